This is an optimization exercise on Yosys and OpenROAD, whose aim is small area, not a production implementation. Where RTL was checked, it was by simulation tests only, not by an equivalence proof against the original. The runs stand in the order in which they began. Some may have run side by side, so a run need not build on the results above it, and the first need not be the original design. Some runs may be left out. An edit can pass the tests and still lose a function that they never use. Function not checked in runs 10 and 11: the RTL went through the layout flow alone. In runs 11 to 21 the design's own scripts or RTL, not TritonCTS, make the clock network. No driver is modelled on the clock port, so clock power and skew are understated where the tree is cut down; a real chip needs a root buffer or a tree. Power and IR drop assume default switching activity.

==> design/flow/run.sh <==
#!/bin/bash
# synth_recipe.tcl (not shown) runs the flow's synth.tcl, then flattens the netlist and writes it again
# the make line also repeats each setting of config.mk as NAME=value (left out here)
make -C /OpenROAD-flow-scripts/flow DESIGN_CONFIG=/design/flow/config.mk WORK_HOME=/design/flow/orfs CLKGATE_MAP_FILE= SYNTH_SCRIPT=/design/flow/synth_recipe.tcl finish
==> design/flow/config.mk <==
export PLATFORM = sky130hd
export DESIGN_NAME = reactiontimer
export DESIGN_NICKNAME = reactiontimer
export VERILOG_FILES = /design/flow/design.v
export SDC_FILE = /design/flow/constraint.sdc
export NUM_CORES = 4
export LEC_CHECK = 0
export CAP_MARGIN = 20
export CORE_MARGIN = 2
export CORE_UTILIZATION = 40
export SLEW_MARGIN = 20
==> design/flow/constraint.sdc <==
create_clock -name core_clock -period 20.0 [get_ports {cin}]
set_input_delay 4.0000 -clock core_clock [delete_from_list [all_inputs] [get_ports {cin}]]
set_output_delay 4.0000 -clock core_clock [all_outputs]
set_load 0.01 [all_outputs]
==> design/flow/design.v <==
module ClockDivider(cin, rst, cout, tick);
	parameter HALF = 2;
	input cin;
	input rst;
	output reg cout;
	output tick;
	reg [14:0]count;
	assign tick = (count == HALF) & ~cout;
	always@(posedge cin) begin
		if (rst) begin
			count <= 15'd0;
			cout <= 1'b0;
		end
		else begin
			count <= count + 1'b1;
			if (count == HALF) begin
				cout <= cout ^ 1'b1;
				count <= 1'b0;
			end
		end
	end
endmodule
module count(cin, rst, reset_button, act, en, wrap, outnum);
	input cin, rst, reset_button, act, en;
	output wrap;
	output reg [3:0] outnum;
	assign wrap = en & act & (outnum == 4'b1001);
	always@(posedge cin)
	begin
		if(rst | reset_button)
			outnum <= 4'b0000;
		else if (en & act)
		begin
			if (outnum == 4'b1001)
				outnum <= 4'b0000;
			else
				outnum <= outnum + 1'b1;
		end
	end
endmodule
module delayCount (cin, rst, r, key, en, output_signal);
	input cin, rst;
	input [11:0]r;
	input key;
	input en;
	output reg output_signal;
	reg [11:0] counter;
	always@(posedge cin)
	begin
		if (rst)
		begin
			counter[11:0] <= 12'b000000000000;
			output_signal <= 1'b0;
		end
		else if (key)
		begin
			counter[11:0] <= r[11:0];
			output_signal <= 1'b0;
		end
		else if (en)
		begin
			if (counter == 12'b000000000000)
			begin
				output_signal <= 1'b1;
			end
			else
			begin
				counter <= counter - 1'b1;
				output_signal <= 1'b0;
			end
		end
	end
	endmodule
module highscore (cin, rst, b, timecount, switch, hs);
	input cin, rst;
	input b,switch;
	input [23:0] timecount;
	output reg [23:0] hs;
	reg b_q, switch_q, x;
	always@(posedge cin)
	begin
		if (rst)
		begin
			b_q <= 1'b0;
			switch_q <= 1'b0;
			x <= 1'b0;
			hs <= 24'd0;
		end
		else
		begin
			b_q <= b;
			switch_q <= switch;
			if (switch & ~switch_q)
				x <= x + 1'b1;
			if (b_q & ~b)
			begin
				if (hs == 0 && timecount != 0)
					hs <= timecount;
				else if(timecount < hs && timecount != 0)
					hs[23:0] <= timecount[23:0];
				else if(switch == 1 && x == 1)
					hs <= 0;
			end
		end
	end
endmodule
module linearshiftR(cin, rst, r);
	input cin, rst;
	output reg [11:0]r;
	always@(posedge cin)
	begin
		if (rst)
			r <= 12'b010010101101;
		else if (r == 12'b000000000000)
			r[11:0] <= 12'b000000001101;
		else
		begin
			r[11] <= r[10];
			r[10] <= r[9];
			r[9] <= r[8];
			r[8] <= r[7];
			r[7] <= r[6];
			r[6] <= r[5];
			r[5] <= r[4];
			r[4] <= r[3];
			r[3] <= r[2];
			r[2] <= r[1];
			r[1] <= r[0];
			r[0] <= r[5]^r[6];
		end
	end
endmodule
module shifter(cin, rst, en, c);
	input cin, rst, en;
	output reg [3:0]c;
	always@(posedge cin)
	begin
		if (rst)
			c <= 4'b0001;
		else if (en)
		begin
			c[3]<=c[2];
			c[2]<=c[1];
			c[1]<=c[0];
			c[0]<=c[3];
		end
	end
endmodule
module statemachine(key, cin, rst, y , s1);
	input key, cin, rst, y;
	output reg s1;
	always@(posedge cin)
	begin
		if (rst)
			s1 <= 1'b0;
		else
			s1 <= (key & ~s1) | (~y & s1);
	end
endmodule
module statereset(cin, rst, switch, en, r);
	input cin, rst, switch, en;
	output reg r;
	reg [1:0] s;
	always@(posedge cin)
	begin
		if (rst)
		begin
			s <= 2'b00;
			r <= 1'b0;
		end
		else if (en)
		begin
			s[1] <= s[0] & switch;
			s[0] <= switch;
			r    <= ~s[1] & s[0];
		end
	end
endmodule
module compareLED (cin, rst, switch, light2, flag);
	input [7:0]switch;
	input [7:0]light2;
	input cin, rst;
	output reg flag;
	always@(posedge cin)
	begin
		if (rst)
			flag <= 1'b0;
		else if (light2 == 8'b00000000)
			flag <= 1'b0;
		else if (switch[7:0] == light2[7:0])
			flag <= 1'b1;
		else
			flag <= 1'b0;
	end
endmodule
module decoder(a,seg);
	input [3:0]a;
	output reg [6:0]seg;
	always@(a)
		case(a)
			4'b0000 : seg[6:0] = 7'b1000000;
			4'b0001 : seg[6:0] = 7'b1111001;
			4'b0010 : seg[6:0] = 7'b0100100;
			4'b0011 : seg[6:0] = 7'b0110000;
			4'b0100 : seg[6:0] = 7'b0011001;
			4'b0101 : seg[6:0] = 7'b0010010;
			4'b0110 : seg[6:0] = 7'b0000010;
			4'b0111 : seg[6:0] = 7'b1111000;
			4'b1000 : seg[6:0] = 7'b0000000;
			4'b1001 : seg[6:0] = 7'b0010000;
			default : seg[6:0] = 7'b1000000;
		endcase
endmodule
module lightdecoder(c1,c2,signal2,cin,rst,light2);
	input [3:0]c1;
	input [3:0]c2;
	input signal2, cin, rst;
	output reg [9:0] light2;
	always@(posedge cin)
	begin
		if (rst)
			light2[9:0] <= 10'b0000000000;
		else if (signal2)
		begin
			if (light2[7:0] == 8'b00000000)
begin
				light2[3:0] <= c1[3:0];
				light2[7:4] <= c2[3:0];
				light2[9:8] <= 2'b00;
end
else
				light2[9:0] <= light2[9:0];
end
else
			light2[9:0] <=10'b0000000000;
end
endmodule
module multiplexer(a,b,switch,result);
	input [3:0]a;
	input [3:0]b;
	input switch;
	output reg [3:0]result;
	always@(a, b, switch)
	case(switch)
			0 : result[3:0] = a[3:0];
			1 : result[3:0] = b[3:0];
		endcase
endmodule
module highscoreMUX (a,b,switch,finalhs);
	input switch;
	input [23:0]a;
	input [23:0]b;
	output reg [23:0]finalhs;
	always@(a, b, switch)
		case(switch)
			0 : finalhs[23:0] = a[23:0];
			1 : finalhs[23:0] = b[23:0];
		endcase
endmodule
module sonic(
   input clock,
   input rst,
	output trig,
	input echo,
	output reg [32:0] distance
);
parameter ONE_US = 2;
parameter TEN_US = 20;
parameter FORTY_MS = 10000;
reg [32:0] us_counter;
reg _trig;
reg [9:0] one_us_cnt;
wire one_us = (one_us_cnt == 0);
reg [9:0] ten_us_cnt;
wire ten_us = (ten_us_cnt == 0);
reg [21:0] forty_ms_cnt;
wire forty_ms = (forty_ms_cnt == 0);
assign trig = _trig;
always @(posedge clock) begin
	if (rst) begin
		us_counter <= 0;
		_trig <= 1'b0;
		one_us_cnt <= 0;
		ten_us_cnt <= 0;
		forty_ms_cnt <= 0;
		distance <= 0;
	end
	else begin
	one_us_cnt <= (one_us ? ONE_US : one_us_cnt) - 1;
	ten_us_cnt <= (ten_us ? TEN_US : ten_us_cnt) - 1;
	forty_ms_cnt <= (forty_ms ? FORTY_MS : forty_ms_cnt) - 1;
	if (ten_us && _trig)
		_trig <= 1'b0;
	if (one_us) begin
		if (echo)
			us_counter <= us_counter + 1;
		else if (us_counter != 0) begin
			distance <= us_counter / 58;
			us_counter <= 0;
		end
	end
   if (forty_ms)
		_trig <= 1'b1;
	end
end
endmodule
module sensor(clock, rst, trig, echo, reset, stop);
input clock;
input rst;
input reset;
output trig;
output reg stop;
input echo;
wire [32:0] distance;
sonic s(clock, rst, trig, echo, distance);
wire cout, tick;
ClockDivider cd(clock, rst, cout, tick);
reg [32:0] b;
always @(posedge clock)  
begin
if (rst)
	begin
	b <= 33'd1;
	stop <= 0;
	end
else if (tick)
begin
b <= distance;
if (reset == 0)  
	begin
	stop <= 0;
	end
else if(b > 32'b000000000000000000000000000001111)
	begin
		stop <= 1;
	end
else if (reset != 0)
	begin
		stop <=0;
       end
end
end
endmodule
module Mode1(cin, rst, selection, selection2, trig, echo, key, counter, tick, highscore_mode1, activation, b,light1);
	input echo;
	output trig;
	input selection, selection2, key, cin, rst, tick;
	input [23:0] counter;
	output reg b;
	output reg activation;
	output reg [9:0] light1;
	output [23:0] highscore_mode1;
	wire [11:0]r;
	wire a;
	linearshiftR lsr1(cin, rst, r[11:0]);
	delayCount dc(cin, rst, r[11:0], ~key, tick, a);
	highscore hs1(cin, rst, b, counter[23:0], selection2, highscore_mode1[23:0]);
always@(posedge cin) begin
		if (rst) begin
			activation <= 1'b0;
			light1[9:0] <= 10'b0000000000;
		end
		else if (selection) begin
			activation <= b && a;
			light1[9:0] <= {10{b && a}};
		end
		else begin
			activation <= 1'b0;
			light1[9:0] <= 10'b0000000000;
		end
	end
wire stop;
sensor sn1(cin, rst, trig, echo, key, stop);
reg decide;
wire decide_next = selection2 ? stop : key;
always@(posedge cin)
begin
	if (rst)
		decide <= 1'b0;
	else
		decide <= decide_next;
end
always@(posedge cin)
begin
		if (rst)
			b <= 1'b0;
		else if (~selection)  
			b <= 1'b0;
		else if (decide_next & ~decide)
			b <= b^1'b1;
	end
endmodule
module Mode2(cin, rst, selection, selection2, key, counter, sw, tick, highscore_mode2, signal2,light2);
	input selection, key, cin, rst, tick;
	input selection2;
	input [23:0]counter;
	input [7:0] sw;
	output [23:0] highscore_mode2;
	output [9:0]light2;
	output reg signal2;
	wire match, s1, s2;
	wire [7:0] c;
	reg W, y;
		always@(posedge cin)
	begin
		if (rst)
		begin
			signal2 <= 1'b0;
			W <= 1'b0;
			y <= 1'b0;
		end
		else if(selection)
		begin
			W <= key;
			y <= match;
			if(s2)
			begin
				if(s1)
					signal2 <= 1'b1;
				else
					signal2 <= 1'b0;
			end
			else
				signal2 <= 1'b0;
		end
		else
		begin
			signal2 <= 1'b0;
			W <= 1'b0;
			y <= 1'b1;
		end
	end
shifter register1(cin, rst, tick, c[7:4]);
shifter register2(cin, rst, 1'b1, c[3:0]);
statemachine sm1(W, cin, rst, y, s1);
delayCount dc2(cin, rst, 12'b010111011100, W, tick, s2);
compareLED cl1(cin, rst, sw[7:0], light2[7:0], match);
lightdecoder ledseries(c[3:0],c[7:4], signal2, cin, rst, light2[9:0]);
highscore hs2(cin, rst, signal2, counter[23:0], selection2, highscore_mode2[23:0]);
endmodule
module reactiontimer(keybutton, selection, trig, echo, cin, rst, segments,d,led);
	input cin;
	input rst;
	input [1:0]keybutton;
	input [9:0]selection;
	output [41:0]segments;
	output d;
	output [9:0]led;
	input echo;
	output trig;
	wire cout, tick, activation1, activation2, activationALL, b;
	wire w0, w1, w2, w3, w4, w5;
	wire [23:0] highscoreone;
	wire [23:0] highscoretwo;
	wire [9:0]light1;
	wire [9:0]light2;
	wire [23:0]highscoreALL;
	wire [23:0]o;
	wire [23:0]C;
	wire R3, R4;
	reg R;
 	ClockDivider cd(cin, rst, cout, tick);
	Mode1 m1(cin, rst, ~selection[9], selection[0], trig, echo, keybutton[0], o[23:0], tick, highscoreone[23:0], activation1, b, light1[9:0]);
	Mode2 m2(cin, rst, selection[9], selection[0], ~keybutton[1], o[23:0], selection[7:0], tick, highscoretwo[23:0], activation2, light2[9:0]);
	statereset sr1(cin, rst, selection[9], tick, R3);
	statereset sr2(cin, rst, ~selection[9], tick, R4);
	assign activationALL = activation1 | activation2;
	assign led[9:0] = light1[9:0] | light2[9:0];
	count counter0(cin, rst, R, activationALL, tick, w0, o[3:0]);
	count counter1(cin, rst, R, activationALL, w0, w1, o[7:4]);
	count counter2(cin, rst, R, activationALL, w1, w2, o[11:8]);
	count counter3(cin, rst, R, activationALL, w2, w3, o[15:12]);
	count counter4(cin, rst, R, activationALL, w3, w4, o[19:16]);
	count counter5(cin, rst, R, activationALL, w4, w5, o[23:20]);
	multiplexer mux0(o[3:0],highscoreALL[3:0],selection[8],C[3:0]);
	multiplexer mux1(o[7:4],highscoreALL[7:4],selection[8],C[7:4]);
	multiplexer mux2(o[11:8],highscoreALL[11:8],selection[8],C[11:8]);
	multiplexer mux3(o[15:12],highscoreALL[15:12],selection[8],C[15:12]);
	multiplexer mux4(o[19:16],highscoreALL[19:16],selection[8],C[19:16]);
	multiplexer mux5(o[23:20],highscoreALL[23:20],selection[8],C[23:20]);
	highscoreMUX hsmux(highscoreone[23:0],highscoretwo[23:0],selection[9],highscoreALL[23:0]);
	always@(posedge cin)
	begin
		if (rst)
			R <= 1'b0;
		else
			R <= (~b & ~keybutton[0] & ~selection[9])  
			   | (~activation2 & ~keybutton[1] & selection[9])
			   | R3 | R4;
	end
	assign d = 0;
	decoder digit0(C[3:0],segments[6:0]);  
	decoder digit1(C[7:4],segments[13:7]);  
	decoder digit2(C[11:8],segments[20:14]);  
	decoder digit3(C[15:12],segments[27:21]);  
	decoder digit4(C[19:16],segments[34:28]);  
	decoder digit5(C[23:20],segments[41:35]);  
endmodule
==> impl_metrics.xml, run 1 <==
<?xml version="1.0" encoding="UTF-8"?>
<metrics>
  <group name="cts">
    <metric name="clkTransAtPathRegs" unit="ns">0.06</metric>
    <metric name="clock-sinks" unit="">303</metric>
    <metric name="cts_repair_resize_count" unit="">0</metric>
    <metric name="ctsRootBufferMaster" unit="">sky130_fd_sc_hd__clkbuf_16</metric>
    <metric name="ctsHoldBuffers" unit="">0</metric>
    <metric name="tritoncts" unit="">built</metric>
    <metric name="htree_levels" unit="">2</metric>
    <metric name="cts_post_setup_buffers_inserted" unit="">0</metric>
    <metric name="insertion_delay" unit="ns">0.53</metric>
    <metric name="cts.path.max_buffers" unit="">3</metric>
    <metric name="cts_inserted_buffers" unit="">36</metric>
  </group>
  <group name="die">
    <metric name="die_width" unit="um">233</metric>
    <metric name="core" unit="mm2">0.0516</metric>
    <metric name="boundaryPins" unit="">69</metric>
    <metric name="floorplan.initialDensity" unit="%">40.6</metric>
    <metric name="num_rows" unit="">83</metric>
    <metric name="chipHeight" unit="um">233</metric>
    <metric name="floorplan.die_area" unit="mm2">0.0543</metric>
  </group>
  <group name="place">
    <metric name="gpl.final_weighted_congestion" unit="">0.872</metric>
    <metric name="hpwl" unit="um">38400</metric>
    <metric name="port_buffers" unit="">67</metric>
    <metric name="place_inst" unit="">3376</metric>
  </group>
  <group name="sta">
    <metric name="report.final.setup_viol" unit="">0</metric>
    <metric name="clock.fmax" unit="MHz">61.7</metric>
    <metric name="fin_setup_tns" unit="ns">0</metric>
    <metric name="post-route-period-util" unit="%">81.0</metric>
    <metric name="whs" unit="ns">0.403</metric>
    <metric name="grt_setup_unrepaired" unit="">false</metric>
    <metric name="fin_worst_skew" unit="ns">0.0139</metric>
    <metric name="hold_viol" unit="">0</metric>
    <metric name="layout_min_cycle_time" unit="ns">16.20</metric>
    <metric name="timing.max_slew.rel_slack" unit="%">33.7</metric>
    <metric name="worst-slew-pin-transition" unit="ns">0.991</metric>
    <metric name="timing_max_transition_violations_final" unit="">0</metric>
  </group>
  <group name="yosys">
    <metric name="area_share_of_the_largest_cell_type_after_synthesis" unit="%">28.9</metric>
    <metric name="ys_ff_latch" unit="">303</metric>
    <metric name="post_synth.cell_area_avg" unit="um2">7.53</metric>
    <metric name="synth-main-ff-cell" unit="">sky130_fd_sc_hd__dfxtp_1</metric>
    <metric name="synth_edf_count" unit="">0</metric>
    <metric name="syn_nets" unit="">2882</metric>
    <metric name="yosys-top-cells-area" unit="">sky130_fd_sc_hd__dfxtp_1 29%, sky130_fd_sc_hd__nor2_1 5.5%, sky130_fd_sc_hd__a21oi_1 5.5%</metric>
    <metric name="syn-cell-area" unit="mm2">0.0210</metric>
    <metric name="synthesis.instances" unit="">2785</metric>
    <metric name="synth_top_cell_by_area" unit="">sky130_fd_sc_hd__dfxtp_1</metric>
    <metric name="async_reset_ff_share" unit="%">0</metric>
    <metric name="distinct_cell_type_count_after_synthesis" unit="">131</metric>
    <metric name="yosys_warnings" unit="">18</metric>
    <metric name="ys_seq_area_share" unit="%">28.9</metric>
  </group>
  <group name="final_layout">
    <metric name="final.fill_count" unit="">5104</metric>
    <metric name="fin_cells" unit="">3441</metric>
    <metric name="areaGrowthSynthToFinish" unit="%">10.1</metric>
    <metric name="diodes" unit="">0</metric>
    <metric name="drive_above_1_share" unit="%">7.46</metric>
    <metric name="final_nets" unit="">2832</metric>
  </group>
  <group name="critical_path">
    <metric name="critical_path.max_stage_delay" unit="ns">0.91</metric>
    <metric name="timing.critical_path.fanout_max" unit="">26</metric>
    <metric name="crit_path_start_kind" unit="">flip-flop</metric>
    <metric name="worstSetupPathType" unit="">reg2reg</metric>
    <metric name="setup.reg_to_reg.worst_slack" unit="ns">3.80</metric>
    <metric name="required_time_worst_endpoint" unit="ns">20.46</metric>
    <metric name="crit_slowest_cell" unit="">sky130_fd_sc_hd__dfxtp_1</metric>
    <metric name="critical_path.endpoint_type" unit="">flip-flop</metric>
    <metric name="worstPathArrival" unit="ns">16.67</metric>
  </group>
  <group name="drt">
    <metric name="drt_iter0_markers" unit="">1312</metric>
    <metric name="routed_via_density" unit="">5.77</metric>
    <metric name="drcViolationCount" unit="">0</metric>
    <metric name="avgRoutedWirePerCell" unit="um">15.9</metric>
    <metric name="routed_via_count" unit="">19900</metric>
    <metric name="drtPass1Iterations" unit="">5</metric>
    <metric name="postRouteAntennaNets" unit="">0</metric>
    <metric name="route.final.wire_length" unit="um">54600</metric>
  </group>
  <group name="global_route">
    <metric name="global_route_wire_length_before_repair" unit="um">90900</metric>
    <metric name="grt_max_degree" unit="">82</metric>
    <metric name="gr-total-overflow" unit="">0</metric>
    <metric name="grt_use_total" unit="%">19.6</metric>
    <metric name="grt_pass1_vias" unit="">18300</metric>
    <metric name="antenna_found_initial" unit="">0</metric>
  </group>
  <group name="flow_run">
    <metric name="max_cap_viol_count" unit="">0</metric>
  </group>
  <group name="run_status">
    <metric name="outcome" unit="">complete, no violations</metric>
  </group>
  <group name="hold_path">
    <metric name="worst_hold_path_type" unit="">reg2reg</metric>
  </group>
  <group name="power_and_ir_drop">
    <metric name="vdd_drop_max" unit="uV">54.6</metric>
    <metric name="power_per_cell_area" unit="mW/mm2">70.2</metric>
    <metric name="static-leakage-power" unit="uW">0.00810</metric>
  </group>
</metrics>
==> layer usage <==
metal / vias to the layer above / part of all wire [%] / global-route usage, %
met2: 516 / 47 / 33.8
met5: - / 0 / 0
li1: 9920 / - / -
met1: 9340 / 47 / 26.1
met4: 0 / 1.7 / 4.76
met3: 78 / 4.7 / 2.06
==> logic make-up after synthesis <==
family / synth area share [%]
AOI/OAI and AO/OA: 24.0
adders and majority gates: 5.04
muxes: 1.65
other: 0.0179
DFF: 28.9
and+or+nand+nor: 28.5
xor gates and xnor gates: 6.27
buffers and inverters: 5.57
==> registers in the layout (all words and copies together) (netlist names), 10 cells and up <==
name / cells
cd.count: 15
m1.dc.counter: 12
m1.hs1.hs: 24
m1.lsr1.r: 12
m1.sn1.b: 24
m1.sn1.cd.count: 15
m1.sn1.s.distance: 24
m1.sn1.s.forty_ms_cnt: 22
m1.sn1.s.one_us_cnt: 10
m1.sn1.s.ten_us_cnt: 10
m1.sn1.s.us_counter: 33
m2.dc2.counter: 12
m2.hs2.hs: 24
==> worst max-delay path, delay by kind of cell, from the launching register on <==
kind | cells | cell delay (ns)
compound gates | 27 | 7.79
simple gates | 19 | 6.15
mux | 3 | 1.27
flops | 1 | 0.91
==> power by group <==
part	total [uW]	internal, uW	switching, uW
sequential	694	653	41.0
clock	657	397	260
combinational	270	120	151
total	1620	1170	452
==> final cells by class <==
type                    count  area [um2]  share of cell area (%)
inverters                 114         428                    1.85
flip-flops and latches    303        6070                    26.3
multi-input cells        2196       13800                    59.6
clock inverters            11        93.8                   0.406
well taps                 680         851                    3.68
repair buffers             84         792                    3.43
clock buffers              53        1110                    4.79
==> cells in the mapped netlist, types with 13 or more instances <==
cell and n:
sky130_fd_sc_hd__nor2_1 307, sky130_fd_sc_hd__dfxtp_1 303, sky130_fd_sc_hd__nand2_1 285, sky130_fd_sc_hd__a21oi_1 230, sky130_fd_sc_hd__nand3_1 137, sky130_fd_sc_hd__clkbuf_1 124, sky130_fd_sc_hd__o21ai_0 113, sky130_fd_sc_hd__inv_1 110
sky130_fd_sc_hd__xnor2_1 85, sky130_fd_sc_hd__ha_1 82, sky130_fd_sc_hd__nor3_1 55, sky130_fd_sc_hd__xor2_1 54, sky130_fd_sc_hd__nor4_1 53, sky130_fd_sc_hd__nor2b_1 49, sky130_fd_sc_hd__or3_1 47, sky130_fd_sc_hd__a211oi_1 41
sky130_fd_sc_hd__nand2b_1 41, sky130_fd_sc_hd__o211ai_1 41, sky130_fd_sc_hd__nand4_1 31, sky130_fd_sc_hd__and2_1 28, sky130_fd_sc_hd__or2_2 28, sky130_fd_sc_hd__a31oi_1 26, sky130_fd_sc_hd__mux2i_1 25, sky130_fd_sc_hd__o21ai_1 25
sky130_fd_sc_hd__and3_1 21, sky130_fd_sc_hd__buf_2 21, sky130_fd_sc_hd__nor3b_1 18, sky130_fd_sc_hd__o31ai_1 18, sky130_fd_sc_hd__a21o_1 17, sky130_fd_sc_hd__o2111ai_1 17, sky130_fd_sc_hd__o21a_1 16, sky130_fd_sc_hd__or4_1 16
sky130_fd_sc_hd__o22ai_1 14, sky130_fd_sc_hd__a311oi_1 13
==> path summary, 6_finish.rpt <==
check / from / endpoint / cells after the start
worst max-delay path: m1.sn1.s.us_counter[31] / m1.sn1.s.distance[4] / 49
worst min-delay path: m2.y / m2.sm1.s1 / 1
worst max register to register: m1.sn1.s.us_counter[31] / m1.sn1.s.distance[4] / 49
worst min register to register: m2.y / m2.sm1.s1 / 1
==> placed cells by master, fill, tap and decap left out, drive strengths merged, types with 12 or more instances in the layout <==
cell type,count
a21o,17
o22ai,15
o211ai,44
buf,19
and2,30
xor2,54
a21oi,234
nand3b,12
xnor2,91
ha,82
or3,47
nor3b,21
dfxtp,303
a31oi,26
nand3,137
a311oi,15
o2111ai,18
clkdlybuf4s50,65
nor2b,49
clkbuf,53
a211oi,45
mux2i,27
nand2,287
nor3,60
nor2,313
inv,114
and3,23
or4,20
o21ai,143
o31ai,19
nor4,57
nand2b,41
or2,36
nand4,31
o21a,21
==> per-stage QoR <==
step / power [uW] / setup WS (ns) / cell area [um2] / util, %
2_1_floorplan: 906 / 6.92 / 21000 / -
3_3_place_gp: 970 / 4.18 / 21900 / 42.4
6_report: 1620 / 3.80 / 23100 / 44.8
5_1_grt: 1710 / 2.40 / 23100 / 44.8
3_5_place_dp: 979 / 4.02 / 21900 / 42.4
4_1_cts: 1650 / 3.97 / 23100 / 44.7
==> run 2, diff against run 1 <==
==> design/flow/design.v (replaced) <==
module reactiontimer(keybutton, selection, trig, echo, cin, rst, segments, d, led);
	input cin;
	input rst;
	input [1:0] keybutton;
	input [9:0] selection;
	output [41:0] segments;
	output d;
	output [9:0] led;
	input echo;
	output trig;
	wire key0 = keybutton[0];
	wire key1 = keybutton[1];
	wire sel9 = selection[9];
	wire sel8 = selection[8];
	wire sel0 = selection[0];
	reg [13:0] ph;
	reg [1:0] m3;
	wire ph_end = (ph == 14'd9999);
	always @(posedge cin) begin
		if (rst) begin
			ph <= 14'd0;
			m3 <= 2'd0;
		end else begin
			ph <= ph_end ? 14'd0 : ph + 1'b1;
			m3 <= (m3 == 2'd2) ? 2'd0 : m3 + 1'b1;
		end
	end
	wire tick = (m3 == 2'd2) & ~ph[0];
	wire one_us = ~ph[0];
	assign trig = (ph[13:5] == 9'd0) & (ph[4:0] != 5'd0) & (ph[4:0] <= 5'd20);
	reg [9:0] usc;
	reg dist_gt;
	wire usc_sat = usc[9] & usc[8] & usc[7] & usc[5];
	always @(posedge cin) begin
		if (rst) begin
			usc <= 10'd0;
			dist_gt <= 1'b0;
		end else if (one_us) begin
			if (echo) begin
				if (~usc_sat)
					usc <= usc + 1'b1;
			end else if (usc != 10'd0) begin
				dist_gt <= usc_sat;
				usc <= 10'd0;
			end
		end
	end
	reg b_gt, stop;
	always @(posedge cin) begin
		if (rst) begin
			b_gt <= 1'b0;
			stop <= 1'b0;
		end else if (tick) begin
			b_gt <= dist_gt;
			stop <= key0 & b_gt;
		end
	end
	reg [11:0] r;
	always @(posedge cin) begin
		if (rst)
			r <= 12'b010010101101;
		else
			r <= {r[10:0], r[5] ^ r[6]};
	end
	reg [11:0] dc1;
	reg a1;
	always @(posedge cin) begin
		if (rst) begin
			dc1 <= 12'd0;
			a1 <= 1'b0;
		end else if (~key0) begin
			dc1 <= r;
			a1 <= 1'b0;
		end else if (tick) begin
			if (dc1 == 12'd0)
				a1 <= 1'b1;
			else begin
				dc1 <= dc1 - 1'b1;
				a1 <= 1'b0;
			end
		end
	end
	reg decide, b, act1;
	wire decide_next = sel0 ? stop : key0;
	always @(posedge cin) begin
		if (rst) begin
			decide <= 1'b0;
			b <= 1'b0;
			act1 <= 1'b0;
		end else begin
			decide <= decide_next;
			if (sel9)
				b <= 1'b0;
			else if (decide_next & ~decide)
				b <= ~b;
			act1 <= ~sel9 & b & a1;
		end
	end
	reg [3:0] c_hi;
	always @(posedge cin) begin
		if (rst)
			c_hi <= 4'b0001;
		else if (tick)
			c_hi <= {c_hi[2:0], c_hi[3]};
	end
	wire [3:0] c_lo = {ph[1:0] == 2'd3, ph[1:0] == 2'd2, ph[1:0] == 2'd1, ph[1:0] == 2'd0};
	reg W, y, s1, signal2, flag;
	reg [10:0] dc2;
	reg s2;
	reg [7:0] light2;
	always @(posedge cin) begin
		if (rst) begin
			W <= 1'b0;
			y <= 1'b0;
			signal2 <= 1'b0;
			s1 <= 1'b0;
			flag <= 1'b0;
			light2 <= 8'd0;
		end else begin
			if (sel9) begin
				W <= ~key1;
				y <= flag;
				signal2 <= s2 & s1;
			end else begin
				W <= 1'b0;
				y <= 1'b1;
				signal2 <= 1'b0;
			end
			s1 <= (W & ~s1) | (~y & s1);
			flag <= (light2 != 8'd0) & (selection[7:0] == light2);
			if (~signal2)
				light2 <= 8'd0;
			else if (light2 == 8'd0)
				light2 <= {c_hi, c_lo};
		end
	end
	always @(posedge cin) begin
		if (rst) begin
			dc2 <= 11'd0;
			s2 <= 1'b0;
		end else if (W) begin
			dc2 <= 11'd1500;
			s2 <= 1'b0;
		end else if (tick) begin
			if (dc2 == 11'd0)
				s2 <= 1'b1;
			else begin
				dc2 <= dc2 - 1'b1;
				s2 <= 1'b0;
			end
		end
	end
	reg m_p, m_pp, m_started, r34;
	always @(posedge cin) begin
		if (rst) begin
			m_p <= 1'b0;
			m_pp <= 1'b0;
			m_started <= 1'b0;
			r34 <= 1'b0;
		end else if (tick) begin
			r34 <= m_p ^ m_pp;
			m_p <= sel9;
			m_pp <= m_started ? m_p : ~sel9;
			m_started <= 1'b1;
		end
	end
	reg R;
	wire act = act1 | signal2;
	always @(posedge cin) begin
		if (rst)
			R <= 1'b0;
		else
			R <= (~b & ~key0 & ~sel9) | (~signal2 & ~key1 & sel9) | r34;
	end
	reg [23:0] o;
	wire [5:0] en;
	assign en[0] = tick & act;
	assign en[1] = en[0] & (o[3:0] == 4'd9);
	assign en[2] = en[1] & (o[7:4] == 4'd9);
	assign en[3] = en[2] & (o[11:8] == 4'd9);
	assign en[4] = en[3] & (o[15:12] == 4'd9);
	assign en[5] = en[4] & (o[19:16] == 4'd9);
	genvar gi;
	generate
		for (gi = 0; gi < 6; gi = gi + 1) begin : digit
			always @(posedge cin) begin
				if (rst | R)
					o[4*gi+3:4*gi] <= 4'd0;
				else if (en[gi])
					o[4*gi+3:4*gi] <= (o[4*gi+3:4*gi] == 4'd9) ? 4'd0 : o[4*gi+3:4*gi] + 1'b1;
			end
		end
	endgenerate
	reg sw_q, x, b_q, s2_q;
	reg [23:0] hs1, hs2;
	wire fall1 = b_q & ~b;
	wire fall2 = s2_q & ~signal2;
	wire o_nz = (o != 24'd0);
	always @(posedge cin) begin
		if (rst) begin
			sw_q <= 1'b0;
			x <= 1'b0;
			b_q <= 1'b0;
			s2_q <= 1'b0;
			hs1 <= 24'd0;
			hs2 <= 24'd0;
		end else begin
			sw_q <= sel0;
			if (sel0 & ~sw_q)
				x <= ~x;
			b_q <= b;
			s2_q <= signal2;
			if (fall1) begin
				if (o_nz & ((hs1 == 24'd0) | (o < hs1)))
					hs1 <= o;
				else if (sel0 & x)
					hs1 <= 24'd0;
			end
			if (fall2) begin
				if (o_nz & ((hs2 == 24'd0) | (o < hs2)))
					hs2 <= o;
				else if (sel0 & x)
					hs2 <= 24'd0;
			end
		end
	end
	assign led = {{2{act1}}, {8{act1}} | light2};
	assign d = 1'b0;
	wire [23:0] C = sel8 ? (sel9 ? hs2 : hs1) : o;
	generate
		for (gi = 0; gi < 6; gi = gi + 1) begin : seg
			reg [6:0] sg;
			always @(*) begin
				case (C[4*gi+3:4*gi])
					4'd0: sg = 7'b1000000;
					4'd1: sg = 7'b1111001;
					4'd2: sg = 7'b0100100;
					4'd3: sg = 7'b0110000;
					4'd4: sg = 7'b0011001;
					4'd5: sg = 7'b0010010;
					4'd6: sg = 7'b0000010;
					4'd7: sg = 7'b1111000;
					4'd8: sg = 7'b0000000;
					4'd9: sg = 7'b0010000;
					default: sg = 7'bxxxxxxx;
				endcase
			end
			assign segments[7*gi+6:7*gi] = sg;
		end
	endgenerate
endmodule
==> impl_metrics.xml, run 2 <==
<?xml version="1.0" encoding="UTF-8"?>
<metrics>
  <group name="sta">
    <metric name="fin_worst_skew" unit="ns">0.0120</metric>
    <metric name="report.final.setup_viol" unit="">0</metric>
    <metric name="whs" unit="ns">0.412</metric>
    <metric name="hold_viol" unit="">0</metric>
    <metric name="timing.max_slew.rel_slack" unit="%">30.7</metric>
    <metric name="grt_setup_unrepaired" unit="">false</metric>
    <metric name="worst-slew-pin-transition" unit="ns">1.04</metric>
    <metric name="fin_setup_tns" unit="ns">0</metric>
    <metric name="post-route-period-util" unit="%">52.7</metric>
    <metric name="timing_max_transition_violations_final" unit="">0</metric>
    <metric name="clock.fmax" unit="MHz">94.9</metric>
    <metric name="layout_min_cycle_time" unit="ns">10.53</metric>
  </group>
  <group name="die">
    <metric name="core" unit="mm2">0.0242</metric>
    <metric name="chipHeight" unit="um">160</metric>
    <metric name="floorplan.initialDensity" unit="%">40.4</metric>
    <metric name="floorplan.die_area" unit="mm2">0.0257</metric>
    <metric name="die_width" unit="um">160</metric>
    <metric name="boundaryPins" unit="">69</metric>
    <metric name="num_rows" unit="">57</metric>
  </group>
  <group name="place">
    <metric name="port_buffers" unit="">67</metric>
    <metric name="hpwl" unit="um">15300</metric>
    <metric name="gpl.final_weighted_congestion" unit="">0.839</metric>
    <metric name="place_inst" unit="">1512</metric>
  </group>
  <group name="yosys">
    <metric name="synth-main-ff-cell" unit="">sky130_fd_sc_hd__dfxtp_1</metric>
    <metric name="distinct_cell_type_count_after_synthesis" unit="">72</metric>
    <metric name="post_synth.cell_area_avg" unit="um2">8.35</metric>
    <metric name="async_reset_ff_share" unit="%">0</metric>
    <metric name="ys_seq_area_share" unit="%">34.2</metric>
    <metric name="most_instantiated_library_cell_after_synthesis" unit="">sky130_fd_sc_hd__dfxtp_1</metric>
    <metric name="yosys_warnings" unit="">1</metric>
    <metric name="synth_edf_count" unit="">0</metric>
    <metric name="syn_nets" unit="">1263</metric>
    <metric name="yosys-top-cells-area" unit="">sky130_fd_sc_hd__dfxtp_1 34%, sky130_fd_sc_hd__ha_1 10%, sky130_fd_sc_hd__mux2i_1 8.0%</metric>
    <metric name="ys_ff_latch" unit="">167</metric>
    <metric name="synth_top_cell_by_area" unit="">sky130_fd_sc_hd__dfxtp_1</metric>
    <metric name="syn-cell-area" unit="mm2">0.00977</metric>
    <metric name="area_share_of_the_largest_cell_type_after_synthesis" unit="%">34.2</metric>
    <metric name="ys_top_cells_by_count" unit="">167 x sky130_fd_sc_hd__dfxtp_1, 136 x sky130_fd_sc_hd__nor2_1, 120 x sky130_fd_sc_hd__nand2_1</metric>
    <metric name="synthesis.instances" unit="">1169</metric>
  </group>
  <group name="power_and_ir_drop">
    <metric name="power.internal" unit="uW">558</metric>
    <metric name="static-leakage-power" unit="uW">0.00423</metric>
    <metric name="combinationalPowerShare" unit="%">11.1</metric>
    <metric name="p_total" unit="uW">761</metric>
    <metric name="vdd_drop_max" unit="uV">62.1</metric>
    <metric name="netSwitchingPower" unit="uW">203</metric>
    <metric name="switching_share" unit="%">26.6</metric>
    <metric name="power_per_cell_area" unit="mW/mm2">68.2</metric>
    <metric name="seqPwrFrac" unit="%">46.1</metric>
    <metric name="power_share_of_the_clock_group" unit="%">42.9</metric>
  </group>
  <group name="cts">
    <metric name="cts_inserted_buffers" unit="">17</metric>
    <metric name="clock-sinks" unit="">167</metric>
    <metric name="cts.path.max_buffers" unit="">2</metric>
    <metric name="ctsRootBufferMaster" unit="">sky130_fd_sc_hd__clkbuf_16</metric>
    <metric name="cts_repair_resize_count" unit="">0</metric>
    <metric name="insertion_delay" unit="ns">0.43</metric>
    <metric name="ctsHoldBuffers" unit="">0</metric>
    <metric name="cts_post_setup_buffers_inserted" unit="">0</metric>
    <metric name="clkTransAtPathRegs" unit="ns">0.06</metric>
    <metric name="tritoncts" unit="">built</metric>
    <metric name="htree_levels" unit="">4</metric>
  </group>
  <group name="critical_path">
    <metric name="critical_path.endpoint_type" unit="">primary output</metric>
    <metric name="cp_cell_sequence" unit="">buf_2 &gt; mux2i_1 &gt; a21oi_1 &gt; inv_1 &gt; ha_1 &gt; nor2_1 &gt; a21oi_1 &gt; nor2_1 &gt; clkdlybuf4s50_1</metric>
    <metric name="critical_path.max_stage_delay" unit="ns">0.77</metric>
    <metric name="crit_slowest_cell" unit="">sky130_fd_sc_hd__buf_2</metric>
    <metric name="worstPathArrival" unit="ns">6.53</metric>
    <metric name="timing.critical_path.fanout_max" unit="">44</metric>
    <metric name="required_time_worst_endpoint" unit="ns">16.00</metric>
    <metric name="crit_path_start_kind" unit="">primary input</metric>
    <metric name="worstSetupPathType" unit="">in2out</metric>
  </group>
  <group name="final_layout">
    <metric name="areaGrowthSynthToFinish" unit="%">14.3</metric>
    <metric name="fin_cells" unit="">1543</metric>
    <metric name="diodes" unit="">0</metric>
    <metric name="final.fill_count" unit="">2378</metric>
    <metric name="most-common-layout-cells" unit="">167 x sky130_fd_sc_hd__dfxtp_1, 136 x sky130_fd_sc_hd__nor2_1, 120 x sky130_fd_sc_hd__nand2_1</metric>
    <metric name="drive_above_1_share" unit="%">7.14</metric>
    <metric name="final_nets" unit="">1301</metric>
    <metric name="layout.cells.most_common" unit="">sky130_fd_sc_hd__dfxtp_1</metric>
    <metric name="reg.largest.list" unit="">hs1: 24 flops, hs2: 24 flops, o: 24 flops</metric>
  </group>
  <group name="drt">
    <metric name="avgRoutedWirePerCell" unit="um">14.0</metric>
    <metric name="drcViolationCount" unit="">0</metric>
    <metric name="routed_via_count" unit="">7861</metric>
    <metric name="route.final.wire_length" unit="um">21600</metric>
    <metric name="postRouteAntennaNets" unit="">0</metric>
    <metric name="drt_iter0_markers" unit="">392</metric>
    <metric name="drtPass1Iterations" unit="">4</metric>
    <metric name="routed_via_density" unit="">5.09</metric>
  </group>
  <group name="global_route">
    <metric name="grt.met2_usage" unit="%">29.1</metric>
    <metric name="gr-max-usage-layer" unit="">met2</metric>
    <metric name="antenna_found_initial" unit="">0</metric>
    <metric name="global_route_wire_length_before_repair" unit="um">36900</metric>
    <metric name="grt_use_total" unit="%">17.3</metric>
    <metric name="gr-total-overflow" unit="">0</metric>
    <metric name="grt_max_degree" unit="">70</metric>
    <metric name="grt_pass1_vias" unit="">7453</metric>
    <metric name="global_route.usage.met3" unit="%">3.71</metric>
    <metric name="global_route.usage.met1" unit="%">22.8</metric>
  </group>
  <group name="run_status">
    <metric name="outcome" unit="">complete, no violations</metric>
  </group>
  <group name="hold_path">
    <metric name="worst_hold_path_type" unit="">reg2reg</metric>
  </group>
  <group name="flow_run">
    <metric name="max_cap_viol_count" unit="">0</metric>
  </group>
</metrics>
## run 2: worst max-delay path: cells and delay by family
| kind | cells | cell delay [ns] |
|---|---|---|
| AOI/OAI and AO/OA | 2 | 0.39 |
| adders and majority gates | 1 | 0.32 |
| buffers and inverters | 3 | 1.43 |
| muxes | 1 | 0.18 |
| and+or+nand+nor | 2 | 0.20 |
## run 2: cell families (layout without fill, tap and decap cells)
family | after synthesis | in the layout | synth area share, %
AND/OR/NAND/NOR | 466 | 466 | 24.4
XOR/XNOR | 58 | 58 | 5.20
flip-flops | 167 | 167 | 34.2
buffers and inverters | 141 | 191 | 6.56
AO/OA/AOI/OAI | 179 | 179 | 11.4
multiplexers | 78 | 78 | 7.99
adder cells (fa/ha/maj) | 79 | 79 | 10.1
other | 1 | 1 | 0.0384
## run 2: routing by layer
| layer | vias to the layer above | part of all wire [%] |
|---|---|---|
| met5 | - | 0 |
| met4 | 0 | 1.1 |
| met3 | 16 | 3.7 |
| met2 | 119 | 47 |
| met1 | 3648 | 48 |
| li1 | 4078 | - |
## run 2: final timing paths
check	from	endpoint	slack (ns)	cells past startpoint
worst min-delay path	y	s1	0.41	1
worst max register to register	o[13]	hs2[14]	16.61	8
worst min register to register	y	s1	0.41	1
worst max-delay path	selection[9]	segments[31]	9.47	9
## run 2: final cells by class
type / instances / area [um2] / area share [%]
multi-input combinational: 861 / 5800 / 52.0
sequential: 167 / 3340 / 30.0
timing repair buffer: 74 / 708 / 6.35
clock buffer: 17 / 425 / 3.81
tap: 324 / 405 / 3.63
inverter: 86 / 323 / 2.89
clock inverter: 14 / 158 / 1.41
## run 2: stage by stage
step	worst slack, ns	area [um2]	utilization, %
finish	9.47	11200	46.2
global route	9.19	11200	46.2
CTS	9.45	11200	46.2
detailed placement	9.44	10600	43.8
global placement	9.50	10600	43.8
floorplan	10.18	9770	-
## run 2: power groups by stage
stage	sequential [uW]	combinational (uW)	clock, uW
2_1_floorplan	356	58.2	0
3_5_place_dp	358	84.9	0
4_1_cts	351	85.4	334
3_3_place_gp	358	84.0	0
6_report	351	84.2	326
5_1_grt	352	94.5	350
==> run 3, diff against run 2 <==
==> design/flow/design.v (replaced) <==
module reactiontimer(keybutton, selection, trig, echo, cin, rst, segments, d, led);
	input cin;
	input rst;
	input [1:0] keybutton;
	input [9:0] selection;
	output [41:0] segments;
	output d;
	output [9:0] led;
	input echo;
	output trig;
	wire key0 = keybutton[0];
	wire key1 = keybutton[1];
	wire sel9 = selection[9];
	wire sel8 = selection[8];
	wire sel0 = selection[0];
	reg [13:0] ph;
	reg [1:0] m3;
	wire [14:0] phc;
	assign phc[0] = 1'b1;
	wire ph_wrap = rst | (ph[13] & ph[10] & ph[9] & ph[8] & ph[3] & ph[2] & ph[1] & ph[0]);  
	genvar gi;
	generate
		for (gi = 0; gi < 14; gi = gi + 1) begin : phbit
			assign phc[gi+1] = phc[gi] & ph[gi];
			always @(posedge cin)
				ph[gi] <= ~ph_wrap & (ph[gi] ^ phc[gi]);
		end
	endgenerate
	always @(posedge cin)
		m3 <= {~rst & m3[0], ~rst & ~m3[0] & ~m3[1]};
	wire tick = m3[1] & ~ph[0];
	wire one_us = ~ph[0];
	assign trig = ~(|ph[13:5]) & (|ph[4:0]) & ~(ph[4] & (ph[3] | (ph[2] & (ph[1] | ph[0]))));
	reg [1:0] k;
	always @(*) begin
		case ({ph[2:0], m3})
			5'b000_00: k = 2'd0;  5'b000_01: k = 2'd3;  5'b000_10: k = 2'd1;
			5'b001_00: k = 2'd2;  5'b001_01: k = 2'd0;  5'b001_10: k = 2'd3;
			5'b010_00: k = 2'd3;  5'b010_01: k = 2'd2;  5'b010_10: k = 2'd0;
			5'b011_00: k = 2'd1;  5'b011_01: k = 2'd3;  5'b011_10: k = 2'd2;
			5'b100_00: k = 2'd2;  5'b100_01: k = 2'd1;  5'b100_10: k = 2'd3;
			5'b101_00: k = 2'd0;  5'b101_01: k = 2'd2;  5'b101_10: k = 2'd1;
			5'b110_00: k = 2'd1;  5'b110_01: k = 2'd0;  5'b110_10: k = 2'd2;
			5'b111_00: k = 2'd3;  5'b111_01: k = 2'd1;  5'b111_10: k = 2'd0;
			default: k = 2'd0;
		endcase
	end
	reg [9:0] usc;
	reg dist_gt;
	wire usc_sat = usc[9] & usc[8] & usc[7] & usc[5];
	wire usc_clr = rst | (one_us & ~echo);
	wire [10:0] usc_c;
	assign usc_c[0] = one_us & echo & ~usc_sat;
	generate
		for (gi = 0; gi < 10; gi = gi + 1) begin : usbit
			assign usc_c[gi+1] = usc_c[gi] & usc[gi];
			always @(posedge cin)
				usc[gi] <= ~usc_clr & (usc[gi] ^ usc_c[gi]);
		end
	endgenerate
	wire dist_ld = one_us & ~echo & (|usc);
	always @(posedge cin)
		dist_gt <= ~rst & (dist_ld ? usc_sat : dist_gt);
	reg b_gt, stop;
	always @(posedge cin) begin
		b_gt <= ~rst & (tick ? dist_gt : b_gt);
		stop <= ~rst & (tick ? (key0 & b_gt) : stop);
	end
	reg [11:0] r;
	always @(posedge cin) begin
		if (rst)
			r <= 12'b010010101101;
		else
			r <= {r[10:0], r[5] ^ r[6]};
	end
	reg [11:0] dc1;
	reg a1;
	wire dc1_nz = |dc1;
	wire [12:0] dc1_b;
	assign dc1_b[0] = tick & dc1_nz;
	generate
		for (gi = 0; gi < 12; gi = gi + 1) begin : dc1bit
			assign dc1_b[gi+1] = dc1_b[gi] & ~dc1[gi];
			always @(posedge cin)
				dc1[gi] <= ~rst & (key0 ? (dc1[gi] ^ dc1_b[gi]) : r[gi]);
		end
	endgenerate
	always @(posedge cin)
		a1 <= ~rst & key0 & (tick ? ~dc1_nz : a1);
	reg decide, b, act1;
	wire decide_next = sel0 ? stop : key0;
	always @(posedge cin) begin
		decide <= ~rst & decide_next;
		b <= ~rst & ~sel9 & (b ^ (decide_next & ~decide));
		act1 <= ~rst & ~sel9 & b & a1;
	end
	reg W, y, s1, signal2, flag;
	reg s2_q;               
	reg [3:0] li;           
	wire [7:0] light2 = {8{s2_q}} & {li[3:2] == 2'd3, li[3:2] == 2'd2, li[3:2] == 2'd1, li[3:2] == 2'd0,
	                                 li[1:0] == 2'd3, li[1:0] == 2'd2, li[1:0] == 2'd1, li[1:0] == 2'd0};
	reg [10:0] dc2;
	reg s2;
	always @(posedge cin) begin
		W <= ~rst & sel9 & ~key1;
		y <= ~sel9 | flag;
		signal2 <= ~rst & sel9 & s2 & s1;
		s1 <= ~rst & ((W & ~s1) | (~y & s1));
		s2_q <= ~rst & signal2;
		flag <= (light2 == selection[7:0]) & s2_q;
		if (~s2_q)
			li <= {k, ph[1:0]};
	end
	wire dc2_nz = |dc2;
	wire [11:0] dc2_b;
	assign dc2_b[0] = tick & dc2_nz;
	generate
		for (gi = 0; gi < 11; gi = gi + 1) begin : dc2bit
			assign dc2_b[gi+1] = dc2_b[gi] & ~dc2[gi];
			always @(posedge cin)
				dc2[gi] <= W ? ((11'd1500 >> gi) & 1'b1) : (dc2[gi] ^ dc2_b[gi]);
		end
	endgenerate
	always @(posedge cin)
		s2 <= ~W & (tick ? ~dc2_nz : s2);
	reg m_p, m_pp, m_started, r34;
	always @(posedge cin) begin
		if (rst) begin
			m_p <= 1'b0;
			m_pp <= 1'b0;
			m_started <= 1'b0;
			r34 <= 1'b0;
		end else if (tick) begin
			r34 <= m_p ^ m_pp;
			m_p <= sel9;
			m_pp <= m_started ? m_p : ~sel9;
			m_started <= 1'b1;
		end
	end
	reg R;
	always @(posedge cin)
		R <= (~b & ~key0 & ~sel9) | (~signal2 & ~key1 & sel9) | r34;
	reg [23:0] o;
	wire o_clr = rst | R;
	wire [6:0] en;
	assign en[0] = tick & (act1 | signal2);
	generate
		for (gi = 0; gi < 6; gi = gi + 1) begin : digit
			wire [3:0] q = o[4*gi+3:4*gi];
			wire e = en[gi];
			assign en[gi+1] = e & q[3] & q[0];
			always @(posedge cin) begin
				o[4*gi]   <= ~o_clr & (q[0] ^ e);
				o[4*gi+1] <= ~o_clr & (q[1] ^ (e & q[0] & ~q[3]));
				o[4*gi+2] <= ~o_clr & (q[2] ^ (e & q[0] & q[1]));
				o[4*gi+3] <= ~o_clr & (q[3] ^ (e & q[0] & (q[3] | (q[1] & q[2]))));
			end
		end
	endgenerate
	reg sw_q, x, b_q;
	reg [23:0] hs1, hs2;
	always @(posedge cin) begin
		sw_q <= ~rst & sel0;
		x <= ~rst & (x ^ (sel0 & ~sw_q));
		b_q <= b;
	end
	wire o_nz = |o;
	wire clr_req = sel0 & x;
	wire [24:0] lt1, lt2;    
	assign lt1[0] = 1'b0;
	assign lt2[0] = 1'b0;
	generate
		for (gi = 0; gi < 24; gi = gi + 1) begin : cmp
			assign lt1[gi+1] = (~o[gi] & hs1[gi]) | (~o[gi] & lt1[gi]) | (hs1[gi] & lt1[gi]);
			assign lt2[gi+1] = (~o[gi] & hs2[gi]) | (~o[gi] & lt2[gi]) | (hs2[gi] & lt2[gi]);
		end
	endgenerate
	wire fall1 = b_q & ~b;
	wire fall2 = s2_q & ~signal2;
	wire ld1 = ~rst & fall1 & o_nz & (~(|hs1) | lt1[24]);
	wire ld2 = ~rst & fall2 & o_nz & (~(|hs2) | lt2[24]);
	wire keep1 = ~rst & ~ld1 & ~(fall1 & clr_req);
	wire keep2 = ~rst & ~ld2 & ~(fall2 & clr_req);
	always @(posedge cin) begin
		hs1 <= ({24{ld1}} & o) | ({24{keep1}} & hs1);
		hs2 <= ({24{ld2}} & o) | ({24{keep2}} & hs2);
	end
	assign led = {{2{act1}}, {8{act1}} | light2};
	assign d = 1'b0;
	wire sh_o = ~sel8;
	wire sh_1 = sel8 & ~sel9;
	wire sh_2 = sel8 & sel9;
	wire [23:0] C = ({24{sh_o}} & o) | ({24{sh_1}} & hs1) | ({24{sh_2}} & hs2);
	generate
		for (gi = 0; gi < 6; gi = gi + 1) begin : seg
			wire [3:0] a = C[4*gi+3:4*gi];
			assign segments[7*gi]   = (~a[3] & ~a[2] & ~a[1] & a[0]) | (a[2] & ~a[1] & ~a[0]);
			assign segments[7*gi+1] = a[2] & (a[1] ^ a[0]);
			assign segments[7*gi+2] = ~a[2] & a[1] & ~a[0];
			assign segments[7*gi+3] = (a[2] & ~(a[1] ^ a[0])) | (~a[3] & ~a[2] & ~a[1] & a[0]);
			assign segments[7*gi+4] = a[0] | (a[2] & ~a[1]);
			assign segments[7*gi+5] = (a[1] & a[0]) | (~a[3] & ~a[2] & (a[1] | a[0]));
			assign segments[7*gi+6] = (~a[3] & ~a[2] & ~a[1]) | (a[2] & a[1] & a[0]);
		end
	endgenerate
endmodule
==> impl_metrics.xml, run 3 <==
<?xml version="1.0" encoding="UTF-8"?>
<metrics>
  <group name="global_route">
    <metric name="global_route.usage.met3" unit="%">3.48</metric>
    <metric name="grt_use_total" unit="%">17.7</metric>
    <metric name="gr-total-overflow" unit="">0</metric>
    <metric name="global_route.usage.met1" unit="%">23.6</metric>
    <metric name="grt.met2_usage" unit="%">28.9</metric>
    <metric name="grt_pass1_vias" unit="">6331</metric>
    <metric name="antenna_found_initial" unit="">0</metric>
    <metric name="gr-max-usage-layer" unit="">met2</metric>
    <metric name="global_route_wire_length_before_repair" unit="um">31800</metric>
    <metric name="grt_max_degree" unit="">59</metric>
  </group>
  <group name="critical_path">
    <metric name="critical_path.max_stage_delay" unit="ns">0.72</metric>
    <metric name="cp_cell_sequence" unit="">buf_2 &gt; mux2i_1 &gt; nand2_1 &gt; o21ai_0 &gt; o211ai_1 &gt; mux2_2 &gt; nor2_1 &gt; clkdlybuf4s50_1</metric>
    <metric name="required_time_worst_endpoint" unit="ns">16.00</metric>
    <metric name="crit_path_start_kind" unit="">primary input</metric>
    <metric name="crit_slowest_cell" unit="">sky130_fd_sc_hd__buf_2</metric>
    <metric name="crit-reg2reg-launch" unit="">ph[0]</metric>
    <metric name="cp.buffers_inverters" unit="">2</metric>
    <metric name="worstPathArrival" unit="ns">6.57</metric>
    <metric name="setup.reg_to_reg.worst_slack" unit="ns">16.45</metric>
    <metric name="timing.critical_path.fanout_max" unit="">38</metric>
    <metric name="worstSetupPathType" unit="">in2out</metric>
    <metric name="ff2ff_path_depth" unit="">15</metric>
    <metric name="worstReg2RegEnd" unit="">dc1[11]</metric>
    <metric name="critical-path-top-delay-family" unit="">buffers and inverters</metric>
    <metric name="critical_path.endpoint_type" unit="">primary output</metric>
  </group>
  <group name="cts">
    <metric name="cts_repair_resize_count" unit="">0</metric>
    <metric name="clkTransAtPathRegs" unit="ns">0.06</metric>
    <metric name="clock-sinks" unit="">159</metric>
    <metric name="insertion_delay" unit="ns">0.43</metric>
    <metric name="cts_inserted_buffers" unit="">17</metric>
    <metric name="cts_post_setup_buffers_inserted" unit="">0</metric>
    <metric name="htree_levels" unit="">4</metric>
    <metric name="ctsHoldBuffers" unit="">0</metric>
    <metric name="ctsRootBufferMaster" unit="">sky130_fd_sc_hd__clkbuf_16</metric>
    <metric name="tritoncts" unit="">built</metric>
    <metric name="cts.path.max_buffers" unit="">2</metric>
  </group>
  <group name="power_and_ir_drop">
    <metric name="p_total" unit="uW">735</metric>
    <metric name="seqPwrFrac" unit="%">46.1</metric>
    <metric name="vdd_drop_max" unit="uV">46.3</metric>
    <metric name="power_per_cell_area" unit="mW/mm2">74.3</metric>
    <metric name="static-leakage-power" unit="uW">0.00413</metric>
    <metric name="power.internal" unit="uW">543</metric>
    <metric name="combinationalPowerShare" unit="%">10.4</metric>
    <metric name="power_share_of_the_clock_group" unit="%">43.4</metric>
    <metric name="switching_share" unit="%">26.1</metric>
    <metric name="netSwitchingPower" unit="uW">192</metric>
  </group>
  <group name="yosys">
    <metric name="synth_edf_count" unit="">4</metric>
    <metric name="most_instantiated_library_cell_after_synthesis" unit="">sky130_fd_sc_hd__dfxtp_1</metric>
    <metric name="distinct_cell_type_count_after_synthesis" unit="">64</metric>
    <metric name="syn_nets" unit="">1032</metric>
    <metric name="ys_ff_latch" unit="">159</metric>
    <metric name="yosys_warnings" unit="">1</metric>
    <metric name="async_reset_ff_share" unit="%">0</metric>
    <metric name="synthesis.instances" unit="">953</metric>
    <metric name="area_share_of_the_largest_cell_type_after_synthesis" unit="%">36.3</metric>
    <metric name="synth-main-ff-cell" unit="">sky130_fd_sc_hd__dfxtp_1</metric>
    <metric name="synth_top_cell_by_area" unit="">sky130_fd_sc_hd__dfxtp_1</metric>
    <metric name="ys_seq_area_share" unit="%">37.7</metric>
    <metric name="ys_top_cells_by_count" unit="">155 x sky130_fd_sc_hd__dfxtp_1, 80 x sky130_fd_sc_hd__nor2_1, 75 x sky130_fd_sc_hd__inv_1</metric>
    <metric name="yosys-top-cells-area" unit="">sky130_fd_sc_hd__dfxtp_1 36%, sky130_fd_sc_hd__ha_1 9.4%, sky130_fd_sc_hd__mux2i_1 4.2%</metric>
    <metric name="syn-cell-area" unit="mm2">0.00856</metric>
    <metric name="post_synth.cell_area_avg" unit="um2">8.98</metric>
  </group>
  <group name="sta">
    <metric name="fin_setup_tns" unit="ns">0</metric>
    <metric name="timing_max_transition_violations_final" unit="">0</metric>
    <metric name="fin_worst_skew" unit="ns">0.00796</metric>
    <metric name="report.final.setup_viol" unit="">0</metric>
    <metric name="hold_viol" unit="">0</metric>
    <metric name="worst-slew-pin-transition" unit="ns">1.01</metric>
    <metric name="clock.fmax" unit="MHz">94.6</metric>
    <metric name="post-route-period-util" unit="%">52.9</metric>
    <metric name="whs" unit="ns">0.420</metric>
    <metric name="layout_min_cycle_time" unit="ns">10.57</metric>
    <metric name="finalWorstSetupSlack" unit="ns">9.43</metric>
    <metric name="grt_setup_unrepaired" unit="">false</metric>
    <metric name="timing.max_slew.rel_slack" unit="%">32.5</metric>
  </group>
  <group name="hold_path">
    <metric name="worst_hold_path_type" unit="">reg2reg</metric>
    <metric name="hold_path_startpoint" unit="">b</metric>
    <metric name="holdPathStages" unit="">0</metric>
    <metric name="worst_hold_path.endpoint" unit="">b_q</metric>
  </group>
  <group name="die">
    <metric name="floorplan.initialDensity" unit="%">40.7</metric>
    <metric name="boundaryPins" unit="">69</metric>
    <metric name="core" unit="mm2">0.0210</metric>
    <metric name="num_rows" unit="">53</metric>
    <metric name="die_width" unit="um">150</metric>
    <metric name="chipHeight" unit="um">150</metric>
    <metric name="floorplan.die_area" unit="mm2">0.0226</metric>
  </group>
  <group name="drt">
    <metric name="drtPass1Iterations" unit="">5</metric>
    <metric name="drt_iter0_markers" unit="">311</metric>
    <metric name="routed_via_density" unit="">5.31</metric>
    <metric name="postRouteAntennaNets" unit="">0</metric>
    <metric name="route.final.wire_length" unit="um">19100</metric>
    <metric name="drcViolationCount" unit="">0</metric>
    <metric name="avgRoutedWirePerCell" unit="um">15.0</metric>
    <metric name="routed_via_count" unit="">6782</metric>
  </group>
  <group name="run_status">
    <metric name="outcome" unit="">complete, no violations</metric>
  </group>
  <group name="final_layout">
    <metric name="most-common-layout-cells" unit="">155 x sky130_fd_sc_hd__dfxtp_1, 80 x sky130_fd_sc_hd__nor2_1, 75 x sky130_fd_sc_hd__inv_1</metric>
    <metric name="diodes" unit="">0</metric>
    <metric name="reg.largest.list" unit="">hs1: 24 flops, hs2: 24 flops, o: 24 flops</metric>
    <metric name="final_nets" unit="">1069</metric>
    <metric name="drive_above_1_share" unit="%">7.68</metric>
    <metric name="areaGrowthSynthToFinish" unit="%">15.6</metric>
    <metric name="layout.cells.most_common" unit="">sky130_fd_sc_hd__dfxtp_1</metric>
  </group>
  <group name="place">
    <metric name="hpwl" unit="um">13400</metric>
    <metric name="port_buffers" unit="">67</metric>
    <metric name="gpl.final_weighted_congestion" unit="">0.815</metric>
    <metric name="worst_slack_placed" unit="ns">9.43</metric>
  </group>
  <group name="flow_run">
    <metric name="max_cap_viol_count" unit="">0</metric>
  </group>
</metrics>
run 3: changes by cell type after synthesis, sizes merged, moves of 24 or more:
cell | previous run | this run
a22o | 0 | 49
mux2i | 78 | 36
a21oi | 78 | 26
nor2b | 23 | 47
nand2 | 120 | 52
nor2 | 137 | 80
run 3: per-layer routing:
metal | part of all wire (%) | routed length (um)
met1 | 49 | 9310
met2 | 46 | 8790
met3 | 3.8 | 732
met4 | 1.6 | 302
met5 | 0 | 0
run 3: cells by family (layout without fill, tap and decap cells):
logic type                 Yosys count  in the layout  share of synthesized area [%]
AOI/OAI and AO/OA                  192            192                           17.3
xor gates and xnor gates            20             20                           2.05
adders and majority gates           71             71                           10.2
buffers and inverters              129            179                           6.54
DFF                                159            159                           37.7
muxes                               46             46                           5.79
other                                1              1                         0.0438
and+or+nand+nor                    335            335                           20.4
run 3: layout make-up:
class | count | area [um2]
fillers | 2026 | 11100
multi-input cells | 665 | 4770
flip-flops and latches | 159 | 3220
repair buffers | 71 | 691
clock buffers | 18 | 429
well taps | 275 | 344
inverters | 76 | 285
clock inverters | 14 | 146
run 3: through the flow:
step           std cells  util (%)  instance area (um2)
3_5_place_dp        1246      44.3                 9320
3_3_place_gp        1246      44.3                 9320
5_1_grt             1278      47.1                 9890
4_1_cts             1278      47.1                 9890
2_1_floorplan        953         -                 8560
6_report            1278      47.1                 9890
run 3: worst max-delay path by stage:
stage / start / depth (start not counted) / to
after floorplan: selection[9] / 6 / segments[38]
after global placement: selection[9] / 8 / segments[28]
after detailed placement: selection[9] / 8 / segments[28]
after CTS: selection[9] / 8 / segments[28]
after global routing: selection[9] / 8 / segments[28]
final: selection[9] / 8 / segments[28]
run 3: power groups by stage:
stage	clock network [uW]	logic (uW)	registers [uW]
after global routing	340	86.6	341
after detailed placement	0	77.0	346
after CTS	327	77.4	339
after global placement	0	75.8	346
after floorplan	0	53.5	342
final	319	76.5	339
==> run 4, diff against run 3 <==
--- a/design/flow/config.mk
+++ b/design/flow/config.mk
@@ -9,3 +9,4 @@
 export CORE_MARGIN = 2
 export CORE_UTILIZATION = 40
+export CTS_BUF_LIST = sky130_fd_sc_hd__clkbuf_8
 export SLEW_MARGIN = 20
==> impl_metrics.xml, run 4 <==
<?xml version="1.0" encoding="UTF-8"?>
<metrics>
  <group name="cts">
    <metric name="tritoncts" unit="">built</metric>
    <metric name="clkTransAtPathRegs" unit="ns">0.09</metric>
    <metric name="clock-sinks" unit="">159</metric>
    <metric name="insertion_delay" unit="ns">0.46</metric>
    <metric name="cts_inserted_buffers" unit="">17</metric>
    <metric name="cts_post_setup_buffers_inserted" unit="">0</metric>
    <metric name="cts_repair_resize_count" unit="">0</metric>
    <metric name="htree_levels" unit="">4</metric>
    <metric name="ctsRootBufferMaster" unit="">sky130_fd_sc_hd__clkbuf_8</metric>
    <metric name="cts.path.max_buffers" unit="">2</metric>
    <metric name="ctsHoldBuffers" unit="">0</metric>
  </group>
  <group name="final_layout">
    <metric name="final_nets" unit="">1069</metric>
    <metric name="final.fill_count" unit="">2045</metric>
    <metric name="diodes" unit="">0</metric>
    <metric name="drive_above_1_share" unit="%">7.68</metric>
    <metric name="most-common-layout-cells" unit="">155 x sky130_fd_sc_hd__dfxtp_1, 80 x sky130_fd_sc_hd__nor2_1, 76 x sky130_fd_sc_hd__inv_1</metric>
    <metric name="layout.cells.most_common" unit="">sky130_fd_sc_hd__dfxtp_1</metric>
    <metric name="reg.largest.list" unit="">hs1: 24 flops, hs2: 24 flops, o: 24 flops</metric>
    <metric name="areaGrowthSynthToFinish" unit="%">13.4</metric>
    <metric name="total_area_of_multi_input_combinational_cells" unit="mm2">0.00477</metric>
    <metric name="finalInstanceArea" unit="mm2">0.00970</metric>
    <metric name="layout.area.seq" unit="mm2">0.00322</metric>
  </group>
  <group name="drt">
    <metric name="routed_via_density" unit="">5.33</metric>
    <metric name="avgRoutedWirePerCell" unit="um">14.9</metric>
    <metric name="route.final.wire_length" unit="um">19000</metric>
    <metric name="drcViolationCount" unit="">0</metric>
    <metric name="drtPass1Iterations" unit="">5</metric>
    <metric name="drt_iter0_markers" unit="">354</metric>
    <metric name="routed_via_count" unit="">6806</metric>
    <metric name="postRouteAntennaNets" unit="">0</metric>
  </group>
  <group name="yosys">
    <metric name="ys_top_cells_by_count" unit="">155 x sky130_fd_sc_hd__dfxtp_1, 80 x sky130_fd_sc_hd__nor2_1, 75 x sky130_fd_sc_hd__inv_1</metric>
    <metric name="most_instantiated_library_cell_after_synthesis" unit="">sky130_fd_sc_hd__dfxtp_1</metric>
    <metric name="distinct_cell_type_count_after_synthesis" unit="">64</metric>
    <metric name="ys_seq_area_share" unit="%">37.7</metric>
    <metric name="area_share_of_the_largest_cell_type_after_synthesis" unit="%">36.3</metric>
    <metric name="synth_top_cell_by_area" unit="">sky130_fd_sc_hd__dfxtp_1</metric>
    <metric name="yosys-top-cells-area" unit="">sky130_fd_sc_hd__dfxtp_1 36%, sky130_fd_sc_hd__ha_1 9.4%, sky130_fd_sc_hd__mux2i_1 4.2%</metric>
    <metric name="yosys_warnings" unit="">1</metric>
    <metric name="post_synth.cell_area_avg" unit="um2">8.98</metric>
    <metric name="synth-main-ff-cell" unit="">sky130_fd_sc_hd__dfxtp_1</metric>
    <metric name="synth_edf_count" unit="">4</metric>
    <metric name="synthesis.instances" unit="">953</metric>
    <metric name="syn-cell-area" unit="mm2">0.00856</metric>
    <metric name="async_reset_ff_share" unit="%">0</metric>
    <metric name="syn_nets" unit="">1032</metric>
    <metric name="ys_ff_latch" unit="">159</metric>
  </group>
  <group name="global_route">
    <metric name="global_route_wire_length_before_repair" unit="um">31600</metric>
    <metric name="grt.met2_usage" unit="%">28.8</metric>
    <metric name="gr-total-overflow" unit="">0</metric>
    <metric name="grt_max_degree" unit="">59</metric>
    <metric name="antenna_found_initial" unit="">0</metric>
    <metric name="global_route.usage.met3" unit="%">3.94</metric>
    <metric name="gr-max-usage-layer" unit="">met2</metric>
    <metric name="grt_use_total" unit="%">17.6</metric>
    <metric name="global_route.usage.met1" unit="%">23.4</metric>
    <metric name="grt_pass1_vias" unit="">6369</metric>
  </group>
  <group name="sta">
    <metric name="grt_setup_unrepaired" unit="">false</metric>
    <metric name="clock.fmax" unit="MHz">94.5</metric>
    <metric name="worst-slew-pin-transition" unit="ns">1.03</metric>
    <metric name="timing.max_slew.rel_slack" unit="%">31.2</metric>
    <metric name="post-route-period-util" unit="%">52.9</metric>
    <metric name="fin_setup_tns" unit="ns">0</metric>
    <metric name="hold_viol" unit="">0</metric>
    <metric name="layout_min_cycle_time" unit="ns">10.59</metric>
    <metric name="fin_worst_skew" unit="ns">0.0130</metric>
    <metric name="report.final.setup_viol" unit="">0</metric>
    <metric name="timing_max_transition_violations_final" unit="">0</metric>
  </group>
  <group name="place">
    <metric name="gpl.final_weighted_congestion" unit="">0.815</metric>
    <metric name="port_buffers" unit="">67</metric>
    <metric name="placedInstanceArea" unit="mm2">0.00932</metric>
    <metric name="hpwl" unit="um">13400</metric>
  </group>
  <group name="critical_path">
    <metric name="worstSetupPathType" unit="">in2out</metric>
    <metric name="timing.critical_path.fanout_max" unit="">38</metric>
    <metric name="worstPathArrival" unit="ns">6.59</metric>
    <metric name="critical_path.endpoint_type" unit="">primary output</metric>
    <metric name="required_time_worst_endpoint" unit="ns">16.00</metric>
    <metric name="crit_path_start_kind" unit="">primary input</metric>
  </group>
  <group name="die">
    <metric name="core" unit="mm2">0.0210</metric>
    <metric name="boundaryPins" unit="">69</metric>
    <metric name="floorplan.initialDensity" unit="%">40.7</metric>
    <metric name="chipHeight" unit="um">150</metric>
    <metric name="die_width" unit="um">150</metric>
    <metric name="num_rows" unit="">53</metric>
    <metric name="floorplan.die_area" unit="mm2">0.0226</metric>
  </group>
  <group name="run_status">
    <metric name="outcome" unit="">complete, no violations</metric>
  </group>
  <group name="power_and_ir_drop">
    <metric name="vdd_drop_max" unit="uV">37.4</metric>
    <metric name="static-leakage-power" unit="uW">0.00405</metric>
    <metric name="power_per_cell_area" unit="mW/mm2">67.0</metric>
  </group>
  <group name="hold_path">
    <metric name="worst_hold_path_type" unit="">reg2reg</metric>
  </group>
  <group name="flow_run">
    <metric name="max_cap_viol_count" unit="">0</metric>
  </group>
</metrics>
-- run 4: cell counts after synthesis --
Identical to the previous run, type by type.
-- run 4: cells by family (layout without fill, tap and decap cells) --
logic type | count (synthesis) | in the layout | share of synthesized area [%]
compound gates | 192 | 192 | 17.3
xor+xnor | 20 | 20 | 2.05
fa+ha+maj | 71 | 71 | 10.2
buf+inv | 129 | 179 | 6.54
flops | 159 | 159 | 37.7
mux | 46 | 46 | 5.79
other cells | 1 | 1 | 0.0438
simple gates | 335 | 335 | 20.4
-- run 4: routing by layer --
layer	wire length, um	up-vias
li1	-	3437
met1	9120	3205
met2	8740	139
met3	864	25
met4	300	0
met5	0	-
-- run 4: worst paths after layout --
check                 end          from  depth (start not counted)  slack, ns
max          segments[28]  selection[9]                          8       9.41
min                   b_q             b                          0       0.42
max reg2reg       dc1[11]         ph[0]                         15      16.48
min reg2reg           b_q             b                          0       0.42
-- run 4: report_power, final --
group	switching, uW	internal, uW	leakage, uW
clock network	132	103	0.000199
logic	39.2	37.4	0.00254
registers	9.39	329	0.00130
total	181	470	0.00405
-- run 4: area by class of cell --
class | instances | share of cell area (%)
multi-input cells | 665 | 49.2
inverters | 76 | 2.94
clock buffers | 17 | 2.41
well taps | 275 | 3.55
flip-flops and latches | 159 | 33.2
repair buffers | 71 | 7.12
clock inverters | 15 | 1.55
-- run 4: worst max-delay path: stages --
cell and delay [ns]:
sky130_fd_sc_hd__buf_2 0.74, sky130_fd_sc_hd__mux2i_1 0.26, sky130_fd_sc_hd__nand2_1 0.06, sky130_fd_sc_hd__o21ai_0 0.26, sky130_fd_sc_hd__o211ai_1 0.29, sky130_fd_sc_hd__mux2_2 0.33
sky130_fd_sc_hd__nor2_1 0.09, sky130_fd_sc_hd__clkdlybuf4s50_1 0.54
-- run 4: stage by stage --
stage,setup WS [ns],power (uW),util (%),hold slack (ns),instances
after floorplan,10.53,395,-,0.386,953
after global placement,9.50,422,44.3,0.399,1246
after detailed placement,9.43,423,44.3,0.413,1246
after CTS,9.43,659,46.1,0.425,1278
after global routing,9.20,683,46.1,0.447,1278
final,9.41,650,46.1,0.423,1278
==> run 5, diff against run 4 <==
==> design/flow/flow/run.sh (new file) <==
#!/bin/bash
# Own layout flow: the standard ORFS flow (standard synthesis unchanged),
# with smaller port buffers, a clock tree without dummy loads, and gate
# downsizing on paths with positive slack.
set -euo pipefail
export BUFFER_PORTS_ARGS="-buffer_cell sky130_fd_sc_hd__buf_1"
export CTS_ARGS="-sink_clustering_enable -repair_clock_nets -dont_use_dummy_load -buf_list sky130_fd_sc_hd__clkbuf_8"
export RECOVER_POWER=100
bash standard.sh > standard.log 2>&1
==> design/flow/standard.sh (new file) <==
#!/bin/bash
# synth_recipe.tcl (not shown) runs the flow's synth.tcl, then flattens the netlist and writes it again
# the make line also repeats each setting of config.mk as NAME=value (left out here)
make -C /OpenROAD-flow-scripts/flow DESIGN_CONFIG=/design/flow/config.mk WORK_HOME=/design/flow/orfs CLKGATE_MAP_FILE= SYNTH_SCRIPT=/design/flow/synth_recipe.tcl "${@:-finish}"
--- a/design/flow/config.mk
+++ b/design/flow/config.mk
@@ -9,4 +9,3 @@
 export CORE_MARGIN = 2
 export CORE_UTILIZATION = 40
-export CTS_BUF_LIST = sky130_fd_sc_hd__clkbuf_8
 export SLEW_MARGIN = 20
removed: design/flow/run.sh
==> impl_metrics.xml, run 5 <==
<?xml version="1.0" encoding="UTF-8"?>
<metrics>
  <group name="cts">
    <metric name="ctsRootBufferMaster" unit="">sky130_fd_sc_hd__clkbuf_8</metric>
    <metric name="clock-sinks" unit="">159</metric>
    <metric name="clkTransAtPathRegs" unit="ns">0.08</metric>
    <metric name="ctsHoldBuffers" unit="">0</metric>
    <metric name="tritoncts" unit="">built</metric>
    <metric name="htree_levels" unit="">4</metric>
    <metric name="insertion_delay" unit="ns">0.45</metric>
    <metric name="cts_inserted_buffers" unit="">17</metric>
    <metric name="cts_repair_resize_count" unit="">0</metric>
    <metric name="cts_post_setup_buffers_inserted" unit="">0</metric>
    <metric name="cts.path.max_buffers" unit="">2</metric>
  </group>
  <group name="global_route">
    <metric name="global_route.usage.met3" unit="%">3.09</metric>
    <metric name="gr-max-usage-layer" unit="">met2</metric>
    <metric name="grt_pass1_vias" unit="">6294</metric>
    <metric name="grt_max_degree" unit="">59</metric>
    <metric name="grt.met2_usage" unit="%">28.8</metric>
    <metric name="global_route_wire_length_before_repair" unit="um">31700</metric>
    <metric name="gr-total-overflow" unit="">0</metric>
    <metric name="grt_use_total" unit="%">17.5</metric>
    <metric name="antenna_found_initial" unit="">0</metric>
    <metric name="global_route.usage.met1" unit="%">23.4</metric>
  </group>
  <group name="final_layout">
    <metric name="final_nets" unit="">1070</metric>
    <metric name="drive_above_1_share" unit="%">6.07</metric>
    <metric name="layout.cells.most_common" unit="">sky130_fd_sc_hd__dfxtp_1</metric>
    <metric name="diodes" unit="">0</metric>
    <metric name="utilization_after_layout" unit="%">43.4</metric>
    <metric name="reg.largest.list" unit="">hs1: 24 flops, hs2: 24 flops, o: 24 flops</metric>
    <metric name="areaGrowthSynthToFinish" unit="%">6.71</metric>
    <metric name="most-common-layout-cells" unit="">155 x sky130_fd_sc_hd__dfxtp_1, 80 x sky130_fd_sc_hd__nor2_1, 75 x sky130_fd_sc_hd__inv_1</metric>
  </group>
  <group name="yosys">
    <metric name="yosys-top-cells-area" unit="">sky130_fd_sc_hd__dfxtp_1 36%, sky130_fd_sc_hd__ha_1 9.4%, sky130_fd_sc_hd__mux2i_1 4.2%</metric>
    <metric name="ys_top_cells_by_count" unit="">155 x sky130_fd_sc_hd__dfxtp_1, 80 x sky130_fd_sc_hd__nor2_1, 75 x sky130_fd_sc_hd__inv_1</metric>
    <metric name="synth_edf_count" unit="">4</metric>
    <metric name="area_share_of_the_largest_cell_type_after_synthesis" unit="%">36.3</metric>
    <metric name="synthesis.instances" unit="">953</metric>
    <metric name="synth-main-ff-cell" unit="">sky130_fd_sc_hd__dfxtp_1</metric>
    <metric name="yosys_warnings" unit="">1</metric>
    <metric name="distinct_cell_type_count_after_synthesis" unit="">64</metric>
    <metric name="ys_seq_area_share" unit="%">37.7</metric>
    <metric name="ys_ff_latch" unit="">159</metric>
    <metric name="most_instantiated_library_cell_after_synthesis" unit="">sky130_fd_sc_hd__dfxtp_1</metric>
    <metric name="async_reset_ff_share" unit="%">0</metric>
    <metric name="post_synth.cell_area_avg" unit="um2">8.98</metric>
    <metric name="syn_nets" unit="">1032</metric>
    <metric name="syn-cell-area" unit="mm2">0.00856</metric>
    <metric name="synth_top_cell_by_area" unit="">sky130_fd_sc_hd__dfxtp_1</metric>
  </group>
  <group name="sta">
    <metric name="post-route-period-util" unit="%">56.6</metric>
    <metric name="layout_min_cycle_time" unit="ns">11.32</metric>
    <metric name="hold_viol" unit="">0</metric>
    <metric name="fin_setup_tns" unit="ns">0</metric>
    <metric name="grt_setup_unrepaired" unit="">false</metric>
    <metric name="fin_worst_skew" unit="ns">0.0339</metric>
    <metric name="whs" unit="ns">0.398</metric>
    <metric name="timing.max_slew.rel_slack" unit="%">-65.8</metric>
    <metric name="clock.fmax" unit="MHz">88.4</metric>
    <metric name="timing_max_transition_violations_final" unit="">98</metric>
    <metric name="worst-slew-pin-transition" unit="ns">2.49</metric>
    <metric name="report.final.setup_viol" unit="">0</metric>
  </group>
  <group name="die">
    <metric name="num_rows" unit="">53</metric>
    <metric name="floorplan.die_area" unit="mm2">0.0226</metric>
    <metric name="chipHeight" unit="um">150</metric>
    <metric name="die_width" unit="um">150</metric>
    <metric name="core" unit="mm2">0.0210</metric>
    <metric name="boundaryPins" unit="">69</metric>
    <metric name="floorplan.initialDensity" unit="%">40.7</metric>
  </group>
  <group name="place">
    <metric name="hpwl" unit="um">13500</metric>
    <metric name="gpl.final_weighted_congestion" unit="">0.789</metric>
    <metric name="port_buffers" unit="">67</metric>
  </group>
  <group name="drt">
    <metric name="route.final.wire_length" unit="um">19100</metric>
    <metric name="postRouteAntennaNets" unit="">0</metric>
    <metric name="drcViolationCount" unit="">0</metric>
    <metric name="drtPass1Iterations" unit="">5</metric>
    <metric name="routed_via_density" unit="">5.33</metric>
    <metric name="avgRoutedWirePerCell" unit="um">15.1</metric>
    <metric name="routed_via_count" unit="">6736</metric>
    <metric name="drt_iter0_markers" unit="">415</metric>
  </group>
  <group name="critical_path">
    <metric name="timing.critical_path.fanout_max" unit="">38</metric>
    <metric name="critical_path.endpoint_type" unit="">primary output</metric>
    <metric name="critical_path.max_stage_delay" unit="ns">1.64</metric>
    <metric name="crit_slowest_cell" unit="">sky130_fd_sc_hd__clkbuf_1</metric>
    <metric name="cp_cell_sequence" unit="">clkbuf_2 &gt; clkbuf_1 &gt; mux2i_1 &gt; nand2_1 &gt; o21ai_0 &gt; o211ai_1 &gt; mux2_2 &gt; nor2_1 &gt; buf_1</metric>
    <metric name="worstPathArrival" unit="ns">7.32</metric>
    <metric name="worstSetupPathType" unit="">in2out</metric>
    <metric name="required_time_worst_endpoint" unit="ns">16.00</metric>
    <metric name="crit_path_start_kind" unit="">primary input</metric>
  </group>
  <group name="power_and_ir_drop">
    <metric name="static-leakage-power" unit="uW">0.00379</metric>
    <metric name="p_total" unit="uW">581</metric>
    <metric name="power_per_cell_area" unit="mW/mm2">63.7</metric>
    <metric name="vdd_drop_max" unit="uV">37.2</metric>
  </group>
  <group name="run_status">
    <metric name="outcome" unit="">failed layout checks</metric>
    <metric name="failed_layout_checks" unit="">capacitance limit, slew limit</metric>
  </group>
  <group name="flow_run">
    <metric name="max_cap_viol_count" unit="">2</metric>
  </group>
  <group name="hold_path">
    <metric name="worst_hold_path_type" unit="">reg2reg</metric>
  </group>
</metrics>
run 5: logic make-up after synthesis:
family | Yosys count | share of synthesized area [%]
AND/OR/NAND/NOR | 335 | 20.4
multiplexers | 46 | 5.79
AO/OA/AOI/OAI | 192 | 17.3
flip-flops | 159 | 37.7
adder cells (fa/ha/maj) | 71 | 10.2
other | 1 | 0.0438
XOR/XNOR | 20 | 2.05
buffers and inverters | 129 | 6.54
run 5: final timing paths:
check | start | end | slack, ns | cells past startpoint
min reg2reg | y | s1 | 0.40 | 1
max | selection[9] | segments[28] | 8.68 | 9
min | y | s1 | 0.40 | 1
max reg2reg | ph[0] | dc1[10] | 16.39 | 16
run 5: metrics by stage:
stage / cell area [um2] / setup WS, ns / instances
global route: 9130 / 8.36 / 1264
finish: 9130 / 8.68 / 1264
CTS: 9150 / 9.90 / 1264
detailed placement: 8920 / 9.92 / 1247
floorplan: 8560 / 10.53 / 953
global placement: 8920 / 10.05 / 1247
run 5: area by class of cell:
type	count	area, um2
fill	2111	11900
multi-input combinational	665	4760
sequential	159	3220
tap	275	344
inverter	76	285
timing repair buffer	72	282
clock buffer	17	234
run 5: routing by layer:
layer | part of all wire, % | up-vias
met2 | 46 | 139
met1 | 48 | 3151
met3 | 3.7 | 20
met5 | 0 | -
li1 | - | 3426
met4 | 1.7 | 0
run 5: critical path: cells and delay by family:
kind                   cells  cell delay, ns
buffers and inverters      3            1.87
multiplexers               2            0.66
AND/OR/NAND/NOR            2            0.15
AO/OA/AOI/OAI              2            0.61
run 5: where the power goes:
| group | switching (uW) | internal (uW) |
|---|---|---|
| logic | 38.8 | 27.4 |
| clock network | 101 | 75.1 |
| registers | 9.61 | 330 |
==> run 6, diff against run 5 <==
==> design/flow/run.sh (new file) <==
#!/bin/bash
# synth_recipe.tcl (not shown) runs the flow's synth.tcl, then flattens the netlist and writes it again
# the make line also repeats each setting of config.mk as NAME=value (left out here)
make -C /OpenROAD-flow-scripts/flow DESIGN_CONFIG=/design/flow/config.mk WORK_HOME=/design/flow/orfs CLKGATE_MAP_FILE= SYNTH_SCRIPT=/design/flow/synth_recipe.tcl finish
--- a/design/flow/config.mk
+++ b/design/flow/config.mk
@@ -8,4 +8,7 @@
 export CAP_MARGIN = 20
 export CORE_MARGIN = 2
-export CORE_UTILIZATION = 40
+export CORE_UTILIZATION = 60
+export CTS_BUF_LIST = sky130_fd_sc_hd__clkbuf_8
+export CTS_CLUSTER_DIAMETER = 100
+export CTS_CLUSTER_SIZE = 30
 export SLEW_MARGIN = 20
removed: design/flow/flow/run.sh
removed: design/flow/standard.sh
==> impl_metrics.xml, run 6 <==
<?xml version="1.0" encoding="UTF-8"?>
<metrics>
  <group name="run_status">
    <metric name="outcome" unit="">complete, no violations</metric>
  </group>
  <group name="critical_path">
    <metric name="critical-path-top-delay-family" unit="">buffers and inverters</metric>
    <metric name="crit-reg2reg-launch" unit="">ph[0]</metric>
    <metric name="ff2ff_path_depth" unit="">16</metric>
    <metric name="crit_path_start_kind" unit="">primary input</metric>
    <metric name="cp_cell_sequence" unit="">buf_2 &gt; mux2i_1 &gt; nand2_1 &gt; o21ai_0 &gt; o211ai_1 &gt; mux2_2 &gt; nor2_1 &gt; clkdlybuf4s50_1</metric>
    <metric name="worstReg2RegEnd" unit="">dc1[10]</metric>
    <metric name="setup.reg_to_reg.worst_slack" unit="ns">16.39</metric>
    <metric name="worstSetupPathType" unit="">in2out</metric>
    <metric name="timing.critical_path.fanout_max" unit="">38</metric>
    <metric name="worstPathArrival" unit="ns">6.61</metric>
    <metric name="critical_path.max_stage_delay" unit="ns">0.73</metric>
    <metric name="crit_slowest_cell" unit="">sky130_fd_sc_hd__buf_2</metric>
    <metric name="cp.buffers_inverters" unit="">2</metric>
    <metric name="required_time_worst_endpoint" unit="ns">16.00</metric>
    <metric name="critical_path.endpoint_type" unit="">primary output</metric>
  </group>
  <group name="yosys">
    <metric name="ys_seq_area_share" unit="%">37.7</metric>
    <metric name="yosys-top-cells-area" unit="">sky130_fd_sc_hd__dfxtp_1 36%, sky130_fd_sc_hd__ha_1 9.4%, sky130_fd_sc_hd__mux2i_1 4.2%</metric>
    <metric name="synth_top_cell_by_area" unit="">sky130_fd_sc_hd__dfxtp_1</metric>
    <metric name="async_reset_ff_share" unit="%">0</metric>
    <metric name="most_instantiated_library_cell_after_synthesis" unit="">sky130_fd_sc_hd__dfxtp_1</metric>
    <metric name="distinct_cell_type_count_after_synthesis" unit="">64</metric>
    <metric name="ys_ff_latch" unit="">159</metric>
    <metric name="synthAdderAreaFrac" unit="%">10.2</metric>
    <metric name="synth_edf_count" unit="">4</metric>
    <metric name="area_share_of_the_largest_cell_type_after_synthesis" unit="%">36.3</metric>
    <metric name="syn-cell-area" unit="mm2">0.00856</metric>
    <metric name="post_synth.cell_area_avg" unit="um2">8.98</metric>
    <metric name="synth_simple_gate_area_share" unit="%">20.4</metric>
    <metric name="yosys-mux-area-fraction" unit="%">5.79</metric>
    <metric name="synthesis.instances" unit="">953</metric>
    <metric name="largest_family_of_logic_cells_by_synthesized_area" unit="">simple AND/OR/NAND/NOR gates</metric>
    <metric name="synth-compound-area-share" unit="%">17.3</metric>
    <metric name="yosys_warnings" unit="">1</metric>
    <metric name="synthXorXnorAreaFrac" unit="%">2.05</metric>
    <metric name="ys_top_cells_by_count" unit="">155 x sky130_fd_sc_hd__dfxtp_1, 80 x sky130_fd_sc_hd__nor2_1, 75 x sky130_fd_sc_hd__inv_1</metric>
    <metric name="syn_nets" unit="">1032</metric>
    <metric name="synth-main-ff-cell" unit="">sky130_fd_sc_hd__dfxtp_1</metric>
  </group>
  <group name="cts">
    <metric name="htree_levels" unit="">4</metric>
    <metric name="ctsHoldBuffers" unit="">0</metric>
    <metric name="cts_repair_resize_count" unit="">0</metric>
    <metric name="insertion_delay" unit="ns">0.46</metric>
    <metric name="tritoncts" unit="">built</metric>
    <metric name="cts_inserted_buffers" unit="">17</metric>
    <metric name="ctsRootBufferMaster" unit="">sky130_fd_sc_hd__clkbuf_8</metric>
    <metric name="clock-sinks" unit="">159</metric>
    <metric name="cts_post_setup_buffers_inserted" unit="">0</metric>
    <metric name="clkTransAtPathRegs" unit="ns">0.09</metric>
    <metric name="cts.path.max_buffers" unit="">2</metric>
  </group>
  <group name="final_layout">
    <metric name="reg.largest.list" unit="">hs1: 24 flops, hs2: 24 flops, o: 24 flops</metric>
    <metric name="diodes" unit="">0</metric>
    <metric name="areaGrowthSynthToFinish" unit="%">12.7</metric>
    <metric name="final_nets" unit="">1068</metric>
    <metric name="utilization_after_layout" unit="%">69.5</metric>
    <metric name="layout.cells.most_common" unit="">sky130_fd_sc_hd__dfxtp_1</metric>
    <metric name="drive_above_1_share" unit="%">7.78</metric>
    <metric name="most-common-layout-cells" unit="">155 x sky130_fd_sc_hd__dfxtp_1, 79 x sky130_fd_sc_hd__nor2_1, 75 x sky130_fd_sc_hd__inv_1</metric>
    <metric name="final.fill_count" unit="">1111</metric>
  </group>
  <group name="drt">
    <metric name="postRouteAntennaNets" unit="">0</metric>
    <metric name="routed_via_density" unit="">5.92</metric>
    <metric name="drtPass1Iterations" unit="">5</metric>
    <metric name="routed_via_count" unit="">7000</metric>
    <metric name="drt_iter0_markers" unit="">564</metric>
    <metric name="avgRoutedWirePerCell" unit="um">16.0</metric>
    <metric name="drcViolationCount" unit="">0</metric>
    <metric name="route.final.wire_length" unit="um">18900</metric>
  </group>
  <group name="flow_run">
    <metric name="max_cap_viol_count" unit="">0</metric>
  </group>
  <group name="sta">
    <metric name="layout_min_cycle_time" unit="ns">10.61</metric>
    <metric name="whs" unit="ns">0.420</metric>
    <metric name="finalWorstSetupSlack" unit="ns">9.39</metric>
    <metric name="fin_worst_skew" unit="ns">0.0158</metric>
    <metric name="grt_setup_unrepaired" unit="">false</metric>
    <metric name="clock.fmax" unit="MHz">94.3</metric>
    <metric name="hold_viol" unit="">0</metric>
    <metric name="post-route-period-util" unit="%">53.0</metric>
    <metric name="report.final.setup_viol" unit="">0</metric>
    <metric name="worst-slew-pin-transition" unit="ns">1.13</metric>
    <metric name="timing_max_transition_violations_final" unit="">0</metric>
    <metric name="timing.max_slew.rel_slack" unit="%">24.4</metric>
    <metric name="fin_setup_tns" unit="ns">0</metric>
  </group>
  <group name="hold_path">
    <metric name="worst_hold_path_type" unit="">reg2reg</metric>
    <metric name="worst_hold_path.endpoint" unit="">b_q</metric>
    <metric name="hold_path_startpoint" unit="">b</metric>
    <metric name="holdPathStages" unit="">0</metric>
  </group>
  <group name="power_and_ir_drop">
    <metric name="vdd_drop_max" unit="uV">53.2</metric>
    <metric name="power_per_cell_area" unit="mW/mm2">69.7</metric>
    <metric name="static-leakage-power" unit="uW">0.00407</metric>
  </group>
  <group name="global_route">
    <metric name="grt_use_total" unit="%">25.7</metric>
    <metric name="gr-total-overflow" unit="">0</metric>
    <metric name="antenna_found_initial" unit="">0</metric>
    <metric name="global_route_wire_length_before_repair" unit="um">31000</metric>
    <metric name="grt_pass1_vias" unit="">6568</metric>
    <metric name="grt_max_degree" unit="">59</metric>
  </group>
  <group name="die">
    <metric name="die_width" unit="um">123</metric>
    <metric name="core" unit="mm2">0.0139</metric>
    <metric name="boundaryPins" unit="">69</metric>
    <metric name="num_rows" unit="">43</metric>
    <metric name="floorplan.die_area" unit="mm2">0.0152</metric>
    <metric name="floorplan.initialDensity" unit="%">61.6</metric>
    <metric name="chipHeight" unit="um">123</metric>
  </group>
  <group name="place">
    <metric name="gpl.final_weighted_congestion" unit="">0.820</metric>
    <metric name="port_buffers" unit="">67</metric>
    <metric name="hpwl" unit="um">13300</metric>
    <metric name="worst_slack_placed" unit="ns">9.40</metric>
  </group>
</metrics>
## run 6: cell families (layout without fill, tap and decap cells)
| logic type | count (synthesis) | after routing |
|---|---|---|
| AOI/OAI and AO/OA | 192 | 192 |
| xor gates and xnor gates | 20 | 20 |
| adders and majority gates | 71 | 71 |
| buffers and inverters | 129 | 178 |
| DFF | 159 | 159 |
| muxes | 46 | 46 |
| other | 1 | 1 |
| and+or+nand+nor | 335 | 335 |
## run 6: worst max-delay path by stage
stage / cells past startpoint / start / slack, ns / endpoint
floorplan: 6 / selection[9] / 10.53 / segments[38]
global placement: 8 / selection[9] / 9.56 / segments[28]
detailed placement: 8 / selection[9] / 9.40 / segments[28]
CTS: 8 / selection[9] / 9.40 / segments[28]
global route: 8 / selection[9] / 9.16 / segments[28]
finish: 8 / selection[9] / 9.39 / segments[28]
## run 6: per-stage QoR
| step | total power [uW] | instances | cell area [um2] |
|---|---|---|---|
| 6_report | 672 | 1182 | 9640 |
| 5_1_grt | 702 | 1182 | 9640 |
| 4_1_cts | 677 | 1181 | 9630 |
| 3_5_place_dp | 424 | 1149 | 9190 |
| 3_3_place_gp | 419 | 1149 | 9190 |
| 2_1_floorplan | 395 | 953 | 8560 |
## run 6: power breakdown
| part | leakage [uW] | internal (uW) | switching (uW) | total, uW |
|---|---|---|---|---|
| Clock | 0.000221 | 121 | 133 | 255 |
| Combinational | 0.00254 | 37.8 | 41.0 | 78.8 |
| Sequential | 0.00130 | 329 | 9.66 | 339 |
| Total | 0.00407 | 488 | 184 | 672 |
## run 6: worst register-to-register path: cells and delay by family, from the launching register on
kind | cells | cell delay (ns)
AO/OA/AOI/OAI | 1 | 0.12
buffers and inverters | 1 | 0.03
flip-flops | 1 | 0.63
multiplexers | 1 | 0.13
adder cells (fa/ha/maj) | 11 | 2.14
AND/OR/NAND/NOR | 2 | 0.45
## run 6: layer usage
layer,routed length (um),GRT usage (%),vias up
met3,1030,6.18,28
met5,0,0,-
li1,-,-,3447
met2,9430,45.7,207
met4,277,6.32,0
met1,8170,31.3,3318
## run 6: cell type report
cell class              instances  area [um2]  share of cell area (%)
multi-input cells             665        4780                    49.6
repair buffers                 70         691                    7.16
inverters                      76         285                    2.96
clock inverters                14         188                    1.95
well taps                     180         225                    2.34
clock buffers                  18         248                    2.57
flip-flops and latches        159        3220                    33.4
==> run 7, diff against run 6 <==
==> design/flow/flow/run.sh (new file) <==
#!/bin/bash
# Own layout flow: the standard ORFS flow (standard synthesis unchanged),
# with smaller port buffers, a clock tree without dummy loads, and gate
# downsizing on paths with positive slack.
set -euo pipefail
export BUFFER_PORTS_ARGS="-buffer_cell sky130_fd_sc_hd__buf_1"
export CTS_ARGS="-sink_clustering_enable -repair_clock_nets -dont_use_dummy_load -buf_list sky130_fd_sc_hd__clkbuf_8"
# no power recovery
bash standard.sh > standard.log 2>&1
==> design/flow/standard.sh (new file) <==
#!/bin/bash
# synth_recipe.tcl (not shown) runs the flow's synth.tcl, then flattens the netlist and writes it again
# the make line also repeats each setting of config.mk as NAME=value (left out here)
make -C /OpenROAD-flow-scripts/flow DESIGN_CONFIG=/design/flow/config.mk WORK_HOME=/design/flow/orfs CLKGATE_MAP_FILE= SYNTH_SCRIPT=/design/flow/synth_recipe.tcl "${@:-finish}"
--- a/design/flow/config.mk
+++ b/design/flow/config.mk
@@ -8,7 +8,4 @@
 export CAP_MARGIN = 20
 export CORE_MARGIN = 2
-export CORE_UTILIZATION = 60
-export CTS_BUF_LIST = sky130_fd_sc_hd__clkbuf_8
-export CTS_CLUSTER_DIAMETER = 100
-export CTS_CLUSTER_SIZE = 30
+export CORE_UTILIZATION = 40
 export SLEW_MARGIN = 20
removed: design/flow/run.sh
==> impl_metrics.xml, run 7 <==
<?xml version="1.0" encoding="UTF-8"?>
<metrics>
  <group name="run_status">
    <metric name="outcome" unit="">complete, no violations</metric>
  </group>
  <group name="sta">
    <metric name="finalWorstSetupSlack" unit="ns">9.91</metric>
    <metric name="layout_min_cycle_time" unit="ns">10.09</metric>
    <metric name="report.final.setup_viol" unit="">0</metric>
    <metric name="timing_max_transition_violations_final" unit="">0</metric>
    <metric name="post-route-period-util" unit="%">50.5</metric>
    <metric name="clock.fmax" unit="MHz">99.1</metric>
    <metric name="fin_worst_skew" unit="ns">0.0330</metric>
    <metric name="fin_setup_tns" unit="ns">0</metric>
    <metric name="worst-slew-pin-transition" unit="ns">1.02</metric>
    <metric name="hold_viol" unit="">0</metric>
    <metric name="grt_setup_unrepaired" unit="">false</metric>
    <metric name="timing.max_slew.rel_slack" unit="%">32.0</metric>
  </group>
  <group name="critical_path">
    <metric name="cp.buffers_inverters" unit="">2</metric>
    <metric name="worstSetupPathType" unit="">in2out</metric>
    <metric name="worstPathArrival" unit="ns">6.09</metric>
    <metric name="required_time_worst_endpoint" unit="ns">16.00</metric>
    <metric name="critical_path.endpoint_type" unit="">primary output</metric>
    <metric name="crit_path_start_kind" unit="">primary input</metric>
    <metric name="critical_path.max_stage_delay" unit="ns">0.73</metric>
    <metric name="timing.critical_path.fanout_max" unit="">48</metric>
    <metric name="crit_slowest_cell" unit="">sky130_fd_sc_hd__o21ai_0</metric>
    <metric name="cp_cell_sequence" unit="">clkbuf_2 &gt; o21ai_0 &gt; o211ai_1 &gt; mux2_2 &gt; nor2_1 &gt; buf_1</metric>
    <metric name="critical-path-top-delay-family" unit="">compound AO/OA/AOI/OAI gates</metric>
  </group>
  <group name="drt">
    <metric name="drtPass1Iterations" unit="">5</metric>
    <metric name="routed_via_density" unit="">5.33</metric>
    <metric name="drt_iter0_markers" unit="">378</metric>
    <metric name="drcViolationCount" unit="">0</metric>
    <metric name="postRouteAntennaNets" unit="">0</metric>
    <metric name="avgRoutedWirePerCell" unit="um">15.1</metric>
    <metric name="route.final.wire_length" unit="um">19100</metric>
    <metric name="routed_via_count" unit="">6739</metric>
  </group>
  <group name="power_and_ir_drop">
    <metric name="power_share_of_the_clock_group" unit="%">30.3</metric>
    <metric name="switching_share" unit="%">25.7</metric>
    <metric name="netSwitchingPower" unit="uW">149</metric>
    <metric name="power.internal" unit="uW">432</metric>
    <metric name="seqPwrFrac" unit="%">58.4</metric>
    <metric name="static-leakage-power" unit="uW">0.00382</metric>
    <metric name="vdd_drop_max" unit="uV">37.2</metric>
    <metric name="p_total" unit="uW">581</metric>
    <metric name="combinationalPowerShare" unit="%">11.4</metric>
    <metric name="power_per_cell_area" unit="mW/mm2">63.5</metric>
  </group>
  <group name="yosys">
    <metric name="ys_top_cells_by_count" unit="">155 x sky130_fd_sc_hd__dfxtp_1, 80 x sky130_fd_sc_hd__nor2_1, 75 x sky130_fd_sc_hd__inv_1</metric>
    <metric name="yosys_warnings" unit="">1</metric>
    <metric name="syn_nets" unit="">1032</metric>
    <metric name="synth_top_cell_by_area" unit="">sky130_fd_sc_hd__dfxtp_1</metric>
    <metric name="ys_ff_latch" unit="">159</metric>
    <metric name="synth_edf_count" unit="">4</metric>
    <metric name="synthesis.instances" unit="">953</metric>
    <metric name="most_instantiated_library_cell_after_synthesis" unit="">sky130_fd_sc_hd__dfxtp_1</metric>
    <metric name="post_synth.cell_area_avg" unit="um2">8.98</metric>
    <metric name="syn-cell-area" unit="mm2">0.00856</metric>
    <metric name="ys_seq_area_share" unit="%">37.7</metric>
    <metric name="synth-main-ff-cell" unit="">sky130_fd_sc_hd__dfxtp_1</metric>
    <metric name="distinct_cell_type_count_after_synthesis" unit="">64</metric>
    <metric name="yosys-top-cells-area" unit="">sky130_fd_sc_hd__dfxtp_1 36%, sky130_fd_sc_hd__ha_1 9.4%, sky130_fd_sc_hd__mux2i_1 4.2%</metric>
    <metric name="area_share_of_the_largest_cell_type_after_synthesis" unit="%">36.3</metric>
    <metric name="async_reset_ff_share" unit="%">0</metric>
  </group>
  <group name="cts">
    <metric name="cts.path.max_buffers" unit="">2</metric>
    <metric name="clkTransAtPathRegs" unit="ns">0.08</metric>
    <metric name="htree_levels" unit="">4</metric>
    <metric name="cts_post_setup_buffers_inserted" unit="">0</metric>
    <metric name="tritoncts" unit="">built</metric>
    <metric name="insertion_delay" unit="ns">0.45</metric>
    <metric name="ctsHoldBuffers" unit="">0</metric>
    <metric name="clock-sinks" unit="">159</metric>
    <metric name="ctsRootBufferMaster" unit="">sky130_fd_sc_hd__clkbuf_8</metric>
    <metric name="cts_inserted_buffers" unit="">17</metric>
    <metric name="cts_repair_resize_count" unit="">0</metric>
  </group>
  <group name="final_layout">
    <metric name="fin_cells" unit="">1264</metric>
    <metric name="reg.largest.list" unit="">hs1: 24 flops, hs2: 24 flops, o: 24 flops</metric>
    <metric name="most-common-layout-cells" unit="">155 x sky130_fd_sc_hd__dfxtp_1, 80 x sky130_fd_sc_hd__nor2_1, 75 x sky130_fd_sc_hd__inv_1</metric>
    <metric name="layout.area.seq" unit="mm2">0.00322</metric>
    <metric name="drive_above_1_share" unit="%">6.57</metric>
    <metric name="final_nets" unit="">1070</metric>
    <metric name="utilization_after_layout" unit="%">43.5</metric>
    <metric name="areaGrowthSynthToFinish" unit="%">6.98</metric>
    <metric name="final.fill_count" unit="">2103</metric>
    <metric name="layout.cells.most_common" unit="">sky130_fd_sc_hd__dfxtp_1</metric>
    <metric name="total_area_of_multi_input_combinational_cells" unit="mm2">0.00477</metric>
    <metric name="diodes" unit="">0</metric>
  </group>
  <group name="flow_run">
    <metric name="max_cap_viol_count" unit="">0</metric>
  </group>
  <group name="place">
    <metric name="hpwl" unit="um">13500</metric>
    <metric name="port_buffers" unit="">67</metric>
    <metric name="place_inst" unit="">1247</metric>
    <metric name="worst_slack_placed" unit="ns">9.92</metric>
    <metric name="gpl.final_weighted_congestion" unit="">0.789</metric>
  </group>
  <group name="die">
    <metric name="boundaryPins" unit="">69</metric>
    <metric name="floorplan.initialDensity" unit="%">40.7</metric>
    <metric name="num_rows" unit="">53</metric>
    <metric name="core" unit="mm2">0.0210</metric>
    <metric name="floorplan.die_area" unit="mm2">0.0226</metric>
    <metric name="chipHeight" unit="um">150</metric>
    <metric name="die_width" unit="um">150</metric>
  </group>
  <group name="global_route">
    <metric name="antenna_found_initial" unit="">0</metric>
    <metric name="global_route_wire_length_before_repair" unit="um">31700</metric>
    <metric name="grt_use_total" unit="%">17.5</metric>
    <metric name="grt_pass1_vias" unit="">6294</metric>
    <metric name="gr-total-overflow" unit="">0</metric>
    <metric name="grt_max_degree" unit="">59</metric>
  </group>
  <group name="hold_path">
    <metric name="worst_hold_path_type" unit="">reg2reg</metric>
  </group>
</metrics>
==> run 7: cell counts after synthesis <==
Identical to the previous run, type by type.
==> run 7: final timing paths <==
check / startpoint / end / slack, ns / cells after the start
min reg2reg: y / s1 / 0.40 / 1
max: selection[8] / segments[28] / 9.91 / 6
min: y / s1 / 0.40 / 1
max reg2reg: ph[0] / dc1[11] / 16.44 / 15
==> run 7: per-stage QoR <==
stage,cell area (um2),hold WS [ns]
finish,9150,0.399
global route,9150,0.414
CTS,9150,0.397
detailed placement,8920,0.391
global placement,8920,0.397
floorplan,8560,0.386
==> run 7: layer usage <==
metal,vias up,share of wire (%),track usage (%)
met5,-,0,0
met4,0,1.4,5.52
li1,3423,-,-
met3,16,3.7,3.09
met1,3180,48,23.4
met2,120,47,28.8
==> run 7: cell families (layout without fill, tap and decap cells) <==
logic type	Yosys count	after routing	share of synthesized area, %
XOR/XNOR	20	20	2.05
AND/OR/NAND/NOR	335	335	20.4
other	1	1	0.0438
multiplexers	46	46	5.79
adder cells (fa/ha/maj)	71	71	10.2
AO/OA/AOI/OAI	192	192	17.3
buffers and inverters	129	165	6.54
flip-flops	159	159	37.7
==> run 7: power by group through the flow <==
stage               logic [uW]  registers, uW  clock network (uW)
finish                    66.1            339                 176
global route              76.0            341                 194
CTS                       67.0            339                 182
detailed placement        66.7            346                   0
global placement          65.5            346                   0
floorplan                 53.5            342                   0
==> run 7: area by class of cell <==
cell class / count / area share, %
timing repair buffer: 72 / 3.20
inverter: 76 / 3.12
multi-input combinational: 665 / 52.2
sequential: 159 / 35.2
tap: 275 / 3.76
clock buffer: 17 / 2.56
==> run 8, diff against run 7 <==
--- a/design/flow/design.v
+++ b/design/flow/design.v
@@ -167,17 +167,17 @@
 	wire o_nz = |o;
 	wire clr_req = sel0 & x;
-	wire [24:0] lt1, lt2;    
-	assign lt1[0] = 1'b0;
-	assign lt2[0] = 1'b0;
+	wire [23:0] hsc = b_q ? hs1 : hs2;
+	wire [24:0] lt;          
+	assign lt[0] = 1'b0;
 	generate
 		for (gi = 0; gi < 24; gi = gi + 1) begin : cmp
-			assign lt1[gi+1] = (~o[gi] & hs1[gi]) | (~o[gi] & lt1[gi]) | (hs1[gi] & lt1[gi]);
-			assign lt2[gi+1] = (~o[gi] & hs2[gi]) | (~o[gi] & lt2[gi]) | (hs2[gi] & lt2[gi]);
-		end
-	endgenerate
+			assign lt[gi+1] = (~o[gi] & hsc[gi]) | (~o[gi] & lt[gi]) | (hsc[gi] & lt[gi]);
+		end
+	endgenerate
+	wire better = o_nz & (~(|hsc) | lt[24]);
 	wire fall1 = b_q & ~b;
 	wire fall2 = s2_q & ~signal2;
-	wire ld1 = ~rst & fall1 & o_nz & (~(|hs1) | lt1[24]);
-	wire ld2 = ~rst & fall2 & o_nz & (~(|hs2) | lt2[24]);
+	wire ld1 = ~rst & fall1 & better;
+	wire ld2 = ~rst & fall2 & better;
 	wire keep1 = ~rst & ~ld1 & ~(fall1 & clr_req);
 	wire keep2 = ~rst & ~ld2 & ~(fall2 & clr_req);
--- a/design/flow/flow/run.sh
+++ b/design/flow/flow/run.sh
@@ -5,5 +5,5 @@
 set -euo pipefail
 export BUFFER_PORTS_ARGS="-buffer_cell sky130_fd_sc_hd__buf_1"
-export CTS_ARGS="-sink_clustering_enable -repair_clock_nets -dont_use_dummy_load -buf_list sky130_fd_sc_hd__clkbuf_8"
+export CTS_ARGS="-sink_clustering_enable -sink_clustering_size 40 -sink_clustering_max_diameter 150 -repair_clock_nets -dont_use_dummy_load -buf_list sky130_fd_sc_hd__clkbuf_8"
 # no power recovery
 bash standard.sh > standard.log 2>&1
==> impl_metrics.xml, run 8 <==
<?xml version="1.0" encoding="UTF-8"?>
<metrics>
  <group name="run_status">
    <metric name="outcome" unit="">complete, no violations</metric>
  </group>
  <group name="sta">
    <metric name="worst-slew-pin-transition" unit="ns">1.09</metric>
    <metric name="report.final.setup_viol" unit="">0</metric>
    <metric name="hold_viol" unit="">0</metric>
    <metric name="fin_worst_skew" unit="ns">0.0241</metric>
    <metric name="clock.fmax" unit="MHz">97.9</metric>
    <metric name="timing.max_slew.rel_slack" unit="%">27.3</metric>
    <metric name="grt_setup_unrepaired" unit="">false</metric>
    <metric name="layout_min_cycle_time" unit="ns">10.21</metric>
    <metric name="timing_max_transition_violations_final" unit="">0</metric>
    <metric name="fin_setup_tns" unit="ns">0</metric>
    <metric name="post-route-period-util" unit="%">51.1</metric>
  </group>
  <group name="final_layout">
    <metric name="layout.cells.most_common" unit="">sky130_fd_sc_hd__dfxtp_1</metric>
    <metric name="diodes" unit="">0</metric>
    <metric name="areaGrowthSynthToFinish" unit="%">7.30</metric>
    <metric name="final.fill_count" unit="">2021</metric>
    <metric name="drive_above_1_share" unit="%">5.77</metric>
    <metric name="most-common-layout-cells" unit="">155 x sky130_fd_sc_hd__dfxtp_1, 86 x sky130_fd_sc_hd__nor2_1, 64 x sky130_fd_sc_hd__ha_1, 64 x sky130_fd_sc_hd__buf_1, 60 x sky130_fd_sc_hd__mux2i_1</metric>
    <metric name="reg.largest.list" unit="">hs1: 24 flops, hs2: 24 flops, o: 24 flops</metric>
    <metric name="final_nets" unit="">999</metric>
  </group>
  <group name="yosys">
    <metric name="syn_nets" unit="">963</metric>
    <metric name="ys_top_cells_by_count" unit="">155 x sky130_fd_sc_hd__dfxtp_1, 86 x sky130_fd_sc_hd__nor2_1, 64 x sky130_fd_sc_hd__ha_1</metric>
    <metric name="ys_seq_area_share" unit="%">39.5</metric>
    <metric name="synthAdderAreaFrac" unit="%">10.2</metric>
    <metric name="yosys-mux-area-fraction" unit="%">9.29</metric>
    <metric name="distinct_cell_type_count_after_synthesis" unit="">61</metric>
    <metric name="synth_edf_count" unit="">4</metric>
    <metric name="largest_family_of_logic_cells_by_synthesized_area" unit="">simple AND/OR/NAND/NOR gates</metric>
    <metric name="most_instantiated_library_cell_after_synthesis" unit="">sky130_fd_sc_hd__dfxtp_1</metric>
    <metric name="synth-compound-area-share" unit="%">14.5</metric>
    <metric name="synth_top_cell_by_area" unit="">sky130_fd_sc_hd__dfxtp_1</metric>
    <metric name="syn-cell-area" unit="mm2">0.00816</metric>
    <metric name="yosys_warnings" unit="">1</metric>
    <metric name="async_reset_ff_share" unit="%">0</metric>
    <metric name="ys_ff_latch" unit="">159</metric>
    <metric name="synthesis.instances" unit="">884</metric>
    <metric name="synthXorXnorAreaFrac" unit="%">2.15</metric>
    <metric name="post_synth.cell_area_avg" unit="um2">9.23</metric>
    <metric name="area_share_of_the_largest_cell_type_after_synthesis" unit="%">38.0</metric>
    <metric name="synth-main-ff-cell" unit="">sky130_fd_sc_hd__dfxtp_1</metric>
    <metric name="synth_simple_gate_area_share" unit="%">18.5</metric>
    <metric name="yosys-top-cells-area" unit="">sky130_fd_sc_hd__dfxtp_1 38%, sky130_fd_sc_hd__ha_1 9.8%, sky130_fd_sc_hd__mux2i_1 7.4%</metric>
  </group>
  <group name="die">
    <metric name="chipHeight" unit="um">147</metric>
    <metric name="floorplan.die_area" unit="mm2">0.0216</metric>
    <metric name="boundaryPins" unit="">69</metric>
    <metric name="floorplan.initialDensity" unit="%">40.6</metric>
    <metric name="core" unit="mm2">0.0201</metric>
    <metric name="die_width" unit="um">147</metric>
    <metric name="num_rows" unit="">52</metric>
  </group>
  <group name="global_route">
    <metric name="gr-total-overflow" unit="">0</metric>
    <metric name="grt_pass1_vias" unit="">5969</metric>
    <metric name="grt_use_total" unit="%">16.6</metric>
    <metric name="grt_max_degree" unit="">56</metric>
    <metric name="global_route_wire_length_before_repair" unit="um">29400</metric>
    <metric name="antenna_found_initial" unit="">0</metric>
  </group>
  <group name="cts">
    <metric name="htree_levels" unit="">4</metric>
    <metric name="cts.path.max_buffers" unit="">2</metric>
    <metric name="tritoncts" unit="">built</metric>
    <metric name="insertion_delay" unit="ns">0.46</metric>
    <metric name="cts_inserted_buffers" unit="">17</metric>
    <metric name="clkTransAtPathRegs" unit="ns">0.08</metric>
    <metric name="clock-sinks" unit="">159</metric>
    <metric name="ctsRootBufferMaster" unit="">sky130_fd_sc_hd__clkbuf_8</metric>
    <metric name="cts_post_setup_buffers_inserted" unit="">0</metric>
    <metric name="cts_repair_resize_count" unit="">0</metric>
    <metric name="ctsHoldBuffers" unit="">0</metric>
  </group>
  <group name="critical_path">
    <metric name="timing.critical_path.fanout_max" unit="">33</metric>
    <metric name="required_time_worst_endpoint" unit="ns">16.00</metric>
    <metric name="worstPathArrival" unit="ns">6.21</metric>
    <metric name="ff2ff_path_depth" unit="">17</metric>
    <metric name="critical_path.endpoint_type" unit="">primary output</metric>
    <metric name="crit_path_start_kind" unit="">primary input</metric>
    <metric name="worstSetupPathType" unit="">in2out</metric>
  </group>
  <group name="drt">
    <metric name="drt_iter0_markers" unit="">310</metric>
    <metric name="routed_via_count" unit="">6197</metric>
    <metric name="routed_via_density" unit="">5.22</metric>
    <metric name="avgRoutedWirePerCell" unit="um">14.4</metric>
    <metric name="drtPass1Iterations" unit="">4</metric>
    <metric name="drcViolationCount" unit="">0</metric>
    <metric name="postRouteAntennaNets" unit="">0</metric>
    <metric name="route.final.wire_length" unit="um">17100</metric>
  </group>
  <group name="power_and_ir_drop">
    <metric name="power_per_cell_area" unit="mW/mm2">66.2</metric>
    <metric name="static-leakage-power" unit="uW">0.00371</metric>
    <metric name="p_total" unit="uW">580</metric>
    <metric name="vdd_drop_max" unit="uV">46.1</metric>
  </group>
  <group name="hold_path">
    <metric name="worst_hold_path_type" unit="">reg2reg</metric>
    <metric name="holdPathStages" unit="">1</metric>
  </group>
  <group name="flow_run">
    <metric name="max_cap_viol_count" unit="">0</metric>
  </group>
  <group name="place">
    <metric name="port_buffers" unit="">67</metric>
    <metric name="hpwl" unit="um">12100</metric>
    <metric name="gpl.final_weighted_congestion" unit="">0.790</metric>
  </group>
</metrics>
## run 8: cell count changes in the layout (fill, tap and decap cells not counted), moves of 13 or more
cell	change
sky130_fd_sc_hd__o211ai_1	-13
sky130_fd_sc_hd__nor2b_1	-24
sky130_fd_sc_hd__mux2i_1	+24
sky130_fd_sc_hd__nand2b_1	-23
sky130_fd_sc_hd__inv_1	-23
## run 8: report_power, final
group	total, uW	leakage [uW]	internal [uW]	switching (uW)
registers	338	0.00130	329	8.86
logic	65.8	0.00228	26.7	39.1
clock network	175	0.000122	74.9	100
## run 8: area by class of cell
type	count	area [um2]	area share (%)
clock buffer	17	234	2.67
sequential	159	3220	36.8
tap	270	338	3.86
inverter	52	195	2.23
multi-input combinational	616	4460	50.9
timing repair buffer	74	308	3.51
## run 8: kinds of logic after synthesis
group	count (synthesis)
AO/OA/AOI/OAI	165
XOR/XNOR	20
adder cells (fa/ha/maj)	67
buffers and inverters	109
flip-flops	159
multiplexers	72
other	1
AND/OR/NAND/NOR	291
## run 8: through the flow
stage	hold WS (ns)	instances	area (um2)	setup slack, ns	util, %
final	0.408	1188	8760	9.79	43.6
after global routing	0.432	1188	8760	9.53	43.6
after floorplan	0.386	884	8160	10.18	-
after CTS	0.411	1188	8760	9.76	43.6
after detailed placement	0.403	1171	8520	9.76	42.4
after global placement	0.397	1171	8520	9.81	42.4
## run 8: routing by layer
metal / GRT usage (%) / vias up / routed length [um] / part of all wire (%)
li1: - / 3178 / - / -
met3: 3.63 / 23 / 803 / 4.7
met2: 27.6 / 111 / 8100 / 47
met5: 0 / - / 0 / 0
met4: 5.53 / 0 / 311 / 1.8
met1: 21.6 / 2885 / 7930 / 46
## run 8: path summary, 6_finish.rpt
kind                      from           end  slack (ns)
setup / recovery  selection[9]  segments[35]        9.79
hold / removal               y            s1        0.41
setup reg to reg         ph[0]       dc1[10]       16.42
hold reg to reg              y            s1        0.41
## run 8: critical path, cell delays in order
cell and delay, ns:
sky130_fd_sc_hd__clkbuf_2 0.80, sky130_fd_sc_hd__mux2i_1 0.27, sky130_fd_sc_hd__nand2_1 0.07, sky130_fd_sc_hd__o21ai_0 0.28
sky130_fd_sc_hd__nand2_1 0.23, sky130_fd_sc_hd__mux2_2 0.32, sky130_fd_sc_hd__nor2_1 0.08, sky130_fd_sc_hd__buf_1 0.16
==> run 9, diff against run 8 <==
==> design/flow/flow/run.sh (replaced) <==
#!/bin/bash
# Own layout flow: the standard ORFS flow (standard synthesis unchanged),
# with smaller port buffers, a clock tree without dummy loads.

set -euo pipefail
export BUFFER_PORTS_ARGS="-buffer_cell sky130_fd_sc_hd__buf_1"
export CTS_ARGS="-sink_clustering_enable -repair_clock_nets -dont_use_dummy_load -buf_list sky130_fd_sc_hd__clkbuf_8"

bash standard.sh > standard.log 2>&1
==> impl_metrics.xml, run 9 <==
<?xml version="1.0" encoding="UTF-8"?>
<metrics>
  <group name="run_status">
    <metric name="outcome" unit="">complete, no violations</metric>
  </group>
  <group name="critical_path">
    <metric name="critical_path.endpoint_type" unit="">primary output</metric>
    <metric name="crit_path_start_kind" unit="">primary input</metric>
    <metric name="cp_cell_sequence" unit="">clkbuf_2 &gt; mux2i_1 &gt; nand2_1 &gt; o21ai_0 &gt; nand2_1 &gt; mux2_2 &gt; nor2_1 &gt; buf_1</metric>
    <metric name="required_time_worst_endpoint" unit="ns">16.00</metric>
    <metric name="critical_path.max_stage_delay" unit="ns">0.80</metric>
    <metric name="setup.reg_to_reg.worst_slack" unit="ns">16.42</metric>
    <metric name="critical-path-top-cell-by-count" unit="">sky130_fd_sc_hd__nand2_1</metric>
    <metric name="worstSetupPathType" unit="">in2out</metric>
    <metric name="crit_slowest_cell" unit="">sky130_fd_sc_hd__clkbuf_2</metric>
    <metric name="timing.critical_path.fanout_max" unit="">33</metric>
    <metric name="ff2ff_path_depth" unit="">17</metric>
    <metric name="crit-reg2reg-launch" unit="">ph[0]</metric>
    <metric name="worstReg2RegEnd" unit="">dc1[10]</metric>
    <metric name="worstPathArrival" unit="ns">6.21</metric>
  </group>
  <group name="die">
    <metric name="chipHeight" unit="um">147</metric>
    <metric name="core" unit="mm2">0.0201</metric>
    <metric name="num_rows" unit="">52</metric>
    <metric name="floorplan.initialDensity" unit="%">40.6</metric>
    <metric name="boundaryPins" unit="">69</metric>
    <metric name="floorplan.die_area" unit="mm2">0.0216</metric>
    <metric name="die_width" unit="um">147</metric>
  </group>
  <group name="drt">
    <metric name="routed_via_density" unit="">5.22</metric>
    <metric name="drt_iter0_markers" unit="">310</metric>
    <metric name="drtPass1Iterations" unit="">4</metric>
    <metric name="avgRoutedWirePerCell" unit="um">14.4</metric>
    <metric name="postRouteAntennaNets" unit="">0</metric>
    <metric name="routed_via_count" unit="">6197</metric>
    <metric name="drcViolationCount" unit="">0</metric>
    <metric name="route.final.wire_length" unit="um">17100</metric>
  </group>
  <group name="cts">
    <metric name="cts.path.max_buffers" unit="">2</metric>
    <metric name="cts_post_setup_buffers_inserted" unit="">0</metric>
    <metric name="clkTransAtPathRegs" unit="ns">0.08</metric>
    <metric name="cts_inserted_buffers" unit="">17</metric>
    <metric name="insertion_delay" unit="ns">0.46</metric>
    <metric name="clock-sinks" unit="">159</metric>
    <metric name="cts_repair_resize_count" unit="">0</metric>
    <metric name="tritoncts" unit="">built</metric>
    <metric name="htree_levels" unit="">4</metric>
    <metric name="ctsRootBufferMaster" unit="">sky130_fd_sc_hd__clkbuf_8</metric>
    <metric name="ctsHoldBuffers" unit="">0</metric>
  </group>
  <group name="final_layout">
    <metric name="layout.cells.most_common" unit="">sky130_fd_sc_hd__dfxtp_1</metric>
    <metric name="most-common-layout-cells" unit="">155 x sky130_fd_sc_hd__dfxtp_1, 86 x sky130_fd_sc_hd__nor2_1, 64 x sky130_fd_sc_hd__ha_1, 64 x sky130_fd_sc_hd__buf_1, 60 x sky130_fd_sc_hd__mux2i_1</metric>
    <metric name="final_nets" unit="">999</metric>
    <metric name="reg.largest.list" unit="">hs1: 24 flops, hs2: 24 flops, o: 24 flops</metric>
    <metric name="drive_above_1_share" unit="%">5.77</metric>
    <metric name="diodes" unit="">0</metric>
    <metric name="areaGrowthSynthToFinish" unit="%">7.30</metric>
  </group>
  <group name="yosys">
    <metric name="synth-main-ff-cell" unit="">sky130_fd_sc_hd__dfxtp_1</metric>
    <metric name="ys_seq_area_share" unit="%">39.5</metric>
    <metric name="synth_edf_count" unit="">4</metric>
    <metric name="async_reset_ff_share" unit="%">0</metric>
    <metric name="ys_ff_latch" unit="">159</metric>
    <metric name="area_share_of_the_largest_cell_type_after_synthesis" unit="%">38.0</metric>
    <metric name="most_instantiated_library_cell_after_synthesis" unit="">sky130_fd_sc_hd__dfxtp_1</metric>
    <metric name="yosys_warnings" unit="">1</metric>
    <metric name="synth_top_cell_by_area" unit="">sky130_fd_sc_hd__dfxtp_1</metric>
    <metric name="yosys-top-cells-area" unit="">sky130_fd_sc_hd__dfxtp_1 38%, sky130_fd_sc_hd__ha_1 9.8%, sky130_fd_sc_hd__mux2i_1 7.4%</metric>
    <metric name="syn_nets" unit="">963</metric>
    <metric name="synthesis.instances" unit="">884</metric>
    <metric name="ys_top_cells_by_count" unit="">155 x sky130_fd_sc_hd__dfxtp_1, 86 x sky130_fd_sc_hd__nor2_1, 64 x sky130_fd_sc_hd__ha_1</metric>
    <metric name="syn-cell-area" unit="mm2">0.00816</metric>
    <metric name="post_synth.cell_area_avg" unit="um2">9.23</metric>
    <metric name="distinct_cell_type_count_after_synthesis" unit="">61</metric>
  </group>
  <group name="hold_path">
    <metric name="hold_path_startpoint" unit="">y</metric>
    <metric name="holdPathStages" unit="">1</metric>
    <metric name="worst_hold_path.endpoint" unit="">s1</metric>
    <metric name="worst_hold_path_type" unit="">reg2reg</metric>
  </group>
  <group name="global_route">
    <metric name="grt_max_degree" unit="">56</metric>
    <metric name="grt_pass1_vias" unit="">5969</metric>
    <metric name="antenna_found_initial" unit="">0</metric>
    <metric name="gr-total-overflow" unit="">0</metric>
    <metric name="grt_use_total" unit="%">16.6</metric>
    <metric name="global_route_wire_length_before_repair" unit="um">29400</metric>
  </group>
  <group name="sta">
    <metric name="hold_viol" unit="">0</metric>
    <metric name="worst-slew-pin-transition" unit="ns">1.09</metric>
    <metric name="timing.max_slew.rel_slack" unit="%">27.3</metric>
    <metric name="whs" unit="ns">0.408</metric>
    <metric name="timing_max_transition_violations_final" unit="">0</metric>
    <metric name="grt_setup_unrepaired" unit="">false</metric>
    <metric name="post-route-period-util" unit="%">51.1</metric>
    <metric name="report.final.setup_viol" unit="">0</metric>
    <metric name="fin_worst_skew" unit="ns">0.0241</metric>
    <metric name="clock.fmax" unit="MHz">97.9</metric>
    <metric name="layout_min_cycle_time" unit="ns">10.21</metric>
    <metric name="fin_setup_tns" unit="ns">0</metric>
  </group>
  <group name="power_and_ir_drop">
    <metric name="vdd_drop_max" unit="uV">46.1</metric>
    <metric name="power_per_cell_area" unit="mW/mm2">66.2</metric>
    <metric name="static-leakage-power" unit="uW">0.00371</metric>
  </group>
  <group name="place">
    <metric name="port_buffers" unit="">67</metric>
    <metric name="hpwl" unit="um">12100</metric>
    <metric name="gpl.final_weighted_congestion" unit="">0.790</metric>
  </group>
  <group name="flow_run">
    <metric name="max_cap_viol_count" unit="">0</metric>
  </group>
</metrics>
run 9: metrics by stage:
stage | utilization, % | power (uW) | worst slack (ns) | instance area, um2 | instances
after floorplan | - | 394 | 10.18 | 8160 | 884
after global placement | 42.4 | 411 | 9.81 | 8520 | 1171
final | 43.6 | 580 | 9.79 | 8760 | 1188
after CTS | 43.6 | 588 | 9.76 | 8760 | 1188
after global routing | 43.6 | 610 | 9.53 | 8760 | 1188
after detailed placement | 42.4 | 412 | 9.76 | 8520 | 1171
run 9: worst max-delay path by stage:
stage	start	to	slack (ns)	cells past startpoint
after floorplan	selection[9]	segments[3]	10.18	7
after global placement	selection[9]	segments[28]	9.81	8
after detailed placement	selection[9]	segments[35]	9.76	8
after CTS	selection[9]	segments[35]	9.76	8
after global routing	selection[9]	segments[21]	9.53	8
final	selection[9]	segments[35]	9.79	8
run 9: cells by family after synthesis:
group,synth area share (%)
buffers and inverters,5.87
AO/OA/AOI/OAI,14.5
other,0.0459
adder cells (fa/ha/maj),10.2
XOR/XNOR,2.15
flip-flops,39.5
multiplexers,9.29
AND/OR/NAND/NOR,18.5
run 9: power breakdown:
group	switching (uW)	leakage (uW)	total, uW	internal [uW]
logic	39.1	0.00228	65.8	26.7
clock network	100	0.000122	175	74.9
registers	8.86	0.00130	338	329
total	148	0.00371	580	431
run 9: cell type report:
| type | count | area [um2] |
|---|---|---|
| fillers | 2021 | 11300 |
| multi-input cells | 616 | 4460 |
| flip-flops and latches | 159 | 3220 |
| well taps | 270 | 338 |
| repair buffers | 74 | 308 |
| clock buffers | 17 | 234 |
| inverters | 52 | 195 |
run 9: critical path: cells and delay by family:
| family | cells | cell delay [ns] |
|---|---|---|
| AOI/OAI and AO/OA | 1 | 0.28 |
| and+or+nand+nor | 3 | 0.38 |
| buffers and inverters | 2 | 0.96 |
| muxes | 2 | 0.59 |
run 9: layer usage:
layer,wire [um],track usage [%],share of wire [%]
met1,7930,21.6,46
met2,8100,27.6,47
met3,803,3.63,4.7
met4,311,5.53,1.8
met5,0,0,0
==> run 10, diff against run 9 <==
--- a/design/flow/design.v
+++ b/design/flow/design.v
@@ -67,25 +67,25 @@
 		stop <= ~rst & (tick ? (key0 & b_gt) : stop);
 	end
-	reg [11:0] r;
+	reg [11:0] rn;
 	always @(posedge cin) begin
 		if (rst)
-			r <= 12'b010010101101;
+			rn <= ~12'b010010101101;
 		else
-			r <= {r[10:0], r[5] ^ r[6]};
-	end
-	reg [11:0] dc1;
+			rn <= {rn[10:0], ~(rn[5] ^ rn[6])};
+	end
+	reg [11:0] u1;
 	reg a1;
-	wire dc1_nz = |dc1;
-	wire [12:0] dc1_b;
-	assign dc1_b[0] = tick & dc1_nz;
+	wire u1_end = &u1;
+	wire [12:0] u1_c;
+	assign u1_c[0] = tick & ~u1_end;
 	generate
 		for (gi = 0; gi < 12; gi = gi + 1) begin : dc1bit
-			assign dc1_b[gi+1] = dc1_b[gi] & ~dc1[gi];
-			always @(posedge cin)
-				dc1[gi] <= ~rst & (key0 ? (dc1[gi] ^ dc1_b[gi]) : r[gi]);
-		end
-	endgenerate
-	always @(posedge cin)
-		a1 <= ~rst & key0 & (tick ? ~dc1_nz : a1);
+			assign u1_c[gi+1] = u1_c[gi] & u1[gi];
+			always @(posedge cin)
+				u1[gi] <= rst | (key0 ? (u1[gi] ^ u1_c[gi]) : rn[gi]);
+		end
+	endgenerate
+	always @(posedge cin)
+		a1 <= ~rst & key0 & (tick ? u1_end : a1);
 	reg decide, b, act1;
 	wire decide_next = sel0 ? stop : key0;
@@ -100,6 +100,4 @@
 	wire [7:0] light2 = {8{s2_q}} & {li[3:2] == 2'd3, li[3:2] == 2'd2, li[3:2] == 2'd1, li[3:2] == 2'd0,
 	                                 li[1:0] == 2'd3, li[1:0] == 2'd2, li[1:0] == 2'd1, li[1:0] == 2'd0};
-	reg [10:0] dc2;
-	reg s2;
 	always @(posedge cin) begin
 		W <= ~rst & sel9 & ~key1;
@@ -112,16 +110,18 @@
 			li <= {k, ph[1:0]};
 	end
-	wire dc2_nz = |dc2;
-	wire [11:0] dc2_b;
-	assign dc2_b[0] = tick & dc2_nz;
+	reg [10:0] u2;
+	reg s2;
+	wire u2_end = &u2;
+	wire [11:0] u2_c;
+	assign u2_c[0] = tick & ~u2_end;
 	generate
 		for (gi = 0; gi < 11; gi = gi + 1) begin : dc2bit
-			assign dc2_b[gi+1] = dc2_b[gi] & ~dc2[gi];
-			always @(posedge cin)
-				dc2[gi] <= W ? ((11'd1500 >> gi) & 1'b1) : (dc2[gi] ^ dc2_b[gi]);
-		end
-	endgenerate
-	always @(posedge cin)
-		s2 <= ~W & (tick ? ~dc2_nz : s2);
+			assign u2_c[gi+1] = u2_c[gi] & u2[gi];
+			always @(posedge cin)
+				u2[gi] <= W ? ((11'd547 >> gi) & 1'b1) : (u2[gi] ^ u2_c[gi]);
+		end
+	endgenerate
+	always @(posedge cin)
+		s2 <= ~W & (tick ? u2_end : s2);
 	reg m_p, m_pp, m_started, r34;
 	always @(posedge cin) begin
--- a/design/flow/config.mk
+++ b/design/flow/config.mk
@@ -6,4 +6,5 @@
 export NUM_CORES = 4
 export LEC_CHECK = 0
+export ABC_AREA = 1
 export CAP_MARGIN = 20
 export CORE_MARGIN = 2
==> impl_metrics.xml, run 10 <==
<?xml version="1.0" encoding="UTF-8"?>
<metrics>
  <group name="run_status">
    <metric name="outcome" unit="">complete, no violations</metric>
  </group>
  <group name="die">
    <metric name="num_rows" unit="">52</metric>
    <metric name="die_width" unit="um">148</metric>
    <metric name="floorplan.initialDensity" unit="%">40.8</metric>
    <metric name="core" unit="mm2">0.0203</metric>
    <metric name="floorplan.die_area" unit="mm2">0.0219</metric>
    <metric name="boundaryPins" unit="">69</metric>
    <metric name="chipHeight" unit="um">148</metric>
  </group>
  <group name="yosys">
    <metric name="post_synth.cell_area_avg" unit="um2">7.14</metric>
    <metric name="synth-compound-area-share" unit="%">11.7</metric>
    <metric name="syn_nets" unit="">1240</metric>
    <metric name="ys_ff_latch" unit="">159</metric>
    <metric name="async_reset_ff_share" unit="%">0</metric>
    <metric name="synth-main-ff-cell" unit="">sky130_fd_sc_hd__dfxtp_1</metric>
    <metric name="synth_simple_gate_area_share" unit="%">27.9</metric>
    <metric name="syn-cell-area" unit="mm2">0.00829</metric>
    <metric name="yosys_warnings" unit="">1</metric>
    <metric name="largest_family_of_logic_cells_by_synthesized_area" unit="">simple AND/OR/NAND/NOR gates</metric>
    <metric name="yosys-top-cells-area" unit="">sky130_fd_sc_hd__dfxtp_1 37%, sky130_fd_sc_hd__nand2_1 11%, sky130_fd_sc_hd__ha_1 9.7%</metric>
    <metric name="synth_edf_count" unit="">4</metric>
    <metric name="ys_seq_area_share" unit="%">38.9</metric>
    <metric name="most_instantiated_library_cell_after_synthesis" unit="">sky130_fd_sc_hd__nand2_1</metric>
    <metric name="synthXorXnorAreaFrac" unit="%">0.423</metric>
    <metric name="synthAdderAreaFrac" unit="%">9.66</metric>
    <metric name="ys_top_cells_by_count" unit="">241 x sky130_fd_sc_hd__nand2_1, 182 x sky130_fd_sc_hd__inv_1, 155 x sky130_fd_sc_hd__dfxtp_1</metric>
    <metric name="synthesis.instances" unit="">1161</metric>
    <metric name="yosys-mux-area-fraction" unit="%">0.242</metric>
    <metric name="area_share_of_the_largest_cell_type_after_synthesis" unit="%">37.5</metric>
    <metric name="distinct_cell_type_count_after_synthesis" unit="">43</metric>
    <metric name="synth_top_cell_by_area" unit="">sky130_fd_sc_hd__dfxtp_1</metric>
  </group>
  <group name="sta">
    <metric name="timing.max_slew.rel_slack" unit="%">39.6</metric>
    <metric name="hold_viol" unit="">0</metric>
    <metric name="whs" unit="ns">0.420</metric>
    <metric name="layout_min_cycle_time" unit="ns">10.78</metric>
    <metric name="timing_max_transition_violations_final" unit="">0</metric>
    <metric name="grt_setup_unrepaired" unit="">false</metric>
    <metric name="fin_setup_tns" unit="ns">0</metric>
    <metric name="worst-slew-pin-transition" unit="ns">0.905</metric>
    <metric name="post-route-period-util" unit="%">53.9</metric>
    <metric name="clock.fmax" unit="MHz">92.7</metric>
    <metric name="report.final.setup_viol" unit="">0</metric>
    <metric name="fin_worst_skew" unit="ns">0.0322</metric>
  </group>
  <group name="final_layout">
    <metric name="drive_above_1_share" unit="%">4.55</metric>
    <metric name="layout.area.seq" unit="mm2">0.00322</metric>
    <metric name="most-common-layout-cells" unit="">241 x sky130_fd_sc_hd__nand2_1, 182 x sky130_fd_sc_hd__inv_1, 155 x sky130_fd_sc_hd__dfxtp_1</metric>
    <metric name="diodes" unit="">0</metric>
    <metric name="areaGrowthSynthToFinish" unit="%">8.37</metric>
    <metric name="reg.largest.list" unit="">hs1: 24 flops, hs2: 24 flops, o: 24 flops</metric>
    <metric name="final.fill_count" unit="">2203</metric>
    <metric name="final_nets" unit="">1289</metric>
    <metric name="total_area_of_multi_input_combinational_cells" unit="mm2">0.00416</metric>
    <metric name="layout.cells.most_common" unit="">sky130_fd_sc_hd__nand2_1</metric>
  </group>
  <group name="cts">
    <metric name="clock-sinks" unit="">159</metric>
    <metric name="clkTransAtPathRegs" unit="ns">0.06</metric>
    <metric name="cts.path.max_buffers" unit="">2</metric>
    <metric name="cts_inserted_buffers" unit="">17</metric>
    <metric name="insertion_delay" unit="ns">0.45</metric>
    <metric name="cts_repair_resize_count" unit="">0</metric>
    <metric name="ctsHoldBuffers" unit="">0</metric>
    <metric name="htree_levels" unit="">4</metric>
    <metric name="ctsRootBufferMaster" unit="">sky130_fd_sc_hd__clkbuf_8</metric>
    <metric name="tritoncts" unit="">built</metric>
    <metric name="cts_post_setup_buffers_inserted" unit="">0</metric>
  </group>
  <group name="global_route">
    <metric name="grt_pass1_vias" unit="">7192</metric>
    <metric name="gr-total-overflow" unit="">0</metric>
    <metric name="global_route_wire_length_before_repair" unit="um">34200</metric>
    <metric name="grt_max_degree" unit="">43</metric>
    <metric name="antenna_found_initial" unit="">0</metric>
    <metric name="grt_use_total" unit="%">19.2</metric>
  </group>
  <group name="critical_path">
    <metric name="timing.critical_path.fanout_max" unit="">26</metric>
    <metric name="worstReg2RegEnd" unit="">hs2[10]</metric>
    <metric name="ff2ff_path_depth" unit="">33</metric>
    <metric name="setup.reg_to_reg.worst_slack" unit="ns">15.76</metric>
    <metric name="crit_slowest_cell" unit="">sky130_fd_sc_hd__clkinv_1</metric>
    <metric name="crit_path_start_kind" unit="">primary input</metric>
    <metric name="critical-path-top-delay-family" unit="">buffers and inverters</metric>
    <metric name="cp_cell_sequence" unit="">buf_1 &gt; buf_4 &gt; nand2_1 &gt; clkinv_1 &gt; nand2_1 &gt; inv_1 &gt; nor3_1 &gt; inv_1 &gt; ha_1 &gt; o21ai_0 &gt; buf_1</metric>
    <metric name="required_time_worst_endpoint" unit="ns">16.00</metric>
    <metric name="worstPathArrival" unit="ns">6.78</metric>
    <metric name="critical_path.endpoint_type" unit="">primary output</metric>
    <metric name="worstSetupPathType" unit="">in2out</metric>
    <metric name="cp.buffers_inverters" unit="">6</metric>
    <metric name="crit-reg2reg-launch" unit="">b_q</metric>
    <metric name="critical_path.max_stage_delay" unit="ns">0.57</metric>
  </group>
  <group name="drt">
    <metric name="avgRoutedWirePerCell" unit="um">13.6</metric>
    <metric name="routed_via_count" unit="">7475</metric>
    <metric name="drt_iter0_markers" unit="">458</metric>
    <metric name="route.final.wire_length" unit="um">20100</metric>
    <metric name="routed_via_density" unit="">5.06</metric>
    <metric name="postRouteAntennaNets" unit="">0</metric>
    <metric name="drcViolationCount" unit="">0</metric>
    <metric name="drtPass1Iterations" unit="">7</metric>
  </group>
  <group name="place">
    <metric name="gpl.final_weighted_congestion" unit="">0.882</metric>
    <metric name="hpwl" unit="um">13900</metric>
    <metric name="port_buffers" unit="">67</metric>
  </group>
  <group name="power_and_ir_drop">
    <metric name="p_total" unit="uW">557</metric>
    <metric name="switching_share" unit="%">24.7</metric>
    <metric name="netSwitchingPower" unit="uW">138</metric>
    <metric name="static-leakage-power" unit="uW">0.00424</metric>
    <metric name="seqPwrFrac" unit="%">60.6</metric>
    <metric name="power.internal" unit="uW">419</metric>
    <metric name="power_per_cell_area" unit="mW/mm2">62.0</metric>
    <metric name="vdd_drop_max" unit="uV">54.4</metric>
    <metric name="power_share_of_the_clock_group" unit="%">31.7</metric>
    <metric name="combinationalPowerShare" unit="%">7.7</metric>
  </group>
  <group name="hold_path">
    <metric name="hold_path_startpoint" unit="">y</metric>
    <metric name="holdPathStages" unit="">1</metric>
    <metric name="worst_hold_path_type" unit="">reg2reg</metric>
    <metric name="worst_hold_path.endpoint" unit="">s1</metric>
  </group>
  <group name="flow_run">
    <metric name="max_cap_viol_count" unit="">0</metric>
  </group>
</metrics>
[run 10: cell count changes after synthesis, moves of 44 or more]
cell	previous run	this run
sky130_fd_sc_hd__mux2i_1	60	2
sky130_fd_sc_hd__nor2_1	86	130
sky130_fd_sc_hd__nand2_1	53	241
sky130_fd_sc_hd__nand3_1	9	63
sky130_fd_sc_hd__a22o_1	49	5
sky130_fd_sc_hd__inv_1	52	182
[run 10: final cells by class]
class | count | share of cell area, %
repair buffers | 76 | 3.55
inverters | 188 | 7.86
flip-flops and latches | 159 | 35.9
clock buffers | 17 | 2.61
well taps | 270 | 3.76
multi-input cells | 768 | 46.3
[run 10: cells by family after synthesis]
family,count (synthesis)
and+or+nand+nor,535
buffers and inverters,234
AOI/OAI and AO/OA,162
DFF,159
adders and majority gates,64
xor gates and xnor gates,4
muxes,2
other,1
[run 10: worst reg2reg max path: cells and delay by family (launching register included)]
family          cells  cell delay [ns]
compound gates      2             0.40
simple gates       29             2.54
flops               1             0.73
buf+inv             2             0.47
[run 10: worst max path at each step]
stage	startpoint	endpoint	cells after the start
floorplan	selection[8]	segments[24]	8
global placement	selection[8]	segments[17]	11
detailed placement	selection[8]	segments[17]	11
CTS	selection[8]	segments[17]	11
global route	selection[8]	segments[17]	11
finish	selection[8]	segments[17]	11
[run 10: metrics by stage]
step                      setup WS [ns]  cell area (um2)  std cells  utilization, %
after CTS                          9.22             8980       1478            44.2
after detailed placement           9.21             8740       1461            43.1
final                              9.22             8980       1478            44.2
after global placement             9.31             8740       1461            43.1
after floorplan                   10.28             8290       1161               -
after global routing               8.90             8980       1478            44.2
[run 10: power by group through the flow]
| stage | logic, uW | registers [uW] | clock network [uW] |
|---|---|---|---|
| 2_1_floorplan | 32.5 | 342 | 0 |
| 3_5_place_dp | 43.1 | 345 | 0 |
| 5_1_grt | 49.7 | 339 | 197 |
| 6_report | 43.0 | 338 | 176 |
| 3_3_place_gp | 42.5 | 345 | 0 |
| 4_1_cts | 43.3 | 338 | 183 |
[run 10: per-layer routing]
| metal | vias up | GRT usage [%] | wire, um |
|---|---|---|---|
| met3 | 26 | 3.49 | 1150 |
| met1 | 3398 | 24.8 | 9190 |
| met5 | - | 0 | 0 |
| met2 | 196 | 32.3 | 9450 |
| met4 | 0 | 7.00 | 314 |
| li1 | 3855 | - | - |
==> run 11, diff against run 10 <==
==> design/flow/flow/run.sh (replaced) <==
#!/bin/bash
# Own layout flow: the standard ORFS flow with the standard synthesis
# unchanged, and these changes to the layout steps:
#  - ports are buffered with the smallest buffer (buf_1);
#  - before placement repair, sized-up gates are set back to their smallest
#    size (downsize.tcl), and repair_design sizes up where it must;
#  - the clock tree is built by clocktree.tcl (a root buffer and one leaf
#    buffer per compact group of 16 registers) in place of TritonCTS.
# Each tool's output is in the ORFS logs under orfs/logs; the make output is
# in standard.log.
set -euo pipefail
here=$(pwd)
export BUFFER_PORTS_ARGS="-buffer_cell sky130_fd_sc_hd__buf_1"
export PRE_RESIZE_TCL="$here/flow/downsize.tcl"
export PRE_CTS_TCL="$here/flow/clocktree.tcl"
bash standard.sh > standard.log 2>&1
==> design/flow/flow/clocktree.tcl (new file) <==
# Builds the clock tree by hand before the CTS step: the register clock pins
# are split into compact groups of at most ct_group by recursive
# bisection of their placement, each group gets one leaf clock buffer at its
# centre, and one root buffer at the centre of the leaves drives them from
# the clock port. The CTS step's own clock_tree_synthesis is then skipped.
set ct_leaf_cell sky130_fd_sc_hd__clkbuf_8
set ct_root_cell sky130_fd_sc_hd__clkbuf_8
set ct_group 16

set ct_db [ord::get_db]
set ct_block [ord::get_db_block]
set ct_clk_src [get_full_name [lindex [get_property [lindex [all_clocks] 0] sources] 0]]
set ct_clk_net [[$ct_block findBTerm $ct_clk_src] getNet]

# register clock pins with their locations
set ct_sinks {}
foreach it [$ct_clk_net getITerms] {
  set inst [$it getInst]
  set bb [$inst getBBox]
  set x [expr {([$bb xMin] + [$bb xMax]) / 2}]
  set y [expr {([$bb yMin] + [$bb yMax]) / 2}]
  lappend ct_sinks [list $it $x $y]
}
puts "clocktree: [llength $ct_sinks] sinks on [$ct_clk_net getName]"

proc ct_split {items size} {
  if {[llength $items] <= $size} { return [list $items] }
  set xs [lmap i $items {lindex $i 1}]
  set ys [lmap i $items {lindex $i 2}]
  set dx [expr {[tcl::mathfunc::max {*}$xs] - [tcl::mathfunc::min {*}$xs]}]
  set dy [expr {[tcl::mathfunc::max {*}$ys] - [tcl::mathfunc::min {*}$ys]}]
  set k [expr {$dx >= $dy ? 1 : 2}]
  set sorted [lsort -integer -index $k $items]
  # split so that both halves hold a balanced number of groups
  set n [llength $sorted]
  set groups [expr {($n + $size - 1) / $size}]
  set left [expr {($groups / 2) * $n / $groups}]
  return [concat [ct_split [lrange $sorted 0 [expr {$left - 1}]] $size] \
                 [ct_split [lrange $sorted $left end] $size]]
}

set ct_groups [ct_split $ct_sinks $ct_group]
set ct_leaf_master [$ct_db findMaster $ct_leaf_cell]
set ct_root_master [$ct_db findMaster $ct_root_cell]
set ct_root [odb::dbInst_create $ct_block $ct_root_master clktree_root]
set ct_root_out [odb::dbNet_create $ct_block clktree_root_net]
$ct_root_out setSigType CLOCK
set ct_i 0
set ct_lx 0; set ct_ly 0
foreach g $ct_groups {
  set leaf [odb::dbInst_create $ct_block $ct_leaf_master clktree_leaf_$ct_i]
  set net [odb::dbNet_create $ct_block clktree_leaf_net_$ct_i]
  $net setSigType CLOCK
  set sx 0; set sy 0
  foreach s $g {
    set it [lindex $s 0]
    $it disconnect
    $it connect $net
    set sx [expr {$sx + [lindex $s 1]}]
    set sy [expr {$sy + [lindex $s 2]}]
  }
  set cx [expr {$sx / [llength $g]}]
  set cy [expr {$sy / [llength $g]}]
  $leaf setLocation $cx $cy
  $leaf setPlacementStatus PLACED
  [$leaf findITerm A] connect $ct_root_out
  [$leaf findITerm X] connect $net
  set ct_lx [expr {$ct_lx + $cx}]
  set ct_ly [expr {$ct_ly + $cy}]
  puts "clocktree: leaf $ct_i drives [llength $g] sinks"
  incr ct_i
}
$ct_root setLocation [expr {$ct_lx / $ct_i}] [expr {$ct_ly / $ct_i}]
$ct_root setPlacementStatus PLACED
[$ct_root findITerm A] connect $ct_clk_net
[$ct_root findITerm X] connect $ct_root_out
puts "clocktree: $ct_i leaf buffers ($ct_leaf_cell), root $ct_root_cell"

# the CTS step's clock tree synthesis is replaced by the tree above
rename clock_tree_synthesis ct_unused_clock_tree_synthesis
proc clock_tree_synthesis {args} { puts "clocktree: clock_tree_synthesis skipped" }
==> design/flow/flow/downsize.tcl (new file) <==
# Before placement repair: every combinational cell that synthesis sized up
# is set back to the smallest cell of its family (same function, lower drive
# strength); repair_design, which runs next, sizes up again wherever slew or
# load limits need it. Registers and tie cells are left as they are.
set ds_db [ord::get_db]
set ds_dont_use [expr {[info exists ::env(DONT_USE_CELLS)] ? $::env(DONT_USE_CELLS) : ""}]
array set ds_family {}
foreach lib [$ds_db getLibs] {
  foreach m [$lib getMasters] {
    set n [$m getName]
    if {![regexp {^(sky130_fd_sc_hd__[a-z0-9]+)_([0-9]+)$} $n -> base size]} { continue }
    set skip 0
    foreach p $ds_dont_use { if {[string match $p $n]} { set skip 1 } }
    if {$skip} { continue }
    lappend ds_family($base) [list $n [$m getWidth] $size]
  }
}
set ds_count 0
foreach inst [[ord::get_db_block] getInsts] {
  set n [[$inst getMaster] getName]
  if {![regexp {^(sky130_fd_sc_hd__[a-z0-9]+)_([0-9]+)$} $n -> base size]} { continue }
  if {[regexp {^sky130_fd_sc_hd__(df|edf|sdf|dl|tap|fill|decap|conb|clk|dlygate|probe|lpflow)} $n]} { continue }
  if {![info exists ds_family($base)]} { continue }
  set best $n
  set bw [[$inst getMaster] getWidth]
  foreach c $ds_family($base) {
    lassign $c cn cw cs
    if {$cw < $bw || ($cw == $bw && $cs == 1 && $best ne $cn && ![string match *_1 $best])} {
      set best $cn; set bw $cw
    }
  }
  if {$best ne $n} {
    replace_cell [$inst getName] $best
    incr ds_count
  }
}
puts "downsize: $ds_count cells set to a smaller size"
--- a/design/flow/config.mk
+++ b/design/flow/config.mk
@@ -6,5 +6,4 @@
 export NUM_CORES = 4
 export LEC_CHECK = 0
-export ABC_AREA = 1
 export CAP_MARGIN = 20
 export CORE_MARGIN = 2
==> impl_metrics.xml, run 11 <==
<?xml version="1.0" encoding="UTF-8"?>
<metrics>
  <group name="hold_path">
    <metric name="worst_hold_path_type" unit="">reg2reg</metric>
    <metric name="holdPathStages" unit="">0</metric>
  </group>
  <group name="critical_path">
    <metric name="crit_start" unit="">selection[9]</metric>
    <metric name="crit_slowest_cell" unit="">sky130_fd_sc_hd__buf_2</metric>
    <metric name="cp_cell_sequence" unit="">buf_2 &gt; o211ai_1 &gt; o21ai_1 &gt; nand2_1 &gt; mux2_1 &gt; nor2_1 &gt; buf_1</metric>
    <metric name="worstSetupPathType" unit="">in2out</metric>
    <metric name="worstPathArrival" unit="ns">6.09</metric>
    <metric name="worstReg2RegEnd" unit="">u1[11]</metric>
    <metric name="crit-reg2reg-launch" unit="">ph[0]</metric>
    <metric name="critical_path.max_stage_delay" unit="ns">0.76</metric>
    <metric name="critPathCapture" unit="">segments[7]</metric>
    <metric name="timing.critical_path.fanout_max" unit="">45</metric>
    <metric name="crit_path_start_kind" unit="">primary input</metric>
    <metric name="setup.reg_to_reg.worst_slack" unit="ns">16.24</metric>
    <metric name="ff2ff_path_depth" unit="">17</metric>
    <metric name="required_time_worst_endpoint" unit="ns">16.00</metric>
    <metric name="critical_path.endpoint_type" unit="">primary output</metric>
  </group>
  <group name="drt">
    <metric name="postRouteAntennaNets" unit="">0</metric>
    <metric name="drcViolationCount" unit="">0</metric>
    <metric name="drt_iter0_markers" unit="">319</metric>
    <metric name="route.final.wire_length" unit="um">18100</metric>
    <metric name="avgRoutedWirePerCell" unit="um">14.5</metric>
    <metric name="routed_via_count" unit="">6585</metric>
    <metric name="drtPass1Iterations" unit="">5</metric>
    <metric name="routed_via_density" unit="">5.28</metric>
  </group>
  <group name="die">
    <metric name="floorplan.initialDensity" unit="%">40.8</metric>
    <metric name="core" unit="mm2">0.0202</metric>
    <metric name="chipHeight" unit="um">148</metric>
    <metric name="die_width" unit="um">148</metric>
    <metric name="num_rows" unit="">52</metric>
    <metric name="boundaryPins" unit="">69</metric>
    <metric name="floorplan.die_area" unit="mm2">0.0218</metric>
  </group>
  <group name="yosys">
    <metric name="synthesis.instances" unit="">941</metric>
    <metric name="ys_seq_area_share" unit="%">39.1</metric>
    <metric name="ys_top_cells_by_count" unit="">155 x sky130_fd_sc_hd__dfxtp_1, 93 x sky130_fd_sc_hd__inv_1, 79 x sky130_fd_sc_hd__nor2_1</metric>
    <metric name="most_instantiated_library_cell_after_synthesis" unit="">sky130_fd_sc_hd__dfxtp_1</metric>
    <metric name="yosys-top-cells-area" unit="">sky130_fd_sc_hd__dfxtp_1 38%, sky130_fd_sc_hd__ha_1 9.7%, sky130_fd_sc_hd__o22ai_1 4.8%</metric>
    <metric name="syn_nets" unit="">1020</metric>
    <metric name="ys_ff_latch" unit="">159</metric>
    <metric name="synth-main-ff-cell" unit="">sky130_fd_sc_hd__dfxtp_1</metric>
    <metric name="post_synth.cell_area_avg" unit="um2">8.77</metric>
    <metric name="area_share_of_the_largest_cell_type_after_synthesis" unit="%">37.6</metric>
    <metric name="synth_edf_count" unit="">4</metric>
    <metric name="yosys_warnings" unit="">1</metric>
    <metric name="syn-cell-area" unit="mm2">0.00825</metric>
    <metric name="synth_top_cell_by_area" unit="">sky130_fd_sc_hd__dfxtp_1</metric>
    <metric name="async_reset_ff_share" unit="%">0</metric>
    <metric name="distinct_cell_type_count_after_synthesis" unit="">57</metric>
  </group>
  <group name="final_layout">
    <metric name="layout.cells.most_common" unit="">sky130_fd_sc_hd__dfxtp_1</metric>
    <metric name="drive_above_1_share" unit="%">2.45</metric>
    <metric name="areaGrowthSynthToFinish" unit="%">6.22</metric>
    <metric name="diodes" unit="">0</metric>
    <metric name="most-common-layout-cells" unit="">155 x sky130_fd_sc_hd__dfxtp_1, 93 x sky130_fd_sc_hd__inv_1, 80 x sky130_fd_sc_hd__nor2_1</metric>
    <metric name="reg.largest.list" unit="">hs1: 24 flops, hs2: 24 flops, o: 24 flops</metric>
    <metric name="final_nets" unit="">1059</metric>
    <metric name="finalInstanceArea" unit="mm2">0.00877</metric>
    <metric name="fin_cells" unit="">1248</metric>
  </group>
  <group name="place">
    <metric name="hpwl" unit="um">12700</metric>
    <metric name="gpl.final_weighted_congestion" unit="">0.799</metric>
    <metric name="placedInstanceArea" unit="mm2">0.00861</metric>
    <metric name="port_buffers" unit="">67</metric>
    <metric name="place_inst" unit="">1237</metric>
  </group>
  <group name="global_route">
    <metric name="grt_pass1_vias" unit="">6297</metric>
    <metric name="global_route_wire_length_before_repair" unit="um">30500</metric>
    <metric name="antenna_found_initial" unit="">0</metric>
    <metric name="grt_use_total" unit="%">16.3</metric>
    <metric name="grt_max_degree" unit="">49</metric>
    <metric name="gr-total-overflow" unit="">0</metric>
  </group>
  <group name="run_status">
    <metric name="outcome" unit="">complete, no violations</metric>
  </group>
  <group name="cts">
    <metric name="ctsHoldBuffers" unit="">0</metric>
    <metric name="insertion_delay" unit="ns">0.44</metric>
    <metric name="cts_repair_resize_count" unit="">0</metric>
    <metric name="cts_post_setup_buffers_inserted" unit="">0</metric>
    <metric name="clkTransAtPathRegs" unit="ns">0.11</metric>
  </group>
  <group name="sta">
    <metric name="fin_worst_skew" unit="ns">0.0167</metric>
    <metric name="grt_setup_unrepaired" unit="">false</metric>
    <metric name="post-route-period-util" unit="%">50.4</metric>
    <metric name="timing_max_transition_violations_final" unit="">0</metric>
    <metric name="timing.max_slew.rel_slack" unit="%">26.3</metric>
    <metric name="fin_setup_tns" unit="ns">0</metric>
    <metric name="whs" unit="ns">0.404</metric>
    <metric name="clock.fmax" unit="MHz">99.1</metric>
    <metric name="layout_min_cycle_time" unit="ns">10.09</metric>
    <metric name="hold_viol" unit="">0</metric>
    <metric name="worst-slew-pin-transition" unit="ns">1.11</metric>
    <metric name="report.final.setup_viol" unit="">0</metric>
  </group>
  <group name="power_and_ir_drop">
    <metric name="power_per_cell_area" unit="mW/mm2">62.7</metric>
    <metric name="p_total" unit="uW">550</metric>
    <metric name="static-leakage-power" unit="uW">0.00337</metric>
    <metric name="vdd_drop_max" unit="uV">43.9</metric>
  </group>
  <group name="flow_run">
    <metric name="max_cap_viol_count" unit="">0</metric>
  </group>
</metrics>
## run 11: cell count changes in the layout (fill, tap and decap cells not counted), moves of 45 or more
cell                      previous run  this run
sky130_fd_sc_hd__nand3_1            63        11
sky130_fd_sc_hd__inv_1             182        93
sky130_fd_sc_hd__o22ai_1            18        63
sky130_fd_sc_hd__o21ai_0            56         0
sky130_fd_sc_hd__nand2_1           241        51
sky130_fd_sc_hd__nor2_1            129        80
## run 11: final cells by class
cell class / instances / area, um2
Buffer: 11 / 151
Fill cell: 2034 / 11500
Inverter: 93 / 349
Multi-Input combinational cell: 641 / 4380
Sequential cell: 159 / 3220
Tap cell: 270 / 338
Timing Repair Buffer: 74 / 328
## run 11: worst max-delay path: cells and delay by family
kind,cells,cell delay [ns]
multiplexers,1,0.34
AND/OR/NAND/NOR,2,0.31
AO/OA/AOI/OAI,2,0.50
buffers and inverters,2,0.93
## run 11: per-stage QoR
stage	util [%]	worst slack [ns]
CTS	43.3	9.84
finish	43.3	9.91
detailed placement	42.6	9.85
floorplan	-	10.29
global placement	42.6	9.89
global route	43.3	9.68
## run 11: cell families after synthesis
kind of cell | after synthesis | share of synthesized area, %
buf+inv | 141 | 7.34
fa+ha+maj | 64 | 9.70
other cells | 1 | 0.0454
flops | 159 | 39.1
mux | 48 | 6.23
simple gates | 305 | 19.1
compound gates | 203 | 16.4
xor+xnor | 20 | 2.12
## run 11: report_power, final
group	switching (uW)	internal (uW)
clock network	98.2	49.6
logic	37.1	26.5
registers	8.86	329
total	144	405
## run 11: worst min-delay path by stage
stage | from | end | slack (ns)
final | b | b_q | 0.40
after global routing | flag | y | 0.43
after CTS | flag | y | 0.39
after detailed placement | flag | y | 0.39
after global placement | flag | y | 0.39
after floorplan | flag | y | 0.39
## run 11: per-layer routing
metal | track usage [%] | vias up | share of wire [%]
li1 | - | 3362 | -
met1 | 22.2 | 3094 | 47
met2 | 28.7 | 112 | 48
met3 | 1.39 | 17 | 3.7
met4 | 2.64 | 0 | 1.6
met5 | 0 | - | 0
==> run 12, diff against run 11 <==
--- a/design/flow/design.v
+++ b/design/flow/design.v
@@ -149,10 +149,10 @@
 			wire [3:0] q = o[4*gi+3:4*gi];
 			wire e = en[gi];
-			assign en[gi+1] = e & q[3] & q[0];
+			assign en[gi+1] = e & ((q[3] & q[2]));
 			always @(posedge cin) begin
-				o[4*gi]   <= ~o_clr & (q[0] ^ e);
-				o[4*gi+1] <= ~o_clr & (q[1] ^ (e & q[0] & ~q[3]));
-				o[4*gi+2] <= ~o_clr & (q[2] ^ (e & q[0] & q[1]));
-				o[4*gi+3] <= ~o_clr & (q[3] ^ (e & q[0] & (q[3] | (q[1] & q[2]))));
+				o[4*gi]   <= ~o_clr & (q[0] ^ (e & (q[3] | ~q[0] | q[1])));
+				o[4*gi+1] <= ~o_clr & (q[1] ^ (e & (q[0])));
+				o[4*gi+2] <= ~o_clr & (q[2] ^ (e & (q[1])));
+				o[4*gi+3] <= ~o_clr & (q[3] ^ (e & ((q[2] & q[1]))));
 			end
 		end
@@ -195,11 +195,11 @@
 		for (gi = 0; gi < 6; gi = gi + 1) begin : seg
 			wire [3:0] a = C[4*gi+3:4*gi];
-			assign segments[7*gi]   = (~a[3] & ~a[2] & ~a[1] & a[0]) | (a[2] & ~a[1] & ~a[0]);
-			assign segments[7*gi+1] = a[2] & (a[1] ^ a[0]);
-			assign segments[7*gi+2] = ~a[2] & a[1] & ~a[0];
-			assign segments[7*gi+3] = (a[2] & ~(a[1] ^ a[0])) | (~a[3] & ~a[2] & ~a[1] & a[0]);
-			assign segments[7*gi+4] = a[0] | (a[2] & ~a[1]);
-			assign segments[7*gi+5] = (a[1] & a[0]) | (~a[3] & ~a[2] & (a[1] | a[0]));
-			assign segments[7*gi+6] = (~a[3] & ~a[2] & ~a[1]) | (a[2] & a[1] & a[0]);
+			assign segments[7*gi+0] = (~a[3] & ~a[1] & a[0]);
+			assign segments[7*gi+1] = (a[3] & ~a[1] & ~a[0]) | (~a[3] & a[2] & a[1]);
+			assign segments[7*gi+2] = (~a[2] & a[1] & a[0]);
+			assign segments[7*gi+3] = (~a[1] & a[0]);
+			assign segments[7*gi+4] = a[2] | (~a[1] & a[0]);
+			assign segments[7*gi+5] = (a[2] & ~a[0]) | (~a[2] & a[0]);
+			assign segments[7*gi+6] = (~a[3] & ~a[2] & ~a[1]) | (~a[2] & ~a[1] & a[0]);
 		end
 	endgenerate
==> impl_metrics.xml, run 12 <==
<?xml version="1.0" encoding="UTF-8"?>
<metrics>
  <group name="global_route">
    <metric name="grt_max_degree" unit="">49</metric>
    <metric name="grt_pass1_vias" unit="">5457</metric>
    <metric name="global_route_wire_length_before_repair" unit="um">27400</metric>
    <metric name="grt_use_total" unit="%">15.7</metric>
    <metric name="antenna_found_initial" unit="">0</metric>
    <metric name="gr-total-overflow" unit="">0</metric>
  </group>
  <group name="place">
    <metric name="gpl.final_weighted_congestion" unit="">0.790</metric>
    <metric name="port_buffers" unit="">67</metric>
    <metric name="hpwl" unit="um">11400</metric>
  </group>
  <group name="sta">
    <metric name="timing_max_transition_violations_final" unit="">0</metric>
    <metric name="grt_setup_unrepaired" unit="">false</metric>
    <metric name="fin_worst_skew" unit="ns">0.0177</metric>
    <metric name="fin_setup_tns" unit="ns">0</metric>
    <metric name="report.final.setup_viol" unit="">0</metric>
    <metric name="timing.max_slew.rel_slack" unit="%">28.1</metric>
    <metric name="layout_min_cycle_time" unit="ns">9.84</metric>
    <metric name="post-route-period-util" unit="%">49.2</metric>
    <metric name="clock.fmax" unit="MHz">102</metric>
    <metric name="whs" unit="ns">0.416</metric>
    <metric name="worst-slew-pin-transition" unit="ns">1.08</metric>
    <metric name="hold_viol" unit="">0</metric>
  </group>
  <group name="yosys">
    <metric name="post_synth.cell_area_avg" unit="um2">9.21</metric>
    <metric name="synthesis.instances" unit="">853</metric>
    <metric name="synth_top_cell_by_area" unit="">sky130_fd_sc_hd__dfxtp_1</metric>
    <metric name="yosys_warnings" unit="">1</metric>
    <metric name="synth-main-ff-cell" unit="">sky130_fd_sc_hd__dfxtp_1</metric>
    <metric name="syn-cell-area" unit="mm2">0.00786</metric>
    <metric name="async_reset_ff_share" unit="%">0</metric>
    <metric name="distinct_cell_type_count_after_synthesis" unit="">63</metric>
    <metric name="yosys-top-cells-area" unit="">sky130_fd_sc_hd__dfxtp_1 39%, sky130_fd_sc_hd__ha_1 7.3%, sky130_fd_sc_hd__mux2i_1 6.6%</metric>
    <metric name="area_share_of_the_largest_cell_type_after_synthesis" unit="%">39.5</metric>
    <metric name="ys_seq_area_share" unit="%">41.0</metric>
    <metric name="ys_top_cells_by_count" unit="">155 x sky130_fd_sc_hd__dfxtp_1, 90 x sky130_fd_sc_hd__nor2_1, 63 x sky130_fd_sc_hd__nand2_1</metric>
    <metric name="synth_edf_count" unit="">4</metric>
    <metric name="ys_ff_latch" unit="">159</metric>
    <metric name="most_instantiated_library_cell_after_synthesis" unit="">sky130_fd_sc_hd__dfxtp_1</metric>
    <metric name="syn_nets" unit="">914</metric>
  </group>
  <group name="die">
    <metric name="core" unit="mm2">0.0194</metric>
    <metric name="floorplan.initialDensity" unit="%">40.5</metric>
    <metric name="num_rows" unit="">51</metric>
    <metric name="die_width" unit="um">144</metric>
    <metric name="chipHeight" unit="um">144</metric>
    <metric name="boundaryPins" unit="">69</metric>
    <metric name="floorplan.die_area" unit="mm2">0.0208</metric>
  </group>
  <group name="critical_path">
    <metric name="critical-path-top-delay-family" unit="">buffers and inverters</metric>
    <metric name="worstPathArrival" unit="ns">5.84</metric>
    <metric name="critical_path.endpoint_type" unit="">primary output</metric>
    <metric name="cp.buffers_inverters" unit="">2</metric>
    <metric name="critical_path.max_stage_delay" unit="ns">0.78</metric>
    <metric name="timing.critical_path.fanout_max" unit="">33</metric>
    <metric name="required_time_worst_endpoint" unit="ns">16.00</metric>
    <metric name="worstSetupPathType" unit="">in2out</metric>
    <metric name="crit_path_start_kind" unit="">primary input</metric>
    <metric name="cp_cell_sequence" unit="">clkbuf_2 &gt; mux2i_1 &gt; a21oi_1 &gt; nand2b_1 &gt; o22ai_1 &gt; buf_1</metric>
    <metric name="crit_slowest_cell" unit="">sky130_fd_sc_hd__clkbuf_2</metric>
  </group>
  <group name="power_and_ir_drop">
    <metric name="combinationalPowerShare" unit="%">10.7</metric>
    <metric name="seqPwrFrac" unit="%">62.5</metric>
    <metric name="power_per_cell_area" unit="mW/mm2">65.1</metric>
    <metric name="switching_share" unit="%">25.5</metric>
    <metric name="vdd_drop_max" unit="uV">37.9</metric>
    <metric name="static-leakage-power" unit="uW">0.00335</metric>
    <metric name="netSwitchingPower" unit="uW">138</metric>
    <metric name="p_total" unit="uW">541</metric>
    <metric name="power_share_of_the_clock_group" unit="%">26.8</metric>
    <metric name="power.internal" unit="uW">403</metric>
  </group>
  <group name="cts">
    <metric name="ctsHoldBuffers" unit="">0</metric>
    <metric name="cts_post_setup_buffers_inserted" unit="">0</metric>
    <metric name="insertion_delay" unit="ns">0.43</metric>
    <metric name="clkTransAtPathRegs" unit="ns">0.10</metric>
    <metric name="cts_repair_resize_count" unit="">0</metric>
  </group>
  <group name="final_layout">
    <metric name="final_nets" unit="">940</metric>
    <metric name="diodes" unit="">0</metric>
    <metric name="areaGrowthSynthToFinish" unit="%">5.84</metric>
    <metric name="layout.cells.most_common" unit="">sky130_fd_sc_hd__dfxtp_1</metric>
    <metric name="most-common-layout-cells" unit="">155 x sky130_fd_sc_hd__dfxtp_1, 90 x sky130_fd_sc_hd__nor2_1, 64 x sky130_fd_sc_hd__buf_1</metric>
    <metric name="drive_above_1_share" unit="%">2.85</metric>
    <metric name="final.fill_count" unit="">1975</metric>
    <metric name="reg.largest.list" unit="">hs1: 24 flops, hs2: 24 flops, o: 24 flops</metric>
  </group>
  <group name="drt">
    <metric name="drcViolationCount" unit="">0</metric>
    <metric name="drtPass1Iterations" unit="">5</metric>
    <metric name="avgRoutedWirePerCell" unit="um">14.7</metric>
    <metric name="postRouteAntennaNets" unit="">0</metric>
    <metric name="routed_via_count" unit="">6000</metric>
    <metric name="route.final.wire_length" unit="um">16800</metric>
    <metric name="routed_via_density" unit="">5.25</metric>
    <metric name="drt_iter0_markers" unit="">374</metric>
  </group>
  <group name="run_status">
    <metric name="outcome" unit="">complete, no violations</metric>
  </group>
  <group name="flow_run">
    <metric name="max_cap_viol_count" unit="">0</metric>
  </group>
  <group name="hold_path">
    <metric name="worst_hold_path_type" unit="">reg2reg</metric>
  </group>
</metrics>
[run 12: final cells by class]
| type | count | area (um2) | area share [%] |
|---|---|---|---|
| Tap cell | 265 | 332 | 3.99 |
| Timing Repair Buffer | 76 | 338 | 4.06 |
| Buffer | 11 | 151 | 1.82 |
| Multi-Input combinational cell | 615 | 4210 | 50.7 |
| Inverter | 16 | 60.1 | 0.722 |
| Sequential cell | 159 | 3220 | 38.7 |
[run 12: final timing paths]
kind	slack, ns	to	from	cells past startpoint
min	0.42	s1	y	1
max reg2reg	16.34	u1[11]	ph[0]	16
max	10.16	segments[36]	selection[9]	6
min reg2reg	0.42	s1	y	1
[run 12: cell families after synthesis]
logic type / count (synthesis) / share of synthesized area [%]
flip-flops: 159 / 41.0
other: 1 / 0.0477
multiplexers: 55 / 7.34
AND/OR/NAND/NOR: 316 / 20.9
adder cells (fa/ha/maj): 47 / 7.45
buffers and inverters: 79 / 4.71
XOR/XNOR: 32 / 3.57
AO/OA/AOI/OAI: 164 / 15.0
[run 12: power groups by stage]
stage / Combinational, uW / Sequential (uW) / Clock (uW)
finish: 57.9 / 338 / 145
global route: 66.4 / 340 / 162
CTS: 58.6 / 346 / 105
detailed placement: 58.4 / 346 / 0
global placement: 57.9 / 346 / 0
floorplan: 45.8 / 342 / 0
[run 12: through the flow]
stage	instance area, um2	setup WS (ns)	util, %	instances
after global placement	8200	10.11	42.3	1129
after global routing	8320	9.97	42.9	1142
after detailed placement	8170	10.17	42.1	1131
final	8320	10.16	42.9	1142
after CTS	8320	10.16	42.9	1142
after floorplan	7860	10.43	-	853
[run 12: routing by layer]
metal  up-vias  wire length (um)  global-route usage (%)
met5         -                 0                       0
met4         0               285                    2.20
met3        15               565                    1.19
met2       107              7440                    26.5
met1      2814              8530                    22.6
li1       3064                 -                       -
==> run 13, diff against run 12 <==
--- a/design/flow/config.mk
+++ b/design/flow/config.mk
@@ -8,4 +8,4 @@
 export CAP_MARGIN = 20
 export CORE_MARGIN = 2
-export CORE_UTILIZATION = 40
+export CORE_UTILIZATION = 65
 export SLEW_MARGIN = 20
==> impl_metrics.xml, run 13 <==
<?xml version="1.0" encoding="UTF-8"?>
<metrics>
  <group name="run_status">
    <metric name="outcome" unit="">complete, no violations</metric>
  </group>
  <group name="yosys">
    <metric name="synth_top_cell_by_area" unit="">sky130_fd_sc_hd__dfxtp_1</metric>
    <metric name="syn_nets" unit="">914</metric>
    <metric name="post_synth.cell_area_avg" unit="um2">9.21</metric>
    <metric name="synthesis.instances" unit="">853</metric>
    <metric name="ys_seq_area_share" unit="%">41.0</metric>
    <metric name="yosys_warnings" unit="">1</metric>
    <metric name="synth-main-ff-cell" unit="">sky130_fd_sc_hd__dfxtp_1</metric>
    <metric name="synth_edf_count" unit="">4</metric>
    <metric name="area_share_of_the_largest_cell_type_after_synthesis" unit="%">39.5</metric>
    <metric name="yosys-top-cells-area" unit="">sky130_fd_sc_hd__dfxtp_1 39%, sky130_fd_sc_hd__ha_1 7.3%, sky130_fd_sc_hd__mux2i_1 6.6%</metric>
    <metric name="syn-cell-area" unit="mm2">0.00786</metric>
    <metric name="async_reset_ff_share" unit="%">0</metric>
    <metric name="ys_top_cells_by_count" unit="">155 x sky130_fd_sc_hd__dfxtp_1, 90 x sky130_fd_sc_hd__nor2_1, 63 x sky130_fd_sc_hd__nand2_1</metric>
    <metric name="ys_ff_latch" unit="">159</metric>
    <metric name="most_instantiated_library_cell_after_synthesis" unit="">sky130_fd_sc_hd__dfxtp_1</metric>
    <metric name="distinct_cell_type_count_after_synthesis" unit="">63</metric>
  </group>
  <group name="sta">
    <metric name="report.final.setup_viol" unit="">0</metric>
    <metric name="fin_worst_skew" unit="ns">0.0113</metric>
    <metric name="grt_setup_unrepaired" unit="">false</metric>
    <metric name="timing_max_transition_violations_final" unit="">0</metric>
    <metric name="whs" unit="ns">0.418</metric>
    <metric name="fin_setup_tns" unit="ns">0</metric>
    <metric name="worst-slew-pin-transition" unit="ns">0.935</metric>
    <metric name="layout_min_cycle_time" unit="ns">9.61</metric>
    <metric name="post-route-period-util" unit="%">48.1</metric>
    <metric name="clock.fmax" unit="MHz">104</metric>
    <metric name="hold_viol" unit="">0</metric>
    <metric name="timing.max_slew.rel_slack" unit="%">37.1</metric>
    <metric name="finalWorstSetupSlack" unit="ns">10.39</metric>
  </group>
  <group name="flow_run">
    <metric name="max_cap_viol_count" unit="">0</metric>
  </group>
  <group name="global_route">
    <metric name="global_route_wire_length_before_repair" unit="um">27500</metric>
    <metric name="grt_max_degree" unit="">49</metric>
    <metric name="grt_use_total" unit="%">25.0</metric>
    <metric name="gr-total-overflow" unit="">0</metric>
    <metric name="grt_pass1_vias" unit="">5882</metric>
    <metric name="antenna_found_initial" unit="">0</metric>
  </group>
  <group name="hold_path">
    <metric name="hold_path_startpoint" unit="">b</metric>
    <metric name="holdPathStages" unit="">0</metric>
    <metric name="worst_hold_path.endpoint" unit="">b_q</metric>
    <metric name="worst_hold_path_type" unit="">reg2reg</metric>
  </group>
  <group name="cts">
    <metric name="cts_repair_resize_count" unit="">0</metric>
    <metric name="ctsHoldBuffers" unit="">0</metric>
    <metric name="insertion_delay" unit="ns">0.42</metric>
    <metric name="clkTransAtPathRegs" unit="ns">0.10</metric>
    <metric name="cts_post_setup_buffers_inserted" unit="">0</metric>
  </group>
  <group name="place">
    <metric name="worst_slack_placed" unit="ns">10.43</metric>
    <metric name="hpwl" unit="um">11800</metric>
    <metric name="port_buffers" unit="">67</metric>
    <metric name="gpl.final_weighted_congestion" unit="">0.849</metric>
  </group>
  <group name="drt">
    <metric name="route.final.wire_length" unit="um">16700</metric>
    <metric name="routed_via_density" unit="">6.05</metric>
    <metric name="drcViolationCount" unit="">0</metric>
    <metric name="avgRoutedWirePerCell" unit="um">16.2</metric>
    <metric name="routed_via_count" unit="">6216</metric>
    <metric name="postRouteAntennaNets" unit="">0</metric>
    <metric name="drtPass1Iterations" unit="">5</metric>
    <metric name="drt_iter0_markers" unit="">299</metric>
  </group>
  <group name="final_layout">
    <metric name="layout.cells.most_common" unit="">sky130_fd_sc_hd__dfxtp_1</metric>
    <metric name="drive_above_1_share" unit="%">3.30</metric>
    <metric name="final_nets" unit="">943</metric>
    <metric name="reg.largest.list" unit="">hs1: 24 flops, hs2: 24 flops, o: 24 flops</metric>
    <metric name="diodes" unit="">0</metric>
    <metric name="final.fill_count" unit="">999</metric>
    <metric name="most-common-layout-cells" unit="">155 x sky130_fd_sc_hd__dfxtp_1, 90 x sky130_fd_sc_hd__nor2_1, 64 x sky130_fd_sc_hd__buf_1</metric>
    <metric name="areaGrowthSynthToFinish" unit="%">4.43</metric>
  </group>
  <group name="power_and_ir_drop">
    <metric name="static-leakage-power" unit="uW">0.00337</metric>
    <metric name="power_per_cell_area" unit="mW/mm2">65.7</metric>
    <metric name="p_total" unit="uW">539</metric>
    <metric name="vdd_drop_max" unit="uV">44.1</metric>
  </group>
  <group name="critical_path">
    <metric name="critical-path-top-delay-family" unit="">buffers and inverters</metric>
    <metric name="critical_path.endpoint_type" unit="">primary output</metric>
    <metric name="setup.reg_to_reg.worst_slack" unit="ns">16.26</metric>
    <metric name="cp.buffers_inverters" unit="">2</metric>
    <metric name="crit-reg2reg-launch" unit="">ph[0]</metric>
    <metric name="cp_cell_sequence" unit="">clkbuf_2 &gt; a21oi_1 &gt; or2_1 &gt; nor2_1 &gt; buf_1</metric>
    <metric name="crit_path_start_kind" unit="">primary input</metric>
    <metric name="ff2ff_path_depth" unit="">16</metric>
    <metric name="worstReg2RegEnd" unit="">u1[11]</metric>
    <metric name="worstSetupPathType" unit="">in2out</metric>
    <metric name="worstPathArrival" unit="ns">5.61</metric>
    <metric name="crit_slowest_cell" unit="">sky130_fd_sc_hd__clkbuf_2</metric>
    <metric name="timing.critical_path.fanout_max" unit="">48</metric>
    <metric name="critical_path.max_stage_delay" unit="ns">0.68</metric>
    <metric name="required_time_worst_endpoint" unit="ns">16.00</metric>
  </group>
  <group name="die">
    <metric name="die_width" unit="um">114</metric>
    <metric name="core" unit="mm2">0.0119</metric>
    <metric name="num_rows" unit="">40</metric>
    <metric name="chipHeight" unit="um">114</metric>
    <metric name="floorplan.initialDensity" unit="%">66.0</metric>
    <metric name="boundaryPins" unit="">69</metric>
    <metric name="floorplan.die_area" unit="mm2">0.0130</metric>
  </group>
</metrics>
==> run 13: how the worst max path moves through the flow <==
stage                         endpoint  cells past startpoint  slack (ns)          from
final                      segments[0]                      5       10.39  selection[8]
after floorplan           segments[14]                      7       10.43  selection[9]
after global placement     segments[0]                      5       10.39  selection[8]
after CTS                 segments[14]                      5       10.42  selection[8]
after global routing      segments[14]                      5       10.23  selection[8]
after detailed placement  segments[14]                      5       10.43  selection[8]
==> run 13: cells by family after synthesis <==
group           count (synthesis)  synth area share, %
other cells                     1               0.0477
compound gates                164                 15.0
fa+ha+maj                      47                 7.45
simple gates                  316                 20.9
mux                            55                 7.34
flops                         159                 41.0
buf+inv                        79                 4.71
xor+xnor                       32                 3.57
==> run 13: cell type report <==
cell class | instances | area (um2) | area share [%]
inverters | 16 | 60.1 | 0.732
flip-flops and latches | 159 | 3220 | 39.3
repair buffers | 79 | 369 | 4.50
well taps | 147 | 184 | 2.24
multi-input cells | 615 | 4220 | 51.4
plain buffers | 11 | 151 | 1.84
==> run 13: report_power, final <==
part	total, uW	internal [uW]	switching, uW
clock network	142	49.6	92.8
logic	58.6	24.4	34.1
registers	338	329	9.05
total	539	403	136
==> run 13: worst register-to-register path, stage by stage (launching register included) <==
cell and delay [ns]:
sky130_fd_sc_hd__dfxtp_1 0.65, sky130_fd_sc_hd__nand2b_1 0.42, sky130_fd_sc_hd__nor2_1 0.12, sky130_fd_sc_hd__ha_1 0.20
sky130_fd_sc_hd__ha_1 0.18, sky130_fd_sc_hd__ha_1 0.18, sky130_fd_sc_hd__ha_1 0.18, sky130_fd_sc_hd__ha_1 0.19
sky130_fd_sc_hd__ha_1 0.18, sky130_fd_sc_hd__ha_1 0.18, sky130_fd_sc_hd__ha_1 0.18, sky130_fd_sc_hd__ha_1 0.18
sky130_fd_sc_hd__ha_1 0.18, sky130_fd_sc_hd__ha_1 0.20, sky130_fd_sc_hd__xnor2_1 0.15, sky130_fd_sc_hd__a21oi_1 0.08
sky130_fd_sc_hd__or2_1 0.22
==> run 13: metrics by stage <==
step	std cells	util [%]	area, um2
2_1_floorplan	853	-	7860
3_3_place_gp	1011	67.6	8050
3_5_place_dp	1016	67.6	8050
4_1_cts	1027	68.9	8210
5_1_grt	1027	68.9	8210
6_report	1027	68.9	8210
==> run 13: layer usage <==
layer	vias to the layer above	GRT usage, %	wire, um	share of wire [%]
li1	3074	-	-	-
met1	2927	31.9	7370	44
met2	176	45.7	8080	48
met3	39	1.75	745	4.5
met4	0	7.07	470	2.8
met5	-	0	0	0
==> run 14, diff against run 13 <==
--- a/design/flow/flow/run.sh
+++ b/design/flow/flow/run.sh
@@ -2,4 +2,6 @@
 # Own layout flow: the standard ORFS flow with the standard synthesis
 # unchanged, and these changes to the layout steps:
+#  - after floorplanning, the logic between the registers is mapped again
+#    for least area (restructure.tcl);
 #  - ports are buffered with the smallest buffer (buf_1);
 #  - before placement repair, sized-up gates are set back to their smallest
@@ -12,4 +14,5 @@
 here=$(pwd)
 export BUFFER_PORTS_ARGS="-buffer_cell sky130_fd_sc_hd__buf_1"
+export POST_FLOORPLAN_TCL="$here/flow/restructure.tcl"
 export PRE_RESIZE_TCL="$here/flow/downsize.tcl"
 export PRE_CTS_TCL="$here/flow/clocktree.tcl"
==> design/flow/flow/restructure.tcl (new file) <==
# After floorplanning: the buffers that synthesis inserted are removed and the
# combinational logic between the registers is mapped again by ABC for least
# area (OpenROAD's restructure). Registers, ports and tie cells stay as
# synthesis made them.
set rs_lib [lindex $::env(LIB_FILES) 0]
set rs_dir [file join $::env(RESULTS_DIR) restructure]
file mkdir $rs_dir
remove_buffers
restructure -target area -liberty_file $rs_lib \
  -tielo_port sky130_fd_sc_hd__conb_1/LO -tiehi_port sky130_fd_sc_hd__conb_1/HI \
  -abc_logfile [file join $::env(LOG_DIR) restructure_abc.log] -work_dir $rs_dir
--- a/design/flow/config.mk
+++ b/design/flow/config.mk
@@ -8,4 +8,4 @@
 export CAP_MARGIN = 20
 export CORE_MARGIN = 2
-export CORE_UTILIZATION = 65
+export CORE_UTILIZATION = 40
 export SLEW_MARGIN = 20
==> impl_metrics.xml, run 14 <==
<?xml version="1.0" encoding="UTF-8"?>
<metrics>
  <group name="run_status">
    <metric name="outcome" unit="">complete, no violations</metric>
  </group>
  <group name="power_and_ir_drop">
    <metric name="static-leakage-power" unit="uW">0.00263</metric>
    <metric name="vdd_drop_max" unit="uV">41.1</metric>
    <metric name="power_per_cell_area" unit="mW/mm2">68.7</metric>
  </group>
  <group name="sta">
    <metric name="grt_setup_unrepaired" unit="">false</metric>
    <metric name="layout_min_cycle_time" unit="ns">10.77</metric>
    <metric name="clock.fmax" unit="MHz">92.8</metric>
    <metric name="worst-slew-pin-transition" unit="ns">1.07</metric>
    <metric name="hold_viol" unit="">0</metric>
    <metric name="fin_setup_tns" unit="ns">0</metric>
    <metric name="report.final.setup_viol" unit="">0</metric>
    <metric name="fin_worst_skew" unit="ns">0.0139</metric>
    <metric name="timing_max_transition_violations_final" unit="">0</metric>
    <metric name="timing.max_slew.rel_slack" unit="%">28.5</metric>
    <metric name="finalWorstSetupSlack" unit="ns">9.23</metric>
    <metric name="post-route-period-util" unit="%">53.9</metric>
  </group>
  <group name="critical_path">
    <metric name="ff2ff_path_depth" unit="">10</metric>
    <metric name="critical_path_depth" unit="">7</metric>
    <metric name="required_time_worst_endpoint" unit="ns">16.00</metric>
    <metric name="critical_path.max_stage_delay" unit="ns">0.83</metric>
    <metric name="worstSetupPathType" unit="">in2out</metric>
    <metric name="crit_slowest_cell" unit="">sky130_fd_sc_hd__clkinv_1</metric>
    <metric name="worstReg2RegEnd" unit="">hs1[19]</metric>
    <metric name="crit_path_start_kind" unit="">primary input</metric>
    <metric name="cp.buffers_inverters" unit="">5</metric>
    <metric name="crit-reg2reg-launch" unit="">b_q</metric>
    <metric name="cp_cell_sequence" unit="">buf_1 &gt; clkbuf_2 &gt; clkinv_1 &gt; o22ai_1 &gt; clkinv_1 &gt; o22ai_1 &gt; buf_1</metric>
    <metric name="critical_path.endpoint_type" unit="">primary output</metric>
    <metric name="critical-path-top-delay-family" unit="">buffers and inverters</metric>
    <metric name="timing.critical_path.fanout_max" unit="">25</metric>
    <metric name="worstPathArrival" unit="ns">6.77</metric>
    <metric name="setup.reg_to_reg.worst_slack" unit="ns">14.82</metric>
  </group>
  <group name="die">
    <metric name="boundaryPins" unit="">69</metric>
    <metric name="floorplan.initialDensity" unit="%">40.5</metric>
    <metric name="die_width" unit="um">144</metric>
    <metric name="floorplan.die_area" unit="mm2">0.0208</metric>
    <metric name="chipHeight" unit="um">144</metric>
    <metric name="core" unit="mm2">0.0194</metric>
    <metric name="num_rows" unit="">51</metric>
  </group>
  <group name="drt">
    <metric name="postRouteAntennaNets" unit="">0</metric>
    <metric name="drcViolationCount" unit="">0</metric>
    <metric name="route.final.wire_length" unit="um">18500</metric>
    <metric name="avgRoutedWirePerCell" unit="um">15.0</metric>
    <metric name="drt_iter0_markers" unit="">400</metric>
    <metric name="routed_via_density" unit="">5.55</metric>
    <metric name="drtPass1Iterations" unit="">7</metric>
    <metric name="routed_via_count" unit="">6810</metric>
  </group>
  <group name="yosys">
    <metric name="ys_seq_area_share" unit="%">41.0</metric>
    <metric name="ys_top_cells_by_count" unit="">155 x sky130_fd_sc_hd__dfxtp_1, 90 x sky130_fd_sc_hd__nor2_1, 63 x sky130_fd_sc_hd__nand2_1</metric>
    <metric name="syn-cell-area" unit="mm2">0.00786</metric>
    <metric name="synth_top_cell_by_area" unit="">sky130_fd_sc_hd__dfxtp_1</metric>
    <metric name="post_synth.cell_area_avg" unit="um2">9.21</metric>
    <metric name="distinct_cell_type_count_after_synthesis" unit="">63</metric>
    <metric name="synthesis.instances" unit="">853</metric>
    <metric name="syn_nets" unit="">914</metric>
    <metric name="synth_edf_count" unit="">4</metric>
    <metric name="yosys_warnings" unit="">1</metric>
    <metric name="area_share_of_the_largest_cell_type_after_synthesis" unit="%">39.5</metric>
    <metric name="synth-main-ff-cell" unit="">sky130_fd_sc_hd__dfxtp_1</metric>
    <metric name="async_reset_ff_share" unit="%">0</metric>
    <metric name="yosys-top-cells-area" unit="">sky130_fd_sc_hd__dfxtp_1 39%, sky130_fd_sc_hd__ha_1 7.3%, sky130_fd_sc_hd__mux2i_1 6.6%</metric>
    <metric name="most_instantiated_library_cell_after_synthesis" unit="">sky130_fd_sc_hd__dfxtp_1</metric>
    <metric name="ys_ff_latch" unit="">159</metric>
  </group>
  <group name="hold_path">
    <metric name="worst_hold_path.endpoint" unit="">b_q</metric>
    <metric name="worst_hold_path_type" unit="">reg2reg</metric>
    <metric name="hold_path_startpoint" unit="">b</metric>
    <metric name="holdPathStages" unit="">0</metric>
  </group>
  <group name="flow_run">
    <metric name="max_cap_viol_count" unit="">0</metric>
  </group>
  <group name="final_layout">
    <metric name="final_nets" unit="">979</metric>
    <metric name="drive_above_1_share" unit="%">1.66</metric>
    <metric name="areaGrowthSynthToFinish" unit="%">0.127</metric>
    <metric name="utilization_after_layout" unit="%">40.6</metric>
    <metric name="final.fill_count" unit="">2064</metric>
    <metric name="layout.cells.most_common" unit="">sky130_fd_sc_hd__clkinv_1</metric>
    <metric name="most-common-layout-cells" unit="">169 x sky130_fd_sc_hd__clkinv_1, 155 x sky130_fd_sc_hd__dfxtp_1, 128 x sky130_fd_sc_hd__o22ai_1</metric>
    <metric name="reg.largest.list" unit="">hs1: 24 flops, hs2: 24 flops, o: 24 flops</metric>
    <metric name="diodes" unit="">0</metric>
  </group>
  <group name="cts">
    <metric name="cts_repair_resize_count" unit="">0</metric>
    <metric name="insertion_delay" unit="ns">0.43</metric>
    <metric name="cts_post_setup_buffers_inserted" unit="">0</metric>
    <metric name="ctsHoldBuffers" unit="">0</metric>
    <metric name="clkTransAtPathRegs" unit="ns">0.09</metric>
  </group>
  <group name="global_route">
    <metric name="antenna_found_initial" unit="">0</metric>
    <metric name="grt_max_degree" unit="">31</metric>
    <metric name="gr-total-overflow" unit="">0</metric>
    <metric name="global_route_wire_length_before_repair" unit="um">30500</metric>
    <metric name="grt_pass1_vias" unit="">6199</metric>
    <metric name="grt_use_total" unit="%">17.5</metric>
  </group>
  <group name="place">
    <metric name="gpl.final_weighted_congestion" unit="">0.828</metric>
    <metric name="worst_slack_placed" unit="ns">8.61</metric>
    <metric name="hpwl" unit="um">12700</metric>
    <metric name="port_buffers" unit="">67</metric>
  </group>
</metrics>
[run 14: kinds of logic (layout without fill, tap and decap cells)]
kind of cell,after synthesis,after routing,share of synthesized area (%)
adders and majority gates,47,0,7.45
other,1,1,0.0477
DFF,159,159,41.0
buffers and inverters,79,253,4.71
xor gates and xnor gates,32,0,3.57
muxes,55,0,7.34
AOI/OAI and AO/OA,164,320,15.0
and+or+nand+nor,316,229,20.9
[run 14: power breakdown]
part | total (uW) | switching, uW | internal [uW]
sequential | 337 | 8.40 | 328
clock | 146 | 96.8 | 49.6
combinational | 57.4 | 36.8 | 20.6
[run 14: how the worst max path moves through the flow]
stage,from,end,slack [ns]
finish,selection[8],segments[5],9.23
global route,selection[8],segments[15],9.03
CTS,selection[8],segments[36],8.57
detailed placement,selection[8],segments[36],8.61
global placement,selection[8],segments[36],9.63
floorplan,selection[9],segments[14],10.43
[run 14: cell type report]
class                      instances  area [um2]  share of cell area (%)
multi-input combinational        550        3240                    41.2
buffer                            11         151                    1.92
timing repair buffer              73         289                    3.67
sequential                       159        3220                    41.0
inverter                         169         634                    8.06
tap                              265         332                    4.21
[run 14: metal layers]
metal  up-vias  share of wire (%)  global-route usage, %
met2       175                 46                   29.3
met1      3169                 48                   25.0
met3        24                5.0                   1.59
met4         0                1.8                   2.86
met5         -                  0                      0
li1       3442                  -                      -
[run 14: per-stage QoR]
stage	hold slack, ns	instance area, um2	total power (uW)	instances
after floorplan	0.386	7860	388	853
after global placement	0.385	7720	399	1215
after detailed placement	0.381	7720	401	1216
after CTS	0.382	7870	507	1227
after global routing	0.418	7870	566	1227
final	0.392	7870	540	1227
==> run 15, diff against run 14 <==
--- a/design/flow/design.v
+++ b/design/flow/design.v
@@ -46,12 +46,12 @@
 		endcase
 	end
-	reg [9:0] usc;
+	reg [32:0] usc;
 	reg dist_gt;
-	wire usc_sat = usc[9] & usc[8] & usc[7] & usc[5];
+	wire usc_sat = (|usc[32:10]) | (usc[9] & usc[8] & usc[7] & (usc[6] | usc[5]));
 	wire usc_clr = rst | (one_us & ~echo);
-	wire [10:0] usc_c;
-	assign usc_c[0] = one_us & echo & ~usc_sat;
-	generate
-		for (gi = 0; gi < 10; gi = gi + 1) begin : usbit
+	wire [33:0] usc_c;
+	assign usc_c[0] = one_us & echo;
+	generate
+		for (gi = 0; gi < 33; gi = gi + 1) begin : usbit
 			assign usc_c[gi+1] = usc_c[gi] & usc[gi];
 			always @(posedge cin)
--- a/design/flow/flow/run.sh
+++ b/design/flow/flow/run.sh
@@ -2,6 +2,4 @@
 # Own layout flow: the standard ORFS flow with the standard synthesis
 # unchanged, and these changes to the layout steps:
-#  - after floorplanning, the logic between the registers is mapped again
-#    for least area (restructure.tcl);
 #  - ports are buffered with the smallest buffer (buf_1);
 #  - before placement repair, sized-up gates are set back to their smallest
@@ -14,5 +12,4 @@
 here=$(pwd)
 export BUFFER_PORTS_ARGS="-buffer_cell sky130_fd_sc_hd__buf_1"
-export POST_FLOORPLAN_TCL="$here/flow/restructure.tcl"
 export PRE_RESIZE_TCL="$here/flow/downsize.tcl"
 export PRE_CTS_TCL="$here/flow/clocktree.tcl"
removed: design/flow/flow/restructure.tcl
==> impl_metrics.xml, run 15 <==
<?xml version="1.0" encoding="UTF-8"?>
<metrics>
  <group name="critical_path">
    <metric name="critical_path_depth" unit="">6</metric>
    <metric name="crit_slowest_cell" unit="">sky130_fd_sc_hd__clkbuf_2</metric>
    <metric name="ff2ff_path_depth" unit="">35</metric>
    <metric name="critical-path-top-delay-family" unit="">buffers and inverters</metric>
    <metric name="critical_path.max_stage_delay" unit="ns">0.79</metric>
    <metric name="worstSetupPathType" unit="">in2out</metric>
    <metric name="critical_path.endpoint_type" unit="">primary output</metric>
    <metric name="required_time_worst_endpoint" unit="ns">16.00</metric>
    <metric name="cp_cell_sequence" unit="">clkbuf_2 &gt; mux2i_1 &gt; a21oi_1 &gt; nand2b_1 &gt; o22ai_1 &gt; buf_1</metric>
    <metric name="cp.buffers_inverters" unit="">2</metric>
    <metric name="timing.critical_path.fanout_max" unit="">33</metric>
    <metric name="worstPathArrival" unit="ns">5.88</metric>
    <metric name="crit_path_start_kind" unit="">primary input</metric>
  </group>
  <group name="sta">
    <metric name="grt_setup_unrepaired" unit="">false</metric>
    <metric name="clock.fmax" unit="MHz">101</metric>
    <metric name="timing_max_transition_violations_final" unit="">0</metric>
    <metric name="layout_min_cycle_time" unit="ns">9.88</metric>
    <metric name="post-route-period-util" unit="%">49.4</metric>
    <metric name="hold_viol" unit="">0</metric>
    <metric name="fin_worst_skew" unit="ns">0.0121</metric>
    <metric name="fin_setup_tns" unit="ns">0</metric>
    <metric name="timing.max_slew.rel_slack" unit="%">27.8</metric>
    <metric name="worst-slew-pin-transition" unit="ns">1.08</metric>
    <metric name="report.final.setup_viol" unit="">0</metric>
  </group>
  <group name="global_route">
    <metric name="grt_max_degree" unit="">49</metric>
    <metric name="global_route_wire_length_before_repair" unit="um">31200</metric>
    <metric name="gr-total-overflow" unit="">0</metric>
    <metric name="grt_pass1_vias" unit="">6130</metric>
    <metric name="antenna_found_initial" unit="">1</metric>
    <metric name="grt_use_total" unit="%">15.5</metric>
  </group>
  <group name="power_and_ir_drop">
    <metric name="power_share_of_the_clock_group" unit="%">27.4</metric>
    <metric name="vdd_drop_max" unit="uV">39.6</metric>
    <metric name="static-leakage-power" unit="uW">0.00400</metric>
    <metric name="power.internal" unit="uW">458</metric>
    <metric name="netSwitchingPower" unit="uW">155</metric>
    <metric name="p_total" unit="uW">613</metric>
    <metric name="switching_share" unit="%">25.2</metric>
    <metric name="power_per_cell_area" unit="mW/mm2">64.7</metric>
    <metric name="seqPwrFrac" unit="%">62.7</metric>
    <metric name="combinationalPowerShare" unit="%">9.9</metric>
  </group>
  <group name="drt">
    <metric name="drtPass1Iterations" unit="">5</metric>
    <metric name="drt_iter0_markers" unit="">331</metric>
    <metric name="route.final.wire_length" unit="um">19000</metric>
    <metric name="avgRoutedWirePerCell" unit="um">15.1</metric>
    <metric name="routed_via_count" unit="">6673</metric>
    <metric name="drcViolationCount" unit="">0</metric>
    <metric name="routed_via_density" unit="">5.29</metric>
    <metric name="postRouteAntennaNets" unit="">0</metric>
  </group>
  <group name="final_layout">
    <metric name="finalInstanceArea" unit="mm2">0.00947</metric>
    <metric name="drive_above_1_share" unit="%">2.76</metric>
    <metric name="layout.cells.most_common" unit="">sky130_fd_sc_hd__dfxtp_1</metric>
    <metric name="areaGrowthSynthToFinish" unit="%">5.05</metric>
    <metric name="flip_flop_count_of_the_largest_register_all_copies_and_words_added" unit="">33</metric>
    <metric name="total_area_of_multi_input_combinational_cells" unit="mm2">0.00486</metric>
    <metric name="final_nets" unit="">1066</metric>
    <metric name="fin_cells" unit="">1261</metric>
    <metric name="most-common-layout-cells" unit="">178 x sky130_fd_sc_hd__dfxtp_1, 83 x sky130_fd_sc_hd__nor2_1, 72 x sky130_fd_sc_hd__nand2_1</metric>
    <metric name="utilization_after_layout" unit="%">43.1</metric>
    <metric name="final.fill_count" unit="">2176</metric>
    <metric name="layout.area.seq" unit="mm2">0.00368</metric>
    <metric name="regMostFlops" unit="">usc</metric>
  </group>
  <group name="flow_run">
    <metric name="max_cap_viol_count" unit="">0</metric>
  </group>
  <group name="yosys">
    <metric name="synth_edf_count" unit="">4</metric>
    <metric name="ys_ff_latch" unit="">182</metric>
    <metric name="synthesis.instances" unit="">956</metric>
    <metric name="distinct_cell_type_count_after_synthesis" unit="">62</metric>
    <metric name="syn_nets" unit="">1040</metric>
    <metric name="ys_top_cells_by_count" unit="">178 x sky130_fd_sc_hd__dfxtp_1, 84 x sky130_fd_sc_hd__nor2_1, 72 x sky130_fd_sc_hd__nand2_1</metric>
    <metric name="yosys-top-cells-area" unit="">sky130_fd_sc_hd__dfxtp_1 40%, sky130_fd_sc_hd__ha_1 9.6%, sky130_fd_sc_hd__mux2i_1 5.6%</metric>
    <metric name="area_share_of_the_largest_cell_type_after_synthesis" unit="%">39.5</metric>
    <metric name="synth-main-ff-cell" unit="">sky130_fd_sc_hd__dfxtp_1</metric>
    <metric name="post_synth.cell_area_avg" unit="um2">9.43</metric>
    <metric name="async_reset_ff_share" unit="%">0</metric>
    <metric name="ys_seq_area_share" unit="%">40.8</metric>
    <metric name="yosys_warnings" unit="">1</metric>
    <metric name="most_instantiated_library_cell_after_synthesis" unit="">sky130_fd_sc_hd__dfxtp_1</metric>
    <metric name="synth_top_cell_by_area" unit="">sky130_fd_sc_hd__dfxtp_1</metric>
    <metric name="syn-cell-area" unit="mm2">0.00902</metric>
  </group>
  <group name="cts">
    <metric name="insertion_delay" unit="ns">0.46</metric>
    <metric name="ctsHoldBuffers" unit="">0</metric>
    <metric name="clkTransAtPathRegs" unit="ns">0.09</metric>
    <metric name="cts_repair_resize_count" unit="">0</metric>
    <metric name="cts_post_setup_buffers_inserted" unit="">0</metric>
  </group>
  <group name="die">
    <metric name="boundaryPins" unit="">69</metric>
    <metric name="floorplan.die_area" unit="mm2">0.0238</metric>
    <metric name="die_width" unit="um">154</metric>
    <metric name="core" unit="mm2">0.0220</metric>
    <metric name="floorplan.initialDensity" unit="%">41.1</metric>
    <metric name="chipHeight" unit="um">154</metric>
    <metric name="num_rows" unit="">54</metric>
  </group>
  <group name="place">
    <metric name="gpl.final_weighted_congestion" unit="">0.777</metric>
    <metric name="placedInstanceArea" unit="mm2">0.00929</metric>
    <metric name="port_buffers" unit="">67</metric>
    <metric name="place_inst" unit="">1247</metric>
    <metric name="hpwl" unit="um">13400</metric>
  </group>
  <group name="hold_path">
    <metric name="holdPathStages" unit="">1</metric>
    <metric name="worst_hold_path_type" unit="">reg2reg</metric>
  </group>
  <group name="run_status">
    <metric name="outcome" unit="">complete, no violations</metric>
  </group>
</metrics>
[run 15: cell type report]
cell class / instances / area share, %
multi-input combinational: 690 / 51.3
sequential: 182 / 38.9
inverter: 20 / 0.792
timing repair buffer: 75 / 3.43
buffer: 13 / 1.89
tap: 280 / 3.70
antenna: 1 / 0.0264
[run 15: kinds of logic after synthesis]
family                   share of synthesized area, %
other                                          0.0416
AND/OR/NAND/NOR                                  21.2
multiplexers                                     6.42
AO/OA/AOI/OAI                                    14.1
adder cells (fa/ha/maj)                          9.82
flip-flops                                       40.8
buffers and inverters                            4.43
XOR/XNOR                                         3.11
[run 15: path summary, 6_finish.rpt]
path | startpoint | endpoint | slack, ns
worst max register to register | ph[0] | usc[32] | 13.52
worst max-delay path | selection[9] | segments[8] | 10.12
worst min register to register | flag | y | 0.42
worst min-delay path | flag | y | 0.42
[run 15: metrics by stage]
step | setup slack (ns) | hold slack [ns]
after floorplan | 10.08 | 0.386
after global placement | 9.85 | 0.391
after detailed placement | 9.69 | 0.395
after CTS | 9.69 | 0.395
after global routing | 9.85 | 0.443
final | 10.12 | 0.416
[run 15: power groups by stage]
stage | Clock (uW) | Sequential, uW | Combinational [uW]
2_1_floorplan | 0 | 389 | 48.4
3_3_place_gp | 0 | 393 | 60.2
5_1_grt | 190 | 387 | 69.2
6_report | 168 | 384 | 60.5
3_5_place_dp | 0 | 393 | 61.3
4_1_cts | 123 | 393 | 61.5
[run 15: layer usage]
metal | GRT usage, % | vias up | wire length [um]
li1 | - | 3437 | -
met1 | 20.8 | 3108 | 8960
met2 | 27.7 | 110 | 9070
met3 | 1.69 | 18 | 760
met4 | 1.56 | 0 | 204
met5 | 0 | - | 0
==> run 16, diff against run 15 <==
--- a/design/flow/design.v
+++ b/design/flow/design.v
@@ -46,12 +46,12 @@
 		endcase
 	end
-	reg [32:0] usc;
+	reg [9:0] usc;
 	reg dist_gt;
-	wire usc_sat = (|usc[32:10]) | (usc[9] & usc[8] & usc[7] & (usc[6] | usc[5]));
+	wire usc_sat = usc[9] & usc[8] & usc[7] & usc[5];
 	wire usc_clr = rst | (one_us & ~echo);
-	wire [33:0] usc_c;
-	assign usc_c[0] = one_us & echo;
-	generate
-		for (gi = 0; gi < 33; gi = gi + 1) begin : usbit
+	wire [10:0] usc_c;
+	assign usc_c[0] = one_us & echo & ~usc_sat;
+	generate
+		for (gi = 0; gi < 10; gi = gi + 1) begin : usbit
 			assign usc_c[gi+1] = usc_c[gi] & usc[gi];
 			always @(posedge cin)
==> design/flow/flow/run.sh (replaced) <==
#!/bin/bash
# Own layout flow: the standard ORFS flow with the standard synthesis
# unchanged, and these changes:
#  - after the standard synthesis, its combinational logic is mapped again
#    for least area by remap.sh (registers, their names and cell types kept);
#  - ports are buffered with the smallest buffer (buf_1);
#  - before placement repair, sized-up gates are set back to their smallest
#    size (downsize.tcl), and repair_design sizes up where it must;
#  - the clock tree is built by clocktree.tcl (a root buffer and one leaf
#    buffer per compact group of 16 registers) in place of TritonCTS.
# Each tool's output is in the ORFS logs under orfs/logs and in remap.log;
# the make output is in standard.log.
set -euo pipefail
here=$(pwd)
export TMPDIR="$here/tmp"
mkdir -p "$TMPDIR"
res="$here/orfs/results/$FLOW_PLATFORM/reactiontimer/base"
bash standard.sh "$res/1_2_yosys.v" > standard_synth.log 2>&1
cp "$res/1_2_yosys.v" "$here/standard_1_2_yosys.v"
bash flow/remap.sh "$here/standard_1_2_yosys.v" "$res/1_2_yosys.v" "$here/remap.log"
export BUFFER_PORTS_ARGS="-buffer_cell sky130_fd_sc_hd__buf_1"
export PRE_RESIZE_TCL="$here/flow/downsize.tcl"
export PRE_CTS_TCL="$here/flow/clocktree.tcl"
bash standard.sh > standard.log 2>&1
==> design/flow/flow/remap.abc (new file) <==
strash
dch -f
amap
strash
dch -f
amap
topo
==> design/flow/flow/remap.sh (new file) <==
#!/bin/bash
# Maps the combinational logic of the standard synthesis netlist again with
# ABC for least area: the netlist's gates are read as their logic functions
# (registers and tie cells stay as they are, with their names), and ABC's
# area mapper (remap.abc) maps that logic to the platform's cells.
#   remap.sh IN.v OUT.v LOG
set -euo pipefail
in=$1; out=$2; log=$3
lib=$FLOW_HOME/platforms/sky130hd/lib/sky130_fd_sc_hd__tt_025C_1v80.lib
here=$(cd "$(dirname "$0")" && pwd)
dont_use=$(sed -n '/^export DONT_USE_CELLS/,/^$/p' $FLOW_HOME/platforms/sky130hd/config.mk \
  | grep -o 'sky130_fd_sc_hd__[a-z0-9_]*' | sed 's/^/-dont_use /' | tr '\n' ' ')
keep=$(grep -o '^ *sky130_fd_sc_hd__\(df\|edf\|sdf\|dl\|conb\)[a-z0-9_]*' "$in" | sort -u | tr '\n' ' ')
printf 'set_driving_cell sky130_fd_sc_hd__buf_1\nset_load 5\n' > "$out.constr"
yosys -l "$log" -p "
read_liberty -ignore_miss_func $lib
read_verilog $in
hierarchy -top $FLOW_TOP
blackbox $keep
flatten
opt_clean
abc -liberty $lib $dont_use -script $here/remap.abc -constr $out.constr
opt_clean -purge
stat -liberty $lib
write_verilog -noattr $out
" > /dev/null
==> impl_metrics.xml, run 16 <==
<?xml version="1.0" encoding="UTF-8"?>
<metrics>
  <group name="cts">
    <metric name="insertion_delay" unit="ns">0.44</metric>
    <metric name="cts_repair_resize_count" unit="">0</metric>
    <metric name="clkTransAtPathRegs" unit="ns">0.09</metric>
    <metric name="ctsHoldBuffers" unit="">0</metric>
    <metric name="cts_post_setup_buffers_inserted" unit="">0</metric>
  </group>
  <group name="yosys">
    <metric name="yosys_warnings" unit="">1</metric>
    <metric name="post_synth.cell_area_avg" unit="um2">7.74</metric>
    <metric name="synthesis.instances" unit="">902</metric>
    <metric name="syn-cell-area" unit="mm2">0.00698</metric>
    <metric name="syn_nets" unit="">917</metric>
  </group>
  <group name="global_route">
    <metric name="gr-total-overflow" unit="">0</metric>
    <metric name="grt_pass1_vias" unit="">6031</metric>
    <metric name="global_route.usage.met3" unit="%">1.98</metric>
    <metric name="grt_use_total" unit="%">19.6</metric>
    <metric name="global_route_wire_length_before_repair" unit="um">30100</metric>
    <metric name="grt_max_degree" unit="">36</metric>
    <metric name="grt.met2_usage" unit="%">32.8</metric>
    <metric name="global_route.usage.met1" unit="%">27.2</metric>
    <metric name="gr-max-usage-layer" unit="">met2</metric>
    <metric name="antenna_found_initial" unit="">0</metric>
  </group>
  <group name="final_layout">
    <metric name="diodes" unit="">0</metric>
    <metric name="fin_cells" unit="">1212</metric>
    <metric name="areaGrowthSynthToFinish" unit="%">10.3</metric>
    <metric name="most-common-layout-cells" unit="">155 x sky130_fd_sc_hd__dfxtp_1, 153 x sky130_fd_sc_hd__clkinv_1, 148 x sky130_fd_sc_hd__nor2_1</metric>
    <metric name="final.fill_count" unit="">1823</metric>
    <metric name="reg.largest.list" unit="">hs1: 24 flops, hs2: 24 flops, o: 24 flops</metric>
    <metric name="layout.cells.most_common" unit="">sky130_fd_sc_hd__dfxtp_1</metric>
    <metric name="drive_above_1_share" unit="%">1.72</metric>
    <metric name="final_nets" unit="">1004</metric>
  </group>
  <group name="drt">
    <metric name="routed_via_density" unit="">5.55</metric>
    <metric name="routed_via_count" unit="">6722</metric>
    <metric name="drtPass1Iterations" unit="">5</metric>
    <metric name="avgRoutedWirePerCell" unit="um">15.3</metric>
    <metric name="drcViolationCount" unit="">0</metric>
    <metric name="route.final.wire_length" unit="um">18600</metric>
    <metric name="drt_iter0_markers" unit="">499</metric>
    <metric name="postRouteAntennaNets" unit="">0</metric>
  </group>
  <group name="sta">
    <metric name="hold_viol" unit="">0</metric>
    <metric name="post-route-period-util" unit="%">55.2</metric>
    <metric name="fin_worst_skew" unit="ns">0.0154</metric>
    <metric name="report.final.setup_viol" unit="">0</metric>
    <metric name="clock.fmax" unit="MHz">90.6</metric>
    <metric name="finalWorstSetupSlack" unit="ns">8.97</metric>
    <metric name="worst-slew-pin-transition" unit="ns">1.11</metric>
    <metric name="fin_setup_tns" unit="ns">0</metric>
    <metric name="timing_max_transition_violations_final" unit="">0</metric>
    <metric name="timing.max_slew.rel_slack" unit="%">26.0</metric>
    <metric name="layout_min_cycle_time" unit="ns">11.03</metric>
    <metric name="grt_setup_unrepaired" unit="">false</metric>
  </group>
  <group name="power_and_ir_drop">
    <metric name="vdd_drop_max" unit="uV">45.6</metric>
    <metric name="static-leakage-power" unit="uW">0.00260</metric>
    <metric name="power_per_cell_area" unit="mW/mm2">70.5</metric>
  </group>
  <group name="critical_path">
    <metric name="critical-path-top-cell-by-count" unit="">sky130_fd_sc_hd__buf_1</metric>
    <metric name="crit_path_start_kind" unit="">primary input</metric>
    <metric name="setup.reg_to_reg.worst_slack" unit="ns">14.03</metric>
    <metric name="critical_path.endpoint_type" unit="">primary output</metric>
    <metric name="worstSetupPathType" unit="">in2out</metric>
    <metric name="worstPathArrival" unit="ns">7.03</metric>
    <metric name="ff2ff_path_depth" unit="">22</metric>
    <metric name="worstReg2RegEnd" unit="">hs1[16]</metric>
    <metric name="cp_cell_sequence" unit="">buf_1 &gt; buf_2 &gt; clkinv_1 &gt; buf_1 &gt; a22oi_1 &gt; o22ai_1 &gt; nand2_1 &gt; clkinv_1 &gt; a21oi_1 &gt; o21a_1 &gt; buf_1</metric>
    <metric name="crit-reg2reg-launch" unit="">b_q</metric>
    <metric name="required_time_worst_endpoint" unit="ns">16.00</metric>
    <metric name="timing.critical_path.fanout_max" unit="">26</metric>
    <metric name="critical-path-top-delay-family" unit="">buffers and inverters</metric>
    <metric name="cp.buffers_inverters" unit="">6</metric>
    <metric name="crit_slowest_cell" unit="">sky130_fd_sc_hd__clkinv_1</metric>
    <metric name="critical_path.max_stage_delay" unit="ns">0.65</metric>
  </group>
  <group name="hold_path">
    <metric name="worst_hold_path_type" unit="">reg2reg</metric>
    <metric name="hold_path_startpoint" unit="">rn[8]</metric>
    <metric name="worst_hold_path.endpoint" unit="">rn[9]</metric>
    <metric name="holdPathStages" unit="">2</metric>
  </group>
  <group name="place">
    <metric name="place_inst" unit="">1201</metric>
    <metric name="hpwl" unit="um">12700</metric>
    <metric name="worst_slack_placed" unit="ns">9.06</metric>
    <metric name="port_buffers" unit="">67</metric>
    <metric name="gpl.final_weighted_congestion" unit="">0.913</metric>
  </group>
  <group name="die">
    <metric name="floorplan.die_area" unit="mm2">0.0185</metric>
    <metric name="chipHeight" unit="um">136</metric>
    <metric name="boundaryPins" unit="">69</metric>
    <metric name="die_width" unit="um">136</metric>
    <metric name="floorplan.initialDensity" unit="%">40.7</metric>
    <metric name="core" unit="mm2">0.0172</metric>
    <metric name="num_rows" unit="">48</metric>
  </group>
  <group name="flow_run">
    <metric name="max_cap_viol_count" unit="">0</metric>
  </group>
  <group name="run_status">
    <metric name="outcome" unit="">complete, no violations</metric>
  </group>
</metrics>
[run 16: report_power, final]
group,total (uW),internal (uW),switching [uW]
clock network,147,49.6,97.6
registers,335,328,7.25
logic,60.5,20.1,40.4
total,543,398,145
[run 16: stage by stage]
step                      power (uW)  hold WS (ns)  cell area (um2)  util (%)
after floorplan                  381         0.385             6980         -
after global placement           402         0.396             7570      44.1
after detailed placement         403         0.396             7550      44.0
after CTS                        509         0.396             7700      44.8
after global routing             567         0.438             7710      44.9
final                            543         0.418             7710      44.9
[run 16: worst max-delay path by stage]
stage	start	endpoint	depth (start not counted)
floorplan	selection[9]	segments[22]	7
global placement	selection[9]	segments[1]	11
detailed placement	selection[9]	segments[1]	11
CTS	selection[9]	segments[1]	11
global route	selection[9]	segments[1]	11
finish	selection[9]	segments[1]	11
[run 16: layer usage]
metal / vias up / share of wire [%]
met5: - / 0
li1: 3428 / -
met4: 0 / 2.7
met3: 32 / 5.5
met1: 3079 / 46
met2: 183 / 46
[run 16: worst register-to-register path, cell delays in order, from the launching register on]
cell and delay [ns]:
sky130_fd_sc_hd__dfxtp_1 0.31, sky130_fd_sc_hd__buf_2 0.44, sky130_fd_sc_hd__clkinv_1 0.82, sky130_fd_sc_hd__nand2_1 0.35, sky130_fd_sc_hd__o21ai_1 0.13, sky130_fd_sc_hd__or2_1 0.23, sky130_fd_sc_hd__a222oi_1 0.23, sky130_fd_sc_hd__nor2_1 0.08
sky130_fd_sc_hd__a31oi_1 0.15, sky130_fd_sc_hd__nor3_1 0.09, sky130_fd_sc_hd__a211oi_1 0.19, sky130_fd_sc_hd__nor3_1 0.07, sky130_fd_sc_hd__a211oi_1 0.20, sky130_fd_sc_hd__a21oi_1 0.06, sky130_fd_sc_hd__a2111oi_0 0.48, sky130_fd_sc_hd__nor4_1 0.09
sky130_fd_sc_hd__nor3_1 0.24, sky130_fd_sc_hd__nor4_1 0.08, sky130_fd_sc_hd__a31oi_1 0.35, sky130_fd_sc_hd__a21oi_1 0.07, sky130_fd_sc_hd__nand2_1 0.11, sky130_fd_sc_hd__o21a_1 0.89, sky130_fd_sc_hd__o22ai_1 0.17
[run 16: area by class of cell]
| cell class | count | area (um2) | share of cell area (%) |
|---|---|---|---|
| Timing Repair Buffer | 74 | 284 | 3.69 |
| Buffer | 11 | 151 | 1.96 |
| Sequential cell | 159 | 3220 | 41.8 |
| Multi-Input combinational cell | 590 | 3190 | 41.4 |
| Inverter | 153 | 574 | 7.45 |
| Tap cell | 225 | 282 | 3.65 |
==> run 17, diff against run 16 <==
--- a/design/flow/flow/run.sh
+++ b/design/flow/flow/run.sh
@@ -20,4 +20,5 @@
 bash flow/remap.sh "$here/standard_1_2_yosys.v" "$res/1_2_yosys.v" "$here/remap.log"
 export BUFFER_PORTS_ARGS="-buffer_cell sky130_fd_sc_hd__buf_1"
+export POST_FLOORPLAN_TCL="$here/flow/restructure.tcl"
 export PRE_RESIZE_TCL="$here/flow/downsize.tcl"
 export PRE_CTS_TCL="$here/flow/clocktree.tcl"
==> design/flow/flow/restructure.tcl (new file) <==
# After floorplanning: the buffers that synthesis inserted are removed and the
# combinational logic between the registers is mapped again by ABC for least
# area (OpenROAD's restructure). Registers, ports and tie cells stay as
# synthesis made them.
set rs_lib [lindex $::env(LIB_FILES) 0]
set rs_dir [file join $::env(RESULTS_DIR) restructure]
file mkdir $rs_dir
remove_buffers
restructure -target area -liberty_file $rs_lib \
  -tielo_port sky130_fd_sc_hd__conb_1/LO -tiehi_port sky130_fd_sc_hd__conb_1/HI \
  -abc_logfile [file join $::env(LOG_DIR) restructure_abc.log] -work_dir $rs_dir
==> impl_metrics.xml, run 17 <==
<?xml version="1.0" encoding="UTF-8"?>
<metrics>
  <group name="sta">
    <metric name="post-route-period-util" unit="%">53.8</metric>
    <metric name="timing.max_slew.rel_slack" unit="%">26.9</metric>
    <metric name="timing_max_transition_violations_final" unit="">0</metric>
    <metric name="hold_viol" unit="">0</metric>
    <metric name="report.final.setup_viol" unit="">0</metric>
    <metric name="fin_setup_tns" unit="ns">0</metric>
    <metric name="grt_setup_unrepaired" unit="">false</metric>
    <metric name="layout_min_cycle_time" unit="ns">10.77</metric>
    <metric name="worst-slew-pin-transition" unit="ns">1.10</metric>
    <metric name="clock.fmax" unit="MHz">92.9</metric>
    <metric name="fin_worst_skew" unit="ns">0.0113</metric>
    <metric name="finalWorstSetupSlack" unit="ns">9.23</metric>
  </group>
  <group name="final_layout">
    <metric name="final.fill_count" unit="">1809</metric>
    <metric name="areaGrowthSynthToFinish" unit="%">11.1</metric>
    <metric name="layout.cells.most_common" unit="">sky130_fd_sc_hd__clkinv_1</metric>
    <metric name="fin_cells" unit="">1185</metric>
    <metric name="reg.largest.list" unit="">hs1: 24 flops, hs2: 24 flops, o: 24 flops</metric>
    <metric name="most-common-layout-cells" unit="">164 x sky130_fd_sc_hd__clkinv_1, 155 x sky130_fd_sc_hd__dfxtp_1, 127 x sky130_fd_sc_hd__o22ai_1</metric>
    <metric name="diodes" unit="">0</metric>
    <metric name="drive_above_1_share" unit="%">1.77</metric>
    <metric name="final_nets" unit="">977</metric>
  </group>
  <group name="critical_path">
    <metric name="worstPathArrival" unit="ns">6.77</metric>
    <metric name="required_time_worst_endpoint" unit="ns">16.00</metric>
    <metric name="crit_start" unit="">selection[9]</metric>
    <metric name="critPathCapture" unit="">segments[7]</metric>
    <metric name="worstSetupPathType" unit="">in2out</metric>
    <metric name="crit-reg2reg-launch" unit="">b_q</metric>
    <metric name="timing.critical_path.fanout_max" unit="">30</metric>
    <metric name="setup.reg_to_reg.worst_slack" unit="ns">14.71</metric>
    <metric name="worstReg2RegEnd" unit="">hs2[12]</metric>
    <metric name="crit_path_start_kind" unit="">primary input</metric>
    <metric name="critical_path.endpoint_type" unit="">primary output</metric>
    <metric name="ff2ff_path_depth" unit="">18</metric>
  </group>
  <group name="yosys">
    <metric name="syn_nets" unit="">917</metric>
    <metric name="synthesis.instances" unit="">902</metric>
    <metric name="yosys_warnings" unit="">1</metric>
    <metric name="syn-cell-area" unit="mm2">0.00698</metric>
    <metric name="post_synth.cell_area_avg" unit="um2">7.74</metric>
  </group>
  <group name="global_route">
    <metric name="grt_pass1_vias" unit="">6017</metric>
    <metric name="grt_max_degree" unit="">31</metric>
    <metric name="gr-total-overflow" unit="">0</metric>
    <metric name="grt_use_total" unit="%">19.7</metric>
    <metric name="antenna_found_initial" unit="">0</metric>
    <metric name="global_route_wire_length_before_repair" unit="um">30500</metric>
  </group>
  <group name="place">
    <metric name="place_inst" unit="">1174</metric>
    <metric name="gpl.final_weighted_congestion" unit="">0.849</metric>
    <metric name="hpwl" unit="um">12800</metric>
    <metric name="worst_slack_placed" unit="ns">9.32</metric>
    <metric name="port_buffers" unit="">67</metric>
  </group>
  <group name="drt">
    <metric name="routed_via_count" unit="">6633</metric>
    <metric name="met1Wirelength" unit="um">8930</metric>
    <metric name="top_layer_used" unit="">met4</metric>
    <metric name="avgRoutedWirePerCell" unit="um">15.6</metric>
    <metric name="met3WireLength" unit="um">980</metric>
    <metric name="met2_wirelength" unit="um">8270</metric>
    <metric name="postRouteAntennaNets" unit="">0</metric>
    <metric name="routed_via_density" unit="">5.60</metric>
    <metric name="route.final.wire_length" unit="um">18500</metric>
    <metric name="drcViolationCount" unit="">0</metric>
    <metric name="drt_iter0_markers" unit="">511</metric>
    <metric name="drtPass1Iterations" unit="">5</metric>
  </group>
  <group name="cts">
    <metric name="cts_repair_resize_count" unit="">0</metric>
    <metric name="insertion_delay" unit="ns">0.44</metric>
    <metric name="ctsHoldBuffers" unit="">0</metric>
    <metric name="cts_post_setup_buffers_inserted" unit="">0</metric>
    <metric name="clkTransAtPathRegs" unit="ns">0.10</metric>
  </group>
  <group name="die">
    <metric name="chipHeight" unit="um">136</metric>
    <metric name="boundaryPins" unit="">69</metric>
    <metric name="floorplan.initialDensity" unit="%">40.7</metric>
    <metric name="die_width" unit="um">136</metric>
    <metric name="num_rows" unit="">48</metric>
    <metric name="core" unit="mm2">0.0172</metric>
    <metric name="floorplan.die_area" unit="mm2">0.0185</metric>
  </group>
  <group name="power_and_ir_drop">
    <metric name="power_per_cell_area" unit="mW/mm2">70.6</metric>
    <metric name="static-leakage-power" unit="uW">0.00267</metric>
    <metric name="vdd_drop_max" unit="uV">34.0</metric>
  </group>
  <group name="hold_path">
    <metric name="worst_hold_path_type" unit="">reg2reg</metric>
  </group>
  <group name="flow_run">
    <metric name="max_cap_viol_count" unit="">0</metric>
  </group>
  <group name="run_status">
    <metric name="outcome" unit="">complete, no violations</metric>
  </group>
</metrics>
[run 17: how the worst min path moves through the flow]
stage,start,end,slack (ns),cells past startpoint
after CTS,b,b_q,0.38,0
final,b,b_q,0.39,0
after global placement,b,b_q,0.38,0
after detailed placement,b,b_q,0.38,0
after floorplan,rn[10],rn[11],0.38,2
after global routing,b,b_q,0.40,0
[run 17: area by class of cell]
class / count / area [um2] / area share [%]
sequential: 159 / 3220 / 41.5
multi-input combinational: 553 / 3200 / 41.2
inverter: 164 / 616 / 7.93
timing repair buffer: 73 / 290 / 3.74
tap: 225 / 282 / 3.63
buffer: 11 / 151 / 1.95
[run 17: routing by layer]
layer	vias up	global-route usage (%)
li1	3374	-
met5	-	0
met2	190	32.3
met4	0	3.18
met3	23	2.13
met1	3046	28.5
[run 17: critical path, cell delays in order]
cell,delay [ns]
sky130_fd_sc_hd__buf_1,0.06
sky130_fd_sc_hd__buf_2,0.49
sky130_fd_sc_hd__clkinv_1,1.01
sky130_fd_sc_hd__o22ai_1,0.43
sky130_fd_sc_hd__o22ai_1,0.20
sky130_fd_sc_hd__nor2_1,0.20
sky130_fd_sc_hd__clkinv_1,0.10
sky130_fd_sc_hd__nor2_1,0.10
sky130_fd_sc_hd__buf_1,0.15
[run 17: where the power goes]
group	leakage (uW)	internal (uW)	switching (uW)
sequential	0.00131	329	7.35
clock	0.0000791	49.6	99.9
combinational	0.00128	22.6	40.1
[run 17: per-stage QoR]
| step | hold slack [ns] | power, uW | utilization (%) | area, um2 |
|---|---|---|---|---|
| 3_5_place_dp | 0.375 | 406 | 44.3 | 7610 |
| 4_1_cts | 0.376 | 511 | 45.2 | 7760 |
| 5_1_grt | 0.399 | 574 | 45.2 | 7760 |
| 2_1_floorplan | 0.385 | 381 | - | 6980 |
| 3_3_place_gp | 0.378 | 404 | 44.3 | 7610 |
| 6_report | 0.388 | 548 | 45.2 | 7760 |
==> run 18, diff against run 17 <==
--- a/design/flow/design.v
+++ b/design/flow/design.v
@@ -46,12 +46,12 @@
 		endcase
 	end
-	reg [9:0] usc;
+	reg [32:0] usc;
 	reg dist_gt;
-	wire usc_sat = usc[9] & usc[8] & usc[7] & usc[5];
+	wire usc_sat = (|usc[32:10]) | (usc[9] & usc[8] & usc[7] & (usc[6] | usc[5]));
 	wire usc_clr = rst | (one_us & ~echo);
-	wire [10:0] usc_c;
-	assign usc_c[0] = one_us & echo & ~usc_sat;
-	generate
-		for (gi = 0; gi < 10; gi = gi + 1) begin : usbit
+	wire [33:0] usc_c;
+	assign usc_c[0] = one_us & echo;
+	generate
+		for (gi = 0; gi < 33; gi = gi + 1) begin : usbit
 			assign usc_c[gi+1] = usc_c[gi] & usc[gi];
 			always @(posedge cin)
--- a/design/flow/flow/run.sh
+++ b/design/flow/flow/run.sh
@@ -20,5 +20,4 @@
 bash flow/remap.sh "$here/standard_1_2_yosys.v" "$res/1_2_yosys.v" "$here/remap.log"
 export BUFFER_PORTS_ARGS="-buffer_cell sky130_fd_sc_hd__buf_1"
-export POST_FLOORPLAN_TCL="$here/flow/restructure.tcl"
 export PRE_RESIZE_TCL="$here/flow/downsize.tcl"
 export PRE_CTS_TCL="$here/flow/clocktree.tcl"
removed: design/flow/flow/restructure.tcl
==> impl_metrics.xml, run 18 <==
<?xml version="1.0" encoding="UTF-8"?>
<metrics>
  <group name="cts">
    <metric name="insertion_delay" unit="ns">0.45</metric>
    <metric name="cts_repair_resize_count" unit="">0</metric>
    <metric name="cts_post_setup_buffers_inserted" unit="">0</metric>
    <metric name="clkTransAtPathRegs" unit="ns">0.10</metric>
    <metric name="ctsHoldBuffers" unit="">0</metric>
  </group>
  <group name="place">
    <metric name="port_buffers" unit="">67</metric>
    <metric name="gpl.final_weighted_congestion" unit="">0.864</metric>
    <metric name="placedInstanceArea" unit="mm2">0.00852</metric>
    <metric name="hpwl" unit="um">13900</metric>
    <metric name="place_inst" unit="">1347</metric>
  </group>
  <group name="sta">
    <metric name="fin_setup_tns" unit="ns">0</metric>
    <metric name="grt_setup_unrepaired" unit="">false</metric>
    <metric name="timing_max_transition_violations_final" unit="">0</metric>
    <metric name="layout_min_cycle_time" unit="ns">10.74</metric>
    <metric name="whs" unit="ns">0.414</metric>
    <metric name="report.final.setup_viol" unit="">0</metric>
    <metric name="worst-slew-pin-transition" unit="ns">1.13</metric>
    <metric name="fin_worst_skew" unit="ns">0.0140</metric>
    <metric name="post-route-period-util" unit="%">53.7</metric>
    <metric name="timing.max_slew.rel_slack" unit="%">24.9</metric>
    <metric name="hold_viol" unit="">0</metric>
    <metric name="clock.fmax" unit="MHz">93.1</metric>
  </group>
  <group name="final_layout">
    <metric name="regMostFlops" unit="">usc</metric>
    <metric name="finalInstanceArea" unit="mm2">0.00872</metric>
    <metric name="most-common-layout-cells" unit="">197 x sky130_fd_sc_hd__nor2_1, 178 x sky130_fd_sc_hd__dfxtp_1, 162 x sky130_fd_sc_hd__clkinv_1</metric>
    <metric name="areaGrowthSynthToFinish" unit="%">10.5</metric>
    <metric name="drive_above_1_share" unit="%">2.01</metric>
    <metric name="layout.cells.most_common" unit="">sky130_fd_sc_hd__nor2_1</metric>
    <metric name="fin_cells" unit="">1361</metric>
    <metric name="diodes" unit="">0</metric>
    <metric name="flip_flop_count_of_the_largest_register_all_copies_and_words_added" unit="">33</metric>
    <metric name="final.fill_count" unit="">2041</metric>
    <metric name="final_nets" unit="">1113</metric>
  </group>
  <group name="drt">
    <metric name="routed_via_density" unit="">5.41</metric>
    <metric name="drcViolationCount" unit="">0</metric>
    <metric name="routed_via_count" unit="">7369</metric>
    <metric name="drt_iter0_markers" unit="">461</metric>
    <metric name="avgRoutedWirePerCell" unit="um">14.7</metric>
    <metric name="drtPass1Iterations" unit="">5</metric>
    <metric name="route.final.wire_length" unit="um">20000</metric>
    <metric name="postRouteAntennaNets" unit="">0</metric>
  </group>
  <group name="critical_path">
    <metric name="required_time_worst_endpoint" unit="ns">16.00</metric>
    <metric name="timing.critical_path.fanout_max" unit="">27</metric>
    <metric name="cp.buffers_inverters" unit="">6</metric>
    <metric name="critical-path-top-delay-family" unit="">buffers and inverters</metric>
    <metric name="crit_slowest_cell" unit="">sky130_fd_sc_hd__clkinv_1</metric>
    <metric name="worstSetupPathType" unit="">in2out</metric>
    <metric name="worstPathArrival" unit="ns">6.74</metric>
    <metric name="critical_path.endpoint_type" unit="">primary output</metric>
    <metric name="critical_path.max_stage_delay" unit="ns">0.68</metric>
    <metric name="cp_cell_sequence" unit="">buf_1 &gt; buf_2 &gt; clkinv_1 &gt; buf_8 &gt; a22oi_1 &gt; o22ai_1 &gt; nand2_1 &gt; clkinv_1 &gt; a21oi_1 &gt; o21a_1 &gt; buf_1</metric>
    <metric name="crit_path_start_kind" unit="">primary input</metric>
  </group>
  <group name="global_route">
    <metric name="grt_max_degree" unit="">37</metric>
    <metric name="global_route.usage.met3" unit="%">1.82</metric>
    <metric name="grt_pass1_vias" unit="">6623</metric>
    <metric name="global_route.usage.met1" unit="%">25.9</metric>
    <metric name="grt.met2_usage" unit="%">31.8</metric>
    <metric name="antenna_found_initial" unit="">0</metric>
    <metric name="gr-total-overflow" unit="">0</metric>
    <metric name="global_route_wire_length_before_repair" unit="um">32800</metric>
    <metric name="grt_use_total" unit="%">18.8</metric>
    <metric name="gr-max-usage-layer" unit="">met2</metric>
  </group>
  <group name="hold_path">
    <metric name="worst_hold_path_type" unit="">reg2reg</metric>
  </group>
  <group name="run_status">
    <metric name="outcome" unit="">complete, no violations</metric>
  </group>
  <group name="power_and_ir_drop">
    <metric name="static-leakage-power" unit="uW">0.00292</metric>
    <metric name="p_total" unit="uW">612</metric>
    <metric name="vdd_drop_max" unit="uV">52.0</metric>
    <metric name="power_per_cell_area" unit="mW/mm2">70.2</metric>
  </group>
  <group name="die">
    <metric name="floorplan.initialDensity" unit="%">40.7</metric>
    <metric name="core" unit="mm2">0.0194</metric>
    <metric name="chipHeight" unit="um">144</metric>
    <metric name="boundaryPins" unit="">69</metric>
    <metric name="num_rows" unit="">51</metric>
    <metric name="die_width" unit="um">144</metric>
    <metric name="floorplan.die_area" unit="mm2">0.0209</metric>
  </group>
  <group name="yosys">
    <metric name="synthesis.instances" unit="">1005</metric>
    <metric name="post_synth.cell_area_avg" unit="um2">7.86</metric>
    <metric name="syn_nets" unit="">1020</metric>
    <metric name="yosys_warnings" unit="">1</metric>
    <metric name="syn-cell-area" unit="mm2">0.00790</metric>
  </group>
  <group name="flow_run">
    <metric name="max_cap_viol_count" unit="">0</metric>
  </group>
</metrics>
[run 18: through the flow]
| stage | util [%] | worst slack (ns) |
|---|---|---|
| finish | 45.0 | 9.26 |
| detailed placement | 43.9 | 9.01 |
| CTS | 44.9 | 8.99 |
| global route | 45.0 | 9.04 |
| global placement | 44.1 | 9.40 |
| floorplan | - | 10.58 |
[run 18: worst reg2reg max path, delay by kind of cell, from the launching register on]
kind / cells / cell delay, ns
buffers and inverters: 1 / 0.13
AOI/OAI and AO/OA: 1 / 0.15
and+or+nand+nor: 32 / 4.71
DFF: 1 / 0.38
[run 18: worst paths after layout]
check                           slack [ns]         start          end  cells past startpoint
worst min register to register        0.41         rn[8]        rn[9]                      2
worst max register to register       14.55         ph[0]      usc[32]                     34
worst min-delay path                  0.41         rn[8]        rn[9]                      2
worst max-delay path                  9.26  selection[9]  segments[8]                     11
[run 18: layer usage]
| layer | vias up | wire [um] |
|---|---|---|
| met2 | 174 | 8960 |
| li1 | 3802 | - |
| met3 | 36 | 1010 |
| met1 | 3357 | 9480 |
| met5 | - | 0 |
| met4 | 0 | 541 |
[run 18: layout make-up]
type,count,area [um2],share of cell area (%)
Multi-Input combinational cell,661,3610,41.3
Timing Repair Buffer,78,313,3.59
Tap cell,265,332,3.80
Inverter,162,608,6.97
Buffer,13,179,2.05
Sequential cell,182,3680,42.2
[run 18: power breakdown]
part / leakage, uW / switching, uW / total [uW] / internal (uW)
sequential: 0.00149 / 7.37 / 381 / 374
clock: 0.0000935 / 111 / 169 / 58.3
combinational: 0.00134 / 39.7 / 61.3 / 21.5
total: 0.00292 / 158 / 612 / 454
==> run 19, diff against run 18 <==
--- a/design/flow/design.v
+++ b/design/flow/design.v
@@ -102,10 +102,12 @@
 	always @(posedge cin) begin
 		W <= ~rst & sel9 & ~key1;
-		y <= ~sel9 | flag;
+		y <= ~rst & (~sel9 | flag);
 		signal2 <= ~rst & sel9 & s2 & s1;
 		s1 <= ~rst & ((W & ~s1) | (~y & s1));
 		s2_q <= ~rst & signal2;
-		flag <= (light2 == selection[7:0]) & s2_q;
-		if (~s2_q)
+		flag <= ~rst & (light2 == selection[7:0]) & s2_q;
+		if (rst)
+			li <= 4'd0;
+		else if (~s2_q)
 			li <= {k, ph[1:0]};
 	end
@@ -119,9 +121,9 @@
 			assign u2_c[gi+1] = u2_c[gi] & u2[gi];
 			always @(posedge cin)
-				u2[gi] <= W ? ((11'd547 >> gi) & 1'b1) : (u2[gi] ^ u2_c[gi]);
-		end
-	endgenerate
-	always @(posedge cin)
-		s2 <= ~W & (tick ? u2_end : s2);
+				u2[gi] <= rst | (W ? ((11'd547 >> gi) & 1'b1) : (u2[gi] ^ u2_c[gi]));
+		end
+	endgenerate
+	always @(posedge cin)
+		s2 <= ~rst & ~W & (tick ? u2_end : s2);
 	reg m_p, m_pp, m_started, r34;
 	always @(posedge cin) begin
@@ -140,5 +142,5 @@
 	reg R;
 	always @(posedge cin)
-		R <= (~b & ~key0 & ~sel9) | (~signal2 & ~key1 & sel9) | r34;
+		R <= ~rst & ((~b & ~key0 & ~sel9) | (~signal2 & ~key1 & sel9) | r34);
 	reg [23:0] o;
 	wire o_clr = rst | R;
@@ -163,5 +165,5 @@
 		sw_q <= ~rst & sel0;
 		x <= ~rst & (x ^ (sel0 & ~sw_q));
-		b_q <= b;
+		b_q <= ~rst & b;
 	end
 	wire o_nz = |o;
==> impl_metrics.xml, run 19 <==
<?xml version="1.0" encoding="UTF-8"?>
<metrics>
  <group name="place">
    <metric name="gpl.final_weighted_congestion" unit="">0.845</metric>
    <metric name="port_buffers" unit="">67</metric>
    <metric name="hpwl" unit="um">14400</metric>
    <metric name="worst_slack_placed" unit="ns">9.00</metric>
  </group>
  <group name="final_layout">
    <metric name="flip_flop_count_of_the_largest_register_all_copies_and_words_added" unit="">33</metric>
    <metric name="final_nets" unit="">1145</metric>
    <metric name="drive_above_1_share" unit="%">1.95</metric>
    <metric name="diodes" unit="">0</metric>
    <metric name="most-common-layout-cells" unit="">189 x sky130_fd_sc_hd__nor2_1, 182 x sky130_fd_sc_hd__dfxtp_1, 159 x sky130_fd_sc_hd__clkinv_1</metric>
    <metric name="layout.cells.most_common" unit="">sky130_fd_sc_hd__nor2_1</metric>
    <metric name="areaGrowthSynthToFinish" unit="%">10.7</metric>
    <metric name="regMostFlops" unit="">usc</metric>
  </group>
  <group name="hold_path">
    <metric name="holdPathStages" unit="">1</metric>
    <metric name="worst_hold_path_type" unit="">reg2reg</metric>
  </group>
  <group name="drt">
    <metric name="postRouteAntennaNets" unit="">0</metric>
    <metric name="drt_iter0_markers" unit="">459</metric>
    <metric name="routed_via_density" unit="">5.42</metric>
    <metric name="routed_via_count" unit="">7548</metric>
    <metric name="route.final.wire_length" unit="um">20800</metric>
    <metric name="avgRoutedWirePerCell" unit="um">15.0</metric>
    <metric name="drcViolationCount" unit="">0</metric>
    <metric name="drtPass1Iterations" unit="">5</metric>
  </group>
  <group name="global_route">
    <metric name="grt_max_degree" unit="">32</metric>
    <metric name="global_route_wire_length_before_repair" unit="um">34600</metric>
    <metric name="global_route.usage.met3" unit="%">2.70</metric>
    <metric name="global_route.usage.met1" unit="%">25.9</metric>
    <metric name="grt_use_total" unit="%">19.1</metric>
    <metric name="grt.met2_usage" unit="%">32.5</metric>
    <metric name="gr-max-usage-layer" unit="">met2</metric>
    <metric name="gr-total-overflow" unit="">0</metric>
    <metric name="grt_pass1_vias" unit="">6959</metric>
    <metric name="antenna_found_initial" unit="">0</metric>
  </group>
  <group name="cts">
    <metric name="insertion_delay" unit="ns">0.46</metric>
    <metric name="cts_post_setup_buffers_inserted" unit="">0</metric>
    <metric name="clkTransAtPathRegs" unit="ns">0.08</metric>
    <metric name="cts_repair_resize_count" unit="">0</metric>
    <metric name="ctsHoldBuffers" unit="">0</metric>
  </group>
  <group name="critical_path">
    <metric name="cp.buffers_inverters" unit="">5</metric>
    <metric name="critPathCapture" unit="">segments[36]</metric>
    <metric name="critical_path.endpoint_type" unit="">primary output</metric>
    <metric name="crit-reg2reg-launch" unit="">b_q</metric>
    <metric name="timing.critical_path.fanout_max" unit="">30</metric>
    <metric name="critical_path_depth" unit="">10</metric>
    <metric name="cp_cell_sequence" unit="">buf_1 &gt; buf_2 &gt; clkinv_1 &gt; a22oi_1 &gt; o22ai_1 &gt; nand2_1 &gt; clkinv_1 &gt; a21oi_1 &gt; o21a_1 &gt; buf_1</metric>
    <metric name="ff2ff_path_depth" unit="">26</metric>
    <metric name="worstPathArrival" unit="ns">7.13</metric>
    <metric name="critical_path.max_stage_delay" unit="ns">1.06</metric>
    <metric name="worstSetupPathType" unit="">in2out</metric>
    <metric name="critical-path-top-delay-family" unit="">buffers and inverters</metric>
    <metric name="worstReg2RegEnd" unit="">hs2[21]</metric>
    <metric name="crit_slowest_cell" unit="">sky130_fd_sc_hd__clkinv_1</metric>
    <metric name="crit_path_start_kind" unit="">primary input</metric>
    <metric name="crit_start" unit="">selection[9]</metric>
    <metric name="required_time_worst_endpoint" unit="ns">16.00</metric>
    <metric name="setup.reg_to_reg.worst_slack" unit="ns">14.11</metric>
  </group>
  <group name="die">
    <metric name="die_width" unit="um">145</metric>
    <metric name="floorplan.initialDensity" unit="%">40.9</metric>
    <metric name="boundaryPins" unit="">69</metric>
    <metric name="floorplan.die_area" unit="mm2">0.0210</metric>
    <metric name="core" unit="mm2">0.0195</metric>
    <metric name="chipHeight" unit="um">145</metric>
    <metric name="num_rows" unit="">51</metric>
  </group>
  <group name="sta">
    <metric name="grt_setup_unrepaired" unit="">false</metric>
    <metric name="worst-slew-pin-transition" unit="ns">1.15</metric>
    <metric name="timing.max_slew.rel_slack" unit="%">23.4</metric>
    <metric name="clock.fmax" unit="MHz">89.9</metric>
    <metric name="hold_viol" unit="">0</metric>
    <metric name="timing_max_transition_violations_final" unit="">0</metric>
    <metric name="fin_setup_tns" unit="ns">0</metric>
    <metric name="layout_min_cycle_time" unit="ns">11.13</metric>
    <metric name="fin_worst_skew" unit="ns">0.0226</metric>
    <metric name="finalWorstSetupSlack" unit="ns">8.87</metric>
    <metric name="report.final.setup_viol" unit="">0</metric>
    <metric name="post-route-period-util" unit="%">55.6</metric>
  </group>
  <group name="flow_run">
    <metric name="max_cap_viol_count" unit="">0</metric>
  </group>
  <group name="power_and_ir_drop">
    <metric name="vdd_drop_max" unit="uV">46.3</metric>
    <metric name="static-leakage-power" unit="uW">0.00302</metric>
    <metric name="power_per_cell_area" unit="mW/mm2">69.2</metric>
  </group>
  <group name="yosys">
    <metric name="post_synth.cell_area_avg" unit="um2">7.69</metric>
    <metric name="yosys_warnings" unit="">1</metric>
    <metric name="synthesis.instances" unit="">1035</metric>
    <metric name="syn_nets" unit="">1050</metric>
    <metric name="syn-cell-area" unit="mm2">0.00796</metric>
  </group>
  <group name="run_status">
    <metric name="outcome" unit="">complete, no violations</metric>
  </group>
</metrics>
-- run 19: worst min-delay path by stage --
stage | endpoint | startpoint | slack (ns)
floorplan | rn[11] | rn[10] | 0.39
global placement | rn[9] | rn[8] | 0.40
detailed placement | s1 | y | 0.40
CTS | rn[9] | rn[8] | 0.40
global route | s1 | y | 0.43
finish | s1 | y | 0.41
-- run 19: cell type report --
cell class              count  area [um2]
multi-input cells         694        3720
well taps                 265         332
repair buffers             80         339
inverters                 159         597
flip-flops and latches    182        3640
fillers                  2007       10700
plain buffers              13         179
-- run 19: metrics by stage --
step	std cells	area, um2	total power, uW	utilization [%]	hold WS (ns)
6_report	1393	8810	609	45.2	0.411
5_1_grt	1393	8810	638	45.2	0.427
4_1_cts	1393	8800	572	45.2	0.401
3_5_place_dp	1380	8630	449	44.3	0.399
3_3_place_gp	1378	8620	447	44.3	0.397
2_1_floorplan	1035	7960	425	-	0.385
-- run 19: power breakdown --
group / internal [uW] / total, uW / switching (uW)
combinational: 21.9 / 63.4 / 41.5
clock: 58.3 / 169 / 110
sequential: 371 / 377 / 6.00
total: 451 / 609 / 158
-- run 19: routing by layer --
metal,routed length [um],vias up
met5,0,-
met2,9570,179
met1,9720,3432
met3,1190,29
li1,-,3908
met4,370,0
==> run 20, diff against run 19 <==
--- a/design/flow/design.v
+++ b/design/flow/design.v
@@ -46,12 +46,12 @@
 		endcase
 	end
-	reg [32:0] usc;
+	reg [9:0] usc;
 	reg dist_gt;
-	wire usc_sat = (|usc[32:10]) | (usc[9] & usc[8] & usc[7] & (usc[6] | usc[5]));
+	wire usc_sat = usc[9] & usc[8] & usc[7] & usc[5];
 	wire usc_clr = rst | (one_us & ~echo);
-	wire [33:0] usc_c;
-	assign usc_c[0] = one_us & echo;
-	generate
-		for (gi = 0; gi < 33; gi = gi + 1) begin : usbit
+	wire [10:0] usc_c;
+	assign usc_c[0] = one_us & echo & ~usc_sat;
+	generate
+		for (gi = 0; gi < 10; gi = gi + 1) begin : usbit
 			assign usc_c[gi+1] = usc_c[gi] & usc[gi];
 			always @(posedge cin)
@@ -102,12 +102,10 @@
 	always @(posedge cin) begin
 		W <= ~rst & sel9 & ~key1;
-		y <= ~rst & (~sel9 | flag);
+		y <= ~sel9 | flag;
 		signal2 <= ~rst & sel9 & s2 & s1;
 		s1 <= ~rst & ((W & ~s1) | (~y & s1));
 		s2_q <= ~rst & signal2;
-		flag <= ~rst & (light2 == selection[7:0]) & s2_q;
-		if (rst)
-			li <= 4'd0;
-		else if (~s2_q)
+		flag <= (light2 == selection[7:0]) & s2_q;
+		if (~s2_q)
 			li <= {k, ph[1:0]};
 	end
@@ -121,9 +119,9 @@
 			assign u2_c[gi+1] = u2_c[gi] & u2[gi];
 			always @(posedge cin)
-				u2[gi] <= rst | (W ? ((11'd547 >> gi) & 1'b1) : (u2[gi] ^ u2_c[gi]));
-		end
-	endgenerate
-	always @(posedge cin)
-		s2 <= ~rst & ~W & (tick ? u2_end : s2);
+				u2[gi] <= W ? ((11'd547 >> gi) & 1'b1) : (u2[gi] ^ u2_c[gi]);
+		end
+	endgenerate
+	always @(posedge cin)
+		s2 <= ~W & (tick ? u2_end : s2);
 	reg m_p, m_pp, m_started, r34;
 	always @(posedge cin) begin
@@ -142,5 +140,5 @@
 	reg R;
 	always @(posedge cin)
-		R <= ~rst & ((~b & ~key0 & ~sel9) | (~signal2 & ~key1 & sel9) | r34);
+		R <= (~b & ~key0 & ~sel9) | (~signal2 & ~key1 & sel9) | r34;
 	reg [23:0] o;
 	wire o_clr = rst | R;
@@ -165,5 +163,5 @@
 		sw_q <= ~rst & sel0;
 		x <= ~rst & (x ^ (sel0 & ~sw_q));
-		b_q <= ~rst & b;
+		b_q <= b;
 	end
 	wire o_nz = |o;
--- a/design/flow/config.mk
+++ b/design/flow/config.mk
@@ -8,4 +8,4 @@
 export CAP_MARGIN = 20
 export CORE_MARGIN = 2
-export CORE_UTILIZATION = 40
+export CORE_UTILIZATION = 55
 export SLEW_MARGIN = 20
==> impl_metrics.xml, run 20 <==
<?xml version="1.0" encoding="UTF-8"?>
<metrics>
  <group name="critical_path">
    <metric name="crit_slowest_cell" unit="">sky130_fd_sc_hd__clkinv_1</metric>
    <metric name="critical_path_depth" unit="">11</metric>
    <metric name="required_time_worst_endpoint" unit="ns">16.00</metric>
    <metric name="worstPathArrival" unit="ns">6.71</metric>
    <metric name="critical-path-top-delay-family" unit="">buffers and inverters</metric>
    <metric name="worstReg2RegEnd" unit="">hs1[14]</metric>
    <metric name="ff2ff_path_depth" unit="">22</metric>
    <metric name="crit_path_start_kind" unit="">primary input</metric>
    <metric name="cp.buffers_inverters" unit="">6</metric>
    <metric name="worstSetupPathType" unit="">in2out</metric>
    <metric name="critical_path.endpoint_type" unit="">primary output</metric>
    <metric name="setup.reg_to_reg.worst_slack" unit="ns">13.83</metric>
    <metric name="crit_start" unit="">selection[9]</metric>
    <metric name="timing.critical_path.fanout_max" unit="">26</metric>
    <metric name="cp_cell_sequence" unit="">buf_1 &gt; buf_2 &gt; clkinv_1 &gt; buf_16 &gt; a22oi_1 &gt; o22ai_1 &gt; nand2_1 &gt; clkinv_1 &gt; a21oi_1 &gt; o21a_1 &gt; buf_1</metric>
    <metric name="crit-reg2reg-launch" unit="">b_q</metric>
    <metric name="critical_path.max_stage_delay" unit="ns">0.67</metric>
    <metric name="critPathCapture" unit="">segments[36]</metric>
  </group>
  <group name="die">
    <metric name="die_width" unit="um">117</metric>
    <metric name="core" unit="mm2">0.0125</metric>
    <metric name="chipHeight" unit="um">117</metric>
    <metric name="num_rows" unit="">41</metric>
    <metric name="floorplan.die_area" unit="mm2">0.0136</metric>
    <metric name="boundaryPins" unit="">69</metric>
    <metric name="floorplan.initialDensity" unit="%">55.8</metric>
  </group>
  <group name="yosys">
    <metric name="synthesis.instances" unit="">902</metric>
    <metric name="syn_nets" unit="">917</metric>
    <metric name="post_synth.cell_area_avg" unit="um2">7.74</metric>
    <metric name="yosys_warnings" unit="">1</metric>
    <metric name="syn-cell-area" unit="mm2">0.00698</metric>
  </group>
  <group name="hold_path">
    <metric name="worst_hold_path_type" unit="">reg2reg</metric>
    <metric name="holdPathStages" unit="">2</metric>
    <metric name="hold_path_startpoint" unit="">rn[9]</metric>
  </group>
  <group name="final_layout">
    <metric name="final.fill_count" unit="">1163</metric>
    <metric name="final_nets" unit="">1004</metric>
    <metric name="drive_above_1_share" unit="%">1.82</metric>
    <metric name="areaGrowthSynthToFinish" unit="%">9.87</metric>
    <metric name="most-common-layout-cells" unit="">155 x sky130_fd_sc_hd__dfxtp_1, 153 x sky130_fd_sc_hd__clkinv_1, 148 x sky130_fd_sc_hd__nor2_1</metric>
    <metric name="reg.largest.list" unit="">hs1: 24 flops, hs2: 24 flops, o: 24 flops</metric>
    <metric name="fin_cells" unit="">1159</metric>
    <metric name="total_area_of_multi_input_combinational_cells" unit="mm2">0.00319</metric>
    <metric name="layout.cells.most_common" unit="">sky130_fd_sc_hd__dfxtp_1</metric>
    <metric name="utilization_after_layout" unit="%">61.3</metric>
    <metric name="diodes" unit="">0</metric>
    <metric name="layout.area.seq" unit="mm2">0.00322</metric>
  </group>
  <group name="place">
    <metric name="port_buffers" unit="">67</metric>
    <metric name="gpl.final_weighted_congestion" unit="">0.949</metric>
    <metric name="place_inst" unit="">1147</metric>
    <metric name="hpwl" unit="um">12900</metric>
  </group>
  <group name="sta">
    <metric name="post-route-period-util" unit="%">53.5</metric>
    <metric name="fin_setup_tns" unit="ns">0</metric>
    <metric name="timing_max_transition_violations_final" unit="">0</metric>
    <metric name="clock.fmax" unit="MHz">93.4</metric>
    <metric name="report.final.setup_viol" unit="">0</metric>
    <metric name="timing.max_slew.rel_slack" unit="%">22.6</metric>
    <metric name="hold_viol" unit="">0</metric>
    <metric name="grt_setup_unrepaired" unit="">false</metric>
    <metric name="fin_worst_skew" unit="ns">0.0207</metric>
    <metric name="layout_min_cycle_time" unit="ns">10.71</metric>
    <metric name="worst-slew-pin-transition" unit="ns">1.16</metric>
  </group>
  <group name="global_route">
    <metric name="gr-total-overflow" unit="">0</metric>
    <metric name="grt_max_degree" unit="">36</metric>
    <metric name="antenna_found_initial" unit="">0</metric>
    <metric name="grt_use_total" unit="%">26.7</metric>
    <metric name="global_route_wire_length_before_repair" unit="um">29700</metric>
    <metric name="grt_pass1_vias" unit="">6030</metric>
  </group>
  <group name="drt">
    <metric name="met1Wirelength" unit="um">8210</metric>
    <metric name="route.final.wire_length" unit="um">18500</metric>
    <metric name="drt_iter0_markers" unit="">570</metric>
    <metric name="drcViolationCount" unit="">0</metric>
    <metric name="drtPass1Iterations" unit="">7</metric>
    <metric name="avgRoutedWirePerCell" unit="um">16.0</metric>
    <metric name="met2_wirelength" unit="um">8540</metric>
    <metric name="routed_via_density" unit="">5.96</metric>
    <metric name="postRouteAntennaNets" unit="">0</metric>
    <metric name="routed_via_count" unit="">6912</metric>
    <metric name="top_layer_used" unit="">met4</metric>
    <metric name="met3WireLength" unit="um">1210</metric>
  </group>
  <group name="power_and_ir_drop">
    <metric name="power_per_cell_area" unit="mW/mm2">70.8</metric>
    <metric name="static-leakage-power" unit="uW">0.00261</metric>
    <metric name="vdd_drop_max" unit="uV">39.5</metric>
  </group>
  <group name="cts">
    <metric name="cts_post_setup_buffers_inserted" unit="">0</metric>
    <metric name="cts_repair_resize_count" unit="">0</metric>
    <metric name="ctsHoldBuffers" unit="">0</metric>
    <metric name="insertion_delay" unit="ns">0.44</metric>
    <metric name="clkTransAtPathRegs" unit="ns">0.09</metric>
  </group>
  <group name="run_status">
    <metric name="outcome" unit="">complete, no violations</metric>
  </group>
  <group name="flow_run">
    <metric name="max_cap_viol_count" unit="">0</metric>
  </group>
</metrics>
==> run 20: power breakdown <==
part	total (uW)	internal (uW)	switching, uW
clock	146	49.6	96.7
sequential	336	328	7.38
combinational	61.6	20.6	41.1
total	544	398	145
==> run 20: worst min path at each step <==
stage / endpoint / slack, ns
2_1_floorplan: rn[11] / 0.38
4_1_cts: rn[8] / 0.40
6_report: rn[10] / 0.42
3_3_place_gp: rn[8] / 0.40
3_5_place_dp: rn[8] / 0.40
5_1_grt: rn[10] / 0.43
==> run 20: area by class of cell <==
cell class	count	share of cell area [%]
Timing Repair Buffer	74	4.14
Tap cell	172	2.80
Sequential cell	159	42.0
Buffer	11	1.97
Inverter	153	7.48
Multi-Input combinational cell	590	41.6
==> run 20: stage by stage <==
stage               setup WS [ns]  cell area, um2  power [uW]  hold slack (ns)
floorplan                   10.55            6980         381            0.385
global placement             9.45            7490         400            0.397
detailed placement           9.12            7490         403            0.398
CTS                          9.11            7640         508            0.398
global route                 9.10            7670         566            0.432
finish                       9.29            7670         544            0.417
==> run 20: worst min-delay path: cells and delay by family, from the launching register on <==
kind / cells / cell delay, ns
flops: 1 / 0.31
buf+inv: 1 / 0.05
simple gates: 1 / 0.03
==> run 20: routing by layer <==
metal | vias to the layer above | global-route usage (%)
met1 | 3170 | 37.0
met5 | - | 0
li1 | 3425 | -
met2 | 269 | 44.4
met3 | 48 | 2.54
met4 | 0 | 8.08
==> run 21, diff against run 20 <==
--- a/design/flow/design.v
+++ b/design/flow/design.v
@@ -102,10 +102,12 @@
 	always @(posedge cin) begin
 		W <= ~rst & sel9 & ~key1;
-		y <= ~sel9 | flag;
+		y <= ~rst & (~sel9 | flag);
 		signal2 <= ~rst & sel9 & s2 & s1;
 		s1 <= ~rst & ((W & ~s1) | (~y & s1));
 		s2_q <= ~rst & signal2;
-		flag <= (light2 == selection[7:0]) & s2_q;
-		if (~s2_q)
+		flag <= ~rst & (light2 == selection[7:0]) & s2_q;
+		if (rst)
+			li <= 4'd0;
+		else if (~s2_q)
 			li <= {k, ph[1:0]};
 	end
@@ -119,9 +121,9 @@
 			assign u2_c[gi+1] = u2_c[gi] & u2[gi];
 			always @(posedge cin)
-				u2[gi] <= W ? ((11'd547 >> gi) & 1'b1) : (u2[gi] ^ u2_c[gi]);
-		end
-	endgenerate
-	always @(posedge cin)
-		s2 <= ~W & (tick ? u2_end : s2);
+				u2[gi] <= rst | (W ? ((11'd547 >> gi) & 1'b1) : (u2[gi] ^ u2_c[gi]));
+		end
+	endgenerate
+	always @(posedge cin)
+		s2 <= ~rst & ~W & (tick ? u2_end : s2);
 	reg m_p, m_pp, m_started, r34;
 	always @(posedge cin) begin
@@ -140,5 +142,5 @@
 	reg R;
 	always @(posedge cin)
-		R <= (~b & ~key0 & ~sel9) | (~signal2 & ~key1 & sel9) | r34;
+		R <= ~rst & ((~b & ~key0 & ~sel9) | (~signal2 & ~key1 & sel9) | r34);
 	reg [23:0] o;
 	wire o_clr = rst | R;
@@ -163,5 +165,5 @@
 		sw_q <= ~rst & sel0;
 		x <= ~rst & (x ^ (sel0 & ~sw_q));
-		b_q <= b;
+		b_q <= ~rst & b;
 	end
 	wire o_nz = |o;
--- a/design/flow/config.mk
+++ b/design/flow/config.mk
@@ -8,4 +8,4 @@
 export CAP_MARGIN = 20
 export CORE_MARGIN = 2
-export CORE_UTILIZATION = 55
+export CORE_UTILIZATION = 40
 export SLEW_MARGIN = 20
==> impl_metrics.xml, run 21 <==
<?xml version="1.0" encoding="UTF-8"?>
<metrics>
  <group name="critical_path">
    <metric name="worstSetupPathType" unit="">in2out</metric>
    <metric name="setup.reg_to_reg.worst_slack" unit="ns">15.07</metric>
    <metric name="crit_path_start_kind" unit="">primary input</metric>
    <metric name="critical_path.max_stage_delay" unit="ns">0.59</metric>
    <metric name="crit_slowest_cell" unit="">sky130_fd_sc_hd__clkinv_1</metric>
    <metric name="worstReg2RegEnd" unit="">hs2[4]</metric>
    <metric name="cp_cell_sequence" unit="">buf_1 &gt; buf_2 &gt; clkinv_1 &gt; buf_1 &gt; a22oi_1 &gt; o22ai_1 &gt; nand2_1 &gt; clkinv_1 &gt; a21oi_1 &gt; o21a_1 &gt; buf_1</metric>
    <metric name="critical-path-top-delay-family" unit="">buffers and inverters</metric>
    <metric name="critical_path_depth" unit="">11</metric>
    <metric name="worstPathArrival" unit="ns">6.92</metric>
    <metric name="crit_start" unit="">selection[9]</metric>
    <metric name="crit-reg2reg-launch" unit="">b_q</metric>
    <metric name="critical-path-top-cell-by-count" unit="">sky130_fd_sc_hd__buf_1</metric>
    <metric name="cp.buffers_inverters" unit="">6</metric>
    <metric name="critPathCapture" unit="">segments[8]</metric>
    <metric name="critical_path.endpoint_type" unit="">primary output</metric>
    <metric name="timing.critical_path.fanout_max" unit="">26</metric>
    <metric name="required_time_worst_endpoint" unit="ns">16.00</metric>
    <metric name="ff2ff_path_depth" unit="">16</metric>
  </group>
  <group name="yosys">
    <metric name="syn_nets" unit="">967</metric>
    <metric name="syn-cell-area" unit="mm2">0.00719</metric>
    <metric name="post_synth.cell_area_avg" unit="um2">7.55</metric>
    <metric name="yosys_warnings" unit="">1</metric>
    <metric name="synthesis.instances" unit="">952</metric>
  </group>
  <group name="cts">
    <metric name="insertion_delay" unit="ns">0.43</metric>
    <metric name="ctsHoldBuffers" unit="">0</metric>
    <metric name="cts_post_setup_buffers_inserted" unit="">0</metric>
    <metric name="cts_repair_resize_count" unit="">0</metric>
    <metric name="clkTransAtPathRegs" unit="ns">0.09</metric>
  </group>
  <group name="die">
    <metric name="num_rows" unit="">49</metric>
    <metric name="boundaryPins" unit="">69</metric>
    <metric name="floorplan.initialDensity" unit="%">40.4</metric>
    <metric name="core" unit="mm2">0.0178</metric>
    <metric name="floorplan.die_area" unit="mm2">0.0191</metric>
    <metric name="die_width" unit="um">138</metric>
    <metric name="chipHeight" unit="um">138</metric>
  </group>
  <group name="drt">
    <metric name="route.final.wire_length" unit="um">19400</metric>
    <metric name="routed_via_count" unit="">7076</metric>
    <metric name="postRouteAntennaNets" unit="">0</metric>
    <metric name="drcViolationCount" unit="">0</metric>
    <metric name="avgRoutedWirePerCell" unit="um">15.3</metric>
    <metric name="drt_iter0_markers" unit="">481</metric>
    <metric name="drtPass1Iterations" unit="">5</metric>
    <metric name="routed_via_density" unit="">5.57</metric>
  </group>
  <group name="sta">
    <metric name="timing_max_transition_violations_final" unit="">0</metric>
    <metric name="layout_min_cycle_time" unit="ns">10.92</metric>
    <metric name="timing.max_slew.rel_slack" unit="%">26.0</metric>
    <metric name="report.final.setup_viol" unit="">0</metric>
    <metric name="hold_viol" unit="">0</metric>
    <metric name="post-route-period-util" unit="%">54.6</metric>
    <metric name="fin_setup_tns" unit="ns">0</metric>
    <metric name="clock.fmax" unit="MHz">91.6</metric>
    <metric name="worst-slew-pin-transition" unit="ns">1.11</metric>
    <metric name="fin_worst_skew" unit="ns">0.0116</metric>
    <metric name="grt_setup_unrepaired" unit="">false</metric>
  </group>
  <group name="global_route">
    <metric name="grt_pass1_vias" unit="">6527</metric>
    <metric name="antenna_found_initial" unit="">0</metric>
    <metric name="grt_use_total" unit="%">19.8</metric>
    <metric name="global_route_wire_length_before_repair" unit="um">32700</metric>
    <metric name="gr-total-overflow" unit="">0</metric>
    <metric name="grt_max_degree" unit="">32</metric>
  </group>
  <group name="power_and_ir_drop">
    <metric name="p_total" unit="uW">540</metric>
    <metric name="power_per_cell_area" unit="mW/mm2">67.8</metric>
    <metric name="static-leakage-power" unit="uW">0.00265</metric>
    <metric name="vdd_drop_max" unit="uV">55.6</metric>
  </group>
  <group name="final_layout">
    <metric name="final_nets" unit="">1058</metric>
    <metric name="most-common-layout-cells" unit="">165 x sky130_fd_sc_hd__nor2_1, 159 x sky130_fd_sc_hd__dfxtp_1, 152 x sky130_fd_sc_hd__clkinv_1</metric>
    <metric name="drive_above_1_share" unit="%">2.02</metric>
    <metric name="layout.cells.most_common" unit="">sky130_fd_sc_hd__nor2_1</metric>
    <metric name="diodes" unit="">0</metric>
    <metric name="reg.largest.list" unit="">hs1: 24 flops, hs2: 24 flops, o: 24 flops</metric>
    <metric name="areaGrowthSynthToFinish" unit="%">10.8</metric>
  </group>
  <group name="flow_run">
    <metric name="max_cap_viol_count" unit="">0</metric>
  </group>
  <group name="run_status">
    <metric name="outcome" unit="">complete, no violations</metric>
  </group>
  <group name="place">
    <metric name="gpl.final_weighted_congestion" unit="">0.844</metric>
    <metric name="port_buffers" unit="">67</metric>
    <metric name="hpwl" unit="um">13500</metric>
  </group>
  <group name="hold_path">
    <metric name="worst_hold_path_type" unit="">reg2reg</metric>
  </group>
</metrics>
-- run 21: cell count changes in the layout (fill, tap and decap cells not counted), moves of 6 or more --
cell,before,now
sky130_fd_sc_hd__o31ai_1,7,0
sky130_fd_sc_hd__nor2_1,148,165
sky130_fd_sc_hd__o21ai_1,49,55
sky130_fd_sc_hd__nand2_1,56,64
sky130_fd_sc_hd__nor3_1,45,39
sky130_fd_sc_hd__nand3_1,8,35
-- run 21: metal layers --
metal	share of wire [%]	GRT usage, %	up-vias
met2	43	32.1	196
li1	-	-	3640
met4	1.9	3.65	0
met1	49	29.1	3207
met5	0	0	-
met3	5.5	1.91	33
-- run 21: worst min-delay path by stage --
| stage | start | endpoint | slack, ns | cells past startpoint |
|---|---|---|---|---|
| floorplan | rn[10] | rn[11] | 0.38 | 2 |
| global placement | rn[8] | rn[9] | 0.39 | 2 |
| detailed placement | rn[8] | rn[9] | 0.39 | 2 |
| CTS | rn[8] | rn[9] | 0.39 | 2 |
| global route | rn[10] | rn[11] | 0.45 | 2 |
| finish | rn[8] | rn[9] | 0.42 | 2 |
-- run 21: power breakdown --
| group | leakage (uW) | internal, uW | switching (uW) |
|---|---|---|---|
| Sequential | 0.00129 | 325 | 6.39 |
| Clock | 0.0000791 | 49.6 | 95.7 |
| Combinational | 0.00128 | 21.7 | 41.4 |
-- run 21: layout make-up --
cell class                      instances  area [um2]
Fill cell                            1842        9820
Buffer                                 11         151
Inverter                              152         571
Timing Repair Buffer                   78         338
Tap cell                              229         287
Sequential cell                       159        3180
Multi-Input combinational cell        641        3430
-- run 21: worst min-delay path: stages, from the launching register on --
cell and delay, ns:
sky130_fd_sc_hd__dfxtp_1 0.32, sky130_fd_sc_hd__nor2_1 0.05, sky130_fd_sc_hd__clkinv_1 0.03
-- run 21: metrics by stage --
stage	instances	worst slack [ns]	util [%]	cell area (um2)	hold WS [ns]
CTS	1269	9.12	44.7	7950	0.394
global route	1270	8.77	44.8	7960	0.447
global placement	1257	9.77	43.9	7810	0.394
floorplan	952	10.53	-	7190	0.385
detailed placement	1258	9.13	43.9	7800	0.394
finish	1270	9.08	44.8	7960	0.417

-- separate check: timing with driven ports --
No port has a modelled driver above. Below, the same layouts with a new extraction and two added sets of constraints. Step 1 sets driving cells, clkbuf_16 on the clock port and buf_2 on the other inputs (assumed; they add their load-dependent delay and slew). Step 2 also shifts input and output timing later by t, the mid clock arrival at the registers, as if the neighbouring blocks saw the same clock. a / b / c = ideal ports / drivers / drivers and shift; a / b = the first two.
run | t (ns) | slack for setup (ns) | clock arrival spread, ns | worst slew at a driven data input, ns
run 1 | 0.577 | 3.797 / 3.797 / 3.797 | 0.015 / 0.016 | 0.05
run 2 | 0.468 | 9.468 / 9.440 / 9.440 | 0.012 / 0.013 | 0.04
run 3 | 0.468 | 9.427 / 9.399 / 9.399 | 0.009 / 0.009 | 0.06
run 4 | 0.495 | 9.414 / 9.386 / 9.386 | 0.012 / 0.013 | 0.06
run 5 | 0.469 | 8.685 / 8.661 / 8.661 | 0.036 / 0.036 | 0.05
run 6 | 0.496 | 9.394 / 9.369 / 9.369 | 0.017 / 0.017 | 0.05
run 7 | 0.468 | 9.908 / 9.886 / 9.886 | 0.036 / 0.036 | 0.05
run 8 | 0.481 | 9.789 / 9.766 / 9.766 | 0.024 / 0.025 | 0.06
run 9 | 0.481 | 9.789 / 9.766 / 9.766 | 0.024 / 0.025 | 0.06
run 10 | 0.479 | 9.217 / 9.199 / 9.199 | 0.037 / 0.037 | 0.04
run 11 | 0.473 | 9.911 / 9.884 / 9.884 | 0.017 / 0.018 | 0.03
run 12 | 0.459 | 10.160 / 10.138 / 10.138 | 0.018 / 0.018 | 0.04
run 13 | 0.446 | 10.388 / 10.363 / 10.363 | 0.017 / 0.016 | 0.03
run 14 | 0.462 | 9.227 / 9.200 / 9.200 | 0.015 / 0.015 | 0.05
run 15 | 0.489 | 10.122 / 10.102 / 9.745 | 0.017 / 0.016 | 0.06
run 16 | 0.467 | 8.965 / 8.941 / 8.941 | 0.016 / 0.016 | 0.03
run 17 | 0.473 | 9.232 / 9.207 / 9.207 | 0.014 / 0.014 | 0.05
run 18 | 0.481 | 9.260 / 9.237 / 9.237 | 0.018 / 0.017 | 0.04
run 19 | 0.484 | 8.875 / 8.847 / 8.847 | 0.023 / 0.023 | 0.05
run 20 | 0.458 | 9.295 / 9.273 / 9.273 | 0.021 / 0.021 | 0.03
run 21 | 0.461 | 9.081 / 9.056 / 9.056 | 0.015 / 0.015 | 0.04
For run 15, which loses most, drivers alone change the setup slack by -0.020 ns; drivers and shift together by -0.377 ns.
